What follows belongs to an exercise in optimizing a design on an open flow for small area and a short achievable clock period; a production flow would make more cautious choices.
At most, simulation tests tie the RTL to the original design; equivalence was not proved.
Order is by start time. A run may have started before the one above it ended, and the first run may already hold edits.
Some runs may be left out. An edit can pass the tests and still lose a function that they never use.
For runs 4 to 7, 18 and 19, only the layout was checked, not whether the RTL still works.
Power is estimated from default activity; no workload was simulated.

==> design.v <==
module coeff_selector #(
    parameter TAP_WIDTH      = 32,
    parameter FF_TAP_COUNT   = 4,
    parameter FB_TAP_COUNT   = 3,
    parameter NUM_LP_FILTERS   = 20
)
(
    input  logic [8:0]           filter_index,   
    output logic [FF_TAP_COUNT*TAP_WIDTH-1:0]   B_flat,        
    output logic [FB_TAP_COUNT*TAP_WIDTH-1:0]   A_flat         
);
    logic signed [TAP_WIDTH-1:0] mem [0:NUM_LP_FILTERS*2*FF_TAP_COUNT-1];
    initial begin
        mem[0*8+0*4+0] = 2;
        mem[0*8+0*4+1] = 6;
        mem[0*8+0*4+2] = 6;
        mem[0*8+0*4+3] = 2;
        mem[0*8+1*4+0] = -22432;
        mem[0*8+1*4+1] = 20560;
        mem[0*8+1*4+2] = -6303;
        mem[0*8+1*4+3] = 0;
        mem[1*8+0*4+0] = 14;
        mem[1*8+0*4+1] = 43;
        mem[1*8+0*4+2] = 43;
        mem[1*8+0*4+3] = 14;
        mem[1*8+1*4+0] = -20298;
        mem[1*8+1*4+1] = 17066;
        mem[1*8+1*4+2] = -4845;
        mem[1*8+1*4+3] = 0;
        mem[2*8+0*4+0] = 43;
        mem[2*8+0*4+1] = 130;
        mem[2*8+0*4+2] = 130;
        mem[2*8+0*4+3] = 43;
        mem[2*8+1*4+0] = -18179;
        mem[2*8+1*4+1] = 14050;
        mem[2*8+1*4+2] = -3715;
        mem[2*8+1*4+3] = 0;
        mem[3*8+0*4+0] = 92;
        mem[3*8+0*4+1] = 278;
        mem[3*8+0*4+2] = 278;
        mem[3*8+0*4+3] = 92;
        mem[3*8+1*4+0] = -16080;
        mem[3*8+1*4+1] = 11468;
        mem[3*8+1*4+2] = -2837;
        mem[3*8+1*4+3] = 0;
        mem[4*8+0*4+0] = 164;
        mem[4*8+0*4+1] = 493;
        mem[4*8+0*4+2] = 493;
        mem[4*8+0*4+3] = 164;
        mem[4*8+1*4+0] = -14004;
        mem[4*8+1*4+1] = 9282;
        mem[4*8+1*4+2] = -2154;
        mem[4*8+1*4+3] = 0;
        mem[5*8+0*4+0] = 259;
        mem[5*8+0*4+1] = 778;
        mem[5*8+0*4+2] = 778;
        mem[5*8+0*4+3] = 259;
        mem[5*8+1*4+0] = -11952;
        mem[5*8+1*4+1] = 7457;
        mem[5*8+1*4+2] = -1620;
        mem[5*8+1*4+3] = 0;
        mem[6*8+0*4+0] = 378;
        mem[6*8+0*4+1] = 1136;
        mem[6*8+0*4+2] = 1136;
        mem[6*8+0*4+3] = 378;
        mem[6*8+1*4+0] = -9922;
        mem[6*8+1*4+1] = 5962;
        mem[6*8+1*4+2] = -1201;
        mem[6*8+1*4+3] = 0;
        mem[7*8+0*4+0] = 523;
        mem[7*8+0*4+1] = 1569;
        mem[7*8+0*4+2] = 1569;
        mem[7*8+0*4+3] = 523;
        mem[7*8+1*4+0] = -7911;
        mem[7*8+1*4+1] = 4773;
        mem[7*8+1*4+2] = -868;
        mem[7*8+1*4+3] = 0;
        mem[8*8+0*4+0] = 692;
        mem[8*8+0*4+1] = 2078;
        mem[8*8+0*4+2] = 2078;
        mem[8*8+0*4+3] = 692;
        mem[8*8+1*4+0] = -5918;
        mem[8*8+1*4+1] = 3868;
        mem[8*8+1*4+2] = -599;
        mem[8*8+1*4+3] = 0;
        mem[9*8+0*4+0] = 888;
        mem[9*8+0*4+1] = 2666;
        mem[9*8+0*4+2] = 2666;
        mem[9*8+0*4+3] = 888;
        mem[9*8+1*4+0] = -3937;
        mem[9*8+1*4+1] = 3232;
        mem[9*8+1*4+2] = -376;
        mem[9*8+1*4+3] = 0;
        mem[10*8+0*4+0] = 1112;
        mem[10*8+0*4+1] = 3337;
        mem[10*8+0*4+2] = 3337;
        mem[10*8+0*4+3] = 1112;
        mem[10*8+1*4+0] = -1966;
        mem[10*8+1*4+1] = 2855;
        mem[10*8+1*4+2] = -181;
        mem[10*8+1*4+3] = 0;
        mem[11*8+0*4+0] = 1365;
        mem[11*8+0*4+1] = 4095;
        mem[11*8+0*4+2] = 4095;
        mem[11*8+0*4+3] = 1365;
        mem[11*8+1*4+0] = -0;
        mem[11*8+1*4+1] = 2730;
        mem[11*8+1*4+2] = -0;
        mem[11*8+1*4+3] = 0;
        mem[12*8+0*4+0] = 1649;
        mem[12*8+0*4+1] = 4948;
        mem[12*8+0*4+2] = 4948;
        mem[12*8+0*4+3] = 1649;
        mem[12*8+1*4+0] = 1966;
        mem[12*8+1*4+1] = 2855;
        mem[12*8+1*4+2] = 181;
        mem[12*8+1*4+3] = 0;
        mem[13*8+0*4+0] = 1967;
        mem[13*8+0*4+1] = 5901;
        mem[13*8+0*4+2] = 5901;
        mem[13*8+0*4+3] = 1967;
        mem[13*8+1*4+0] = 3937;
        mem[13*8+1*4+1] = 3232;
        mem[13*8+1*4+2] = 376;
        mem[13*8+1*4+3] = 0;
        mem[14*8+0*4+0] = 2322;
        mem[14*8+0*4+1] = 6966;
        mem[14*8+0*4+2] = 6966;
        mem[14*8+0*4+3] = 2322;
        mem[14*8+1*4+0] = 5918;
        mem[14*8+1*4+1] = 3868;
        mem[14*8+1*4+2] = 599;
        mem[14*8+1*4+3] = 0;
        mem[15*8+0*4+0] = 2718;
        mem[15*8+0*4+1] = 8154;
        mem[15*8+0*4+2] = 8154;
        mem[15*8+0*4+3] = 2718;
        mem[15*8+1*4+0] = 7911;
        mem[15*8+1*4+1] = 4773;
        mem[15*8+1*4+2] = 868;
        mem[15*8+1*4+3] = 0;
        mem[16*8+0*4+0] = 3159;
        mem[16*8+0*4+1] = 9479;
        mem[16*8+0*4+2] = 9479;
        mem[16*8+0*4+3] = 3159;
        mem[16*8+1*4+0] = 9922;
        mem[16*8+1*4+1] = 5962;
        mem[16*8+1*4+2] = 1201;
        mem[16*8+1*4+3] = 0;
        mem[17*8+0*4+0] = 3652;
        mem[17*8+0*4+1] = 10958;
        mem[17*8+0*4+2] = 10958;
        mem[17*8+0*4+3] = 3652;
        mem[17*8+1*4+0] = 11952;
        mem[17*8+1*4+1] = 7457;
        mem[17*8+1*4+2] = 1620;
        mem[17*8+1*4+3] = 0;
        mem[18*8+0*4+0] = 4204;
        mem[18*8+0*4+1] = 12612;
        mem[18*8+0*4+2] = 12612;
        mem[18*8+0*4+3] = 4204;
        mem[18*8+1*4+0] = 14004;
        mem[18*8+1*4+1] = 9282;
        mem[18*8+1*4+2] = 2154;
        mem[18*8+1*4+3] = 0;
        mem[19*8+0*4+0] = 4822;
        mem[19*8+0*4+1] = 14467;
        mem[19*8+0*4+2] = 14467;
        mem[19*8+0*4+3] = 4822;
        mem[19*8+1*4+0] = 16080;
        mem[19*8+1*4+1] = 11468;
        mem[19*8+1*4+2] = 2837;
        mem[19*8+1*4+3] = 0;
    end
    always_comb begin
        B_flat = '0;
        A_flat = '0;
        if (filter_index < NUM_LP_FILTERS) begin
            B_flat[0*TAP_WIDTH +: TAP_WIDTH] = mem[filter_index*8+0*4+0];
            B_flat[1*TAP_WIDTH +: TAP_WIDTH] = mem[filter_index*8+0*4+1];
            B_flat[2*TAP_WIDTH +: TAP_WIDTH] = mem[filter_index*8+0*4+2];
            B_flat[3*TAP_WIDTH +: TAP_WIDTH] = mem[filter_index*8+0*4+3];
            A_flat[0*TAP_WIDTH +: TAP_WIDTH] = mem[filter_index*8+1*4+0];
            A_flat[1*TAP_WIDTH +: TAP_WIDTH] = mem[filter_index*8+1*4+1];
            A_flat[2*TAP_WIDTH +: TAP_WIDTH] = mem[filter_index*8+1*4+2];
        end
    end
endmodule
module iir_filter 
#(
    parameter DATA_IN_WIDTH  = 16,
    parameter DATA_OUT_WIDTH = 32,
    parameter TAP_WIDTH      = 16,
    parameter FF_TAP_COUNT   = 4,
    parameter FB_TAP_COUNT   = 3
)
(
    input  wire                               clk,
    input  wire                               reset_n,
    input  wire   signed [DATA_IN_WIDTH-1:0]  data_in,
    output wire    signed [DATA_OUT_WIDTH-1:0] data_out,
    input  wire   [FF_TAP_COUNT*TAP_WIDTH-1:0] B_flat,
    input  wire   [FB_TAP_COUNT*TAP_WIDTH-1:0] A_flat
);
    reg signed [DATA_IN_WIDTH-1:0] x_delay [0:FF_TAP_COUNT-2];
    reg signed [DATA_OUT_WIDTH-1:0] y_delay [0:FF_TAP_COUNT-2];
    wire signed [DATA_OUT_WIDTH-1:0] w_product_a [0:FB_TAP_COUNT-1];
    wire signed [DATA_OUT_WIDTH-1:0] w_product_b [0:FF_TAP_COUNT-1];
    integer i, j;
    wire signed [DATA_OUT_WIDTH-1:0] sum;
    reg signed [DATA_IN_WIDTH-1:0] r_x;
    reg signed [DATA_OUT_WIDTH-1:0] data_out_reg;
    wire signed [TAP_WIDTH-1:0] B [0:FF_TAP_COUNT-1] ;
    wire signed [TAP_WIDTH-1:0] A [0:FB_TAP_COUNT-1] ;
    generate
        genvar k;
        for (k = 0; k < FF_TAP_COUNT; k = k + 1) begin : b_unpack
            assign B[k] = B_flat[k*TAP_WIDTH +: TAP_WIDTH];
        end
        for (k = 0; k < FB_TAP_COUNT; k = k + 1) begin : a_unpack
            assign A[k] = A_flat[k*TAP_WIDTH +: TAP_WIDTH];
        end
    endgenerate
    always @(posedge clk or negedge reset_n) begin
        if (!reset_n) begin
            for (i = 0; i < FF_TAP_COUNT-1; i = i + 1)
                x_delay[i] <= 0;
            for (j = 0; j < FF_TAP_COUNT-1; j = j + 1)
                y_delay[j] <= 0;
            r_x <= 0;
            data_out_reg <= 0;
        end else begin
            r_x <= data_in;
            for (i = 1; i < FF_TAP_COUNT-1; i = i + 1)
                x_delay[i] <= x_delay[i-1];
            x_delay[0] <= r_x;
            for (j = 1; j < FF_TAP_COUNT-1; j = j + 1)
                y_delay[j] <= y_delay[j-1];
            y_delay[0] <= sum >>> TAP_WIDTH-3;
            data_out_reg <= sum >>> TAP_WIDTH-3;
        end
    end
    generate
		 genvar o;
		 for (o = 0; o < FB_TAP_COUNT; o = o + 1) begin : a_loop
		 assign w_product_a[o] = (-(A[o]) * y_delay[o]);
		 end
    endgenerate
    generate
		 genvar c;
		 for (c = 1; c < FF_TAP_COUNT; c = c + 1) begin : b_loop
		 assign w_product_b[c] = B[c] * x_delay[c-1];
		 end
    endgenerate
    assign w_product_b[0] = B[0] * r_x;
    wire signed [DATA_OUT_WIDTH-1:0] sum_a = w_product_a[0]+w_product_a[1]+w_product_a[2];
    wire signed [DATA_OUT_WIDTH-1:0] sum_b = w_product_b[0]+w_product_b[1]+w_product_b[2]+w_product_b[3];
    assign sum = sum_a + sum_b;
    assign data_out = data_out_reg;
endmodule
module iir_variable_filter
#(
    parameter DATA_IN_WIDTH  = 16,
    parameter DATA_OUT_WIDTH = 32,
    parameter TAP_WIDTH      = 16,
    parameter FF_TAP_COUNT   = 4,
    parameter FB_TAP_COUNT   = 3,
    parameter NUM_LP_FILTERS = 20
)
(
    input  wire                               clk,
    input  wire                               reset_n,
    input  wire        [8:0]                  filter_index,
    input  wire signed [DATA_IN_WIDTH-1:0]    data_in,
    output wire signed [DATA_OUT_WIDTH-1:0]   data_out
);
    wire [FF_TAP_COUNT*TAP_WIDTH-1:0] B_flat;
    wire [FB_TAP_COUNT*TAP_WIDTH-1:0] A_flat;
    coeff_selector #(
        .TAP_WIDTH(TAP_WIDTH),
        .FF_TAP_COUNT(FF_TAP_COUNT),
        .FB_TAP_COUNT(FB_TAP_COUNT),
        .NUM_LP_FILTERS(NUM_LP_FILTERS)
    ) coeff_sel (
        .filter_index(filter_index),
        .B_flat(B_flat),
        .A_flat(A_flat)
    );
    iir_filter #(
        .DATA_IN_WIDTH(DATA_IN_WIDTH),
        .DATA_OUT_WIDTH(DATA_OUT_WIDTH),
        .TAP_WIDTH(TAP_WIDTH),
        .FF_TAP_COUNT(FF_TAP_COUNT),
        .FB_TAP_COUNT(FB_TAP_COUNT)
    ) IIR (
        .clk(clk),
        .reset_n(reset_n),
        .data_in(data_in),
        .data_out(data_out),
        .B_flat(B_flat),
        .A_flat(A_flat)
    );
endmodule
==> run.sh <==
#!/bin/bash
# synth_recipe.tcl (not shown) runs the flow's synth.tcl, then flattens the netlist and writes it again
# the make line also repeats each setting of config.mk as NAME=value (left out here)
make -C /OpenROAD-flow-scripts/flow DESIGN_CONFIG=/design/flow/config.mk WORK_HOME=/design/flow/orfs CLKGATE_MAP_FILE= SYNTH_SCRIPT=/design/flow/synth_recipe.tcl finish
==> config.mk <==
export PLATFORM = sky130hd
export DESIGN_NAME = iir_variable_filter
export DESIGN_NICKNAME = iir_variable_filter
export VERILOG_FILES = /design/flow/design.v
export SDC_FILE = /design/flow/constraint.sdc
export NUM_CORES = 4
export LEC_CHECK = 0
export CAP_MARGIN = 20
export CORE_MARGIN = 2
export CORE_UTILIZATION = 40
export SLEW_MARGIN = 20
==> constraint.sdc <==
create_clock -name core_clock -period 15.0 [get_ports {clk}]
set_input_delay 3.0000 -clock core_clock [delete_from_list [all_inputs] [get_ports {clk}]]
set_output_delay 3.0000 -clock core_clock [all_outputs]
set_load 0.01 [all_outputs]
==> results.toml, run 1 <==
[synthesis]
yosysTopAreaCell = "fa_1"
avgSynthCellArea_sq_um = 9.31
synthesis.area_sq_um = 74900
syn_inst = 8047
yosysMostFrequentCell = "inv_1"
async_flop_share_pct = 100
ys_seq_area_share_pct = 4.04
yosysWarnings = 4
synth_fp_nets = 10700
synth_common_cells = "2,311 x inv_1, 2,006 x fa_1, 1,106 x nand2_1, 776 x and2_1, 580 x ha_1"
synth_cell_type_count = 90
yosys-top-cells-area = "fa_1 54%, inv_1 12%, ha_1 9.7%, and2_1 6.5%, nand2_1 5.5%"
synth_top_flop_cell = "dfrtp_1"
synth_top_area_share_pct = 53.6
ys_seq_elements = 121
synth_edf_count = 0

[timing]
worstMarginPinSlew_ns = 1.20
rsz0062_at_grt = "no"
final.setup_skew_ns = 0.0232
finalHoldViolCount = 0
fin_crit_sh_pct = 97.1
final_max_slew_viol_count = 0
slew_headroom_pct = 20.0
fin_crit_ns = 14.57
finalSetupViolCount = 0
setup_slack_ns = 0.435
max_freq_ghz = 0.0687
tns_ns = 0

[final_layout]
syn2layout_area_growth_pct = 8.64
final_nets = 10700
final_cell_area_sq_um = 81400
fin_util_pct = 43.8
drive_gt1_share_pct = 6.28
fillers = 18000

[clocking]
insertion_delay_ns = 0.55
numCtsBuffers = 17
htree_num_levels = 4
clock-root-buffer = "clkbuf_16"
cts_tree = "built"
path_clk_slew_ns = 0.07
cts.sinks = 121
clk_path_buf_depth = 2
ctsHoldBuffers = 0

[worst_setup_path]
critPathMaxStageDelay_ns = 0.73
critPathCaptureType = "register"
cp.arrival_ns = 14.98
crit_required_ns = 15.42
cp_common_cell = "fa_1"
critPathMaxFanout = 20
critPathLaunchType = "primary input"
slowest_stage = "or4_1"
path_class = "in -> reg"

[global_route]
grt_first_pass_wirelength_microns = 375000
first_global_vias = 60000
overflow = 0
grt_use_total_pct = 26.4
grt_max_degree = 52
antenna_found_initial = 8

[place]
gp_congestion = 0.996
hpwlAfterDp_microns = 205000
portBuffers = 58
dp_slack_ns = -0.262
placed_cell_area_sq_um = 80700

[die]
coreArea_sq_um = 186000
dieArea_sq_um = 191000
num_rows = 158
die_x_microns = 437
initial_core_util_pct = 40.3
pin_count = 59
die_h_microns = 437

[detailed_routing]
num_vias = 53100
wl_microns = 242000
ant_nets = 0
drtPass1Iterations = 6
drcViolationCount = 0
wl_per_cell_microns = 22.7
first_iter_violations = 3565
viasPerCell = 5.00

[flow_run]
drv_cap = 0

[outcome]
status = "complete, no violations"

[min_path]
hold_path_class = "reg -> reg"
==> sequential cells by signal, summed over array words and instances, names as in the netlist <==
register	cells
IIR.r_x	16
IIR.y_delay	57
IIR.x_delay	48
==> final timing paths <==
| check | from | to | slack, ns | depth (start not counted) |
|---|---|---|---|---|
| hold / removal | IIR.y_delay[0][13] | IIR.y_delay[1][13] | 0.36 | 0 |
| max in group asynchronous | reset_n | IIR.x_delay[0][6] | 11.34 | 2 |
| setup / recovery | filter_index[5] | IIR.y_delay[0][18] | 0.43 | 39 |
| setup reg to reg | IIR.y_delay[2][2] | IIR.y_delay[0][18] | 5.06 | 31 |
| hold reg to reg | IIR.y_delay[0][13] | IIR.y_delay[1][13] | 0.36 | 0 |
| min in group asynchronous | reset_n | IIR.y_delay[0][18] | 2.49 | 1 |
==> placed cells by master (no fill, tap or decap), drive strengths merged, types with 7 or more instances in the layout <==
cell type,instances
a211oi,11
a21oi,57
a31oi,10
and2,779
and3,28
buf,394
clkbuf,19
clkdlybuf4s50,54
clkinv,11
dfrtp,121
fa,2006
ha,580
inv,2313
mux2i,7
nand2,1107
nand2b,93
nand3,14
nor2,108
nor2b,59
nor3,16
o211ai,9
o21a,11
o21ai,45
o22ai,7
o31a,7
o31ai,7
or2,10
xnor2,125
xor2,29
==> what timing repair did <==
item | 4_1_cts | 5_1_grt
hold endpoints to repair | 0 | 0
setup endpoints to repair | 0 | 6
gates resized for setup | 0 | 22
setup buffers | 0 | 3
==> critical path, delay by kind of cell <==
family,cells,cell delay [ns]
compound gates,3,0.75
buf+inv,12,1.89
xor+xnor,10,2.48
simple gates,3,1.24
fa+ha+maj,11,5.59
==> cell type report <==
cell class	instances	area, sq um	area share (%)
clock buffers	19	433	0.532
clock inverters	12	104	0.128
multi-input cells	5221	61800	76.0
well taps	2480	3100	3.81
repair buffers	448	4150	5.10
flip-flops and latches	121	3030	3.73
diodes	3	7.51	0.00923
inverters	2316	8690	10.7
==> stage by stage <==
step / std cells / hold WS (ns)
finish: 10600 / 0.364
global route: 10600 / 0.369
CTS: 10600 / 0.366
detailed placement: 10600 / 0.370
global placement: 10600 / 0.357
floorplan: 8047 / 0.352
==> cell families (layout without fill, tap and decap cells) <==
kind of cell / count (synthesis) / after routing / share of synthesized area (%)
fa+ha+maj: 2587 / 2587 / 63.3
compound gates: 221 / 221 / 2.04
flops: 121 / 121 / 4.04
simple gates: 2242 / 2242 / 14.7
xor+xnor: 158 / 158 / 1.93
other cells: 0 / 3 / 0
mux: 13 / 13 / 0.199
buf+inv: 2705 / 2795 / 13.7
==> layer usage <==
layer	up-vias	GRT usage, %	part of all wire (%)
met3	440	4.30	6.3
met5	-	0	0.010
met2	1672	43.4	48
met4	4	11.7	5.3
li1	22700	-	-
met1	28300	34.5	41
Power of run 1 is not shown: default switching activity piles up to over one toggle a cycle in this logic, so the estimate is an artifact.
==> run 2: too many edits to list; what changed since run 1 <==
design.v: 303 -> 2249 lines; modules unchanged: 0
  coeff_selector: edited, 188 -> 357 lines
  iir_filter: edited, 72 -> 1868 lines, shown in part
  iir_variable_filter: edited, 43 -> 24 lines
==> module coeff_selector as of run 2 <==
module coeff_selector (
    input  logic [8:0] filter_index,
    output logic [6:0] b_neg,
    output logic [6:0] b_one,
    output logic [6:0] b_two,
    output logic [0:0] d_one,
    output logic [0:0] d_two,
    output logic [7:0] c0_neg,
    output logic [7:0] c0_one,
    output logic [7:0] c0_two,
    output logic [7:0] c1_neg,
    output logic [7:0] c1_one,
    output logic [7:0] c1_two,
    output logic [6:0] c2_neg,
    output logic [6:0] c2_one,
    output logic [6:0] c2_two
);
    always_comb begin
        b_neg = '0;
        b_one = '0;
        b_two = '0;
        d_one = '0;
        d_two = '0;
        c0_neg = '0;
        c0_one = '0;
        c0_two = '0;
        c1_neg = '0;
        c1_one = '0;
        c1_two = '0;
        c2_neg = '0;
        c2_one = '0;
        c2_two = '0;
        case (filter_index)
            9'd0: begin
                b_neg = 7'b0000001;
                b_one = 7'b0000010;
                b_two = 7'b0000001;
                d_one = 1'b0;
                d_two = 1'b0;
                c0_neg = 8'b00001100;
                c0_one = 8'b11001000;
                c0_two = 8'b00100100;
                c1_neg = 8'b11001100;
                c1_one = 8'b11001100;
                c1_two = 8'b00000000;
                c2_neg = 7'b0101001;
                c2_one = 7'b0010001;
                c2_two = 7'b1101100;
            end
            9'd1: begin
                b_neg = 7'b0000001;
                b_one = 7'b0000100;
                b_two = 7'b0000001;
                d_one = 1'b1;
                d_two = 1'b0;
                c0_neg = 8'b00010011;
                c0_one = 8'b11011110;
                c0_two = 8'b00000001;
                c1_neg = 8'b10100001;
                c1_one = 8'b10111100;
                c1_two = 8'b00000011;
                c2_neg = 7'b0010110;
                c2_one = 7'b1110111;
                c2_two = 7'b0000000;
            end
            9'd2: begin
                b_neg = 7'b0000111;
                b_one = 7'b0001111;
                b_two = 7'b0000000;
                d_one = 1'b1;
                d_two = 1'b0;
                c0_neg = 8'b00010001;
                c0_one = 8'b10010011;
                c0_two = 8'b00100000;
                c1_neg = 8'b10100001;
                c1_one = 8'b11010000;
                c1_two = 8'b00100101;
                c2_neg = 7'b0011001;
                c2_one = 7'b1010011;
                c2_two = 7'b0001000;
            end
            9'd3: begin
                b_neg = 7'b0000010;
                b_one = 7'b0001010;
                b_two = 7'b0000100;
                d_one = 1'b0;
                d_two = 1'b1;
                c0_neg = 8'b00011000;
                c0_one = 8'b10011100;
                c0_two = 8'b00000000;
                c1_neg = 8'b10010100;
                c1_one = 8'b11111110;
                c1_two = 8'b00000000;
                c2_neg = 7'b0110000;
                c2_one = 7'b1110111;
                c2_two = 7'b0000000;
            end
            9'd4: begin
                b_neg = 7'b0001100;
                b_one = 7'b0011010;
                b_two = 7'b0000100;
                d_one = 1'b1;
                d_two = 1'b0;
                c0_neg = 8'b01011100;
                c0_one = 8'b11011110;
                c0_two = 8'b00100000;
                c1_neg = 8'b10101001;
                c1_one = 8'b10101000;
                c1_two = 8'b01000001;
                c2_neg = 7'b0100111;
                c2_one = 7'b1000110;
                c2_two = 7'b0101001;
            end
            9'd5: begin
                b_neg = 7'b0000001;
                b_one = 7'b0010011;
                b_two = 7'b0000000;
                d_one = 1'b1;
                d_two = 1'b0;
                c0_neg = 8'b01011100;
                c0_one = 8'b11011100;
                c0_two = 8'b00000000;
                c1_neg = 8'b01011001;
                c1_one = 8'b00111001;
                c1_two = 8'b01000100;
                c2_neg = 7'b0010000;
                c2_one = 7'b0001110;
                c2_two = 7'b0110000;
            end
            9'd6: begin
                b_neg = 7'b0000011;
                b_one = 7'b0010010;
                b_two = 7'b0001001;
                d_one = 1'b0;
                d_two = 1'b1;
                c0_neg = 8'b01011001;
                c0_one = 8'b10011010;
                c0_two = 8'b01100001;
                c1_neg = 8'b01101101;
                c1_one = 8'b01011100;
                c1_two = 8'b00100011;
                c2_neg = 7'b0001100;
                c2_one = 7'b0111101;
                c2_two = 7'b0000000;
            end
            9'd7: begin
                b_neg = 7'b0010011;
                b_one = 7'b0100111;
                b_two = 7'b0010000;
                d_one = 1'b0;
                d_two = 1'b0;
                c0_neg = 8'b00010101;
                c0_one = 8'b00010001;
                c0_two = 8'b01000110;
                c1_neg = 8'b01100011;
                c1_one = 8'b01111011;
                c1_two = 8'b00000100;
                c2_neg = 7'b0010100;
                c2_one = 7'b0110010;
                c2_two = 7'b0001100;
            end
            9'd8: begin
                b_neg = 7'b0011100;
                b_one = 7'b0111110;
                b_two = 7'b0000000;
                d_one = 1'b0;
                d_two = 1'b1;
                c0_neg = 8'b00010001;
                c0_one = 8'b01010000;
                c0_two = 8'b00100101;
                c1_neg = 8'b01000100;
                c1_one = 8'b01010010;
                c1_two = 8'b00000100;
                c2_neg = 7'b0010001;
                c2_one = 7'b0101101;
                c2_two = 7'b0010010;
            end
            9'd9: begin
                b_neg = 7'b0010010;
                b_one = 7'b0110000;
                b_two = 7'b0001010;
                d_one = 1'b0;
                d_two = 1'b1;
                c0_neg = 8'b00010100;
                c0_one = 8'b01010001;
                c0_two = 8'b00001100;
                c1_neg = 8'b01010100;
                c1_one = 8'b01110000;
                c1_two = 8'b00001100;
                c2_neg = 7'b0000010;
                c2_one = 7'b0010000;
                c2_two = 7'b0001010;
            end
            9'd10: begin
                b_neg = 7'b0000010;
                b_one = 7'b0101000;
                b_two = 7'b0000110;
                d_one = 1'b1;
                d_two = 1'b0;
                c0_neg = 8'b00001101;
                c0_one = 8'b00001100;
                c0_two = 8'b00100001;
                c1_neg = 8'b01001010;
                c1_one = 8'b01111001;
                c1_two = 8'b00000110;
                c2_neg = 7'b0001100;
                c2_one = 7'b0011111;
                c2_two = 7'b0000000;
            end
            9'd11: begin
                b_neg = 7'b0000000;
                b_one = 7'b0111111;
                b_two = 7'b0000000;
                d_one = 1'b0;
                d_two = 1'b0;
                c0_neg = 8'b00000000;
                c0_one = 8'b00000000;
                c0_two = 8'b00000000;
                c1_neg = 8'b01000001;
                c1_one = 8'b01111100;
                c1_two = 8'b00000011;
                c2_neg = 7'b0000000;
                c2_one = 7'b0000000;
                c2_two = 7'b0000000;
            end
            9'd12: begin
                b_neg = 7'b0010100;
                b_one = 7'b0000101;
                b_two = 7'b0111000;
                d_one = 1'b1;
                d_two = 1'b0;
                c0_neg = 8'b00100001;
                c0_one = 8'b00001110;
                c0_two = 8'b00100001;
                c1_neg = 8'b01001010;
                c1_one = 8'b01111001;
                c1_two = 8'b00000110;
                c2_neg = 7'b0010011;
                c2_one = 7'b0011111;
                c2_two = 7'b0000000;
            end
            9'd13: begin
                b_neg = 7'b0001101;
                b_one = 7'b0001101;
                b_two = 7'b0100000;
                d_one = 1'b0;
                d_two = 1'b0;
                c0_neg = 8'b01001001;
                c0_one = 8'b01010001;
                c0_two = 8'b00001100;
                c1_neg = 8'b01010100;
                c1_one = 8'b01110000;
                c1_two = 8'b00001100;
                c2_neg = 7'b0011010;
                c2_one = 7'b0010100;
                c2_two = 7'b0001010;
            end
            9'd14: begin
                b_neg = 7'b0100001;
                b_one = 7'b1010110;
                b_two = 7'b0100001;
                d_one = 1'b0;
                d_two = 1'b0;
                c0_neg = 8'b01100101;
                c0_one = 8'b01010010;
                c0_two = 8'b00100101;
                c1_neg = 8'b01000100;
                c1_one = 8'b01010010;
                c1_two = 8'b00000100;
                c2_neg = 7'b0101110;
                c2_one = 7'b0101101;
                c2_two = 7'b0010010;
            end
            9'd15: begin
                b_neg = 7'b0111001;
                b_one = 7'b1110000;
                b_two = 7'b0001101;
                d_one = 1'b0;
                d_two = 1'b0;
                c0_neg = 8'b01000010;
                c0_one = 8'b00010001;
                c0_two = 8'b01000110;
                c1_neg = 8'b01100011;
                c1_one = 8'b01111011;
                c1_two = 8'b00000100;
                c2_neg = 7'b0101010;
                c2_one = 7'b0110010;
                c2_two = 7'b0001100;
            end
            9'd16: begin
                b_neg = 7'b0100001;
                b_one = 7'b1101101;
                b_two = 7'b0000010;
                d_one = 1'b0;
                d_two = 1'b1;
                c0_neg = 8'b10100001;
                c0_one = 8'b10011000;
                c0_two = 8'b01100001;
                c1_neg = 8'b01101101;
                c1_one = 8'b01011100;
                c1_two = 8'b00100011;
                c2_neg = 7'b0110001;
                c2_one = 7'b0111101;
                c2_two = 7'b0000000;
            end
            9'd17: begin
                b_neg = 7'b0010000;
                b_one = 7'b1001010;
                b_two = 7'b0010000;
                d_one = 1'b0;
                d_two = 1'b1;
                c0_neg = 8'b10000000;
                c0_one = 8'b11011100;
                c0_two = 8'b00000000;
                c1_neg = 8'b01011001;
                c1_one = 8'b00111001;
                c1_two = 8'b01000100;
                c2_neg = 7'b0101110;
                c2_one = 7'b0001110;
                c2_two = 7'b0110000;
            end
            9'd18: begin
                b_neg = 7'b0000110;
                b_one = 7'b1000110;
                b_two = 7'b0001000;
                d_one = 1'b0;
                d_two = 1'b0;
                c0_neg = 8'b10100010;
                c0_one = 8'b11011110;
                c0_two = 8'b00100000;
                c1_neg = 8'b10101001;
                c1_one = 8'b10101000;
                c1_two = 8'b01000001;
                c2_neg = 7'b1001001;
                c2_one = 7'b1000100;
                c2_two = 7'b0101011;
            end
            9'd19: begin
                b_neg = 7'b0011001;
                b_one = 7'b1111100;
                b_two = 7'b0000011;
                d_one = 1'b1;
                d_two = 1'b0;
                c0_neg = 8'b10000100;
                c0_one = 8'b10011100;
                c0_two = 8'b00000000;
                c1_neg = 8'b10010100;
                c1_one = 8'b11111110;
                c1_two = 8'b00000000;
                c2_neg = 7'b1000111;
                c2_one = 7'b1110111;
                c2_two = 7'b0000000;
            end
            default: ;
        endcase
    end
endmodule
==> module iir_filter, changes in run 2, first 48 of 1934 lines <==
@@ -1,72 +1,1868 @@
-module iir_filter 
-#(
-    parameter DATA_IN_WIDTH  = 16,
-    parameter DATA_OUT_WIDTH = 32,
-    parameter TAP_WIDTH      = 16,
-    parameter FF_TAP_COUNT   = 4,
-    parameter FB_TAP_COUNT   = 3
-)
-(
-    input  wire                               clk,
-    input  wire                               reset_n,
-    input  wire   signed [DATA_IN_WIDTH-1:0]  data_in,
-    output wire    signed [DATA_OUT_WIDTH-1:0] data_out,
-    input  wire   [FF_TAP_COUNT*TAP_WIDTH-1:0] B_flat,
-    input  wire   [FB_TAP_COUNT*TAP_WIDTH-1:0] A_flat
+module iir_filter (
+    input  wire               clk,
+    input  wire               reset_n,
+    input  wire signed [15:0] data_in,
+    output wire signed [31:0] data_out,
+    input  wire [6:0] b_neg,
+    input  wire [6:0] b_one,
+    input  wire [6:0] b_two,
+    input  wire [0:0] d_one,
+    input  wire [0:0] d_two,
+    input  wire [7:0] c0_neg,
+    input  wire [7:0] c0_one,
+    input  wire [7:0] c0_two,
+    input  wire [7:0] c1_neg,
+    input  wire [7:0] c1_one,
+    input  wire [7:0] c1_two,
+    input  wire [6:0] c2_neg,
+    input  wire [6:0] c2_one,
+    input  wire [6:0] c2_two
 );
-    reg signed [DATA_IN_WIDTH-1:0] x_delay [0:FF_TAP_COUNT-2];
-    reg signed [DATA_OUT_WIDTH-1:0] y_delay [0:FF_TAP_COUNT-2];
-    wire signed [DATA_OUT_WIDTH-1:0] w_product_a [0:FB_TAP_COUNT-1];
-    wire signed [DATA_OUT_WIDTH-1:0] w_product_b [0:FF_TAP_COUNT-1];
-    integer i, j;
-    wire signed [DATA_OUT_WIDTH-1:0] sum;
-    reg signed [DATA_IN_WIDTH-1:0] r_x;
-    reg signed [DATA_OUT_WIDTH-1:0] data_out_reg;
-    wire signed [TAP_WIDTH-1:0] B [0:FF_TAP_COUNT-1] ;
-    wire signed [TAP_WIDTH-1:0] A [0:FB_TAP_COUNT-1] ;
-    generate
-        genvar k;
==> module iir_variable_filter as of run 2 <==
module iir_variable_filter (
    input  wire               clk,
    input  wire               reset_n,
    input  wire        [8:0]  filter_index,
    input  wire signed [15:0] data_in,
    output wire signed [31:0] data_out
);
    wire [6:0] b_neg;
    wire [6:0] b_one;
    wire [6:0] b_two;
    wire [0:0] d_one;
    wire [0:0] d_two;
    wire [7:0] c0_neg;
    wire [7:0] c0_one;
    wire [7:0] c0_two;
    wire [7:0] c1_neg;
    wire [7:0] c1_one;
    wire [7:0] c1_two;
    wire [6:0] c2_neg;
    wire [6:0] c2_one;
    wire [6:0] c2_two;
    coeff_selector coeff_sel (.filter_index(filter_index), .b_neg(b_neg), .b_one(b_one), .b_two(b_two), .d_one(d_one), .d_two(d_two), .c0_neg(c0_neg), .c0_one(c0_one), .c0_two(c0_two), .c1_neg(c1_neg), .c1_one(c1_one), .c1_two(c1_two), .c2_neg(c2_neg), .c2_one(c2_one), .c2_two(c2_two));
    iir_filter IIR (.clk(clk), .reset_n(reset_n), .data_in(data_in), .data_out(data_out), .b_neg(b_neg), .b_one(b_one), .b_two(b_two), .d_one(d_one), .d_two(d_two), .c0_neg(c0_neg), .c0_one(c0_one), .c0_two(c0_two), .c1_neg(c1_neg), .c1_one(c1_one), .c1_two(c1_two), .c2_neg(c2_neg), .c2_one(c2_one), .c2_two(c2_two));
endmodule
==> run 2 against run 1 <==
Compared with the run above:
- flip-flop and latch count unchanged
- cell count down 57%
- sequential share of layout area up 4.9 points
- via count down 49%
- hold slack better by 0.010 ns
- critical path type is now reg -> reg
- die area down 56%
- utilization down 0.15 points
- wire length down 48%
- clock-buffer cell count unchanged
- synthesized area down 57%
==> results.toml, run 2 <==
[worst_setup_path]
critPathMaxFanout = 7
slowest_stage = "xor2_1"
reg2reg_slack_ns = 0.99
timing.rr.start = "IIR.x2[0]"
crit_required_ns = 15.38
r2r-end = "IIR.y0[18]"
cp_common_cell = "fa_1"
critPathMaxStageDelay_ns = 0.69
cp.arrival_ns = 14.38
critPathLaunchType = "register"
rr_worst_depth = 51
path_class = "reg -> reg"
critPathCaptureType = "register"

[final_layout]
fin_util_pct = 43.7
syn2layout_area_growth_pct = 8.52
diodes = 0
most-common-layout-cells = "704 x inv_1, 599 x fa_1, 455 x xnor2_1"
top_regs = "IIR.y0 (19), IIR.y1 (19), IIR.y2 (19)"
drive_gt1_share_pct = 8.09
layout_commonest_cell = "inv_1"
fin_cells = 4618
final_nets = 4246

[synthesis]
synthesis.area_sq_um = 32300
ys_seq_area_share_pct = 9.37
yosysWarnings = 2
syn_inst = 3558
synth_top_area_share_pct = 37.1
ys_seq_elements = 121
synth_common_cells = "704 x inv_1, 599 x fa_1, 457 x xnor2_1, 354 x a22oi_1, 157 x nand2_1"
avgSynthCellArea_sq_um = 9.08
yosysMostFrequentCell = "inv_1"
synth_edf_count = 0
yosysTopAreaCell = "fa_1"
synth_cell_type_count = 74
async_flop_share_pct = 100
yosys-top-cells-area = "fa_1 37%, xnor2_1 12%, dfrtp_1 9.4%, a22oi_1 8.2%, inv_1 8.2%"
synth_fp_nets = 4258
synth_top_flop_cell = "dfrtp_1"

[detailed_routing]
wl_per_cell_microns = 27.4
viasPerCell = 5.84
first_iter_violations = 3754
num_vias = 27000
ant_nets = 0
wl_microns = 126000
drtPass1Iterations = 6
drcViolationCount = 0

[timing]
final_max_slew_viol_count = 0
final.setup_skew_ns = 0.0239
finalSetupViolCount = 0
fin_crit_ns = 14.01
fin_crit_sh_pct = 93.4
slew_headroom_pct = 24.8
setup_slack_ns = 0.995
rsz0062_at_grt = "no"
tns_ns = 0
worstMarginPinSlew_ns = 1.13
finalHoldViolCount = 0
max_freq_ghz = 0.0714

[global_route]
antenna_found_initial = 0
first_global_vias = 27900
overflow = 0
grt_first_pass_wirelength_microns = 189000
grt_use_total_pct = 31.5
grt_max_degree = 70

[clocking]
htree_num_levels = 4
clock-root-buffer = "clkbuf_16"
ctsHoldBuffers = 0
cts.sinks = 121
numCtsBuffers = 17
cts_tree = "built"
clk_path_buf_depth = 2
cts_resized = 0
path_clk_slew_ns = 0.06
insertion_delay_ns = 0.52
cts_setup_buffers = 0

[die]
pin_count = 59
num_rows = 104
die_h_microns = 288
die_x_microns = 288
coreArea_sq_um = 80300
initial_core_util_pct = 40.2
dieArea_sq_um = 83100

[power]
ir_drop_mv = 0.265
pwr_density_cell_nw_per_um2 = 187
internal_power_mw = 2.80
p_clk_share_pct = 6.5
leakagePower_nw = 14.7
swShare_pct = 57.2
seq_power_share_pct = 11.3
pwr-share-comb_pct = 82.2
p_sw_mw = 3.74

[min_path]
min_delay_path_depth = 0
hold_path_class = "reg -> reg"
hold_end = "IIR.x2[3]"
min-delay-start = "IIR.x1[3]"

[outcome]
status = "complete, no violations"

[flow_run]
drv_cap = 0

[place]
gp_congestion = 1.08
portBuffers = 58
hpwlAfterDp_microns = 99500
placedCellCount = 4587
dp_slack_ns = 0.929
-- run 2: kinds of logic after synthesis --
family | count (synthesis) | synth area share (%)
multiplexers | 3 | 0.0929
XOR/XNOR | 601 | 16.4
flip-flops | 121 | 9.37
AO/OA/AOI/OAI | 769 | 16.2
buffers and inverters | 972 | 11.8
adder cells (fa/ha/maj) | 678 | 40.1
AND/OR/NAND/NOR | 414 | 6.00
-- run 2: cell type report --
type | count | area (sq um)
flip-flops and latches | 121 | 3030
inverters | 714 | 2680
multi-input cells | 2465 | 25600
repair buffers | 227 | 1840
clock buffers | 19 | 453
well taps | 1060 | 1330
clock inverters | 12 | 119
fillers | 7892 | 45200
-- run 2: metrics by stage --
step | hold slack (ns) | cell area [sq um] | total power, mW
2_1_floorplan | 0.354 | 32300 | 4.29
3_3_place_gp | 0.360 | 34500 | 5.96
3_5_place_dp | 0.364 | 34500 | 6.02
4_1_cts | 0.377 | 35100 | 6.48
5_1_grt | 0.386 | 35100 | 7.11
6_report | 0.374 | 35100 | 6.54
-- run 2: worst max-delay path, delay by kind of cell, from the launching register on --
family	cells	cell delay [ns]
simple gates	7	1.05
compound gates	13	3.15
flops	1	0.38
buf+inv	8	0.68
xor+xnor	6	1.68
fa+ha+maj	17	6.93
-- run 2: worst max path at each step --
| stage | end | startpoint | depth (start not counted) |
|---|---|---|---|
| after floorplan | IIR.y0[17] | filter_index[0] | 41 |
| after global placement | IIR.y0[18] | filter_index[1] | 38 |
| after detailed placement | IIR.y0[18] | filter_index[1] | 41 |
| after CTS | IIR.y0[18] | IIR.x2[0] | 51 |
| after global routing | IIR.y0[18] | IIR.x2[0] | 51 |
| final | IIR.y0[18] | IIR.x2[0] | 51 |
-- run 2: power by group through the flow --
stage | logic (mW) | registers, mW | clock network [mW]
after detailed placement | 5.30 | 0.726 | 0
after global placement | 5.23 | 0.725 | 0
after floorplan | 3.69 | 0.597 | 0
after global routing | 5.93 | 0.738 | 0.446
after CTS | 5.32 | 0.721 | 0.433
final | 5.38 | 0.737 | 0.425
-- run 2: metal layers --
metal / share of wire, % / global-route usage, % / routed length [microns]
met5: 0 / 0 / 0
met1: 39 / 42.4 / 49800
met3: 12 / 7.72 / 14600
met4: 7.0 / 18.2 / 8820
met2: 42 / 46.3 / 53200
==> run 3: too many edits to list; what changed since run 2 <==
design.v: 2249 -> 1972 lines; modules unchanged: 0
  coeff_selector: edited, 357 -> 30 lines
  iir_filter: edited, 1868 -> 1923 lines, shown in part
  iir_fa: new, 4 lines
  iir_ha: new, 4 lines
  iir_variable_filter: edited, 24 -> 11 lines
==> module coeff_selector as of run 3 <==
module coeff_selector (
    input  logic [8:0] filter_index,
    output logic [83:0] cw
);
    always_comb begin
        case (filter_index)
            9'd0: cw = 84'b110110000100010101001000000110011001001100010100110100000001100000000010000010000001;
            9'd1: cw = 84'b000000011101110010110000011101111000100001000001111111000010011010000010000100000001;
            9'd2: cw = 84'b000100010100110011001010101110100000100001010000101001100010001010000000001111000111;
            9'd3: cw = 84'b000000011101110110000000000111111100010100000000101110000011000100001000001010000010;
            9'd4: cw = 84'b010100110001100100111100001101010000101001010000111111001011100010001000011010001100;
            9'd5: cw = 84'b011000000011100010000100100001110011011001000000111110001011100010000000010011000001;
            9'd6: cw = 84'b000000001111010001100010011010111001101101110001101101001011001100010010010010000011;
            9'd7: cw = 84'b000110001100100010100000100011110111100011100110001000100010101000100000100111010011;
            9'd8: cw = 84'b001001001011010010001000100010100101000100010101011000000010001100000000111110011100;
            9'd9: cw = 84'b000101000100000000010001100011100001010100001100011000100010100100010100110000010010;
            9'd10: cw = 84'b000000000111110001100000110011110011001010010001000110000001101010001100101000000010;
            9'd11: cw = 84'b000000000000000000000000011011111001000001000000000000000000000000000000111111000000;
            9'd12: cw = 84'b000000000111110010011000110011110011001010010001000111000100001011110000000101010100;
            9'd13: cw = 84'b000101000101000011010001100011100001010100001100011000101001001001000000001101001101;
            9'd14: cw = 84'b001001001011010101110000100010100101000100010101011001001100101001000011010110100001;
            9'd15: cw = 84'b000110001100100101010000100011110111100011100110001000101000010000011011110000111001;
            9'd16: cw = 84'b000000001111010110001010011010111001101101110001101100010100001100000101101101100001;
            9'd17: cw = 84'b011000000011100101110100100001110011011001000000111110010000000100100001001010010000;
            9'd18: cw = 84'b010101110001001001001100001101010000101001010000111111010100010000010001000110000110;
            9'd19: cw = 84'b000000011101111000111000000111111100010100000000101110010000100010000111111100011001;
            default: cw = '0;
        endcase
    end
endmodule
==> module iir_filter as of run 3, first 43 of 1923 lines <==
module iir_filter (
    input  wire               clk,
    input  wire               reset_n,
    input  wire signed [15:0] data_in,
    output wire signed [31:0] data_out,
    input  wire [83:0] cw      
);
    reg signed [15:0] r_x, x1, x2;
    reg signed [18:0] s;         
    reg signed [18:0] y0, y1, y2;    
    wire signed [16:0] q = x1 + x2;
    wire signed [16:0] qn = r_x + x1;    
    wire shs0, shc0;
    iir_ha u_sh0 (.a(x2[1]), .b(qn[1]), .s(shs0), .co(shc0));
    wire ss0, sc0;
    iir_fa u_sa0 (.a(x2[2]), .b(qn[2]), .c(qn[1]), .s(ss0), .co(sc0));
    wire ss1, sc1;
    iir_fa u_sa1 (.a(x2[3]), .b(qn[3]), .c(qn[2]), .s(ss1), .co(sc1));
    wire ss2, sc2;
    iir_fa u_sa2 (.a(x2[4]), .b(qn[4]), .c(qn[3]), .s(ss2), .co(sc2));
    wire ss3, sc3;
    iir_fa u_sa3 (.a(x2[5]), .b(qn[5]), .c(qn[4]), .s(ss3), .co(sc3));
    wire ss4, sc4;
    iir_fa u_sa4 (.a(x2[6]), .b(qn[6]), .c(qn[5]), .s(ss4), .co(sc4));
    wire ss5, sc5;
    iir_fa u_sa5 (.a(x2[7]), .b(qn[7]), .c(qn[6]), .s(ss5), .co(sc5));
    wire ss6, sc6;
    iir_fa u_sa6 (.a(x2[8]), .b(qn[8]), .c(qn[7]), .s(ss6), .co(sc6));
    wire ss7, sc7;
    iir_fa u_sa7 (.a(x2[9]), .b(qn[9]), .c(qn[8]), .s(ss7), .co(sc7));
    wire ss8, sc8;
    iir_fa u_sa8 (.a(x2[10]), .b(qn[10]), .c(qn[9]), .s(ss8), .co(sc8));
    wire ss9, sc9;
    iir_fa u_sa9 (.a(x2[11]), .b(qn[11]), .c(qn[10]), .s(ss9), .co(sc9));
    wire ss10, sc10;
    iir_fa u_sa10 (.a(x2[12]), .b(qn[12]), .c(qn[11]), .s(ss10), .co(sc10));
    wire ss11, sc11;
    iir_fa u_sa11 (.a(x2[13]), .b(qn[13]), .c(qn[12]), .s(ss11), .co(sc11));
    wire ss12, sc12;
    iir_fa u_sa12 (.a(x2[14]), .b(qn[14]), .c(qn[13]), .s(ss12), .co(sc12));
    wire ss13, sc13;
    iir_fa u_sa13 (.a(~x2[15]), .b(qn[15]), .c(qn[14]), .s(ss13), .co(sc13));
    wire shs1, shc1;
==> module iir_fa as of run 3 <==
module iir_fa (input wire a, input wire b, input wire c, output wire s, output wire co);
    assign s = a ^ b ^ c;
    assign co = (a & b) | (a & c) | (b & c);
endmodule
==> module iir_ha as of run 3 <==
module iir_ha (input wire a, input wire b, output wire s, output wire co);
    assign s = a ^ b;
    assign co = a & b;
endmodule
==> module iir_variable_filter as of run 3 <==
module iir_variable_filter (
    input  wire               clk,
    input  wire               reset_n,
    input  wire        [8:0]  filter_index,
    input  wire signed [15:0] data_in,
    output wire signed [31:0] data_out
);
    wire [83:0] cw;
    coeff_selector coeff_sel (.filter_index(filter_index), .cw(cw));
    iir_filter IIR (.clk(clk), .reset_n(reset_n), .data_in(data_in), .data_out(data_out), .cw(cw));
endmodule
--- a/config.mk
+++ b/config.mk
@@ -11 +11,2 @@
 export SLEW_MARGIN = 20
+export SYNTH_HIERARCHICAL = 1
==> run 3 against run 2 <==
Compared with the run above:
- setup slack better by 1.3 ns
- combinational power is 17% lower
- global-route usage is 1.2 points lower
- first-iteration DRC count is 6.1% lower
- die area is 2.7% lower
- hold slack better by 0.0080 ns
- sequential power is 44% higher
- total power is 9.4% lower
- critical path type is now in -> reg
- synthesized area is 2.8% lower
- highest routed layer is now met5
==> results.toml, run 3 <==
[final_layout]
fin_util_pct = 43.5
most-common-layout-cells = "607 x fa_1, 552 x xnor2_1, 435 x a22oi_1"
diodes = 0
multi_input_area_sq_um = 27200
fillers = 7532
drive_gt1_share_pct = 7.20
layout_commonest_cell = "fa_1"
syn2layout_area_growth_pct = 7.54
final_nets = 3732
seq_area_sq_um = 3100
final_cell_area_sq_um = 33800

[worst_setup_path]
critPathCaptureType = "register"
critPathMaxStageDelay_ns = 0.92
crit_required_ns = 15.36
cp.arrival_ns = 13.03
cp_top_family = "adder cells"
crit_buf_inv = 3
slowest_stage = "ha_1"
cp_common_cell = "fa_1"
critPathLaunchType = "primary input"
path_class = "in -> reg"
critPathMaxFanout = 19

[timing]
tns_ns = 0
slew_headroom_pct = 24.8
worstMarginPinSlew_ns = 1.13
final.setup_skew_ns = 0.0149
finalSetupViolCount = 0
fin_crit_sh_pct = 84.5
max_freq_ghz = 0.0789
final_max_slew_viol_count = 0
finalHoldViolCount = 0
timing.hold.ws_ns = 0.383
fin_crit_ns = 12.67
rsz0062_at_grt = "no"

[synthesis]
synth_cell_type_count = 75
synth_compound_area_share_pct = 18.3
yosys.area_share.simple_pct = 6.48
muxShareOfSynthArea_pct = 0.104
yosysWarnings = 8
ys_seq_elements = 124
synth_common_cells = "607 x fa_1, 552 x xnor2_1, 435 x a22oi_1, 233 x clkbuf_1, 221 x nand2_1"
yosysTopAreaCell = "fa_1"
async_flop_share_pct = 100
synthXorXnorAreaFrac_pct = 17.1
ys_seq_area_share_pct = 9.88
synth_top_family_by_area = "adder cells"
synth_top_flop_cell = "dfrtp_1"
synth_edf_count = 0
synth_fa_ha_area_share_pct = 43.6
synth_fp_nets = 3848
yosys-top-cells-area = "fa_1 39%, xnor2_1 15%, a22oi_1 10%, dfrtp_1 9.9%, ha_1 4.9%"
syn_inst = 3091
synthesis.area_sq_um = 31400
avgSynthCellArea_sq_um = 10.2
synth_top_area_share_pct = 38.7
yosysMostFrequentCell = "fa_1"

[die]
num_rows = 102
die_x_microns = 284
pin_count = 59
dieArea_sq_um = 80800
initial_core_util_pct = 40.5
coreArea_sq_um = 77600
die_h_microns = 284

[clocking]
ctsHoldBuffers = 0
clock-root-buffer = "clkbuf_16"
cts.sinks = 124
clk_path_buf_depth = 2
cts_setup_buffers = 0
htree_num_levels = 4
path_clk_slew_ns = 0.07
insertion_delay_ns = 0.49
cts_resized = 0
numCtsBuffers = 17
cts_tree = "built"

[global_route]
overflow = 0
grt_first_pass_wirelength_microns = 180000
grt_use_total_pct = 30.3
grt_max_degree = 78
antenna_found_initial = 1
first_global_vias = 26700

[place]
gp_congestion = 1.01
portBuffers = 58
hpwlAfterDp_microns = 88700
placed_cell_area_sq_um = 33200

[power]
ir_drop_mv = 0.259
leakagePower_nw = 13.5
pwr_density_cell_nw_per_um2 = 176

[detailed_routing]
drcViolationCount = 0
ant_nets = 0
first_iter_violations = 3526
viasPerCell = 6.33
drtPass1Iterations = 9
wl_per_cell_microns = 29.9
wl_microns = 121000
num_vias = 25500

[outcome]
status = "complete, no violations"

[min_path]
hold_path_class = "reg -> reg"

[flow_run]
drv_cap = 0
==> run 3: cell count changes after synthesis, moves of 46 or more <==
cell	before	now
xor2_1	142	60
a22oi_1	354	435
o22ai_1	95	3
xnor2_1	457	552
clkbuf_1	153	233
buf_2	68	22
nand2_1	157	221
ha_1	74	123
inv_1	704	53
==> run 3: per-layer routing <==
layer | vias to the layer above | part of all wire (%) | GRT usage, %
met1 | 13000 | 37 | 38.3
li1 | 10300 | - | -
met4 | 2 | 7.6 | 19.1
met2 | 1739 | 45 | 46.5
met3 | 422 | 11 | 7.46
met5 | - | 0.011 | 0.119
==> run 3: final timing paths <==
check                                startpoint         end  slack (ns)  cells past startpoint
min in group asynchronous               reset_n  IIR.y1[10]        2.44                      1
worst min-delay path                 IIR.r_x[0]   IIR.x1[0]        0.38                      0
worst max register to register        IIR.x1[1]  IIR.y0[14]        6.42                     24
worst max-delay path            filter_index[1]  IIR.y0[17]        2.33                     26
max in group asynchronous               reset_n   IIR.x2[2]       11.33                      2
worst min register to register       IIR.r_x[0]   IIR.x1[0]        0.38                      0
==> run 3: cell families (layout without fill, tap and decap cells) <==
logic type / after synthesis / in the layout
mux: 2 / 2
compound gates: 818 / 818
flops: 124 / 124
xor+xnor: 612 / 612
simple gates: 447 / 447
fa+ha+maj: 730 / 730
buf+inv: 358 / 255
==> run 3: layout make-up <==
| type | count | share of cell area (%) |
|---|---|---|
| tap | 1040 | 3.85 |
| multi-input combinational | 2609 | 80.6 |
| clock inverter | 13 | 0.319 |
| sequential | 124 | 9.19 |
| clock buffer | 19 | 1.31 |
| inverter | 55 | 0.611 |
| timing repair buffer | 168 | 4.13 |
==> run 3: per-stage QoR <==
step           cells  worst slack (ns)  power [mW]
2_1_floorplan   3091              4.34        3.86
3_3_place_gp    3996              2.35        5.33
3_5_place_dp    3996              2.22        5.37
4_1_cts         4028              2.71        5.80
5_1_grt         4028              1.97        6.35
6_report        4028              2.33        5.93
==> run 3: worst reg2reg max path, delay by kind of cell (launching register included) <==
family,cells,cell delay [ns]
adders and majority gates,9,4.12
and+or+nand+nor,8,2.11
AOI/OAI and AO/OA,6,1.59
DFF,1,0.46
xor gates and xnor gates,1,0.15
==> run 3: report_power, final <==
group	switching, mW	internal [mW]	total, mW
logic	2.63	1.82	4.45
registers	0.565	0.496	1.06
clock network	0.201	0.219	0.420
total	3.39	2.53	5.93
==> run 3: Yosys stat by module, one instance, submodules excluded, a selection <==
module,flops+latches,cells inside,copies in the design
coeff_selector,0,398,1
iir_ha,0,1,27
iir_filter,124,2062,1
iir_fa,0,1,604
==> inputs of run 4 (changes only) <==
--- a/design.v
+++ b/design.v
@@ -2,29 +2,42 @@
     input  logic [8:0] filter_index,
-    output logic [83:0] cw
+    output logic [83:0] cw,
+    output logic       valid
 );
     always_comb begin
-        case (filter_index)
-            9'd0: cw = 84'b110110000100010101001000000110011001001100010100110100000001100000000010000010000001;
-            9'd1: cw = 84'b000000011101110010110000011101111000100001000001111111000010011010000010000100000001;
-            9'd2: cw = 84'b000100010100110011001010101110100000100001010000101001100010001010000000001111000111;
-            9'd3: cw = 84'b000000011101110110000000000111111100010100000000101110000011000100001000001010000010;
-            9'd4: cw = 84'b010100110001100100111100001101010000101001010000111111001011100010001000011010001100;
-            9'd5: cw = 84'b011000000011100010000100100001110011011001000000111110001011100010000000010011000001;
-            9'd6: cw = 84'b000000001111010001100010011010111001101101110001101101001011001100010010010010000011;
-            9'd7: cw = 84'b000110001100100010100000100011110111100011100110001000100010101000100000100111010011;
-            9'd8: cw = 84'b001001001011010010001000100010100101000100010101011000000010001100000000111110011100;
-            9'd9: cw = 84'b000101000100000000010001100011100001010100001100011000100010100100010100110000010010;
-            9'd10: cw = 84'b000000000111110001100000110011110011001010010001000110000001101010001100101000000010;
-            9'd11: cw = 84'b000000000000000000000000011011111001000001000000000000000000000000000000111111000000;
-            9'd12: cw = 84'b000000000111110010011000110011110011001010010001000111000100001011110000000101010100;
-            9'd13: cw = 84'b000101000101000011010001100011100001010100001100011000101001001001000000001101001101;
-            9'd14: cw = 84'b001001001011010101110000100010100101000100010101011001001100101001000011010110100001;
-            9'd15: cw = 84'b000110001100100101010000100011110111100011100110001000101000010000011011110000111001;
-            9'd16: cw = 84'b000000001111010110001010011010111001101101110001101100010100001100000101101101100001;
-            9'd17: cw = 84'b011000000011100101110100100001110011011001000000111110010000000100100001001010010000;
-            9'd18: cw = 84'b010101110001001001001100001101010000101001010000111111010100010000010001000110000110;
-            9'd19: cw = 84'b000000011101111000111000000111111100010100000000101110010000100010000111111100011001;
-            default: cw = '0;
+        case (filter_index[4:0])
+            5'd0: cw = 84'b110110000100010101001000000110011001101101010100110100000011101000000010000010011001;
+            5'd1: cw = 84'b000000011101110011110000011101111001100001000001111111000010011010000010000100010001;
+            5'd2: cw = 84'b000100010100110111101010101110100000101011010000101001100011001010000000001111000111;
+            5'd3: cw = 84'b000000011101110111000000000111111100010101000000101110000011011100001000001010010011;
+            5'd4: cw = 84'b010100110001100110111100001101010000101011010000111111001011101010001000011010001100;
+            5'd5: cw = 84'b011000000011100010000100100001110011011011000000111110001011101010000000010011001101;
+            5'd6: cw = 84'b000000001111010001100010011010111001101101110001101101001011101100010010010010000111;
+            5'd7: cw = 84'b000110001100100010100000100011110111100011100110001000100011101000100000100111011011;
+            5'd8: cw = 84'b001001001011010010001000100010100101001100010101011000000010001100000000111110011100;
+            5'd9: cw = 84'b000101000100000000110001100011100001010101001100011000100010110100010100110000010110;
+            5'd10: cw = 84'b000000000111110101100000110011110011001010010001000110000011101010001100101000000010;
+            5'd11: cw = 84'b000000000000000100010000011011111001000001000000000000000011110000000000111111000000;
+            5'd12: cw = 84'b000000000111110010011000110011110011001010010001000111001100001011110000000101010100;
+            5'd13: cw = 84'b000101000101000011010001100011100001010111001100011000101101011001000000001101011111;
+            5'd14: cw = 84'b001001001011010101110000100010100101101100010101011001001101101001000011010110100001;
+            5'd15: cw = 84'b000110001100100101010000100011110111100011100110001000101101010000011011110000111001;
+            5'd16: cw = 84'b000000001111011110001010011010111001101101110001101100010100111100000101101101110001;
+            5'd17: cw = 84'b011000000011101101111100100001110011011001000000111110010100011100100001001010110001;
+            5'd18: cw = 84'b010101110001001011001100001101010000101011010000111111010100011000010001000110000111;
+            5'd19: cw = 84'b000000011101111001111000000111111100010101000000101110010100111010000111111100011001;
+            5'd20: cw = 84'b000000110011101110111110011001111000101011110001101111011100101110001101111011100100;
+            5'd21: cw = 84'b011000000011101111101100100001110011011011000000111110011100101100100001011011100101;
+            5'd22: cw = 84'b010001101011001011111100011001011001101101110001111101011100101100010011010010000101;
+            5'd23: cw = 84'b000110001101101001101000000011110111100011100010001000010100101010100111111111011001;
+            5'd24: cw = 84'b001001001011011110001010101010111101001100110001001000010100011100010101111101110100;
+            5'd25: cw = 84'b001101000011001101111101100011110011011101001000011000010100110100110101111010110110;
+            5'd26: cw = 84'b000001100011001111001100011011010011001010010001010110010100111000001101101000000010;
+            5'd27: cw = 84'b000000000001001101111000001011111001000001000000000000010100110010010111111101001000;
+            5'd28: cw = 84'b000000000111111110011010111011111011001010110001000111011100011111110101101101110100;
+            5'd29: cw = 84'b001101000011001111111101100011110011011111001000011000011100011101100001001011110111;
+            5'd30: cw = 84'b001001101011001111011100001011010101101100010001011001011100111001000011010110100001;
+            5'd31: cw = 84'b000110001101101101111000000011110111100011100010001000011100110010011111111000111001;
         endcase
     end
+    assign valid = filter_index < 9'd20;
 endmodule
@@ -35,3 +48,4 @@
     output wire signed [31:0] data_out,
-    input  wire [83:0] cw      
+    input  wire [83:0] cw,     
+    input  wire        valid   
 );
@@ -1948,3 +1962,3 @@
             r_x <= data_in; x1 <= r_x; x2 <= x1; s <= s_next;
-            y0 <= sum[31:13]; y1 <= y0; y2 <= y1;
+            y0 <= sum[31:13] & {19{valid}}; y1 <= y0; y2 <= y1;
         end
@@ -1969,4 +1983,5 @@
     wire [83:0] cw;
-    coeff_selector coeff_sel (.filter_index(filter_index), .cw(cw));
-    iir_filter IIR (.clk(clk), .reset_n(reset_n), .data_in(data_in), .data_out(data_out), .cw(cw));
+    wire valid;
+    coeff_selector coeff_sel (.filter_index(filter_index), .cw(cw), .valid(valid));
+    iir_filter IIR (.clk(clk), .reset_n(reset_n), .data_in(data_in), .data_out(data_out), .cw(cw), .valid(valid));
 endmodule
--- a/config.mk
+++ b/config.mk
@@ -10,2 +10,3 @@
 export CORE_UTILIZATION = 40
+export SETUP_SLACK_MARGIN = 5
 export SLEW_MARGIN = 20
==> run 4 against run 3 <==
Compared with the run above:
- clock-buffer cell count shrank 2
- first-iteration DRC count is 5.5% lower
- die area grew 0.64%
- via count is 2.3% higher
- clock skew up 0.0065 ns
- register-to-register slack improved by 0.06 ns
- maximum frequency rose by 26%
- wire length decreased by 0.24%
- non-clock buffer count is 124 higher
- sequential share of layout area down 0.66 points
- critical path depth is 4 higher
- critical endpoint is now IIR.y0[18]
- highest routed layer is now met4
==> results.toml, run 4 <==
[final_layout]
fin_util_pct = 46.3
seq_area_sq_um = 3100
diodes = 0
multi_input_area_sq_um = 28400
fillers = 7411
final_nets = 3825
most-common-layout-cells = "547 x fa_1, 546 x xnor2_1, 406 x a22oi_1"
syn2layout_area_growth_pct = 15.1
layout_commonest_cell = "fa_1"
drive_gt1_share_pct = 17.2

[global_route]
grt_use_total_pct = 29.6
grt_max_degree = 68
first_global_vias = 26900
antenna_found_initial = 1
grt_first_pass_wirelength_microns = 179000
overflow = 0

[die]
num_rows = 103
initial_core_util_pct = 40.2
die_h_microns = 285
coreArea_sq_um = 78600
die_x_microns = 285
pin_count = 59
dieArea_sq_um = 81300

[clocking]
htree_num_levels = 4
clock-root-buffer = "clkbuf_16"
insertion_delay_ns = 0.49
ctsHoldBuffers = 0
cts_tree = "built"
clk_path_buf_depth = 2
numCtsBuffers = 17
cts.sinks = 124
path_clk_slew_ns = 0.08

[detailed_routing]
num_vias = 26100
first_iter_violations = 3331
wl_per_cell_microns = 29.1
drcViolationCount = 0
ant_nets = 0
drtPass1Iterations = 8
viasPerCell = 6.32
wl_microns = 120000

[worst_setup_path]
critPathLaunchType = "primary input"
crit_required_ns = 15.39
reg2reg_slack_ns = 6.48
r2r-end = "IIR.y0[15]"
critPathMaxStageDelay_ns = 0.60
slowest_stage = "fa_2"
cp_common_cell = "fa_2"
cp.arrival_ns = 10.48
crit_path_start = "filter_index[1]"
rr_worst_depth = 27
critPathCaptureType = "register"
critPathMaxFanout = 7
path_class = "in -> reg"
timing.rr.start = "IIR.x1[0]"

[synthesis]
ys_seq_elements = 124
synth_edf_count = 0
synth_top_flop_cell = "dfrtp_1"
yosysMostFrequentCell = "fa_1"
synth_fp_nets = 3823
yosysWarnings = 8
yosysTopAreaCell = "fa_1"
avgSynthCellArea_sq_um = 10.3
synth_top_area_share_pct = 38.4
synth_cell_type_count = 87
async_flop_share_pct = 100
syn_inst = 3061
synthesis.area_sq_um = 31600
synth_common_cells = "607 x fa_1, 557 x xnor2_1, 437 x a22oi_1, 224 x clkbuf_1, 186 x nand2_1"
ys_seq_area_share_pct = 9.81
yosys-top-cells-area = "fa_1 38%, xnor2_1 15%, a22oi_1 10%, dfrtp_1 9.8%, ha_1 5.1%"

[min_path]
min_delay_path_depth = 0
hold_path_class = "reg -> reg"
hold_end = "IIR.x1[0]"
min-delay-start = "IIR.r_x[0]"

[place]
hpwlAfterDp_microns = 83200
portBuffers = 58
gp_congestion = 0.944

[timing]
finalHoldViolCount = 0
fin_crit_ns = 10.09
rsz0062_at_grt = "yes"
slew_headroom_pct = 26.4
final_max_slew_viol_count = 0
final.setup_skew_ns = 0.0214
worstMarginPinSlew_ns = 1.10
fin_crit_sh_pct = 67.2
max_freq_ghz = 0.0991
finalSetupViolCount = 0
tns_ns = 0

[flow_run]
drv_cap = 0

[outcome]
status = "complete, no violations"
run 4: changes by cell type after synthesis, moves of 6 or more:
cell and change:
o21ai_0 -15, nand2_1 -35, buf_4 +10, mux2i_1 +6
clkbuf_1 -9, nor2b_1 +6, o31ai_1 +7, o21a_1 +14
a21oi_1 -38, nor2_1 -20, and3_1 -8, o22ai_1 +6
o21ai_1 +7
run 4: repair_timing:
action                     4_1_cts  5_1_grt
setup endpoints to repair       19       17
cloned                          11        5
gates resized for setup        150      159
pin swaps                       38       92
buffers inserted                68       62
run 4: critical path: cells and delay by family:
kind,cells,cell delay [ns]
compound gates,8,1.71
buf+inv,8,1.04
simple gates,4,0.64
fa+ha+maj,9,3.89
xor+xnor,1,0.18
run 4: kinds of logic after synthesis:
kind of cell    share of synthesized area, %
fa+ha+maj                               43.5
mux                                    0.447
buf+inv                                 4.96
simple gates                            6.10
compound gates                          18.2
flops                                   9.81
xor+xnor                                17.0
run 4: worst max path at each step:
stage / to / slack (ns) / cells past startpoint
finish: IIR.y0[18] / 4.91 / 30
global route: IIR.y0[18] / 4.72 / 29
CTS: IIR.y0[18] / 4.94 / 27
detailed placement: IIR.y0[18] / 3.00 / 24
global placement: IIR.y0[18] / 3.05 / 24
floorplan: IIR.y0[18] / 5.00 / 26
run 4: layer usage:
metal  part of all wire, %  up-vias  global-route usage (%)
li1                      -    10500                       -
met1                    37    13200                    38.2
met2                    44     1849                    44.9
met3                    11      492                    5.97
met4                   8.4        0                    20.2
met5                     0        -                   0.174
run 4: Yosys stat by module (local to each module, per instance), a selection:
module / flip-flops and latches / cells / area [sq um]
iir_fa: 0 / 1 / 20.0
coeff_selector: 0 / 355 / 2340
iir_ha: 0 / 1 / 12.5
iir_filter: 124 / 2075 / 16800
run 4: cell type report:
| class | count | share of cell area [%] |
|---|---|---|
| inverter | 55 | 0.608 |
| timing repair inverter | 1 | 0.0137 |
| sequential | 124 | 8.52 |
| multi-input combinational | 2572 | 77.9 |
| clock inverter | 15 | 0.406 |
| timing repair buffer | 292 | 7.78 |
| tap | 1050 | 3.61 |
| clock buffer | 17 | 1.17 |
run 4: stage by stage:
| step | hold WS (ns) | instances | cell area (sq um) | worst slack, ns |
|---|---|---|---|---|
| detailed placement | 0.368 | 3948 | 33200 | 3.00 |
| floorplan | 0.360 | 3061 | 31900 | 5.00 |
| CTS | 0.380 | 4059 | 35100 | 4.94 |
| finish | 0.382 | 4126 | 36400 | 4.91 |
| global route | 0.389 | 4126 | 36400 | 4.72 |
| global placement | 0.363 | 3948 | 33200 | 3.05 |
Power of run 4 is not shown: default switching activity piles up to over one toggle a cycle in this logic, so the estimate is an artifact.
==> inputs of run 5 (changes only) <==
==> flow/run.sh (new file) <==
#!/bin/bash
set -euo pipefail
bash standard.sh SETUP_SLACK_MARGIN=6.5 finish > flow_make.log 2>&1
==> standard.sh (new file) <==
#!/bin/bash
# synth_recipe.tcl (not shown) runs the flow's synth.tcl, then flattens the netlist and writes it again
# the make line also repeats each setting of config.mk as NAME=value (left out here)
make -C /OpenROAD-flow-scripts/flow DESIGN_CONFIG=/design/flow/config.mk WORK_HOME=/design/flow/orfs CLKGATE_MAP_FILE= SYNTH_SCRIPT=/design/flow/synth_recipe.tcl "${@:-finish}"
--- a/config.mk
+++ b/config.mk
@@ -9,3 +9,3 @@
 export CORE_MARGIN = 2
-export CORE_UTILIZATION = 40
+export CORE_UTILIZATION = 60
 export SETUP_SLACK_MARGIN = 5
removed: run.sh
==> run 5 against run 4 <==
Compared with the run above:
- die area shrank 33%
- hold slack lost 0.0079 ns
- setup slack lost 0.10 ns
- synthesized cell count did not move
- highest routed layer unchanged
- flip-flop and latch count unchanged
- still clean on timing, DRC and antenna
- clock-buffer cell count unchanged
==> results.toml, run 5 <==
[timing]
finalHoldViolCount = 0
finalSetupViolCount = 0
slew_headroom_pct = 15.4
final_max_slew_viol_count = 0
max_freq_ghz = 0.0981
worstMarginPinSlew_ns = 1.27
setup_slack_ns = 4.81
rsz0062_at_grt = "yes"
tns_ns = 0
fin_crit_sh_pct = 67.9
fin_crit_ns = 10.19
final.setup_skew_ns = 0.0171

[clocking]
insertion_delay_ns = 0.48
path_clk_slew_ns = 0.07
cts.sinks = 124
clk_path_buf_depth = 2
clock-root-buffer = "clkbuf_16"
numCtsBuffers = 17
cts_tree = "built"
htree_num_levels = 4

[final_layout]
syn2layout_area_growth_pct = 16.6
most-common-layout-cells = "541 x xnor2_1, 536 x fa_1, 396 x a22oi_1"
drive_gt1_share_pct = 19.6
final_nets = 3856
layout_commonest_cell = "xnor2_1"

[synthesis]
synth_top_area_share_pct = 38.4
synth_top_flop_cell = "dfrtp_1"
yosysWarnings = 8
yosysTopAreaCell = "fa_1"
async_flop_share_pct = 100
synth_fp_nets = 3823
ys_seq_area_share_pct = 9.81
synth_edf_count = 0
ys_seq_elements = 124
synth_common_cells = "607 x fa_1, 557 x xnor2_1, 437 x a22oi_1, 224 x clkbuf_1, 186 x nand2_1"
yosys-top-cells-area = "fa_1 38%, xnor2_1 15%, a22oi_1 10%, dfrtp_1 9.8%, ha_1 5.1%"
avgSynthCellArea_sq_um = 10.3
synth_cell_type_count = 87
syn_inst = 3061
yosysMostFrequentCell = "fa_1"
synthesis.area_sq_um = 31600

[worst_setup_path]
path_class = "in -> reg"
critPathMaxFanout = 10
critPathLaunchType = "primary input"
cp.arrival_ns = 10.54
rr_worst_depth = 27
critPathCaptureType = "register"
crit_required_ns = 15.35

[global_route]
grt_first_pass_wirelength_microns = 193000
first_global_vias = 29000
overflow = 0
grt_max_degree = 87
antenna_found_initial = 8
grt_use_total_pct = 49.5

[detailed_routing]
viasPerCell = 7.28
first_iter_violations = 3980
num_vias = 27600
drtPass1Iterations = 9
top_layer = "met4"
wl_per_cell_microns = 34.7
route.met2.wl_microns = 55700
dr_wl_met3_microns = 19200
drcViolationCount = 0
wl_met1_microns = 44100
ant_nets = 0
wl_microns = 132000

[die]
coreArea_sq_um = 52300
pin_count = 59
dieArea_sq_um = 54500
initial_core_util_pct = 60.4
die_h_microns = 234
num_rows = 84
die_x_microns = 234

[place]
dp_slack_ns = 2.53
portBuffers = 58
hpwlAfterDp_microns = 86100
gp_congestion = 1.01

[min_path]
hold_path_class = "reg -> reg"
min_delay_path_depth = 0

[outcome]
status = "complete, no violations"

[flow_run]
drv_cap = 0
[run 5: cell counts after synthesis]
No cell type changed its count.
[run 5: layout make-up]
cell class	instances	area (sq um)
Fill cell	3895	15500
Clock buffer	17	425
Clock inverter	15	175
Inverter	55	223
Multi-Input combinational cell	2575	28700
Tap cell	688	861
Antenna cell	4	10.0
Sequential cell	124	3100
Timing Repair Buffer	321	3340
[run 5: per-stage QoR]
stage | utilization [%] | hold slack, ns | std cells | cell area [sq um]
2_1_floorplan | - | 0.360 | 3061 | 32200
3_3_place_gp | 63.0 | 0.364 | 3582 | 33000
3_5_place_dp | 63.0 | 0.368 | 3582 | 33000
4_1_cts | 68.9 | 0.378 | 3757 | 36100
5_1_grt | 70.4 | 0.391 | 3795 | 36900
6_report | 70.4 | 0.374 | 3799 | 36900
[run 5: metal layers]
layer	GRT usage, %	vias up
li1	-	10600
met1	60.7	13800
met2	71.0	2479
met3	17.9	756
met4	37.9	0
met5	0.368	-
[run 5: kinds of logic after synthesis]
group	synth area share, %
AO/OA/AOI/OAI	18.2
XOR/XNOR	17.0
adder cells (fa/ha/maj)	43.5
buffers and inverters	4.96
flip-flops	9.81
multiplexers	0.447
AND/OR/NAND/NOR	6.10
[run 5: worst paths after layout]
path	startpoint	to	slack, ns
worst min-delay path	IIR.r_x[9]	IIR.x1[9]	0.37
max in group asynchronous	reset_n	IIR.y1[11]	11.25
min in group asynchronous	reset_n	IIR.r_x[1]	2.58
worst min register to register	IIR.r_x[9]	IIR.x1[9]	0.37
worst max register to register	IIR.x1[0]	IIR.y0[15]	6.42
worst max-delay path	filter_index[0]	IIR.y0[12]	4.81
[run 5: per-module statistics from Yosys, one instance, submodules excluded, a selection]
module	area, sq um	flip-flops and latches	copies in the design	cells inside
iir_ha	12.5	0	27	1
iir_fa	20.0	0	604	1
iir_filter	16800	124	1	2075
coeff_selector	2340	0	1	355
[run 5: timing repair]
action,CTS,global route
setup buffers,124,34
pin swaps,98,94
cloned,19,4
endpoints found under the setup margin,19,19
gates resized for setup,260,93
hold buffers,0,0
[run 5: worst max-delay path: stages]
cell	delay [ns]
buf_8	0.10
buf_12	0.12
clkinvlp_4	0.13
buf_6	0.13
ha_4	0.25
nand2_2	0.13
a21oi_1	0.47
a211o_4	0.31
a22oi_2	0.13
xnor2_2	0.19
fa_1	0.52
fa_1	0.44
fa_2	0.66
fa_1	0.45
fa_2	0.36
fa_1	0.48
fa_1	0.53
ha_4	0.33
nand4_1	0.21
or3_1	0.37
o22a_4	0.28
nand4_4	0.15
a31oi_4	0.16
buf_6	0.16
o31ai_2	0.25
xnor2_1	0.15
nor2_1	0.05
Power of run 5 is left out for the same reason.
==> inputs of run 6 (changes only) <==
--- a/design.v
+++ b/design.v
@@ -5,38 +5,115 @@
 );
+    wire [4:0] f = filter_index[4:0];
+    logic [83:0] rf, rlo, rhi;
     always_comb begin
-        case (filter_index[4:0])
-            5'd0: cw = 84'b110110000100010101001000000110011001101101010100110100000011101000000010000010011001;
-            5'd1: cw = 84'b000000011101110011110000011101111001100001000001111111000010011010000010000100010001;
-            5'd2: cw = 84'b000100010100110111101010101110100000101011010000101001100011001010000000001111000111;
-            5'd3: cw = 84'b000000011101110111000000000111111100010101000000101110000011011100001000001010010011;
-            5'd4: cw = 84'b010100110001100110111100001101010000101011010000111111001011101010001000011010001100;
-            5'd5: cw = 84'b011000000011100010000100100001110011011011000000111110001011101010000000010011001101;
-            5'd6: cw = 84'b000000001111010001100010011010111001101101110001101101001011101100010010010010000111;
-            5'd7: cw = 84'b000110001100100010100000100011110111100011100110001000100011101000100000100111011011;
-            5'd8: cw = 84'b001001001011010010001000100010100101001100010101011000000010001100000000111110011100;
-            5'd9: cw = 84'b000101000100000000110001100011100001010101001100011000100010110100010100110000010110;
-            5'd10: cw = 84'b000000000111110101100000110011110011001010010001000110000011101010001100101000000010;
-            5'd11: cw = 84'b000000000000000100010000011011111001000001000000000000000011110000000000111111000000;
-            5'd12: cw = 84'b000000000111110010011000110011110011001010010001000111001100001011110000000101010100;
-            5'd13: cw = 84'b000101000101000011010001100011100001010111001100011000101101011001000000001101011111;
-            5'd14: cw = 84'b001001001011010101110000100010100101101100010101011001001101101001000011010110100001;
-            5'd15: cw = 84'b000110001100100101010000100011110111100011100110001000101101010000011011110000111001;
-            5'd16: cw = 84'b000000001111011110001010011010111001101101110001101100010100111100000101101101110001;
-            5'd17: cw = 84'b011000000011101101111100100001110011011001000000111110010100011100100001001010110001;
-            5'd18: cw = 84'b010101110001001011001100001101010000101011010000111111010100011000010001000110000111;
-            5'd19: cw = 84'b000000011101111001111000000111111100010101000000101110010100111010000111111100011001;
-            5'd20: cw = 84'b000000110011101110111110011001111000101011110001101111011100101110001101111011100100;
-            5'd21: cw = 84'b011000000011101111101100100001110011011011000000111110011100101100100001011011100101;
-            5'd22: cw = 84'b010001101011001011111100011001011001101101110001111101011100101100010011010010000101;
-            5'd23: cw = 84'b000110001101101001101000000011110111100011100010001000010100101010100111111111011001;
-            5'd24: cw = 84'b001001001011011110001010101010111101001100110001001000010100011100010101111101110100;
-            5'd25: cw = 84'b001101000011001101111101100011110011011101001000011000010100110100110101111010110110;
-            5'd26: cw = 84'b000001100011001111001100011011010011001010010001010110010100111000001101101000000010;
-            5'd27: cw = 84'b000000000001001101111000001011111001000001000000000000010100110010010111111101001000;
-            5'd28: cw = 84'b000000000111111110011010111011111011001010110001000111011100011111110101101101110100;
-            5'd29: cw = 84'b001101000011001111111101100011110011011111001000011000011100011101100001001011110111;
-            5'd30: cw = 84'b001001101011001111011100001011010101101100010001011001011100111001000011010110100001;
-            5'd31: cw = 84'b000110001101101101111000000011110111100011100010001000011100110010011111111000111001;
+        case (f[3:0])
+            4'd0: rlo = 84'b110110000100010101001000000110011001101101010100110100000011101000000010000010001101;
+            4'd1: rlo = 84'b000000011101110011110000011101111001100001000001111111000010011010000010000100001011;
+            4'd2: rlo = 84'b000100010100110111101010101110100000101011010000101001100011101010000000001111000111;
+            4'd3: rlo = 84'b000000011101110111000000000111111100010101000000101110000011011100001000001010000011;
+            4'd4: rlo = 84'b010100110001100110111100001101010000101011010000111111001011101010001000011010001101;
+            4'd5: rlo = 84'b011000000011100010000100100001110011011011000000111110001011101010000000010011001001;
+            4'd6: rlo = 84'b000000001111010001110010011010111001101101110001101101001011101100010010010010000111;
+            4'd7: rlo = 84'b000110001100100010100000100011110111100011100110001000100011101000100000100111011011;
+            4'd8: rlo = 84'b001001001011010010001000100010100101001100010101011000000010001100000000111110011100;
+            4'd9: rlo = 84'b000101000100000000110001100011100001010101001100011000100010110100010100110000010110;
+            4'd10: rlo = 84'b000000000111110101100000110011110011001010010001000110000011101010001100101000000010;
+            4'd11: rlo = 84'b000000000000000100000000011011111001000001000000000000000011110000000000111111000000;
+            4'd12: rlo = 84'b000000000111110010011000110011110011001010010001000111001100001011110000000101010100;
+            4'd13: rlo = 84'b000101000101000011010001100011100001010111001100011000101101011001000000001101011101;
+            4'd14: rlo = 84'b001001001011010101110000100010100101101100010101011001001101101001000011010110100001;
+            4'd15: rlo = 84'b000110001100100101010000100011110111100011100110001000101101010000011011110000111001;
+        endcase
+        case (f[1:0])
+            2'd0: rhi = 84'b000000001111011110001010011010111001101101110001101100010100011100000101101101110001;
+            2'd1: rhi = 84'b011000000011101101111100100001110011011001000000111110010100011100100001001010110001;
+            2'd2: rhi = 84'b010101110001001011001100001101010000101101010000111111010100011000010001000110010111;
+            2'd3: rhi = 84'b000000011101111001111000000111111100010101000000101110010100111010000111111100011001;
         endcase
     end
+    assign rf = f[4] ? rhi : rlo;
+    assign cw[0] = rf[0];
+    assign cw[1] = rf[1];
+    assign cw[2] = rf[2];
+    assign cw[3] = rf[3];
+    assign cw[4] = rf[4];
+    assign cw[5] = rf[5];
+    assign cw[6] = rf[6];
+    assign cw[7] = rf[7];
+    assign cw[8] = rf[8];
+    assign cw[9] = rf[9];
+    assign cw[10] = rf[10];
+    assign cw[11] = rf[11];
+    assign cw[12] = rf[12];
+    assign cw[13] = rf[13];
+    assign cw[14] = rf[14];
+    assign cw[15] = rf[15];
+    assign cw[16] = rf[16];
+    assign cw[17] = rf[17];
+    assign cw[18] = rf[18];
+    assign cw[19] = rf[19];
+    assign cw[20] = rf[20];
+    assign cw[21] = rf[21];
+    assign cw[22] = rf[22];
+    assign cw[23] = rf[23];
+    assign cw[24] = rf[24];
+    assign cw[25] = rf[25];
+    assign cw[26] = rf[26];
+    assign cw[27] = rf[27];
+    assign cw[28] = rf[28];
+    assign cw[29] = rf[29];
+    assign cw[30] = rf[30];
+    assign cw[31] = rf[31];
+    assign cw[32] = rf[32];
+    assign cw[33] = rf[33];
+    assign cw[34] = rf[34];
+    assign cw[35] = rf[35];
+    assign cw[36] = rf[36];
+    assign cw[37] = rf[37];
+    assign cw[38] = rf[38];
+    assign cw[39] = rf[39];
+    assign cw[40] = rf[40];
+    assign cw[41] = rf[41];
+    assign cw[42] = rf[42];
+    assign cw[43] = rf[43];
+    assign cw[44] = rf[44];
+    assign cw[45] = rf[45];
+    assign cw[46] = rf[46];
+    assign cw[47] = rf[47];
+    assign cw[48] = rf[48];
+    assign cw[49] = rf[49];
+    assign cw[50] = rf[50];
+    assign cw[51] = rf[51];
+    assign cw[52] = rf[52];
+    assign cw[53] = rf[53];
+    assign cw[54] = rf[54];
+    assign cw[55] = rf[55];
+    assign cw[56] = rf[56];
+    assign cw[57] = rf[57];
+    assign cw[58] = rf[58];
+    assign cw[59] = rf[59];
+    assign cw[60] = rf[60];
+    assign cw[61] = rf[61];
+    assign cw[62] = rf[62];
+    assign cw[63] = rf[63];
+    assign cw[64] = rf[64];
+    assign cw[65] = rf[65];
+    assign cw[66] = rf[66];
+    assign cw[67] = rf[67];
+    assign cw[68] = rf[68];
+    assign cw[69] = rf[69];
+    assign cw[70] = rf[70];
+    assign cw[71] = rf[71];
+    assign cw[72] = rf[72];
+    assign cw[73] = rf[73];
+    assign cw[74] = rf[74];
+    assign cw[75] = rf[75];
+    assign cw[76] = rf[76];
+    assign cw[77] = rf[77];
+    assign cw[78] = rf[78];
+    assign cw[79] = rf[79];
+    assign cw[80] = rf[80];
+    assign cw[81] = rf[81];
+    assign cw[82] = rf[82];
+    assign cw[83] = rf[83];
     assign valid = filter_index < 9'd20;
==> run.sh (new file) <==
#!/bin/bash
# synth_recipe.tcl (not shown) runs the flow's synth.tcl, then flattens the netlist and writes it again
# the make line also repeats each setting of config.mk as NAME=value (left out here)
make -C /OpenROAD-flow-scripts/flow DESIGN_CONFIG=/design/flow/config.mk WORK_HOME=/design/flow/orfs CLKGATE_MAP_FILE= SYNTH_SCRIPT=/design/flow/synth_recipe.tcl finish
--- a/config.mk
+++ b/config.mk
@@ -9,3 +9,3 @@
 export CORE_MARGIN = 2
-export CORE_UTILIZATION = 60
+export CORE_UTILIZATION = 50
 export SETUP_SLACK_MARGIN = 5
removed: flow/run.sh
removed: standard.sh
==> run 6 against run 5 <==
Compared with the run above:
- first-iteration DRC count decreased by 18%
- hold slack improved by 0.011 ns
- register-to-register slack better by 0.32 ns
- maximum frequency increased by 2.5%
- clock-buffer cell count did not move
- cell area down 4.7%
- global-route usage down 8.5 points
- sequential share of layout area grew 0.42 points
- wire length fell by 2.5%
- clock skew decreased by 0.0021 ns
- flip-flop and latch count unchanged
- utilization decreased by 13 points
==> results.toml, run 6 <==
[outcome]
status = "complete, no violations"

[timing]
fin_crit_ns = 9.95
final.setup_skew_ns = 0.0150
timing.hold.ws_ns = 0.385
finalSetupViolCount = 0
slew_headroom_pct = 17.2
tns_ns = 0
final_max_slew_viol_count = 0
worstMarginPinSlew_ns = 1.24
fin_crit_sh_pct = 66.3
max_freq_ghz = 0.101
finalHoldViolCount = 0
setup_slack_ns = 5.05
rsz0062_at_grt = "yes"

[clocking]
cts_tree = "built"
cts.sinks = 124
path_clk_slew_ns = 0.07
htree_num_levels = 4
ctsHoldBuffers = 0
clock-root-buffer = "clkbuf_16"
insertion_delay_ns = 0.51
numCtsBuffers = 17
clk_path_buf_depth = 2

[worst_setup_path]
critPathCaptureType = "register"
path_class = "in -> reg"
critPathLaunchType = "primary input"
cp.arrival_ns = 10.32
crit_required_ns = 15.37
critPathMaxFanout = 19

[detailed_routing]
num_vias = 26000
dr_wl_met3_microns = 16100
wl_microns = 128000
first_iter_violations = 3258
top_layer = "met5"
drcViolationCount = 0
viasPerCell = 6.90
ant_nets = 0
route.met2.wl_microns = 55100
wl_met1_microns = 45500
wl_per_cell_microns = 34.1
drtPass1Iterations = 6

[place]
portBuffers = 58
gp_congestion = 0.988
hpwlAfterDp_microns = 88500
dp_slack_ns = 2.33

[synthesis]
synth_fa_ha_area_share_pct = 44.2
synth_common_cells = "607 x fa_1, 557 x xnor2_1, 434 x a22oi_1, 224 x clkbuf_1, 180 x nand2_1"
yosysWarnings = 8
synth_top_family_by_area = "adder cells"
yosys-top-cells-area = "fa_1 39%, xnor2_1 16%, a22oi_1 11%, dfrtp_1 10%, ha_1 5.0%"
ys_seq_area_share_pct = 10.0
async_flop_share_pct = 100
yosysTopAreaCell = "fa_1"
synth_cell_type_count = 86
synth_compound_area_share_pct = 17.6
synthXorXnorAreaFrac_pct = 17.3
yosysMostFrequentCell = "fa_1"
synth_top_area_share_pct = 39.2
yosys.area_share.simple_pct = 5.99
synthesis.area_sq_um = 31000
avgSynthCellArea_sq_um = 10.4
ys_seq_elements = 124
synth_top_flop_cell = "dfrtp_1"
synth_fp_nets = 3736
muxShareOfSynthArea_pct = 0.295
synth_edf_count = 0
syn_inst = 2979

[final_layout]
multi_input_area_sq_um = 27600
fillers = 5266
drive_gt1_share_pct = 15.2
final_nets = 3723
seq_area_sq_um = 3100
syn2layout_area_growth_pct = 13.4
most-common-layout-cells = "575 x fa_1, 547 x xnor2_1, 418 x a22oi_1"
layout_commonest_cell = "fa_1"

[global_route]
antenna_found_initial = 4
grt_use_total_pct = 41.0
first_global_vias = 27600
grt_max_degree = 75
grt_first_pass_wirelength_microns = 187000
overflow = 0

[flow_run]
drv_cap = 0

[min_path]
hold_path_class = "reg -> reg"

[die]
die_x_microns = 253
dieArea_sq_um = 64000
coreArea_sq_um = 61500
pin_count = 59
num_rows = 91
initial_core_util_pct = 50.4
die_h_microns = 253
## run 6: changes by cell type after synthesis, moves of 6 or more
cell | previous run | this run
or2_2 | 9 | 3
a21oi_1 | 86 | 71
nand2_1 | 186 | 180
buf_2 | 22 | 10
o21ai_0 | 74 | 84
nand2b_1 | 24 | 11
a31oi_1 | 21 | 10
## run 6: critical path, stage by stage
cell and delay (ns):
buf_16 0.11, clkinvlp_4 0.18, buf_4 0.20, ha_4 0.20, and2_4 0.21, nor3_2 0.17
nor3_2 0.06, buf_6 0.20, a22oi_1 0.27, xnor2_1 0.20, fa_1 0.47, fa_1 0.53
fa_1 0.47, fa_1 0.54, fa_2 0.38, fa_1 0.48, fa_1 0.52, ha_4 0.31
nand4_1 0.18, or3_4 0.44, o22a_4 0.28, nand4_4 0.17, a31oi_4 0.15, buf_6 0.16
o31ai_4 0.17, xnor2_1 0.17, nor2_1 0.06
## run 6: layout make-up
cell class                 instances  share of cell area (%)
multi-input combinational       2509                    78.6
clock buffer                      17                    1.21
tap                              790                    2.81
clock inverter                    15                   0.581
inverter                          52                   0.595
antenna                            1                 0.00712
sequential                       124                    8.83
timing repair buffer             262                    7.35
## run 6: path summary, 6_finish.rpt
check	from	to	slack, ns	depth (start not counted)
worst max-delay path	filter_index[1]	IIR.y0[12]	5.05	27
worst min-delay path	IIR.r_x[6]	IIR.x1[6]	0.38	0
worst max register to register	IIR.x1[0]	IIR.y0[18]	6.74	25
worst min register to register	IIR.r_x[6]	IIR.x1[6]	0.38	0
max in group asynchronous	reset_n	IIR.y1[5]	11.03	2
min in group asynchronous	reset_n	IIR.r_x[13]	2.51	1
## run 6: what timing repair did
action,CTS,global route
cloned,4,5
setup endpoints to repair,19,17
pin swaps,31,83
resized for setup,139,176
setup buffers,55,54
hold endpoints to repair,0,0
## run 6: kinds of logic after synthesis
family                     after synthesis
muxes                                    9
xor gates and xnor gates               612
and+or+nand+nor                        392
DFF                                    124
buffers and inverters                  347
AOI/OAI and AO/OA                      765
adders and majority gates              730
## run 6: layer usage
metal  global-route usage [%]  vias up
met5                        0        -
met4                     29.6        2
met3                     12.8      594
met2                     60.4     2006
met1                     51.0    13300
li1                         -    10200
## run 6: through the flow
stage               instance area [sq um]  util, %  std cells
CTS                                 33900     55.1       3710
floorplan                           31100        -       2979
finish                              35100     57.1       3770
detailed placement                  32200     52.4       3619
global placement                    32200     52.4       3619
global route                        35100     57.1       3769
## run 6: per-module statistics from Yosys, one instance, submodules excluded, excerpt
| module | area (sq um) | flip-flops and latches | cells | times used |
|---|---|---|---|---|
| iir_filter | 16800 | 124 | 2075 | 1 |
| coeff_selector | 1710 | 0 | 273 | 1 |
| iir_fa | 20.0 | 0 | 1 | 604 |
| iir_ha | 12.5 | 0 | 1 | 27 |
Power of run 6 is left out for the same reason.
==> inputs of run 7 (changes only) <==
--- a/design.v
+++ b/design.v
@@ -131,4 +131,12 @@
     reg signed [18:0] y0, y1, y2;    
-    wire signed [16:0] q = x1 + x2;
-    wire signed [16:0] qn = r_x + x1;    
+    reg  signed [16:0] q;        
+    wire [16:0] qn;
+    wire [16:0] qc;
+    iir_ha u_qa0 (.a(r_x[0]), .b(x1[0]), .s(qn[0]), .co(qc[1]));
+    genvar gi;
+    generate for (gi = 1; gi < 16; gi = gi + 1) begin : qrip
+        iir_fa u_qa (.a(r_x[gi]), .b(x1[gi]), .c(qc[gi]), .s(qn[gi]), .co(qc[gi+1]));
+    end endgenerate
+    assign qn[16] = r_x[15] ^ x1[15] ^ qc[16];
+    assign qc[0] = 1'b0;
     wire shs0, shc0;
@@ -2035,6 +2043,6 @@
         if (!reset_n) begin
-            r_x <= 0; x1 <= 0; x2 <= 0; s <= 0;
+            r_x <= 0; x1 <= 0; x2 <= 0; s <= 0; q <= 0;
             y0 <= 0; y1 <= 0; y2 <= 0;
         end else begin
-            r_x <= data_in; x1 <= r_x; x2 <= x1; s <= s_next;
+            r_x <= data_in; x1 <= r_x; x2 <= x1; s <= s_next; q <= qn;
             y0 <= sum[31:13] & {19{valid}}; y1 <= y0; y2 <= y1;
==> run 7 against run 6 <==
Compared with the run above:
- highest routed layer unchanged
- still clean on timing, DRC and antenna
- cell count fell by 3.0%
- die area fell by 1.3%
- global-route usage fell by 0.52 points
- critical endpoint is now IIR.y0[18]
- sequential share of layout area rose by 1.3 points
- largest cell class unchanged
- clock-buffer cell count rose by 1
- maximum frequency fell by 0.21%
- synthesized cell count fell by 3.4%
==> results.toml, run 7 <==
[detailed_routing]
route.met2.wl_microns = 54100
first_iter_violations = 3393
top_layer = "met5"
viasPerCell = 6.94
drcViolationCount = 0
drtPass1Iterations = 6
num_vias = 25400
wl_met1_microns = 44400
ant_nets = 0
wl_microns = 126000
wl_per_cell_microns = 34.5
dr_wl_met3_microns = 15600

[worst_setup_path]
slowest_stage = "fa_2"
path_class = "in -> reg"
rr_worst_depth = 24
cp.depth = 28
r2r-end = "IIR.s[18]"
critPathLaunchType = "primary input"
crit_required_ns = 15.39
critPathCaptureType = "register"
timing.rr.start = "IIR.r_x[0]"
cp_common_cell = "fa_1"
critPathMaxStageDelay_ns = 0.60
crit_buf_inv = 8
cp.arrival_ns = 10.36
critPathMaxFanout = 7
reg2reg_slack_ns = 6.22
cp_top_family = "adder cells"
crit_path_start = "filter_index[0]"

[synthesis]
syn_inst = 2879
synth_fp_nets = 3618
yosysWarnings = 8
synth_top_flop_cell = "dfrtp_1"
ys_seq_area_share_pct = 11.5
synthesis.area_sq_um = 30600
async_flop_share_pct = 100
ys_seq_elements = 141
synth_common_cells = "620 x fa_1, 533 x xnor2_1, 434 x a22oi_1, 230 x clkbuf_1, 190 x nand2_1"
synth_edf_count = 0
yosys-top-cells-area = "fa_1 41%, xnor2_1 15%, dfrtp_1 12%, a22oi_1 11%, ha_1 3.8%"
yosysTopAreaCell = "fa_1"
yosysMostFrequentCell = "fa_1"
synth_top_area_share_pct = 40.6
avgSynthCellArea_sq_um = 10.6
synth_cell_type_count = 73

[final_layout]
layout_commonest_cell = "fa_1"
most-common-layout-cells = "585 x fa_1, 522 x xnor2_1, 409 x a22oi_1"
final_nets = 3598
drive_gt1_share_pct = 16.3
fillers = 5100
seq_area_sq_um = 3530
fin_cells = 3658
syn2layout_area_growth_pct = 13.7
multi_input_area_sq_um = 26900

[die]
die_h_microns = 251
initial_core_util_pct = 50.7
coreArea_sq_um = 60400
die_x_microns = 251
dieArea_sq_um = 63100
num_rows = 90
pin_count = 59

[timing]
finalSetupViolCount = 0
rsz0062_at_grt = "yes"
max_freq_ghz = 0.100
fin_crit_ns = 9.97
worstMarginPinSlew_ns = 1.23
fin_crit_sh_pct = 66.5
final.setup_skew_ns = 0.0233
finalHoldViolCount = 0
final_max_slew_viol_count = 0
tns_ns = 0
slew_headroom_pct = 17.7

[clocking]
htree_num_levels = 4
path_clk_slew_ns = 0.08
numCtsBuffers = 17
ctsHoldBuffers = 0
clock-root-buffer = "clkbuf_16"
cts.sinks = 141
clk_path_buf_depth = 2
cts_tree = "built"
insertion_delay_ns = 0.51

[place]
gp_congestion = 0.944
portBuffers = 58
hpwlAfterDp_microns = 86600
placedCellCount = 3504

[outcome]
status = "complete, no violations"

[min_path]
min_delay_path_depth = 0
hold_end = "IIR.x2[0]"
hold_path_class = "reg -> reg"
min-delay-start = "IIR.x1[0]"

[flow_run]
drv_cap = 0

[global_route]
grt_max_degree = 86
overflow = 0
first_global_vias = 27200
antenna_found_initial = 4
grt_use_total_pct = 40.5
grt_first_pass_wirelength_microns = 184000
==> run 7: cell count changes in the layout (fill, tap and decap cells not counted), sizes merged, moves of 10 or more <==
cell	before	now
a21o	29	18
dfrtp	124	141
xnor2	557	533
xor2	55	45
o21a	23	12
fa	607	620
nor2	69	39
ha	123	92
nand2	181	191
==> run 7: layout make-up <==
| type | instances | area share, % |
|---|---|---|
| multi-input cells | 2392 | 77.5 |
| flip-flops and latches | 141 | 10.1 |
| repair buffers | 258 | 7.15 |
| well taps | 782 | 2.81 |
| clock buffers | 18 | 1.26 |
| inverters | 49 | 0.558 |
| clock inverters | 14 | 0.540 |
| diodes | 4 | 0.0288 |
==> run 7: modules after synthesis (local to each module, per instance), excerpt <==
| module | area (sq um) | flops+latches | cells |
|---|---|---|---|
| coeff_selector | 1710 | 0 | 273 |
| iir_fa | 20.0 | 0 | 1 |
| iir_filter | 16100 | 141 | 1959 |
| iir_ha | 12.5 | 0 | 1 |
==> run 7: per-stage QoR <==
step / setup WS [ns] / area, sq um / utilization [%] / hold slack (ns)
CTS: 5.02 / 33500 / 55.5 / 0.393
floorplan: 5.02 / 30600 / - / 0.357
finish: 5.03 / 34800 / 57.6 / 0.389
global route: 4.96 / 34800 / 57.6 / 0.407
global placement: 2.09 / 31700 / 52.5 / 0.364
detailed placement: 2.14 / 31700 / 52.5 / 0.377
==> run 7: worst max path at each step <==
stage	end	slack, ns
floorplan	IIR.y0[18]	5.02
global placement	IIR.y0[9]	2.09
detailed placement	IIR.y0[9]	2.14
CTS	IIR.y0[18]	5.02
global route	IIR.y0[18]	4.96
finish	IIR.y0[18]	5.03
==> run 7: cell families (layout without fill, tap and decap cells) <==
logic type,Yosys count,in the layout,synth area share [%]
AOI/OAI and AO/OA,715,716,16.5
muxes,18,18,0.597
DFF,141,141,11.5
buffers and inverters,349,339,4.73
other,0,4,0
xor gates and xnor gates,578,578,16.6
and+or+nand+nor,366,368,5.70
adders and majority gates,712,712,44.4
==> run 7: worst reg2reg max path, cell delays in order (launching register included) <==
cell     delay, ns
dfrtp_1       0.39
ha_1          0.21
fa_1          0.38
fa_1          0.40
fa_1          0.39
fa_1          0.39
fa_1          0.38
fa_1          0.39
fa_1          0.38
fa_1          0.38
fa_1          0.39
fa_1          0.39
fa_1          0.38
fa_1          0.40
fa_1          0.40
fa_1          0.40
fa_1          0.54
fa_1          0.56
fa_1          0.42
ha_1          0.35
nand3_1       0.11
a21oi_1       0.14
o21ai_0       0.20
a31oi_1       0.23
nor2_1        0.07
==> run 7: what timing repair did <==
item                       4_1_cts  5_1_grt
cloned                           7        8
setup endpoints to repair       19       16
buffers inserted                55       48
gates resized for setup        175      171
pin swaps                       50       97
==> run 7: metal layers <==
| layer | GRT usage [%] | up-vias |
|---|---|---|
| met5 | 0 | - |
| met4 | 28.6 | 6 |
| met3 | 10.9 | 616 |
| met2 | 60.8 | 2067 |
| met1 | 50.9 | 13000 |
| li1 | - | 9745 |
Power of run 7 is left out for the same reason.
==> inputs of run 8 (changes only) <==
--- a/design.v
+++ b/design.v
@@ -205,3 +205,96 @@
     iir_fa u_sa29 (.a(~qn[16]), .b(qn[15]), .c(sc13), .s(ss29), .co(sc29));
-    wire [18:0] s_next = {1'b1, sc29, sc28, sc27, sc26, sc25, sc24, sc23, sc22, sc21, sc20, sc19, sc18, sc17, sc16, sc15, sc14, shc1, shs1} + {1'b0, ~qn[16], ss29, ss28, ss27, ss26, ss25, ss24, ss23, ss22, ss21, ss20, ss19, ss18, ss17, ss16, ss15, ss14, data_in[0]};
+    wire [18:0] s_next;
+    wire [18:0] sn_a = {1'b1, sc29, sc28, sc27, sc26, sc25, sc24, sc23, sc22, sc21, sc20, sc19, sc18, sc17, sc16, sc15, sc14, shc1, shs1};
+    wire [18:0] sn_b = {1'b0, ~qn[16], ss29, ss28, ss27, ss26, ss25, ss24, ss23, ss22, ss21, ss20, ss19, ss18, ss17, ss16, ss15, ss14, data_in[0]};
+    wire [18:0] sn_g = sn_a & sn_b;
+    wire [18:0] sn_p = sn_a ^ sn_b;
+    wire sn_G1 = sn_g[1] | (sn_p[1] & sn_g[0]);
+    wire sn_P1 = sn_p[1] & sn_p[0];
+    wire sn_G2 = sn_g[3] | (sn_p[3] & sn_g[2]);
+    wire sn_P2 = sn_p[3] & sn_p[2];
+    wire sn_G3 = sn_g[5] | (sn_p[5] & sn_g[4]);
+    wire sn_P3 = sn_p[5] & sn_p[4];
+    wire sn_G4 = sn_g[7] | (sn_p[7] & sn_g[6]);
+    wire sn_P4 = sn_p[7] & sn_p[6];
+    wire sn_G5 = sn_g[9] | (sn_p[9] & sn_g[8]);
+    wire sn_P5 = sn_p[9] & sn_p[8];
+    wire sn_G6 = sn_g[11] | (sn_p[11] & sn_g[10]);
+    wire sn_P6 = sn_p[11] & sn_p[10];
+    wire sn_G7 = sn_g[13] | (sn_p[13] & sn_g[12]);
+    wire sn_P7 = sn_p[13] & sn_p[12];
+    wire sn_G8 = sn_g[15] | (sn_p[15] & sn_g[14]);
+    wire sn_P8 = sn_p[15] & sn_p[14];
+    wire sn_G9 = sn_g[17] | (sn_p[17] & sn_g[16]);
+    wire sn_P9 = sn_p[17] & sn_p[16];
+    wire sn_G10 = sn_g[2] | (sn_p[2] & sn_G1);
+    wire sn_P10 = sn_p[2] & sn_P1;
+    wire sn_G11 = sn_G2 | (sn_P2 & sn_G1);
+    wire sn_P11 = sn_P2 & sn_P1;
+    wire sn_G12 = sn_g[6] | (sn_p[6] & sn_G3);
+    wire sn_P12 = sn_p[6] & sn_P3;
+    wire sn_G13 = sn_G4 | (sn_P4 & sn_G3);
+    wire sn_P13 = sn_P4 & sn_P3;
+    wire sn_G14 = sn_g[10] | (sn_p[10] & sn_G5);
+    wire sn_P14 = sn_p[10] & sn_P5;
+    wire sn_G15 = sn_G6 | (sn_P6 & sn_G5);
+    wire sn_P15 = sn_P6 & sn_P5;
+    wire sn_G16 = sn_g[14] | (sn_p[14] & sn_G7);
+    wire sn_P16 = sn_p[14] & sn_P7;
+    wire sn_G17 = sn_G8 | (sn_P8 & sn_G7);
+    wire sn_P17 = sn_P8 & sn_P7;
+    wire sn_G18 = sn_g[4] | (sn_p[4] & sn_G11);
+    wire sn_P18 = sn_p[4] & sn_P11;
+    wire sn_G19 = sn_G3 | (sn_P3 & sn_G11);
+    wire sn_P19 = sn_P3 & sn_P11;
+    wire sn_G20 = sn_G12 | (sn_P12 & sn_G11);
+    wire sn_P20 = sn_P12 & sn_P11;
+    wire sn_G21 = sn_G13 | (sn_P13 & sn_G11);
+    wire sn_P21 = sn_P13 & sn_P11;
+    wire sn_G22 = sn_g[12] | (sn_p[12] & sn_G15);
+    wire sn_P22 = sn_p[12] & sn_P15;
+    wire sn_G23 = sn_G7 | (sn_P7 & sn_G15);
+    wire sn_P23 = sn_P7 & sn_P15;
+    wire sn_G24 = sn_G16 | (sn_P16 & sn_G15);
+    wire sn_P24 = sn_P16 & sn_P15;
+    wire sn_G25 = sn_G17 | (sn_P17 & sn_G15);
+    wire sn_P25 = sn_P17 & sn_P15;
+    wire sn_G26 = sn_g[8] | (sn_p[8] & sn_G21);
+    wire sn_P26 = sn_p[8] & sn_P21;
+    wire sn_G27 = sn_G5 | (sn_P5 & sn_G21);
+    wire sn_P27 = sn_P5 & sn_P21;
+    wire sn_G28 = sn_G14 | (sn_P14 & sn_G21);
+    wire sn_P28 = sn_P14 & sn_P21;
+    wire sn_G29 = sn_G15 | (sn_P15 & sn_G21);
+    wire sn_P29 = sn_P15 & sn_P21;
+    wire sn_G30 = sn_G22 | (sn_P22 & sn_G21);
+    wire sn_P30 = sn_P22 & sn_P21;
+    wire sn_G31 = sn_G23 | (sn_P23 & sn_G21);
+    wire sn_P31 = sn_P23 & sn_P21;
+    wire sn_G32 = sn_G24 | (sn_P24 & sn_G21);
+    wire sn_P32 = sn_P24 & sn_P21;
+    wire sn_G33 = sn_G25 | (sn_P25 & sn_G21);
+    wire sn_P33 = sn_P25 & sn_P21;
+    wire sn_G34 = sn_g[16] | (sn_p[16] & sn_G33);
+    wire sn_P34 = sn_p[16] & sn_P33;
+    wire sn_G35 = sn_G9 | (sn_P9 & sn_G33);
+    wire sn_P35 = sn_P9 & sn_P33;
+    assign s_next[0] = sn_p[0];
+    assign s_next[1] = sn_p[1] ^ sn_g[0];
+    assign s_next[2] = sn_p[2] ^ sn_G1;
+    assign s_next[3] = sn_p[3] ^ sn_G10;
+    assign s_next[4] = sn_p[4] ^ sn_G11;
+    assign s_next[5] = sn_p[5] ^ sn_G18;
+    assign s_next[6] = sn_p[6] ^ sn_G19;
+    assign s_next[7] = sn_p[7] ^ sn_G20;
+    assign s_next[8] = sn_p[8] ^ sn_G21;
+    assign s_next[9] = sn_p[9] ^ sn_G26;
+    assign s_next[10] = sn_p[10] ^ sn_G27;
+    assign s_next[11] = sn_p[11] ^ sn_G28;
+    assign s_next[12] = sn_p[12] ^ sn_G29;
+    assign s_next[13] = sn_p[13] ^ sn_G30;
+    assign s_next[14] = sn_p[14] ^ sn_G31;
+    assign s_next[15] = sn_p[15] ^ sn_G32;
+    assign s_next[16] = sn_p[16] ^ sn_G33;
+    assign s_next[17] = sn_p[17] ^ sn_G34;
+    assign s_next[18] = sn_p[18] ^ sn_G35;
     wire pp_b_0_0 = (((cw[6] & s[0])) ^ cw[0]);
@@ -2038,5 +2131,176 @@
     iir_fa u_fa581 (.a(fs550), .b(fc517), .c(fc549), .s(fs581), .co(fc581));
-    wire [31:0] sa = {fc580, fc579, fc578, fc577, fc576, fc575, fc574, fc573, fc572, fc571, fc570, fc569, fc568, fc567, fc566, fc565, fc564, fc563, fc562, fc561, fc560, fc559, fc558, fc557, fc556, fc555, fc554, fc553, fc552, fc551, fhc26, fhs26};
-    wire [31:0] sb = {fs581, fs580, fs579, fs578, fs577, fs576, fs575, fs574, fs573, fs572, fs571, fs570, fs569, fs568, fs567, fs566, fs565, fs564, fs563, fs562, fs561, fs560, fs559, fs558, fs557, fs556, fs555, fs554, fs553, fs552, fs551, fhs25};
-    wire [31:0] sum = sa + sb;
+    wire [31:0] sum;    
+    wire [31:0] cp_a = {fc580, fc579, fc578, fc577, fc576, fc575, fc574, fc573, fc572, fc571, fc570, fc569, fc568, fc567, fc566, fc565, fc564, fc563, fc562, fc561, fc560, fc559, fc558, fc557, fc556, fc555, fc554, fc553, fc552, fc551, fhc26, fhs26};
+    wire [31:0] cp_b = {fs581, fs580, fs579, fs578, fs577, fs576, fs575, fs574, fs573, fs572, fs571, fs570, fs569, fs568, fs567, fs566, fs565, fs564, fs563, fs562, fs561, fs560, fs559, fs558, fs557, fs556, fs555, fs554, fs553, fs552, fs551, fhs25};
+    wire [31:0] cp_g = cp_a & cp_b;
+    wire [31:0] cp_p = cp_a ^ cp_b;
+    wire cp_G1 = cp_g[1] | (cp_p[1] & cp_g[0]);
+    wire cp_P1 = cp_p[1] & cp_p[0];
+    wire cp_G2 = cp_g[3] | (cp_p[3] & cp_g[2]);
+    wire cp_P2 = cp_p[3] & cp_p[2];
+    wire cp_G3 = cp_g[5] | (cp_p[5] & cp_g[4]);
+    wire cp_P3 = cp_p[5] & cp_p[4];
+    wire cp_G4 = cp_g[7] | (cp_p[7] & cp_g[6]);
+    wire cp_P4 = cp_p[7] & cp_p[6];
+    wire cp_G5 = cp_g[9] | (cp_p[9] & cp_g[8]);
+    wire cp_P5 = cp_p[9] & cp_p[8];
+    wire cp_G6 = cp_g[11] | (cp_p[11] & cp_g[10]);
+    wire cp_P6 = cp_p[11] & cp_p[10];
+    wire cp_G7 = cp_g[13] | (cp_p[13] & cp_g[12]);
+    wire cp_P7 = cp_p[13] & cp_p[12];
+    wire cp_G8 = cp_g[15] | (cp_p[15] & cp_g[14]);
+    wire cp_P8 = cp_p[15] & cp_p[14];
+    wire cp_G9 = cp_g[17] | (cp_p[17] & cp_g[16]);
+    wire cp_P9 = cp_p[17] & cp_p[16];
+    wire cp_G10 = cp_g[19] | (cp_p[19] & cp_g[18]);
+    wire cp_P10 = cp_p[19] & cp_p[18];
+    wire cp_G11 = cp_g[21] | (cp_p[21] & cp_g[20]);
+    wire cp_P11 = cp_p[21] & cp_p[20];
+    wire cp_G12 = cp_g[23] | (cp_p[23] & cp_g[22]);
+    wire cp_P12 = cp_p[23] & cp_p[22];
+    wire cp_G13 = cp_g[25] | (cp_p[25] & cp_g[24]);
+    wire cp_P13 = cp_p[25] & cp_p[24];
+    wire cp_G14 = cp_g[27] | (cp_p[27] & cp_g[26]);
+    wire cp_P14 = cp_p[27] & cp_p[26];
+    wire cp_G15 = cp_g[29] | (cp_p[29] & cp_g[28]);
+    wire cp_P15 = cp_p[29] & cp_p[28];
+    wire cp_G16 = cp_g[2] | (cp_p[2] & cp_G1);
+    wire cp_P16 = cp_p[2] & cp_P1;
+    wire cp_G17 = cp_G2 | (cp_P2 & cp_G1);
+    wire cp_P17 = cp_P2 & cp_P1;
+    wire cp_G18 = cp_g[6] | (cp_p[6] & cp_G3);
+    wire cp_P18 = cp_p[6] & cp_P3;
+    wire cp_G19 = cp_G4 | (cp_P4 & cp_G3);
+    wire cp_P19 = cp_P4 & cp_P3;
+    wire cp_G20 = cp_g[10] | (cp_p[10] & cp_G5);
+    wire cp_P20 = cp_p[10] & cp_P5;
+    wire cp_G21 = cp_G6 | (cp_P6 & cp_G5);
+    wire cp_P21 = cp_P6 & cp_P5;
+    wire cp_G22 = cp_g[14] | (cp_p[14] & cp_G7);
+    wire cp_P22 = cp_p[14] & cp_P7;
+    wire cp_G23 = cp_G8 | (cp_P8 & cp_G7);
+    wire cp_P23 = cp_P8 & cp_P7;
+    wire cp_G24 = cp_g[18] | (cp_p[18] & cp_G9);
+    wire cp_P24 = cp_p[18] & cp_P9;
+    wire cp_G25 = cp_G10 | (cp_P10 & cp_G9);
+    wire cp_P25 = cp_P10 & cp_P9;
+    wire cp_G26 = cp_g[22] | (cp_p[22] & cp_G11);
+    wire cp_P26 = cp_p[22] & cp_P11;
+    wire cp_G27 = cp_G12 | (cp_P12 & cp_G11);
+    wire cp_P27 = cp_P12 & cp_P11;
+    wire cp_G28 = cp_g[26] | (cp_p[26] & cp_G13);
+    wire cp_P28 = cp_p[26] & cp_P13;
+    wire cp_G29 = cp_G14 | (cp_P14 & cp_G13);
+    wire cp_P29 = cp_P14 & cp_P13;
+    wire cp_G30 = cp_g[30] | (cp_p[30] & cp_G15);
+    wire cp_P30 = cp_p[30] & cp_P15;
+    wire cp_G31 = cp_g[4] | (cp_p[4] & cp_G17);
+    wire cp_P31 = cp_p[4] & cp_P17;
+    wire cp_G32 = cp_G3 | (cp_P3 & cp_G17);
+    wire cp_P32 = cp_P3 & cp_P17;
+    wire cp_G33 = cp_G18 | (cp_P18 & cp_G17);
+    wire cp_P33 = cp_P18 & cp_P17;
+    wire cp_G34 = cp_G19 | (cp_P19 & cp_G17);
+    wire cp_P34 = cp_P19 & cp_P17;
+    wire cp_G35 = cp_g[12] | (cp_p[12] & cp_G21);
+    wire cp_P35 = cp_p[12] & cp_P21;
+    wire cp_G36 = cp_G7 | (cp_P7 & cp_G21);
+    wire cp_P36 = cp_P7 & cp_P21;
+    wire cp_G37 = cp_G22 | (cp_P22 & cp_G21);
+    wire cp_P37 = cp_P22 & cp_P21;
+    wire cp_G38 = cp_G23 | (cp_P23 & cp_G21);
+    wire cp_P38 = cp_P23 & cp_P21;
+    wire cp_G39 = cp_g[20] | (cp_p[20] & cp_G25);
+    wire cp_P39 = cp_p[20] & cp_P25;
+    wire cp_G40 = cp_G11 | (cp_P11 & cp_G25);
+    wire cp_P40 = cp_P11 & cp_P25;
+    wire cp_G41 = cp_G26 | (cp_P26 & cp_G25);
+    wire cp_P41 = cp_P26 & cp_P25;
+    wire cp_G42 = cp_G27 | (cp_P27 & cp_G25);
+    wire cp_P42 = cp_P27 & cp_P25;
+    wire cp_G43 = cp_g[28] | (cp_p[28] & cp_G29);
+    wire cp_P43 = cp_p[28] & cp_P29;
+    wire cp_G44 = cp_G15 | (cp_P15 & cp_G29);
+    wire cp_P44 = cp_P15 & cp_P29;
+    wire cp_G45 = cp_G30 | (cp_P30 & cp_G29);
+    wire cp_P45 = cp_P30 & cp_P29;
+    wire cp_G46 = cp_g[8] | (cp_p[8] & cp_G34);
+    wire cp_P46 = cp_p[8] & cp_P34;
+    wire cp_G47 = cp_G5 | (cp_P5 & cp_G34);
+    wire cp_P47 = cp_P5 & cp_P34;
+    wire cp_G48 = cp_G20 | (cp_P20 & cp_G34);
+    wire cp_P48 = cp_P20 & cp_P34;
+    wire cp_G49 = cp_G21 | (cp_P21 & cp_G34);
+    wire cp_P49 = cp_P21 & cp_P34;
+    wire cp_G50 = cp_G35 | (cp_P35 & cp_G34);
+    wire cp_P50 = cp_P35 & cp_P34;
+    wire cp_G51 = cp_G36 | (cp_P36 & cp_G34);
+    wire cp_P51 = cp_P36 & cp_P34;
+    wire cp_G52 = cp_G37 | (cp_P37 & cp_G34);
+    wire cp_P52 = cp_P37 & cp_P34;
+    wire cp_G53 = cp_G38 | (cp_P38 & cp_G34);
+    wire cp_P53 = cp_P38 & cp_P34;
+    wire cp_G54 = cp_g[24] | (cp_p[24] & cp_G42);
+    wire cp_P54 = cp_p[24] & cp_P42;
+    wire cp_G55 = cp_G13 | (cp_P13 & cp_G42);
+    wire cp_P55 = cp_P13 & cp_P42;
+    wire cp_G56 = cp_G28 | (cp_P28 & cp_G42);
+    wire cp_P56 = cp_P28 & cp_P42;
+    wire cp_G57 = cp_G29 | (cp_P29 & cp_G42);
+    wire cp_P57 = cp_P29 & cp_P42;
+    wire cp_G58 = cp_G43 | (cp_P43 & cp_G42);
+    wire cp_P58 = cp_P43 & cp_P42;
+    wire cp_G59 = cp_G44 | (cp_P44 & cp_G42);
+    wire cp_P59 = cp_P44 & cp_P42;
+    wire cp_G60 = cp_G45 | (cp_P45 & cp_G42);
+    wire cp_P60 = cp_P45 & cp_P42;
+    wire cp_G61 = cp_g[16] | (cp_p[16] & cp_G53);
+    wire cp_P61 = cp_p[16] & cp_P53;
+    wire cp_G62 = cp_G9 | (cp_P9 & cp_G53);
+    wire cp_P62 = cp_P9 & cp_P53;
+    wire cp_G63 = cp_G24 | (cp_P24 & cp_G53);
+    wire cp_P63 = cp_P24 & cp_P53;
+    wire cp_G64 = cp_G25 | (cp_P25 & cp_G53);
+    wire cp_P64 = cp_P25 & cp_P53;
+    wire cp_G65 = cp_G39 | (cp_P39 & cp_G53);
+    wire cp_P65 = cp_P39 & cp_P53;
+    wire cp_G66 = cp_G40 | (cp_P40 & cp_G53);
+    wire cp_P66 = cp_P40 & cp_P53;
+    wire cp_G67 = cp_G41 | (cp_P41 & cp_G53);
+    wire cp_P67 = cp_P41 & cp_P53;
+    wire cp_G68 = cp_G42 | (cp_P42 & cp_G53);
+    wire cp_P68 = cp_P42 & cp_P53;
+    wire cp_G69 = cp_G54 | (cp_P54 & cp_G53);
+    wire cp_P69 = cp_P54 & cp_P53;
+    wire cp_G70 = cp_G55 | (cp_P55 & cp_G53);
+    wire cp_P70 = cp_P55 & cp_P53;
+    wire cp_G71 = cp_G56 | (cp_P56 & cp_G53);
+    wire cp_P71 = cp_P56 & cp_P53;
+    wire cp_G72 = cp_G57 | (cp_P57 & cp_G53);
+    wire cp_P72 = cp_P57 & cp_P53;
+    wire cp_G73 = cp_G58 | (cp_P58 & cp_G53);
+    wire cp_P73 = cp_P58 & cp_P53;
+    wire cp_G74 = cp_G59 | (cp_P59 & cp_G53);
+    wire cp_P74 = cp_P59 & cp_P53;
+    wire cp_G75 = cp_G60 | (cp_P60 & cp_G53);
+    wire cp_P75 = cp_P60 & cp_P53;
+    assign sum[13] = cp_p[13] ^ cp_G50;
+    assign sum[14] = cp_p[14] ^ cp_G51;
+    assign sum[15] = cp_p[15] ^ cp_G52;
+    assign sum[16] = cp_p[16] ^ cp_G53;
+    assign sum[17] = cp_p[17] ^ cp_G61;
+    assign sum[18] = cp_p[18] ^ cp_G62;
+    assign sum[19] = cp_p[19] ^ cp_G63;
+    assign sum[20] = cp_p[20] ^ cp_G64;
+    assign sum[21] = cp_p[21] ^ cp_G65;
+    assign sum[22] = cp_p[22] ^ cp_G66;
+    assign sum[23] = cp_p[23] ^ cp_G67;
+    assign sum[24] = cp_p[24] ^ cp_G68;
+    assign sum[25] = cp_p[25] ^ cp_G69;
+    assign sum[26] = cp_p[26] ^ cp_G70;
+    assign sum[27] = cp_p[27] ^ cp_G71;
+    assign sum[28] = cp_p[28] ^ cp_G72;
+    assign sum[29] = cp_p[29] ^ cp_G73;
+    assign sum[30] = cp_p[30] ^ cp_G74;
+    assign sum[31] = cp_p[31] ^ cp_G75;
     always @(posedge clk or negedge reset_n) begin
--- a/config.mk
+++ b/config.mk
@@ -10,2 +10,3 @@
 export CORE_UTILIZATION = 50
+export CTS_BUF_LIST = sky130_fd_sc_hd__clkbuf_4 sky130_fd_sc_hd__clkbuf_8
 export SETUP_SLACK_MARGIN = 5
==> run 8 against run 7 <==
Compared with the run above:
- critical endpoint is now IIR.y0[13]
- non-clock buffer count shrank 33
- critical path depth shrank 2
- first-iteration DRC count shrank 12%
- synthesized cell count decreased by 4.5%
- cell count is 4.4% lower
- maximum frequency shrank 0.32%
==> results.toml, run 8 <==
[worst_setup_path]
critPathLaunchType = "primary input"
reg2reg_slack_ns = 5.92
r2r-end = "IIR.s[17]"
crit_path_start = "filter_index[1]"
crit_path_end = "IIR.y0[13]"
critPathMaxFanout = 21
rr_worst_depth = 24
timing.rr.start = "IIR.x1[0]"
path_class = "in -> reg"
critPathCaptureType = "register"
crit_required_ns = 15.45
cp.arrival_ns = 10.45

[timing]
final.setup_skew_ns = 0.0407
final_max_slew_viol_count = 0
worstMarginPinSlew_ns = 1.22
fin_crit_ns = 10.0
rsz0062_at_grt = "yes"
tns_ns = 0
setup_slack_ns = 5.00
finalSetupViolCount = 0
slew_headroom_pct = 18.5
fin_crit_sh_pct = 66.7
max_freq_ghz = 0.100
finalHoldViolCount = 0

[global_route]
grt_use_total_pct = 39.4
overflow = 0
first_global_vias = 26100
grt_max_degree = 58
antenna_found_initial = 4
grt_first_pass_wirelength_microns = 176000

[synthesis]
ys_seq_elements = 141
synthesis.area_sq_um = 30000
synth_edf_count = 0
avgSynthCellArea_sq_um = 10.9
yosys-top-cells-area = "fa_1 42%, xnor2_1 16%, dfrtp_1 12%, a22oi_1 11%, ha_1 3.8%"
yosysWarnings = 8
synth_top_flop_cell = "dfrtp_1"
synth_cell_type_count = 74
syn_inst = 2750
yosysMostFrequentCell = "fa_1"
synth_top_area_share_pct = 41.8
yosysTopAreaCell = "fa_1"
ys_seq_area_share_pct = 11.8
synth_common_cells = "625 x fa_1, 535 x xnor2_1, 434 x a22oi_1, 217 x clkbuf_1, 164 x nand2_1"
synth_fp_nets = 3493
async_flop_share_pct = 100

[clocking]
clk_path_buf_depth = 2
cts_tree = "built"
insertion_delay_ns = 0.56
htree_num_levels = 4
numCtsBuffers = 17
clock-root-buffer = "clkbuf_8"
path_clk_slew_ns = 0.12
cts.sinks = 141

[die]
initial_core_util_pct = 50.7
coreArea_sq_um = 59100
dieArea_sq_um = 61900
num_rows = 89
die_x_microns = 249
pin_count = 59
die_h_microns = 249

[place]
dp_slack_ns = 2.63
portBuffers = 58
hpwlAfterDp_microns = 82000
gp_congestion = 0.986

[final_layout]
most-common-layout-cells = "589 x fa_1, 534 x xnor2_1, 422 x a22oi_1"
fin_util_pct = 56.5
syn2layout_area_growth_pct = 11.4
final_nets = 3451
layout_commonest_cell = "fa_1"
drive_gt1_share_pct = 14.1

[detailed_routing]
wl_microns = 121000
drtPass1Iterations = 6
ant_nets = 0
num_vias = 24000
drcViolationCount = 0
first_iter_violations = 2972
viasPerCell = 6.87
wl_per_cell_microns = 34.5

[min_path]
min_delay_path_depth = 0
hold_path_class = "reg -> reg"

[outcome]
status = "complete, no violations"

[flow_run]
drv_cap = 0
==> run 8: cell count changes after synthesis, moves of 5 or more <==
cell      previous run  this run
buf_1               32        37
mux2i_1             16         8
a21oi_1             69        37
nand4_1              9         2
clkbuf_1           230       217
nand2_1            190       164
nand3_1             19        12
nand2b_1            17         7
fa_1               620       625
o21ai_0             81        62
==> run 8: worst min path at each step <==
| stage | startpoint | end | slack (ns) |
|---|---|---|---|
| finish | IIR.r_x[0] | IIR.x1[0] | 0.38 |
| global route | IIR.r_x[0] | IIR.x1[0] | 0.39 |
| CTS | IIR.r_x[0] | IIR.x1[0] | 0.37 |
| detailed placement | IIR.r_x[0] | IIR.x1[0] | 0.37 |
| global placement | IIR.r_x[0] | IIR.x1[0] | 0.37 |
| floorplan | IIR.x1[0] | IIR.x2[0] | 0.36 |
==> run 8: Yosys stat by module, one instance, submodules excluded, excerpt <==
module | copies in the design | cells | cell area, sq um
coeff_selector | 1 | 273 | 1710
iir_fa | 619 | 1 | 20.0
iir_filter | 1 | 1830 | 15500
iir_ha | 28 | 1 | 12.5
==> run 8: metal layers <==
metal / part of all wire [%] / vias to the layer above / track usage [%] / wire [microns]
met4: 9.0 / 2 / 30.0 / 10900
met3: 12 / 563 / 11.9 / 14300
met1: 35 / 12400 / 47.2 / 42100
met5: 0.014 / - / 0 / 17
li1: - / 9191 / - / -
met2: 44 / 1867 / 59.8 / 53500
==> run 8: stage by stage <==
step | instance area (sq um) | hold WS [ns] | instances
2_1_floorplan | 30200 | 0.357 | 2750
3_3_place_gp | 31200 | 0.368 | 3370
3_5_place_dp | 31200 | 0.374 | 3370
4_1_cts | 32800 | 0.373 | 3461
5_1_grt | 33400 | 0.386 | 3495
6_report | 33400 | 0.379 | 3497
==> run 8: layout make-up <==
class,instances,area [sq um]
Clock buffer,17,234
Timing Repair Buffer,225,2260
Antenna cell,3,7.51
Clock inverter,15,175
Sequential cell,141,3530
Tap cell,773,967
Fill cell,5035,25700
Multi-Input combinational cell,2276,26000
Inverter,47,186
==> run 8: critical path, cell delays in order <==
cell     delay [ns]
buf_4          0.14
buf_12         0.13
inv_4          0.11
ha_4           0.19
buf_2          0.18
nor2b_2        0.26
o21ai_1        0.11
nand3_1        0.11
buf_4          0.52
xnor2_1        0.19
fa_1           0.52
fa_1           0.53
fa_1           0.44
fa_1           0.41
fa_1           0.59
fa_1           0.45
fa_1           0.57
ha_4           0.23
a21o_1         0.20
a21o_1         0.19
a221o_1        0.38
and2_4         0.20
or3_4          0.38
a21oi_2        0.16
xnor2_1        0.07
and2_1         0.15
==> run 8: timing repair <==
action | CTS | global route
gates cloned | 10 | 2
setup endpoints to repair | 19 | 13
setup buffers | 49 | 31
endpoints found under the hold margin | 0 | 0
hold buffers | 0 | 0
resized for setup | 147 | 75
pin swaps | 27 | 40
==> run 8: cells by family after synthesis <==
family	Yosys count	synth area share [%]
flops	141	11.8
simple gates	326	5.26
xor+xnor	582	17.0
mux	9	0.305
fa+ha+maj	716	45.6
buf+inv	337	4.66
compound gates	639	15.4
Power of run 8 is left out for the same reason.
==> inputs of run 9 (changes only) <==
--- a/config.mk
+++ b/config.mk
@@ -10,3 +10,2 @@
 export CORE_UTILIZATION = 50
-export CTS_BUF_LIST = sky130_fd_sc_hd__clkbuf_4 sky130_fd_sc_hd__clkbuf_8
 export SETUP_SLACK_MARGIN = 5
==> run 9 against run 8 <==
Compared with the run above:
- synthesized cell count unchanged
- highest routed layer is now met4
- utilization increased by 1.2 points
- clock skew decreased by 0.019 ns
==> results.toml, run 9 <==
[outcome]
status = "complete, no violations"

[timing]
final_max_slew_viol_count = 0
fin_crit_ns = 10.0
max_freq_ghz = 0.100
final.setup_skew_ns = 0.0221
worstMarginPinSlew_ns = 1.21
tns_ns = 0
finalSetupViolCount = 0
fin_crit_sh_pct = 66.7
finalHoldViolCount = 0
slew_headroom_pct = 19.0
rsz0062_at_grt = "yes"

[synthesis]
synth_top_flop_cell = "dfrtp_1"
yosysTopAreaCell = "fa_1"
async_flop_share_pct = 100
yosysMostFrequentCell = "fa_1"
avgSynthCellArea_sq_um = 10.9
synth_fp_nets = 3493
synth_common_cells = "625 x fa_1, 535 x xnor2_1, 434 x a22oi_1, 217 x clkbuf_1, 164 x nand2_1"
yosys-top-cells-area = "fa_1 42%, xnor2_1 16%, dfrtp_1 12%, a22oi_1 11%, ha_1 3.8%"
ys_seq_elements = 141
syn_inst = 2750
synthesis.area_sq_um = 30000
synth_top_area_share_pct = 41.8
yosysWarnings = 8
synth_edf_count = 0
synth_cell_type_count = 74
ys_seq_area_share_pct = 11.8

[detailed_routing]
ant_nets = 0
num_vias = 24200
viasPerCell = 6.87
drtPass1Iterations = 7
first_iter_violations = 3184
wl_per_cell_microns = 34.6
wl_microns = 122000
drcViolationCount = 0

[die]
die_h_microns = 249
dieArea_sq_um = 61900
num_rows = 89
die_x_microns = 249
pin_count = 59
initial_core_util_pct = 50.7
coreArea_sq_um = 59100

[worst_setup_path]
crit_required_ns = 15.40
timing.rr.start = "IIR.x1[0]"
cp_common_cell = "fa_2"
critPathMaxFanout = 6
rr_worst_depth = 24
path_class = "in -> reg"
critPathMaxStageDelay_ns = 0.57
cp_top_family = "adder cells"
crit_path_start = "filter_index[1]"
crit_buf_inv = 6
cp.arrival_ns = 10.40
cp.depth = 29
critPathLaunchType = "primary input"
critPathCaptureType = "register"
slowest_stage = "fa_1"

[clocking]
insertion_delay_ns = 0.49
htree_num_levels = 4
cts_tree = "built"
clock-root-buffer = "clkbuf_16"
cts.sinks = 141
clk_path_buf_depth = 2
numCtsBuffers = 17
path_clk_slew_ns = 0.08

[global_route]
overflow = 0
antenna_found_initial = 2
first_global_vias = 26200
grt_max_degree = 58
grt_use_total_pct = 39.6
grt_first_pass_wirelength_microns = 177000

[place]
hpwlAfterDp_microns = 82000
portBuffers = 58
gp_congestion = 0.986

[flow_run]
drv_cap = 0

[final_layout]
syn2layout_area_growth_pct = 13.7
layout_commonest_cell = "fa_1"
seq_area_sq_um = 3530
multi_input_area_sq_um = 26200
fillers = 4962
final_nets = 3476
most-common-layout-cells = "575 x fa_1, 529 x xnor2_1, 420 x a22oi_1"
drive_gt1_share_pct = 16.1

[min_path]
hold_path_class = "reg -> reg"
min-delay-start = "IIR.r_x[0]"
min_delay_path_depth = 0
## run 9: timing repair
action	in CTS	in global routing
endpoints found under the setup margin	19	13
setup buffers	63	39
pin swaps	52	71
hold buffers	0	0
cloned	11	4
resized for setup	183	98
## run 9: through the flow
stage,cell area (sq um),hold slack (ns),cells,util [%],setup WS [ns]
6_report,34100,0.382,3520,57.6,5.00
5_1_grt,34100,0.385,3519,57.6,4.84
4_1_cts,33300,0.376,3476,56.3,5.00
3_5_place_dp,31200,0.374,3370,52.8,2.63
3_3_place_gp,31200,0.368,3370,52.8,2.77
2_1_floorplan,30200,0.357,2750,-,5.00
## run 9: Yosys stat by module, one instance, submodules excluded, excerpt
module,area (sq um),times used
iir_filter,15500,1
coeff_selector,1710,1
iir_fa,20.0,619
iir_ha,12.5,28
## run 9: layout make-up
class | count | area share [%]
diodes | 1 | 0.00734
clock buffers | 17 | 1.25
clock inverters | 15 | 0.514
inverters | 47 | 0.562
multi-input cells | 2275 | 76.9
flip-flops and latches | 141 | 10.4
well taps | 773 | 2.84
repair buffers | 251 | 7.53
## run 9: final timing paths
check / endpoint / slack (ns)
hold / removal: IIR.x1[0] / 0.38
hold reg to reg: IIR.x1[0] / 0.38
max in group asynchronous: IIR.y2[16] / 10.79
setup reg to reg: IIR.s[17] / 5.94
setup / recovery: IIR.y0[17] / 5.00
min in group asynchronous: IIR.r_x[4] / 2.46
## run 9: cell families (layout without fill, tap and decap cells)
family          count (synthesis)  count (layout)  share of synthesized area (%)
flops                         141             141                           11.8
other cells                     0               1                              0
xor+xnor                      582             582                           17.0
mux                             9               9                          0.305
simple gates                  326             327                           5.26
fa+ha+maj                     716             716                           45.6
compound gates                639             641                           15.4
buf+inv                       337             330                           4.66
## run 9: metal layers
metal	track usage (%)	vias up	wire (microns)
li1	-	9242	-
met1	47.6	12400	42100
met2	60.4	1939	53700
met3	11.7	574	14700
met4	30.0	0	11200
met5	0	-	0
Power of run 9 is left out for the same reason.
## Run 10: large edit since run 9, in outline
design.v: 2336 -> 2324 lines; modules unchanged: 4
  iir_filter: edited, 2196 -> 2184 lines, shown in part
==> module iir_filter, changes in run 10, first 34 of 1966 lines <==
@@ -21,69 +21,69 @@
     assign qc[0] = 1'b0;
-    wire shs0, shc0;
-    iir_ha u_sh0 (.a(x2[1]), .b(qn[1]), .s(shs0), .co(shc0));
     wire ss0, sc0;
-    iir_fa u_sa0 (.a(x2[2]), .b(qn[2]), .c(qn[1]), .s(ss0), .co(sc0));
+    iir_fa u_sa0 (.a(x2[1]), .b(qn[1]), .c(qn[0]), .s(ss0), .co(sc0));
     wire ss1, sc1;
-    iir_fa u_sa1 (.a(x2[3]), .b(qn[3]), .c(qn[2]), .s(ss1), .co(sc1));
+    iir_fa u_sa1 (.a(x2[2]), .b(qn[2]), .c(qn[1]), .s(ss1), .co(sc1));
     wire ss2, sc2;
-    iir_fa u_sa2 (.a(x2[4]), .b(qn[4]), .c(qn[3]), .s(ss2), .co(sc2));
+    iir_fa u_sa2 (.a(x2[3]), .b(qn[3]), .c(qn[2]), .s(ss2), .co(sc2));
     wire ss3, sc3;
-    iir_fa u_sa3 (.a(x2[5]), .b(qn[5]), .c(qn[4]), .s(ss3), .co(sc3));
+    iir_fa u_sa3 (.a(x2[4]), .b(qn[4]), .c(qn[3]), .s(ss3), .co(sc3));
     wire ss4, sc4;
-    iir_fa u_sa4 (.a(x2[6]), .b(qn[6]), .c(qn[5]), .s(ss4), .co(sc4));
+    iir_fa u_sa4 (.a(x2[5]), .b(qn[5]), .c(qn[4]), .s(ss4), .co(sc4));
     wire ss5, sc5;
-    iir_fa u_sa5 (.a(x2[7]), .b(qn[7]), .c(qn[6]), .s(ss5), .co(sc5));
+    iir_fa u_sa5 (.a(x2[6]), .b(qn[6]), .c(qn[5]), .s(ss5), .co(sc5));
     wire ss6, sc6;
-    iir_fa u_sa6 (.a(x2[8]), .b(qn[8]), .c(qn[7]), .s(ss6), .co(sc6));
+    iir_fa u_sa6 (.a(x2[7]), .b(qn[7]), .c(qn[6]), .s(ss6), .co(sc6));
     wire ss7, sc7;
-    iir_fa u_sa7 (.a(x2[9]), .b(qn[9]), .c(qn[8]), .s(ss7), .co(sc7));
+    iir_fa u_sa7 (.a(x2[8]), .b(qn[8]), .c(qn[7]), .s(ss7), .co(sc7));
     wire ss8, sc8;
-    iir_fa u_sa8 (.a(x2[10]), .b(qn[10]), .c(qn[9]), .s(ss8), .co(sc8));
+    iir_fa u_sa8 (.a(x2[9]), .b(qn[9]), .c(qn[8]), .s(ss8), .co(sc8));
     wire ss9, sc9;
-    iir_fa u_sa9 (.a(x2[11]), .b(qn[11]), .c(qn[10]), .s(ss9), .co(sc9));
+    iir_fa u_sa9 (.a(x2[10]), .b(qn[10]), .c(qn[9]), .s(ss9), .co(sc9));
removed: run.sh
==> flow/run.sh (new file) <==
#!/bin/bash
# The standard layout (standard.sh: the standard flow's synthesis and ORFS flow, unchanged), except that the
# port buffers are the platform's smallest buffer (buffer_ports -buffer_cell) instead of the
# delay cell the resizer picks by default. make's full output goes to flow_make.log; ORFS keeps
# each step's own log under orfs/logs/.
set -euo pipefail
bash standard.sh "BUFFER_PORTS_ARGS=-buffer_cell sky130_fd_sc_hd__buf_1" finish > flow_make.log 2>&1
==> standard.sh (new file) <==
#!/bin/bash
# synth_recipe.tcl (not shown) runs the flow's synth.tcl, then flattens the netlist and writes it again
# the make line also repeats each setting of config.mk as NAME=value (left out here)
make -C /OpenROAD-flow-scripts/flow DESIGN_CONFIG=/design/flow/config.mk WORK_HOME=/design/flow/orfs CLKGATE_MAP_FILE= SYNTH_SCRIPT=/design/flow/synth_recipe.tcl "${@:-finish}"
--- a/config.mk
+++ b/config.mk
@@ -10,2 +10,3 @@
 export CORE_UTILIZATION = 50
+export CTS_BUF_LIST = sky130_fd_sc_hd__clkbuf_8
 export SETUP_SLACK_MARGIN = 5
==> run 10 against run 9 <==
Compared with the run above:
- still clean
- synthesized cell count barely moved
- clock skew increased by 0.013 ns
- cell area decreased by 3.6%
- critical path type unchanged
- die area decreased by 0.39%
- hold slack improved by 0.016 ns
- maximum frequency down 0.34%
==> results.toml, run 10 <==
[synthesis]
ys_seq_elements = 141
synth_common_cells = "624 x fa_1, 530 x xnor2_1, 434 x a22oi_1, 218 x clkbuf_1, 164 x nand2_1"
yosysWarnings = 8
muxShareOfSynthArea_pct = 0.340
synth_cell_type_count = 79
synth_fp_nets = 3485
synth_fa_ha_area_share_pct = 45.5
yosys-top-cells-area = "fa_1 42%, xnor2_1 16%, dfrtp_1 12%, a22oi_1 11%, ha_1 3.6%"
yosysMostFrequentCell = "fa_1"
ys_seq_area_share_pct = 11.8
yosys.area_share.simple_pct = 5.25
synth_top_area_share_pct = 41.9
synthesis.area_sq_um = 29800
synth_top_flop_cell = "dfrtp_1"
syn_inst = 2748
synth_top_family_by_area = "adder cells"
yosysTopAreaCell = "fa_1"
synth_edf_count = 0
synthXorXnorAreaFrac_pct = 16.9
synth_compound_area_share_pct = 15.5
async_flop_share_pct = 100
avgSynthCellArea_sq_um = 10.9

[global_route]
grtUsageMet1_pct = 49.6
antenna_found_initial = 6
grt_first_pass_wirelength_microns = 175000
grtUsageMet3_pct = 12.6
grt_max_degree = 55
top_usage_layer = "met2"
first_global_vias = 26100
overflow = 0
grt_use_met2_pct = 60.6
grt_use_total_pct = 40.0

[worst_setup_path]
cp_top_family = "adder cells"
critPathCaptureType = "register"
critPathMaxFanout = 8
path_class = "in -> reg"
slowest_stage = "fa_2"
cp_common_cell = "fa_1"
critPathMaxStageDelay_ns = 0.61
cp.arrival_ns = 10.53
crit_buf_inv = 7
critPathLaunchType = "primary input"
reg2reg_slack_ns = 6.03
crit_required_ns = 15.50

[place]
hpwlAfterDp_microns = 82000
gp_congestion = 0.977
portBuffers = 58
placedCellCount = 3382

[clocking]
path_clk_slew_ns = 0.11
numCtsBuffers = 17
cts_tree = "built"
ctsHoldBuffers = 0
clk_path_buf_depth = 2
cts.sinks = 141
insertion_delay_ns = 0.61
clock-root-buffer = "clkbuf_8"
htree_num_levels = 4

[final_layout]
fin_cells = 3508
syn2layout_area_growth_pct = 10.1
final_nets = 3455
most-common-layout-cells = "599 x fa_1, 527 x xnor2_1, 421 x a22oi_1"
fin_util_pct = 55.7
layout_commonest_cell = "fa_1"
drive_gt1_share_pct = 14.0

[die]
dieArea_sq_um = 61700
die_h_microns = 248
initial_core_util_pct = 50.6
die_x_microns = 248
pin_count = 59
num_rows = 89
coreArea_sq_um = 59000

[timing]
max_freq_ghz = 0.0997
timing.hold.ws_ns = 0.398
fin_crit_ns = 10.03
tns_ns = 0
finalSetupViolCount = 0
rsz0062_at_grt = "yes"
final.setup_skew_ns = 0.0352
worstMarginPinSlew_ns = 1.11
finalHoldViolCount = 0
fin_crit_sh_pct = 66.9
final_max_slew_viol_count = 0
slew_headroom_pct = 26.2

[detailed_routing]
num_vias = 24200
wl_microns = 120000
wl_per_cell_microns = 34.1
drtPass1Iterations = 7
drcViolationCount = 0
ant_nets = 0
viasPerCell = 6.88
first_iter_violations = 3066

[min_path]
hold_path_class = "reg -> reg"

[outcome]
status = "complete, no violations"

[flow_run]
drv_cap = 0
## run 10: layout make-up
cell class | count | area [sq um]
inverters | 50 | 201
flip-flops and latches | 141 | 3530
well taps | 773 | 967
diodes | 4 | 10.0
multi-input cells | 2267 | 25800
clock buffers | 18 | 248
fillers | 5175 | 26200
repair buffers | 241 | 1980
clock inverters | 14 | 145
## run 10: per-module statistics from Yosys, one instance, submodules excluded, a selection
module | cells inside | area (sq um) | flops+latches | times used
coeff_selector | 273 | 1710 | 0 | 1
iir_fa | 1 | 20.0 | 0 | 619
iir_filter | 1834 | 15500 | 141 | 1
iir_ha | 1 | 12.5 | 0 | 22
## run 10: cell families after synthesis
logic type | count (synthesis)
buffers and inverters | 340
muxes | 10
AOI/OAI and AO/OA | 640
adders and majority gates | 710
xor gates and xnor gates | 575
DFF | 141
and+or+nand+nor | 332
## run 10: path summary, 6_finish.rpt
path                                 start           to  cells past startpoint
setup reg to reg                IIR.r_x[0]    IIR.s[17]                     23
setup / recovery           filter_index[1]   IIR.y0[18]                     28
max in group asynchronous          reset_n   IIR.y0[18]                      3
hold / removal                   IIR.x1[1]    IIR.x2[1]                      0
hold reg to reg                  IIR.x1[1]    IIR.x2[1]                      0
min in group asynchronous          reset_n  IIR.r_x[10]                      1
## run 10: stage by stage
step                area [sq um]  setup slack (ns)
global placement           30800              3.45
finish                     32900              4.97
global route               32800              4.90
detailed placement         30800              3.40
CTS                        31800              5.00
floorplan                  29900              5.00
## run 10: routing by layer
layer  wire length, microns  vias to the layer above  share of wire (%)
met3                  15300                      582                 13
li1                       -                     9196                  -
met5                     13                        -              0.011
met1                  41900                    12400                 35
met2                  53000                     1990                 44
met4                   9500                        2                7.9
## run 10: what timing repair did
item                                    CTS  global route
endpoints found under the setup margin   18            16
pin swaps                                10            67
cloned                                    3             6
gates resized for setup                  91           142
setup buffers                            21            60
Power of run 10 is left out for the same reason.
==> inputs of run 11 (changes only) <==
--- a/config.mk
+++ b/config.mk
@@ -14 +14,2 @@
 export SYNTH_HIERARCHICAL = 1
+export TNS_END_PERCENT = 0
==> run 11 against run 10 <==
Compared with the run above:
- wire length down 0.37%
- global-route usage unchanged
- critical path type unchanged
- register-to-register slack about the same
- clock skew down 0.0051 ns
- maximum frequency about the same
- first-iteration DRC count down 0.23%
- hold slack about the same
- still clean
- die area unchanged
==> results.toml, run 11 <==
[outcome]
status = "complete, no violations"

[timing]
worstMarginPinSlew_ns = 1.10
fin_crit_sh_pct = 66.8
fin_crit_ns = 10.02
max_freq_ghz = 0.0998
finalHoldViolCount = 0
rsz0062_at_grt = "yes"
slew_headroom_pct = 26.9
final_max_slew_viol_count = 0
finalSetupViolCount = 0
final.setup_skew_ns = 0.0302
tns_ns = 0

[min_path]
hold_path_class = "reg -> reg"
min_delay_path_depth = 0

[detailed_routing]
first_iter_violations = 3059
wl_per_cell_microns = 34.1
drcViolationCount = 0
drtPass1Iterations = 8
num_vias = 24000
wl_microns = 119000
viasPerCell = 6.87
ant_nets = 0

[worst_setup_path]
slowest_stage = "fa_2"
crit_path_end = "IIR.y0[18]"
critPathLaunchType = "primary input"
crit_path_start = "filter_index[1]"
timing.rr.start = "IIR.r_x[0]"
cp_common_cell = "fa_1"
r2r-end = "IIR.s[17]"
crit_buf_inv = 7
cp.depth = 28
cp.arrival_ns = 10.51
critPathMaxStageDelay_ns = 0.61
path_class = "in -> reg"
critPathMaxFanout = 8
cp_top_family = "adder cells"
reg2reg_slack_ns = 6.02
critPathCaptureType = "register"
rr_worst_depth = 23
crit_required_ns = 15.49

[synthesis]
synth_cell_type_count = 79
yosysMostFrequentCell = "fa_1"
avgSynthCellArea_sq_um = 10.9
synth_edf_count = 0
yosysTopAreaCell = "fa_1"
ys_seq_area_share_pct = 11.8
synth_top_flop_cell = "dfrtp_1"
syn_inst = 2748
synth_top_area_share_pct = 41.9
synth_fp_nets = 3485
async_flop_share_pct = 100
synthesis.area_sq_um = 29800
yosysWarnings = 8
synth_common_cells = "624 x fa_1, 530 x xnor2_1, 434 x a22oi_1, 218 x clkbuf_1, 164 x nand2_1"
ys_seq_elements = 141
yosys-top-cells-area = "fa_1 42%, xnor2_1 16%, dfrtp_1 12%, a22oi_1 11%, ha_1 3.6%"

[place]
portBuffers = 58
hpwlAfterDp_microns = 82000
gp_congestion = 0.977

[flow_run]
drv_cap = 0

[global_route]
grt_max_degree = 55
grt_use_total_pct = 40.0
overflow = 0
antenna_found_initial = 6
first_global_vias = 26100
grt_first_pass_wirelength_microns = 175000

[clocking]
clk_path_buf_depth = 2
htree_num_levels = 4
cts.sinks = 141
path_clk_slew_ns = 0.12
insertion_delay_ns = 0.59
cts_tree = "built"
clock-root-buffer = "clkbuf_8"
numCtsBuffers = 17

[final_layout]
most-common-layout-cells = "599 x fa_1, 527 x xnor2_1, 421 x a22oi_1"
layout_commonest_cell = "fa_1"
drive_gt1_share_pct = 13.7
syn2layout_area_growth_pct = 9.84
final_nets = 3448

[die]
num_rows = 89
dieArea_sq_um = 61700
die_h_microns = 248
initial_core_util_pct = 50.6
pin_count = 59
coreArea_sq_um = 59000
die_x_microns = 248
run 11: through the flow:
step	utilization [%]	setup WS [ns]	hold WS [ns]	instance area, sq um	cells
after floorplan	-	5.00	0.357	29900	2748
after global placement	52.1	3.45	0.368	30800	3382
after detailed placement	52.1	3.40	0.387	30800	3382
after CTS	53.8	5.00	0.400	31800	3438
after global routing	55.5	4.90	0.421	32800	3499
final	55.5	4.98	0.397	32800	3500
run 11: worst min-delay path by stage:
stage | end | start | slack [ns]
2_1_floorplan | IIR.x2[0] | IIR.x1[0] | 0.36
3_3_place_gp | IIR.x1[0] | IIR.r_x[0] | 0.37
3_5_place_dp | IIR.x2[0] | IIR.x1[0] | 0.39
4_1_cts | IIR.x2[1] | IIR.x1[1] | 0.40
5_1_grt | IIR.x1[0] | IIR.r_x[0] | 0.42
6_report | IIR.x2[1] | IIR.x1[1] | 0.40
run 11: what timing repair did:
item	CTS	global route
buffers inserted	21	54
cloned	3	5
pin swaps	10	64
endpoints found under the setup margin	18	16
hold buffers	0	0
resized for setup	91	142
run 11: per-layer routing:
layer / vias to the layer above / GRT usage [%] / share of wire, %
met3: 582 / 12.6 / 13
li1: 9179 / - / -
met4: 4 / 25.5 / 7.8
met5: - / 0 / 0.021
met1: 12300 / 49.6 / 35
met2: 1968 / 60.6 / 44
run 11: kinds of logic after synthesis:
family / share of synthesized area (%)
AO/OA/AOI/OAI: 15.5
XOR/XNOR: 16.9
adder cells (fa/ha/maj): 45.5
buffers and inverters: 4.72
flip-flops: 11.8
multiplexers: 0.340
AND/OR/NAND/NOR: 5.25
run 11: area by class of cell:
class                   instances  area (sq um)
diodes                          3          7.51
clock buffers                  18           248
clock inverters                14           145
fillers                      5183         26200
inverters                      50           201
multi-input cells            2267         25800
flip-flops and latches        141          3530
well taps                     773           967
repair buffers                234          1910
run 11: modules after synthesis, one instance, submodules excluded, excerpt:
module          cells inside  copies in the design
coeff_selector           273                     1
iir_fa                     1                   619
iir_filter              1834                     1
iir_ha                     1                    22
Power of run 11 is left out for the same reason.
==> inputs of run 12 (changes only) <==
--- a/config.mk
+++ b/config.mk
@@ -7,3 +7,3 @@
 export LEC_CHECK = 0
-export CAP_MARGIN = 20
+export CAP_MARGIN = 5
 export CORE_MARGIN = 2
@@ -12,3 +12,3 @@
 export SETUP_SLACK_MARGIN = 5
-export SLEW_MARGIN = 20
+export SLEW_MARGIN = 5
 export SYNTH_HIERARCHICAL = 1
==> run 12 against run 11 <==
Compared with the run above:
- first-iteration DRC count unchanged
- utilization unchanged
- sequential share of layout area unchanged
- die area unchanged
- cell area unchanged
- setup slack unchanged
- non-clock buffer count unchanged
- global-route usage unchanged
- still clean
- largest cell class unchanged
- flip-flop and latch count unchanged
- maximum frequency unchanged
- synthesized area unchanged
==> results.toml, run 12 <==
[outcome]
status = "complete, no violations"

[die]
coreArea_sq_um = 59000
die_x_microns = 248
initial_core_util_pct = 50.6
num_rows = 89
die_h_microns = 248
pin_count = 59
dieArea_sq_um = 61700

[timing]
rsz0062_at_grt = "yes"
slew_headroom_pct = 26.9
tns_ns = 0
final_max_slew_viol_count = 0
fin_crit_sh_pct = 66.8
finalHoldViolCount = 0
final.setup_skew_ns = 0.0302
finalSetupViolCount = 0
max_freq_ghz = 0.0998
worstMarginPinSlew_ns = 1.10
fin_crit_ns = 10.02

[worst_setup_path]
path_class = "in -> reg"
slowest_stage = "fa_2"
cp.arrival_ns = 10.51
critPathMaxFanout = 8
cp_top_family = "adder cells"
cp_common_cell = "fa_1"
crit_buf_inv = 7
critPathLaunchType = "primary input"
critPathMaxStageDelay_ns = 0.61
crit_required_ns = 15.49
critPathCaptureType = "register"

[global_route]
grt_max_degree = 55
grtUsageMet3_pct = 12.6
top_usage_layer = "met2"
grt_use_met2_pct = 60.6
first_global_vias = 26100
grt_use_total_pct = 40.0
antenna_found_initial = 6
grt_first_pass_wirelength_microns = 175000
overflow = 0
grtUsageMet1_pct = 49.6

[synthesis]
async_flop_share_pct = 100
avgSynthCellArea_sq_um = 10.9
yosysWarnings = 8
synth_top_area_share_pct = 41.9
synth_edf_count = 0
ys_seq_area_share_pct = 11.8
synth_top_flop_cell = "dfrtp_1"
synth_common_cells = "624 x fa_1, 530 x xnor2_1, 434 x a22oi_1, 218 x clkbuf_1, 164 x nand2_1"
synth_fp_nets = 3485
yosysTopAreaCell = "fa_1"
ys_seq_elements = 141
synthesis.area_sq_um = 29800
yosysMostFrequentCell = "fa_1"
synth_cell_type_count = 79
syn_inst = 2748
yosys-top-cells-area = "fa_1 42%, xnor2_1 16%, dfrtp_1 12%, a22oi_1 11%, ha_1 3.6%"

[final_layout]
layout_commonest_cell = "fa_1"
most-common-layout-cells = "599 x fa_1, 527 x xnor2_1, 421 x a22oi_1"
drive_gt1_share_pct = 13.7
syn2layout_area_growth_pct = 9.84
final_nets = 3448

[min_path]
hold_path_class = "reg -> reg"

[clocking]
clock-root-buffer = "clkbuf_8"
insertion_delay_ns = 0.59
clk_path_buf_depth = 2
htree_num_levels = 4
ctsHoldBuffers = 0
cts.sinks = 141
numCtsBuffers = 17
cts_tree = "built"
path_clk_slew_ns = 0.12

[place]
gp_congestion = 0.977
hpwlAfterDp_microns = 82000
portBuffers = 58

[detailed_routing]
wl_per_cell_microns = 34.1
drcViolationCount = 0
first_iter_violations = 3059
wl_microns = 119000
ant_nets = 0
drtPass1Iterations = 8
viasPerCell = 6.87
num_vias = 24000

[flow_run]
drv_cap = 0
-- run 12: cell counts after synthesis --
Identical to the previous run, type by type.
-- run 12: what timing repair did --
| item | CTS | global route |
|---|---|---|
| gates resized for setup | 91 | 142 |
| gates cloned | 3 | 5 |
| setup endpoints to repair | 18 | 16 |
| pin swaps | 10 | 64 |
| setup buffers | 21 | 54 |
-- run 12: area by class of cell --
class | instances | area (sq um)
diodes | 3 | 7.51
clock buffers | 18 | 248
clock inverters | 14 | 145
fillers | 5183 | 26200
inverters | 50 | 201
multi-input cells | 2267 | 25800
flip-flops and latches | 141 | 3530
well taps | 773 | 967
repair buffers | 234 | 1910
-- run 12: per-stage QoR --
stage               cells  setup WS, ns  util (%)  cell area [sq um]  hold slack, ns
floorplan            2748          5.00         -              29900           0.357
global placement     3382          3.45      52.1              30800           0.368
detailed placement   3382          3.40      52.1              30800           0.387
CTS                  3438          5.00      53.8              31800           0.400
global route         3499          4.90      55.5              32800           0.421
finish               3500          4.98      55.5              32800           0.397
-- run 12: path summary, 6_finish.rpt --
path / startpoint / end / slack (ns) / cells past startpoint
min in group asynchronous: reset_n / IIR.x1[3] / 2.49 / 1
max in group asynchronous: reset_n / IIR.y0[18] / 10.60 / 3
setup reg to reg: IIR.r_x[0] / IIR.s[17] / 6.02 / 23
hold / removal: IIR.x1[1] / IIR.x2[1] / 0.40 / 0
hold reg to reg: IIR.x1[1] / IIR.x2[1] / 0.40 / 0
setup / recovery: filter_index[1] / IIR.y0[18] / 4.98 / 28
-- run 12: per-layer routing --
layer / vias up / part of all wire [%] / wire length (microns)
li1: 9179 / - / -
met1: 12300 / 35 / 42100
met2: 1968 / 44 / 53000
met3: 582 / 13 / 15000
met4: 4 / 7.8 / 9280
met5: - / 0.021 / 25
-- run 12: per-module statistics from Yosys (local to each module, per instance), excerpt --
module	times used	cells inside
iir_fa	619	1
iir_filter	1	1834
iir_ha	22	1
coeff_selector	1	273
-- run 12: cell families (layout without fill, tap and decap cells) --
logic type               Yosys count  after routing  synth area share [%]
XOR/XNOR                         575            575                  16.9
multiplexers                      10             10                 0.340
adder cells (fa/ha/maj)          710            710                  45.5
flip-flops                       141            141                  11.8
other                              0              3                     0
AND/OR/NAND/NOR                  332            332                  5.25
buffers and inverters            340            316                  4.72
AO/OA/AOI/OAI                    640            640                  15.5
Power of run 12 is left out for the same reason.
==> inputs of run 13 (changes only) <==
--- a/config.mk
+++ b/config.mk
@@ -7,8 +7,8 @@
 export LEC_CHECK = 0
-export CAP_MARGIN = 5
+export CAP_MARGIN = 20
 export CORE_MARGIN = 2
 export CORE_UTILIZATION = 50
-export CTS_BUF_LIST = sky130_fd_sc_hd__clkbuf_8
+export CTS_BUF_LIST = sky130_fd_sc_hd__clkbuf_8 sky130_fd_sc_hd__clkbuf_16
 export SETUP_SLACK_MARGIN = 5
-export SLEW_MARGIN = 5
+export SLEW_MARGIN = 20
 export SYNTH_HIERARCHICAL = 1
==> run 13 against run 12 <==
Compared with the run above:
- still clean
- utilization grew 0.96 points
- global-route usage grew 0.31 points
- sequential share of layout area shrank 0.18 points
- clock-buffer cell count unchanged
- flip-flop and latch count unchanged
- first-iteration DRC count is 1.8% higher
- non-clock buffer count increased by 3
- synthesized cell count stayed put
- wire length grew 1.4%
- synthesized area stayed put
- largest cell class unchanged
==> results.toml, run 13 <==
[global_route]
first_global_vias = 26200
overflow = 0
antenna_found_initial = 4
grt_max_degree = 55
grt_use_total_pct = 40.3
grt_first_pass_wirelength_microns = 176000

[synthesis]
yosysWarnings = 8
muxShareOfSynthArea_pct = 0.340
yosysMostFrequentCell = "fa_1"
yosys-top-cells-area = "fa_1 42%, xnor2_1 16%, dfrtp_1 12%, a22oi_1 11%, ha_1 3.6%"
synth_fa_ha_area_share_pct = 45.5
ys_seq_elements = 141
synth_compound_area_share_pct = 15.5
synth_cell_type_count = 79
synth_top_family_by_area = "adder cells"
synth_edf_count = 0
async_flop_share_pct = 100
avgSynthCellArea_sq_um = 10.9
yosysTopAreaCell = "fa_1"
synth_fp_nets = 3485
syn_inst = 2748
synth_top_flop_cell = "dfrtp_1"
yosys.area_share.simple_pct = 5.25
synthXorXnorAreaFrac_pct = 16.9
synthesis.area_sq_um = 29800
ys_seq_area_share_pct = 11.8
synth_common_cells = "624 x fa_1, 530 x xnor2_1, 434 x a22oi_1, 218 x clkbuf_1, 164 x nand2_1"
synth_top_area_share_pct = 41.9

[timing]
slew_headroom_pct = 20.7
setup_slack_ns = 4.98
fin_crit_ns = 10.02
final_max_slew_viol_count = 0
final.setup_skew_ns = 0.0192
rsz0062_at_grt = "yes"
finalHoldViolCount = 0
worstMarginPinSlew_ns = 1.19
finalSetupViolCount = 0
tns_ns = 0
max_freq_ghz = 0.0998
fin_crit_sh_pct = 66.8

[worst_setup_path]
cp.arrival_ns = 10.43
critPathMaxStageDelay_ns = 0.60
slowest_stage = "fa_1"
critPathCaptureType = "register"
path_class = "in -> reg"
crit_required_ns = 15.41
critPathLaunchType = "primary input"
critPathMaxFanout = 8
cp_common_cell = "fa_1"

[clocking]
path_clk_slew_ns = 0.08
cts_tree = "built"
cts.sinks = 141
insertion_delay_ns = 0.51
ctsHoldBuffers = 0
htree_num_levels = 4
numCtsBuffers = 17
clock-root-buffer = "clkbuf_16"
clk_path_buf_depth = 2

[final_layout]
drive_gt1_share_pct = 15.2
layout_commonest_cell = "fa_1"
syn2layout_area_growth_pct = 11.7
final_nets = 3452
most-common-layout-cells = "591 x fa_1, 522 x xnor2_1, 414 x a22oi_1"

[die]
dieArea_sq_um = 61700
coreArea_sq_um = 59000
num_rows = 89
initial_core_util_pct = 50.6
die_x_microns = 248
pin_count = 59
die_h_microns = 248

[outcome]
status = "complete, no violations"

[min_path]
hold_path_class = "reg -> reg"

[detailed_routing]
num_vias = 24100
drtPass1Iterations = 7
ant_nets = 0
wl_per_cell_microns = 34.6
wl_microns = 121000
drcViolationCount = 0
first_iter_violations = 3115
viasPerCell = 6.88

[place]
portBuffers = 58
dp_slack_ns = 3.40
hpwlAfterDp_microns = 82000
gp_congestion = 0.977

[flow_run]
drv_cap = 0
[run 13: routing by layer]
layer  global-route usage (%)  share of wire (%)  wire length (microns)  up-vias
li1                         -                  -                      -     9203
met1                     50.2                 35                  42800    12400
met2                     60.5                 44                  53500     1912
met3                     12.9                 13                  15400      558
met4                     25.8                7.8                   9420        2
met5                        0              0.011                     13        -
[run 13: kinds of logic (layout without fill, tap and decap cells)]
| family | Yosys count | in the layout |
|---|---|---|
| simple gates | 332 | 332 |
| flops | 141 | 141 |
| compound gates | 640 | 641 |
| other cells | 0 | 2 |
| mux | 10 | 10 |
| xor+xnor | 575 | 575 |
| fa+ha+maj | 710 | 710 |
| buf+inv | 340 | 319 |
[run 13: metrics by stage]
step / cells / cell area [sq um] / hold slack [ns] / util (%)
after floorplan: 2748 / 29900 / 0.357 / -
after global placement: 3382 / 30800 / 0.368 / 52.1
after detailed placement: 3382 / 30800 / 0.387 / 52.1
after CTS: 3454 / 32200 / 0.401 / 54.6
after global routing: 3502 / 33300 / 0.411 / 56.5
final: 3503 / 33300 / 0.397 / 56.5
[run 13: worst max-delay path: cells and delay by family]
kind                     cells  cell delay, ns
AO/OA/AOI/OAI                6            1.17
XOR/XNOR                     1            0.26
adder cells (fa/ha/maj)      9            3.94
buffers and inverters        7            0.98
AND/OR/NAND/NOR              5            1.06
[run 13: layout make-up]
class / instances / area [sq um]
antenna: 2 / 5.00
clock buffer: 18 / 439
clock inverter: 14 / 145
fill: 5120 / 25700
inverter: 50 / 201
multi-input combinational: 2268 / 26000
sequential: 141 / 3530
tap: 773 / 967
timing repair buffer: 237 / 2050
[run 13: worst paths after layout]
| kind | startpoint | to | slack [ns] | cells after the start |
|---|---|---|---|---|
| worst max register to register | IIR.r_x[0] | IIR.s[17] | 6.02 | 23 |
| worst min-delay path | IIR.r_x[0] | IIR.x1[0] | 0.40 | 0 |
| worst max-delay path | filter_index[1] | IIR.y0[18] | 4.98 | 28 |
| min in group asynchronous | reset_n | IIR.r_x[10] | 2.58 | 1 |
| worst min register to register | IIR.r_x[0] | IIR.x1[0] | 0.40 | 0 |
| max in group asynchronous | reset_n | IIR.y0[18] | 10.51 | 3 |
[run 13: Yosys stat by module (local to each module, per instance), a selection]
module / cells inside / times used
coeff_selector: 273 / 1
iir_fa: 1 / 619
iir_filter: 1834 / 1
iir_ha: 1 / 22
[run 13: what timing repair did]
action	in CTS	in global routing
pin swaps	21	84
hold endpoints to repair	0	0
resized for setup	121	166
gates cloned	5	8
setup endpoints to repair	19	16
buffers inserted	35	39
Power of run 13 is left out for the same reason.
==> inputs of run 14 (changes only) <==
--- a/config.mk
+++ b/config.mk
@@ -11,3 +11,3 @@
 export CTS_BUF_LIST = sky130_fd_sc_hd__clkbuf_8 sky130_fd_sc_hd__clkbuf_16
-export SETUP_SLACK_MARGIN = 5
+export SETUP_SLACK_MARGIN = 4
 export SLEW_MARGIN = 20
==> run 14 against run 13 <==
Compared with the run above:
- first-iteration DRC count decreased by 15%
- flip-flop and latch count unchanged
- cell count shrank 2.2%
- wire length fell by 6.4%
- hold slack worse by 0.0027 ns
- via count shrank 3.4%
- synthesized cell count unchanged
- clock-buffer cell count down 1
- cell area decreased by 5.1%
- non-clock buffer count down 79
- maximum frequency is 7.2% lower
==> results.toml, run 14 <==
[outcome]
status = "complete, no violations"

[detailed_routing]
first_iter_violations = 2651
num_vias = 23300
wl_microns = 113000
viasPerCell = 6.80
drcViolationCount = 0
drtPass1Iterations = 5
wl_per_cell_microns = 33.1
ant_nets = 0

[die]
initial_core_util_pct = 50.6
die_x_microns = 248
die_h_microns = 248
num_rows = 89
pin_count = 59
dieArea_sq_um = 61700
coreArea_sq_um = 59000

[worst_setup_path]
crit_path_end = "IIR.y0[17]"
slowest_stage = "a211o_1"
path_class = "in -> reg"
critPathMaxStageDelay_ns = 0.82
cp_common_cell = "fa_1"
crit_required_ns = 15.42
crit_buf_inv = 3
critPathLaunchType = "primary input"
critPathCaptureType = "register"
cp.depth = 22
cp_top_family = "adder cells"
timing.rr.start = "IIR.r_x[0]"
reg2reg_slack_ns = 6.13
r2r-end = "IIR.s[17]"
cp.arrival_ns = 11.22
crit_path_start = "filter_index[4]"
rr_worst_depth = 23
crit_chain = "buf_4 -> buf_6 -> a211o_1 -> buf_4 -> a22oi_1 -> xnor2_1 -> fa_1 -> fa_1 -> fa_1 -> fa_1 -> fa_1 -> fa_1 -> fa_1 -> ha_1 -> a21o_1 -> a21oi_1 -> o21ai_0 -> o211ai_1 -> o211a_1 -> nor3_4 -> a31oi_1 -> mux2i_1"
critPathMaxFanout = 50

[synthesis]
synthesis.area_sq_um = 29800
yosysMostFrequentCell = "fa_1"
yosysTopAreaCell = "fa_1"
synth_common_cells = "624 x fa_1, 530 x xnor2_1, 434 x a22oi_1, 218 x clkbuf_1, 164 x nand2_1"
synth_cell_type_count = 79
synth_fp_nets = 3485
syn_inst = 2748
yosysWarnings = 8
yosys-top-cells-area = "fa_1 42%, xnor2_1 16%, dfrtp_1 12%, a22oi_1 11%, ha_1 3.6%"
ys_seq_area_share_pct = 11.8
synth_top_area_share_pct = 41.9
synth_edf_count = 0
synth_top_flop_cell = "dfrtp_1"
avgSynthCellArea_sq_um = 10.9
async_flop_share_pct = 100
ys_seq_elements = 141

[global_route]
first_global_vias = 25000
overflow = 0
grt_use_total_pct = 38.4
grt_max_degree = 79
antenna_found_initial = 2
grt_first_pass_wirelength_microns = 169000

[flow_run]
drv_cap = 0

[timing]
tns_ns = 0
rsz0062_at_grt = "yes"
final_max_slew_viol_count = 0
fin_crit_ns = 10.80
slew_headroom_pct = 22.2
final.setup_skew_ns = 0.0338
finalSetupViolCount = 0
worstMarginPinSlew_ns = 1.17
fin_crit_sh_pct = 72.0
finalHoldViolCount = 0
max_freq_ghz = 0.0926

[clocking]
htree_num_levels = 4
clock-root-buffer = "clkbuf_16"
cts_tree = "built"
cts.sinks = 141
insertion_delay_ns = 0.52
path_clk_slew_ns = 0.07
numCtsBuffers = 17
ctsHoldBuffers = 0
clk_path_buf_depth = 2

[final_layout]
fin_util_pct = 53.6
fillers = 5196
drive_gt1_share_pct = 8.15
most-common-layout-cells = "624 x fa_1, 530 x xnor2_1, 434 x a22oi_1"
seq_area_sq_um = 3530
multi_input_area_sq_um = 25300
layout_commonest_cell = "fa_1"
final_nets = 3374
syn2layout_area_growth_pct = 5.99

[min_path]
min_delay_path_depth = 0
hold_path_class = "reg -> reg"

[place]
hpwlAfterDp_microns = 80000
gp_congestion = 0.993
portBuffers = 58
[run 14: changes by cell type in the layout (fill, tap and decap cells not counted), moves of 12 or more]
cell	change
a22oi_1	+20
o21ai_0	+12
buf_4	-19
buf_6	-25
fa_1	+33
buf_12	-14
ha_1	+14
fa_2	-33
a22oi_2	-20
ha_4	-15
[run 14: area by class of cell]
| class | count | area share [%] |
|---|---|---|
| timing repair buffer | 158 | 3.28 |
| clock inverter | 15 | 0.641 |
| inverter | 50 | 0.593 |
| tap | 773 | 3.06 |
| sequential | 141 | 11.2 |
| antenna | 2 | 0.0158 |
| multi-input combinational | 2269 | 79.9 |
| clock buffer | 17 | 1.34 |
[run 14: stage by stage]
stage / instance area [sq um] / hold slack, ns / setup WS (ns) / std cells
after floorplan: 29800 / 0.357 / 4.59 / 2748
after global placement: 30700 / 0.371 / 2.86 / 3379
after detailed placement: 30700 / 0.379 / 2.80 / 3379
after CTS: 31400 / 0.397 / 4.03 / 3418
after global routing: 31600 / 0.411 / 4.00 / 3423
final: 31600 / 0.394 / 4.20 / 3425
[run 14: what timing repair did]
item	4_1_cts	5_1_grt
pin swaps	2	0
setup endpoints to repair	16	11
cloned	1	1
resized for setup	12	25
buffers inserted	6	3
[run 14: cell families (layout without fill, tap and decap cells)]
logic type,Yosys count,count (layout),synth area share (%)
AOI/OAI and AO/OA,640,642,15.5
xor gates and xnor gates,575,575,16.9
adders and majority gates,710,710,45.5
buffers and inverters,340,240,4.72
DFF,141,141,11.8
muxes,10,10,0.340
other,0,2,0
and+or+nand+nor,332,332,5.25
[run 14: modules after synthesis (local to each module, per instance), a selection]
module	copies in the design	cells	flops+latches	cell area, sq um
coeff_selector	1	273	0	1710
iir_filter	1	1834	141	15500
iir_ha	22	1	0	12.5
iir_fa	619	1	0	20.0
[run 14: routing by layer]
metal / up-vias / part of all wire [%] / GRT usage (%)
met2: 1677 / 45 / 57.7
met3: 444 / 11 / 9.39
met1: 12100 / 37 / 49.9
li1: 9036 / - / -
met5: - / 0 / 0
met4: 0 / 7.5 / 24.4
[run 14: how the worst min path moves through the flow]
stage / endpoint / start / slack, ns
finish: IIR.x2[0] / IIR.x1[0] / 0.39
global placement: IIR.x1[0] / IIR.r_x[0] / 0.37
global route: IIR.x2[0] / IIR.x1[0] / 0.41
floorplan: IIR.x2[0] / IIR.x1[0] / 0.36
CTS: IIR.x2[0] / IIR.x1[0] / 0.40
detailed placement: IIR.x2[0] / IIR.x1[0] / 0.38
[run 14: worst register-to-register path: cells and delay by family, from the launching register on]
family | cells | cell delay (ns)
and+or+nand+nor | 1 | 0.23
xor gates and xnor gates | 1 | 0.17
AOI/OAI and AO/OA | 1 | 0.14
adders and majority gates | 20 | 7.80
DFF | 1 | 0.39
Power of run 14 is left out for the same reason.
==> inputs of run 15 (changes only) <==
==> flow/run.sh (replaced) <==
#!/bin/bash
# The standard layout (standard.sh: the standard flow's synthesis and ORFS flow, unchanged), except that the
# port buffers are the platform's smallest buffer (buffer_ports -buffer_cell) instead of the
# delay cell the resizer picks by default, and repair_timing aims for 6 ns of setup slack. make's full output goes to flow_make.log; ORFS keeps
# each step's own log under orfs/logs/.
set -euo pipefail
bash standard.sh "BUFFER_PORTS_ARGS=-buffer_cell sky130_fd_sc_hd__buf_1" SETUP_SLACK_MARGIN=6 finish > flow_make.log 2>&1
--- a/config.mk
+++ b/config.mk
@@ -7,2 +7,3 @@
 export LEC_CHECK = 0
+export ABC_AREA = 1
 export CAP_MARGIN = 20
@@ -11,3 +12,3 @@
 export CTS_BUF_LIST = sky130_fd_sc_hd__clkbuf_8 sky130_fd_sc_hd__clkbuf_16
-export SETUP_SLACK_MARGIN = 4
+export SETUP_SLACK_MARGIN = 5
 export SLEW_MARGIN = 20
==> run 15 against run 14 <==
Compared with the run above:
- utilization increased by 6.0 points
- cell area increased by 11%
- clock skew increased by 0.0049 ns
- hold slack about the same
- still clean on timing, DRC and antenna
- synthesized cell count increased by 11%
- die area increased by 0.42%
- critical endpoint is now IIR.y0[3]
- non-clock buffer count increased by 129
- register-to-register slack got worse by 0.14 ns
- maximum frequency increased by 16%
- global-route usage increased by 5.2 points
==> results.toml, run 15 <==
[synthesis]
synth_cell_type_count = 45
synth_common_cells = "624 x fa_1, 545 x xor2_1, 447 x o22ai_1, 369 x nand2_1, 211 x inv_1"
yosysMostFrequentCell = "fa_1"
ys_seq_elements = 141
syn_inst = 3040
yosys-top-cells-area = "fa_1 42%, xor2_1 16%, dfrtp_1 12%, o22ai_1 9.3%, nand2_1 4.6%"
async_flop_share_pct = 100
synth_top_flop_cell = "dfrtp_1"
synth_top_area_share_pct = 41.7
avgSynthCellArea_sq_um = 9.86
synth_fp_nets = 3777
synthesis.area_sq_um = 30000
yosysTopAreaCell = "fa_1"
synth_edf_count = 0
ys_seq_area_share_pct = 11.8
yosysWarnings = 8

[place]
hpwlAfterDp_microns = 94800
gp_congestion = 1.01
portBuffers = 58

[flow_run]
drv_cap = 0

[timing]
worstMarginPinSlew_ns = 0.977
rsz0062_at_grt = "yes"
tns_ns = 0
slew_headroom_pct = 34.9
finalSetupViolCount = 0
max_freq_ghz = 0.107
fin_crit_sh_pct = 62.1
final_max_slew_viol_count = 0
finalHoldViolCount = 0
final.setup_skew_ns = 0.0387
fin_crit_ns = 9.31

[clocking]
htree_num_levels = 4
insertion_delay_ns = 0.53
cts_tree = "built"
cts.sinks = 141
numCtsBuffers = 17
clock-root-buffer = "clkbuf_16"
clk_path_buf_depth = 2
path_clk_slew_ns = 0.11

[worst_setup_path]
r2r-end = "IIR.s[17]"
critPathMaxFanout = 7
critPathMaxStageDelay_ns = 0.61
cp.arrival_ns = 9.79
reg2reg_slack_ns = 5.99
crit_required_ns = 15.47
critPathLaunchType = "primary input"
critPathCaptureType = "register"
slowest_stage = "fa_1"
path_class = "in -> reg"
cp_common_cell = "fa_1"
timing.rr.start = "IIR.r_x[0]"
rr_worst_depth = 24

[final_layout]
fillers = 4998
most-common-layout-cells = "559 x fa_1, 527 x xor2_1, 397 x o22ai_1"
drive_gt1_share_pct = 20.0
layout_commonest_cell = "fa_1"
fin_util_pct = 59.6
final_nets = 3883
diodes = 0
syn2layout_area_growth_pct = 17.6
multi_input_area_sq_um = 26000
seq_area_sq_um = 3530

[die]
dieArea_sq_um = 61900
coreArea_sq_um = 59100
die_h_microns = 249
die_x_microns = 249
num_rows = 89
pin_count = 59
initial_core_util_pct = 50.7

[detailed_routing]
ant_nets = 0
drtPass1Iterations = 7
wl_per_cell_microns = 33.5
first_iter_violations = 3497
viasPerCell = 6.60
wl_microns = 132000
drcViolationCount = 0
num_vias = 25900

[outcome]
status = "complete, no violations"

[min_path]
min_delay_path_depth = 0
min-delay-start = "IIR.x1[0]"
hold_path_class = "reg -> reg"
hold_end = "IIR.x2[0]"

[global_route]
first_global_vias = 27800
grt_use_total_pct = 43.6
antenna_found_initial = 1
overflow = 0
grt_max_degree = 79
grt_first_pass_wirelength_microns = 193000
run 15: timing repair:
action	4_1_cts	5_1_grt
pin swaps	112	46
gates cloned	13	0
setup buffers	157	12
hold buffers	0	0
gates resized for setup	400	46
setup endpoints to repair	22	21
run 15: per-module statistics from Yosys, one instance, submodules excluded, excerpt:
| module | cell area [sq um] | cells inside |
|---|---|---|
| iir_ha | 12.5 | 1 |
| iir_fa | 20.0 | 1 |
| coeff_selector | 1600 | 316 |
| iir_filter | 15700 | 2083 |
run 15: worst max path at each step:
stage | startpoint | endpoint | slack [ns] | cells past startpoint
5_1_grt | filter_index[1] | IIR.y0[6] | 5.57 | 32
3_3_place_gp | filter_index[0] | IIR.y0[3] | 3.13 | 26
2_1_floorplan | filter_index[0] | IIR.y0[3] | 5.70 | 28
4_1_cts | filter_index[1] | IIR.y0[3] | 5.85 | 28
3_5_place_dp | filter_index[0] | IIR.y0[3] | 3.08 | 26
6_report | filter_index[1] | IIR.y0[3] | 5.69 | 30
run 15: metal layers:
layer  vias to the layer above  global-route usage [%]  share of wire [%]  routed length, microns
li1                      10100                       -                  -                       -
met1                     13100                    55.5                 36                   47900
met2                      2095                    63.2                 42                   55800
met3                       567                    14.6                 13                   17200
met4                         2                    29.3                8.2                   10900
met5                         -                       0              0.011                      14
run 15: cell type report:
type | count | share of cell area (%)
repair inverters | 6 | 0.131
multi-input cells | 2404 | 73.8
inverters | 289 | 4.10
clock buffers | 17 | 1.21
flip-flops and latches | 141 | 10.0
repair buffers | 287 | 7.41
well taps | 773 | 2.74
clock inverters | 15 | 0.572
run 15: cells by family after synthesis:
group           after synthesis  share of synthesized area, %
compound gates              593                          12.0
xor+xnor                    567                          16.6
fa+ha+maj                   710                          45.3
buf+inv                     497                          6.97
flops                       141                          11.8
simple gates                532                          7.39
run 15: metrics by stage:
step           cell area [sq um]  hold WS (ns)  instances  worst slack (ns)
2_1_floorplan              30500         0.352       3040              5.70
3_3_place_gp               30900         0.365       3717              3.13
3_5_place_dp               30900         0.380       3717              3.08
4_1_cts                    34900         0.395       3919              5.85
5_1_grt                    35200         0.406       3932              5.57
6_report                   35200         0.394       3932              5.69
run 15: critical path, delay by kind of cell:
| kind | cells | cell delay, ns |
|---|---|---|
| compound gates | 3 | 0.38 |
| xor+xnor | 1 | 0.19 |
| fa+ha+maj | 10 | 4.40 |
| buf+inv | 10 | 1.11 |
| simple gates | 6 | 0.66 |
Power of run 15 is left out for the same reason.
==> inputs of run 16 (changes only) <==
==> flow/run.sh (replaced) <==
#!/bin/bash
# The standard layout (standard.sh: the standard flow's synthesis and ORFS flow, unchanged), except that the
# port buffers are the platform's smallest buffer (buffer_ports -buffer_cell) instead of the
# delay cell the resizer picks by default. make's full output goes to flow_make.log; ORFS keeps
# each step's own log under orfs/logs/.
set -euo pipefail
bash standard.sh "BUFFER_PORTS_ARGS=-buffer_cell sky130_fd_sc_hd__buf_1" finish > flow_make.log 2>&1
==> run 16 against run 15 <==
Compared with the run above:
- utilization fell by 5.2 points
- global-route usage is 4.3 points lower
- via count down 3.9%
- cell count fell by 3.3%
- maximum frequency is 5.9% lower
- sequential share of layout area up 0.96 points
- flip-flop and latch count is the same
- critical path depth is 4 lower
- wire length decreased by 9.6%
- register-to-register slack worse by 0.04 ns
==> results.toml, run 16 <==
[timing]
fin_crit_sh_pct = 66.0
max_freq_ghz = 0.101
final.setup_skew_ns = 0.0239
finalSetupViolCount = 0
fin_crit_ns = 9.89
worstMarginPinSlew_ns = 0.950
slew_headroom_pct = 36.7
finalHoldViolCount = 0
final_max_slew_viol_count = 0
rsz0062_at_grt = "yes"
tns_ns = 0

[global_route]
antenna_found_initial = 1
grt_first_pass_wirelength_microns = 176000
overflow = 0
first_global_vias = 26200
grt_use_total_pct = 39.3
grt_max_degree = 76

[detailed_routing]
wl_per_cell_microns = 31.3
viasPerCell = 6.56
num_vias = 24900
wl_microns = 119000
drcViolationCount = 0
first_iter_violations = 3034
ant_nets = 0
drtPass1Iterations = 5

[synthesis]
yosysTopAreaCell = "fa_1"
ys_seq_area_share_pct = 11.8
synthesis.area_sq_um = 30000
synth_top_area_share_pct = 41.7
syn_inst = 3040
async_flop_share_pct = 100
synth_edf_count = 0
synth_cell_type_count = 45
yosys-top-cells-area = "fa_1 42%, xor2_1 16%, dfrtp_1 12%, o22ai_1 9.3%, nand2_1 4.6%"
yosysMostFrequentCell = "fa_1"
ys_seq_elements = 141
synth_fp_nets = 3777
yosysWarnings = 8
avgSynthCellArea_sq_um = 9.86
synth_common_cells = "624 x fa_1, 545 x xor2_1, 447 x o22ai_1, 369 x nand2_1, 211 x inv_1"
synth_top_flop_cell = "dfrtp_1"

[die]
initial_core_util_pct = 50.7
die_h_microns = 249
coreArea_sq_um = 59100
num_rows = 89
die_x_microns = 249
pin_count = 59
dieArea_sq_um = 61900

[worst_setup_path]
slowest_stage = "fa_1"
cp_common_cell = "fa_1"
critPathMaxStageDelay_ns = 0.58
critPathMaxFanout = 21
cp.arrival_ns = 10.27
critPathCaptureType = "register"
path_class = "in -> reg"
crit_required_ns = 15.38
critPathLaunchType = "primary input"

[clocking]
insertion_delay_ns = 0.51
path_clk_slew_ns = 0.07
clock-root-buffer = "clkbuf_16"
cts.sinks = 141
cts_tree = "built"
ctsHoldBuffers = 0
htree_num_levels = 4
numCtsBuffers = 17
clk_path_buf_depth = 2

[final_layout]
diodes = 0
final_nets = 3754
most-common-layout-cells = "619 x fa_1, 543 x xor2_1, 442 x o22ai_1"
syn2layout_area_growth_pct = 7.32
drive_gt1_share_pct = 9.11
layout_commonest_cell = "fa_1"

[place]
portBuffers = 58
gp_congestion = 1.06
hpwlAfterDp_microns = 91300

[flow_run]
drv_cap = 0

[outcome]
status = "complete, no violations"

[min_path]
hold_path_class = "reg -> reg"
==> run 16: cell type report <==
type | count | area [sq um]
clock inverter | 15 | 171
inverter | 289 | 1230
tap | 773 | 967
sequential | 141 | 3530
fill | 5391 | 27000
clock buffer | 17 | 425
timing repair buffer | 165 | 1160
multi-input combinational | 2403 | 24700
==> run 16: path summary, 6_finish.rpt <==
check / from / endpoint / slack (ns) / depth (start not counted)
min: IIR.x1[0] / IIR.x2[0] / 0.39 / 0
max in group asynchronous: reset_n / IIR.r_x[10] / 11.36 / 2
max reg2reg: IIR.r_x[0] / IIR.s[17] / 5.95 / 24
min reg2reg: IIR.x1[0] / IIR.x2[0] / 0.39 / 0
max: filter_index[0] / IIR.y0[14] / 5.11 / 26
min in group asynchronous: reset_n / IIR.y2[18] / 2.40 / 1
==> run 16: cells by family (layout without fill, tap and decap cells) <==
family | after synthesis | count (layout) | synth area share (%)
AND/OR/NAND/NOR | 532 | 533 | 7.39
flip-flops | 141 | 141 | 11.8
adder cells (fa/ha/maj) | 710 | 710 | 45.3
XOR/XNOR | 567 | 567 | 16.6
AO/OA/AOI/OAI | 593 | 593 | 12.0
buffers and inverters | 497 | 486 | 6.97
==> run 16: layer usage <==
| metal | vias up | part of all wire, % | global-route usage [%] |
|---|---|---|---|
| met5 | - | 0 | 0 |
| met4 | 0 | 7.3 | 24.3 |
| met1 | 12500 | 37 | 51.8 |
| met3 | 490 | 12 | 11.3 |
| met2 | 2030 | 43 | 57.2 |
| li1 | 9890 | - | - |
==> run 16: Yosys stat by module (local to each module, per instance), excerpt <==
| module | times used | cell area [sq um] | flip-flops and latches |
|---|---|---|---|
| iir_ha | 22 | 12.5 | 0 |
| iir_fa | 619 | 20.0 | 0 |
| iir_filter | 1 | 15700 | 141 |
| coeff_selector | 1 | 1600 | 0 |
==> run 16: worst max-delay path: cells and delay by family <==
family          cells  cell delay [ns]
compound gates      1             0.16
xor+xnor            1             0.47
fa+ha+maj           9             4.15
simple gates        9             1.16
buf+inv             6             1.32
==> run 16: repair_timing <==
item,CTS,global route
gates cloned,0,1
pin swaps,3,5
setup buffers,10,38
resized for setup,80,72
endpoints found under the setup margin,19,16
==> run 16: metrics by stage <==
stage	worst slack, ns	util [%]	std cells	hold slack, ns	instance area (sq um)
after floorplan	5.26	-	3040	0.352	30000
after global placement	3.37	51.8	3722	0.369	30600
after detailed placement	3.32	51.8	3722	0.376	30600
after CTS	4.97	53.3	3764	0.394	31500
after global routing	4.91	54.4	3803	0.406	32200
final	5.11	54.4	3803	0.389	32200
Power of run 16 is left out for the same reason.
==> inputs of run 17 (changes only) <==
--- a/config.mk
+++ b/config.mk
@@ -12,2 +12,4 @@
 export CTS_BUF_LIST = sky130_fd_sc_hd__clkbuf_8 sky130_fd_sc_hd__clkbuf_16
+export CTS_CLUSTER_DIAMETER = 100
+export CTS_CLUSTER_SIZE = 30
 export SETUP_SLACK_MARGIN = 5
==> run 17 against run 16 <==
Compared with the run above:
- via count unchanged
- die area stayed put
- synthesized area unchanged
- cell count stayed put
- maximum frequency is the same
- global-route usage did not move
- non-clock buffer count unchanged
- register-to-register slack barely moved
- cell area unchanged
- clock skew unchanged
- flip-flop and latch count unchanged
==> results.toml, run 17 <==
[place]
portBuffers = 58
placedCellCount = 3722
gp_congestion = 1.06
hpwlAfterDp_microns = 91300

[synthesis]
yosys-top-cells-area = "fa_1 42%, xor2_1 16%, dfrtp_1 12%, o22ai_1 9.3%, nand2_1 4.6%"
ys_seq_area_share_pct = 11.8
syn_inst = 3040
synth_edf_count = 0
yosysWarnings = 8
synth_top_flop_cell = "dfrtp_1"
avgSynthCellArea_sq_um = 9.86
synthesis.area_sq_um = 30000
synth_common_cells = "624 x fa_1, 545 x xor2_1, 447 x o22ai_1, 369 x nand2_1, 211 x inv_1"
synth_fp_nets = 3777
async_flop_share_pct = 100
synth_top_area_share_pct = 41.7
synth_cell_type_count = 45
yosysMostFrequentCell = "fa_1"
ys_seq_elements = 141
yosysTopAreaCell = "fa_1"

[final_layout]
final_nets = 3754
drive_gt1_share_pct = 9.11
layout_commonest_cell = "fa_1"
diodes = 0
syn2layout_area_growth_pct = 7.32
multi_input_area_sq_um = 24700
fillers = 5391
fin_cells = 3803
seq_area_sq_um = 3530
most-common-layout-cells = "619 x fa_1, 543 x xor2_1, 442 x o22ai_1"

[worst_setup_path]
critPathMaxFanout = 21
critPathCaptureType = "register"
cp.arrival_ns = 10.27
crit_required_ns = 15.38
reg2reg_slack_ns = 5.95
critPathLaunchType = "primary input"
r2r-end = "IIR.s[17]"
path_class = "in -> reg"
timing.rr.start = "IIR.r_x[0]"
rr_worst_depth = 24

[clocking]
ctsHoldBuffers = 0
cts_tree = "built"
clock-root-buffer = "clkbuf_16"
cts.sinks = 141
clk_path_buf_depth = 2
insertion_delay_ns = 0.51
path_clk_slew_ns = 0.07
htree_num_levels = 4
numCtsBuffers = 17

[die]
initial_core_util_pct = 50.7
coreArea_sq_um = 59100
die_h_microns = 249
pin_count = 59
dieArea_sq_um = 61900
die_x_microns = 249
num_rows = 89

[flow_run]
drv_cap = 0

[timing]
fin_crit_sh_pct = 66.0
rsz0062_at_grt = "yes"
final_max_slew_viol_count = 0
worstMarginPinSlew_ns = 0.950
max_freq_ghz = 0.101
tns_ns = 0
finalSetupViolCount = 0
final.setup_skew_ns = 0.0239
finalHoldViolCount = 0
fin_crit_ns = 9.89
slew_headroom_pct = 36.7

[detailed_routing]
viasPerCell = 6.56
drcViolationCount = 0
first_iter_violations = 3034
wl_per_cell_microns = 31.3
wl_microns = 119000
drtPass1Iterations = 5
num_vias = 24900
ant_nets = 0

[min_path]
min-delay-start = "IIR.x1[0]"
hold_end = "IIR.x2[0]"
min_delay_path_depth = 0
hold_path_class = "reg -> reg"

[global_route]
first_global_vias = 26200
top_usage_layer = "met2"
overflow = 0
grtUsageMet3_pct = 11.3
grtUsageMet1_pct = 51.8
grt_first_pass_wirelength_microns = 176000
antenna_found_initial = 1
grt_max_degree = 76
grt_use_met2_pct = 57.2
grt_use_total_pct = 39.3

[outcome]
status = "complete, no violations"
==> run 17: modules after synthesis, one instance, submodules excluded, excerpt <==
module          cells  times used  area (sq um)  flip-flops and latches
coeff_selector    316           1          1600                       0
iir_fa              1         619          20.0                       0
iir_filter       2083           1         15700                     141
iir_ha              1          22          12.5                       0
==> run 17: through the flow <==
step                cell area, sq um  hold slack (ns)  utilization (%)  setup WS, ns
floorplan                      30000            0.352                -          5.26
global placement               30600            0.369             51.8          3.37
detailed placement             30600            0.376             51.8          3.32
CTS                            31500            0.394             53.3          4.97
global route                   32200            0.406             54.4          4.91
finish                         32200            0.389             54.4          5.11
==> run 17: cells by family (layout without fill, tap and decap cells) <==
logic type | after synthesis | after routing | synth area share [%]
adder cells (fa/ha/maj) | 710 | 710 | 45.3
AO/OA/AOI/OAI | 593 | 593 | 12.0
XOR/XNOR | 567 | 567 | 16.6
AND/OR/NAND/NOR | 532 | 533 | 7.39
buffers and inverters | 497 | 486 | 6.97
flip-flops | 141 | 141 | 11.8
==> run 17: worst max-delay path by stage <==
stage               slack [ns]             from  depth (start not counted)          to
finish                    5.11  filter_index[0]                         26  IIR.y0[14]
global route              4.91  filter_index[1]                         28  IIR.y0[16]
global placement          3.37  filter_index[3]                         27   IIR.y0[4]
CTS                       4.97  filter_index[3]                         27   IIR.y0[4]
detailed placement        3.32  filter_index[0]                         28   IIR.y0[4]
floorplan                 5.26  filter_index[0]                         29   IIR.y0[4]
==> run 17: critical path: stages <==
cell and delay [ns]:
clkbuf_4 0.23, clkinvlp_4 0.20, buf_4 0.19, ha_4 0.19, inv_1 0.14, nand2_1 0.23
nand2_1 0.15, buf_4 0.48, xor2_1 0.47, fa_1 0.54, fa_1 0.55, fa_1 0.50
fa_1 0.58, fa_1 0.45, fa_1 0.56, fa_1 0.42, ha_1 0.36, nand2_1 0.10
inv_2 0.08, nand2_1 0.06, nor2_2 0.15, nand2_2 0.16, nor3_2 0.16, nand2_2 0.08
a21oi_1 0.16, nor2_1 0.07
==> run 17: timing repair <==
item	CTS	global route
hold endpoints to repair	0	0
pin swaps	3	5
buffers inserted	10	38
gates cloned	0	1
resized for setup	80	72
endpoints found under the setup margin	19	16
==> run 17: final cells by class <==
| type | instances | area share (%) |
|---|---|---|
| inverter | 289 | 3.84 |
| clock buffer | 17 | 1.32 |
| multi-input combinational | 2403 | 76.7 |
| clock inverter | 15 | 0.533 |
| tap | 773 | 3.01 |
| timing repair buffer | 165 | 3.61 |
| sequential | 141 | 11.0 |
==> run 17: layer usage <==
metal,up-vias,part of all wire (%)
li1,9890,-
met1,12500,37
met2,2030,43
met3,490,12
met4,0,7.3
met5,-,0
Power of run 17 is left out for the same reason.
==> inputs of run 18 (changes only) <==
--- a/design.v
+++ b/design.v
@@ -6,30 +6,107 @@
     wire [4:0] f = filter_index[4:0];
-    logic [83:0] rf, rlo, rhi;
-    always_comb begin
-        case (f[3:0])
-            4'd0: rlo = 84'b110110000100010101001000000110011001101101010100110100000011101000000010000010001101;
-            4'd1: rlo = 84'b000000011101110011110000011101111001100001000001111111000010011010000010000100001011;
-            4'd2: rlo = 84'b000100010100110111101010101110100000101011010000101001100011101010000000001111000111;
-            4'd3: rlo = 84'b000000011101110111000000000111111100010101000000101110000011011100001000001010000011;
-            4'd4: rlo = 84'b010100110001100110111100001101010000101011010000111111001011101010001000011010001101;
-            4'd5: rlo = 84'b011000000011100010000100100001110011011011000000111110001011101010000000010011001001;
-            4'd6: rlo = 84'b000000001111010001110010011010111001101101110001101101001011101100010010010010000111;
-            4'd7: rlo = 84'b000110001100100010100000100011110111100011100110001000100011101000100000100111011011;
-            4'd8: rlo = 84'b001001001011010010001000100010100101001100010101011000000010001100000000111110011100;
-            4'd9: rlo = 84'b000101000100000000110001100011100001010101001100011000100010110100010100110000010110;
-            4'd10: rlo = 84'b000000000111110101100000110011110011001010010001000110000011101010001100101000000010;
-            4'd11: rlo = 84'b000000000000000100000000011011111001000001000000000000000011110000000000111111000000;
-            4'd12: rlo = 84'b000000000111110010011000110011110011001010010001000111001100001011110000000101010100;
-            4'd13: rlo = 84'b000101000101000011010001100011100001010111001100011000101101011001000000001101011101;
-            4'd14: rlo = 84'b001001001011010101110000100010100101101100010101011001001101101001000011010110100001;
-            4'd15: rlo = 84'b000110001100100101010000100011110111100011100110001000101101010000011011110000111001;
-        endcase
-        case (f[1:0])
-            2'd0: rhi = 84'b000000001111011110001010011010111001101101110001101100010100011100000101101101110001;
-            2'd1: rhi = 84'b011000000011101101111100100001110011011001000000111110010100011100100001001010110001;
-            2'd2: rhi = 84'b010101110001001011001100001101010000101101010000111111010100011000010001000110010111;
-            2'd3: rhi = 84'b000000011101111001111000000111111100010101000000101110010100111010000111111100011001;
-        endcase
-    end
-    assign rf = f[4] ? rhi : rlo;
+    wire [4:0] sel;
+    assign sel[0] = ~f[4] & (f[3:2] == 2'd0);
+    assign sel[1] = ~f[4] & (f[3:2] == 2'd1);
+    assign sel[2] = ~f[4] & (f[3:2] == 2'd2);
+    assign sel[3] = ~f[4] & (f[3:2] == 2'd3);
+    assign sel[4] = f[4];
+    wire g1 = (f[1:0] == 2'd0);
+    wire g2 = (f[1:0] == 2'd1);
+    wire g3 = (f[1:0] == 2'd0) | (f[1:0] == 2'd1);
+    wire g4 = (f[1:0] == 2'd2);
+    wire g5 = (f[1:0] == 2'd0) | (f[1:0] == 2'd2);
+    wire g6 = (f[1:0] == 2'd1) | (f[1:0] == 2'd2);
+    wire g7 = (f[1:0] == 2'd0) | (f[1:0] == 2'd1) | (f[1:0] == 2'd2);
+    wire g8 = (f[1:0] == 2'd3);
+    wire g9 = (f[1:0] == 2'd0) | (f[1:0] == 2'd3);
+    wire g10 = (f[1:0] == 2'd1) | (f[1:0] == 2'd3);
+    wire g11 = (f[1:0] == 2'd0) | (f[1:0] == 2'd1) | (f[1:0] == 2'd3);
+    wire g12 = (f[1:0] == 2'd2) | (f[1:0] == 2'd3);
+    wire g13 = (f[1:0] == 2'd0) | (f[1:0] == 2'd2) | (f[1:0] == 2'd3);
+    wire g14 = (f[1:0] == 2'd1) | (f[1:0] == 2'd2) | (f[1:0] == 2'd3);
+    wire [83:0] rf;
+    assign rf[0] = sel[0] | sel[1] | (sel[3] & g14) | sel[4];
+    assign rf[1] = (sel[0] & g14) | (sel[1] & g12) | (sel[2] & g6) | (sel[4] & g4);
+    assign rf[2] = (sel[0] & g5) | (sel[1] & g5) | (sel[2] & g3) | (sel[3] & g3) | (sel[4] & g4);
+    assign rf[3] = (sel[0] & g3) | (sel[1] & g11) | (sel[2] & g1) | (sel[3] & g10) | (sel[4] & g8);
+    assign rf[4] = (sel[1] & g8) | (sel[2] & g3) | (sel[3] & g11) | sel[4];
+    assign rf[5] = (sel[3] & g12) | (sel[4] & g3);
+    assign rf[6] = (sel[0] & g4) | (sel[1] & g10) | (sel[2] & g8) | (sel[3] & g3) | (sel[4] & g1);
+    assign rf[7] = (sel[0] & g13) | sel[1] | (sel[2] & g9) | (sel[3] & g4) | (sel[4] & g6);
+    assign rf[8] = (sel[0] & g6) | (sel[1] & g8) | (sel[2] & g9) | (sel[3] & g7) | (sel[4] & g13);
+    assign rf[9] = (sel[0] & g12) | (sel[1] & g1) | (sel[2] & g13) | (sel[3] & g2) | (sel[4] & g11);
+    assign rf[10] = (sel[1] & g7) | (sel[2] & g11) | (sel[3] & g12) | (sel[4] & g8);
+    assign rf[11] = (sel[1] & g8) | sel[2] | (sel[3] & g8) | (sel[4] & g9);
+    assign rf[12] = (sel[3] & g12) | sel[4];
+    assign rf[13] = (sel[0] & g3) | (sel[1] & g4) | (sel[3] & g12) | (sel[4] & g8);
+    assign rf[14] = (sel[2] & g6) | (sel[4] & g9);
+    assign rf[15] = (sel[0] & g8) | (sel[1] & g1) | (sel[2] & g4) | (sel[3] & g8);
+    assign rf[16] = (sel[1] & g4) | (sel[2] & g2) | (sel[3] & g9) | (sel[4] & g4);
+    assign rf[17] = (sel[1] & g8) | (sel[3] & g1) | (sel[4] & g2);
+    assign rf[18] = (sel[3] & g7);
+    assign rf[19] = (sel[0] & g6) | (sel[1] & g3) | (sel[2] & g4) | (sel[3] & g1) | (sel[4] & g8);
+    assign rf[20] = (sel[0] & g8) | (sel[1] & g4) | (sel[2] & g3) | (sel[4] & g3);
+    assign rf[21] = sel[0] | sel[1] | (sel[2] & g5) | (sel[3] & g7) | sel[4];
+    assign rf[22] = (sel[0] & g10) | (sel[2] & g10) | (sel[3] & g10) | sel[4];
+    assign rf[23] = (sel[0] & g5) | sel[1] | (sel[2] & g14) | (sel[3] & g4) | (sel[4] & g8);
+    assign rf[24] = (sel[0] & g13) | sel[1] | (sel[2] & g12) | (sel[3] & g14);
+    assign rf[25] = sel[0] | sel[1] | sel[2];
+    assign rf[26] = sel[3] | sel[4];
+    assign rf[27] = (sel[1] & g7) | sel[3];
+    assign rf[28] = sel[4];
+    assign rf[29] = (sel[0] & g4) | (sel[1] & g8) | (sel[2] & g2) | (sel[3] & g10);
+    assign rf[30] = (sel[0] & g6) | (sel[1] & g5) | (sel[3] & g5) | (sel[4] & g4);
+    assign rf[31] = (sel[0] & g10) | (sel[1] & g3) | (sel[2] & g4) | (sel[3] & g1) | (sel[4] & g14);
+    assign rf[32] = (sel[0] & g11) | (sel[1] & g7) | (sel[2] & g4) | (sel[3] & g1) | sel[4];
+    assign rf[33] = (sel[0] & g14) | sel[1] | (sel[2] & g3) | (sel[3] & g14) | sel[4];
+    assign rf[34] = (sel[0] & g3) | (sel[1] & g3) | (sel[2] & g3) | (sel[3] & g6) | (sel[4] & g6);
+    assign rf[35] = sel[0] | (sel[1] & g7) | sel[4];
+    assign rf[36] = (sel[0] & g2) | (sel[1] & g4) | (sel[2] & g5) | (sel[3] & g5) | (sel[4] & g1);
+    assign rf[37] = (sel[1] & g8) | (sel[3] & g8);
+    assign rf[38] = (sel[0] & g1) | (sel[1] & g8) | (sel[2] & g3) | (sel[3] & g14);
+    assign rf[39] = (sel[2] & g2) | (sel[3] & g2);
+    assign rf[40] = (sel[0] & g5) | (sel[1] & g5) | (sel[2] & g5) | (sel[3] & g5) | (sel[4] & g5);
+    assign rf[41] = (sel[1] & g12) | (sel[3] & g8) | (sel[4] & g1);
+    assign rf[42] = sel[0] | sel[1] | (sel[2] & g10) | (sel[3] & g10) | sel[4];
+    assign rf[43] = (sel[0] & g4) | (sel[1] & g11) | (sel[2] & g4) | (sel[3] & g11);
+    assign rf[44] = (sel[0] & g9) | (sel[1] & g4) | (sel[2] & g3) | (sel[3] & g6) | (sel[4] & g13);
+    assign rf[45] = (sel[0] & g5) | (sel[1] & g7) | (sel[2] & g5) | (sel[3] & g5) | (sel[4] & g7);
+    assign rf[46] = (sel[0] & g8) | (sel[1] & g2) | (sel[2] & g2) | (sel[3] & g2) | (sel[4] & g10);
+    assign rf[47] = (sel[0] & g7) | (sel[1] & g13) | (sel[3] & g12) | (sel[4] & g5);
+    assign rf[48] = (sel[0] & g3) | (sel[1] & g14) | sel[2] | sel[3] | (sel[4] & g3);
+    assign rf[49] = (sel[1] & g10) | (sel[2] & g4) | (sel[3] & g9) | (sel[4] & g2);
+    assign rf[50] = (sel[0] & g8) | (sel[1] & g8) | (sel[2] & g1) | (sel[3] & g12) | (sel[4] & g8);
+    assign rf[51] = (sel[0] & g11) | (sel[1] & g4) | (sel[2] & g8) | (sel[4] & g9);
+    assign rf[52] = (sel[0] & g11) | sel[1] | (sel[2] & g12) | (sel[3] & g9) | sel[4];
+    assign rf[53] = (sel[0] & g14) | (sel[1] & g14) | sel[2] | sel[3] | (sel[4] & g11);
+    assign rf[54] = (sel[0] & g10) | (sel[1] & g11) | (sel[2] & g14) | (sel[3] & g11) | (sel[4] & g14);
+    assign rf[55] = (sel[0] & g13) | (sel[1] & g12) | sel[2] | sel[3] | (sel[4] & g9);
+    assign rf[56] = sel[0] | (sel[1] & g1) | (sel[4] & g12);
+    assign rf[57] = (sel[0] & g6) | (sel[1] & g5) | (sel[2] & g8) | (sel[4] & g5);
+    assign rf[58] = (sel[0] & g2) | (sel[1] & g4) | (sel[2] & g12) | (sel[3] & g1) | (sel[4] & g1);
+    assign rf[59] = (sel[0] & g4) | (sel[1] & g10) | (sel[2] & g7) | sel[3] | (sel[4] & g2);
+    assign rf[60] = (sel[2] & g2) | (sel[3] & g2);
+    assign rf[61] = (sel[0] & g4) | (sel[1] & g4) | (sel[4] & g1);
+    assign rf[62] = (sel[1] & g3) | (sel[4] & g6);
+    assign rf[63] = (sel[0] & g5) | (sel[1] & g1) | (sel[2] & g1) | (sel[3] & g1) | sel[4];
+    assign rf[64] = (sel[0] & g2) | (sel[1] & g5) | (sel[2] & g2) | sel[3] | (sel[4] & g10);
+    assign rf[65] = (sel[0] & g6) | (sel[1] & g13) | (sel[2] & g6) | (sel[3] & g4) | (sel[4] & g10);
+    assign rf[66] = sel[0] | (sel[1] & g4) | (sel[2] & g4) | (sel[3] & g14) | (sel[4] & g14);
+    assign rf[67] = (sel[0] & g14) | (sel[1] & g11) | (sel[2] & g1) | (sel[3] & g3) | (sel[4] & g5);
+    assign rf[68] = (sel[0] & g13) | (sel[1] & g1) | (sel[2] & g12) | (sel[3] & g12) | (sel[4] & g3);
+    assign rf[69] = sel[4];
+    assign rf[70] = sel[0] | (sel[1] & g4) | (sel[2] & g5) | (sel[3] & g5) | (sel[4] & g9);
+    assign rf[71] = (sel[0] & g14) | (sel[1] & g11) | (sel[2] & g4) | (sel[3] & g9) | (sel[4] & g10);
+    assign rf[72] = (sel[0] & g10) | (sel[1] & g7) | (sel[2] & g5) | (sel[3] & g7) | sel[4];
+    assign rf[73] = (sel[1] & g6) | (sel[2] & g5) | (sel[3] & g5) | (sel[4] & g3);
+    assign rf[74] = sel[0] | (sel[1] & g12) | (sel[2] & g6) | (sel[3] & g11) | (sel[4] & g9);
+    assign rf[75] = (sel[0] & g10) | (sel[1] & g12) | (sel[2] & g1) | (sel[3] & g12) | (sel[4] & g9);
+    assign rf[76] = (sel[0] & g14) | (sel[1] & g1) | (sel[4] & g12);
+    assign rf[77] = (sel[1] & g1) | (sel[4] & g4);
+    assign rf[78] = (sel[2] & g3) | (sel[3] & g6) | (sel[4] & g4);
+    assign rf[79] = (sel[0] & g1) | (sel[1] & g8) | (sel[3] & g8);
+    assign rf[80] = (sel[0] & g5) | (sel[1] & g9) | (sel[2] & g2) | (sel[3] & g10) | (sel[4] & g4);
+    assign rf[81] = (sel[1] & g2) | (sel[2] & g1) | (sel[3] & g4) | (sel[4] & g2);
+    assign rf[82] = (sel[0] & g1) | (sel[1] & g3) | (sel[4] & g6);
+    assign rf[83] = (sel[0] & g1);
     assign cw[0] = rf[0];
--- a/config.mk
+++ b/config.mk
@@ -12,4 +12,2 @@
 export CTS_BUF_LIST = sky130_fd_sc_hd__clkbuf_8 sky130_fd_sc_hd__clkbuf_16
-export CTS_CLUSTER_DIAMETER = 100
-export CTS_CLUSTER_SIZE = 30
 export SETUP_SLACK_MARGIN = 5
==> run 18 against run 17 <==
Compared with the run above:
- flip-flop and latch count is the same
- die area shrank 0.28%
- cell count hardly changed
- wire length up 3.4%
==> results.toml, run 18 <==
[synthesis]
synth_top_flop_cell = "dfrtp_1"
yosysWarnings = 7
yosysMostFrequentCell = "fa_1"
syn_inst = 3036
yosysTopAreaCell = "fa_1"
async_flop_share_pct = 100
synth_common_cells = "624 x fa_1, 545 x xor2_1, 446 x o22ai_1, 352 x nand2_1, 235 x inv_1"
synth_top_area_share_pct = 41.8
yosys-top-cells-area = "fa_1 42%, xor2_1 16%, dfrtp_1 12%, o22ai_1 9.3%, nand2_1 4.4%"
synth_fp_nets = 3773
ys_seq_elements = 141
avgSynthCellArea_sq_um = 9.84
synthesis.area_sq_um = 29900
synth_edf_count = 0
ys_seq_area_share_pct = 11.8
synth_cell_type_count = 40

[clocking]
path_clk_slew_ns = 0.08
cts_tree = "built"
clk_path_buf_depth = 2
ctsHoldBuffers = 0
insertion_delay_ns = 0.50
htree_num_levels = 4
numCtsBuffers = 17
clock-root-buffer = "clkbuf_16"
cts.sinks = 141

[die]
die_h_microns = 248
num_rows = 89
die_x_microns = 248
pin_count = 59
dieArea_sq_um = 61700
initial_core_util_pct = 50.6
coreArea_sq_um = 59000

[worst_setup_path]
crit_required_ns = 15.41
crit_buf_inv = 4
slowest_stage = "fa_1"
critPathCaptureType = "register"
path_class = "in -> reg"
critPathLaunchType = "primary input"
cp.depth = 25
cp.arrival_ns = 10.25
cp_top_family = "adder cells"
critPathMaxFanout = 15
critPathMaxStageDelay_ns = 0.53
rr_worst_depth = 24
cp_common_cell = "fa_1"

[timing]
final.setup_skew_ns = 0.0281
finalSetupViolCount = 0
slew_headroom_pct = 32.0
final_max_slew_viol_count = 0
finalHoldViolCount = 0
rsz0062_at_grt = "yes"
max_freq_ghz = 0.102
worstMarginPinSlew_ns = 1.02
timing.hold.ws_ns = 0.395
fin_crit_sh_pct = 65.6
fin_crit_ns = 9.84
tns_ns = 0

[outcome]
status = "complete, no violations"

[place]
hpwlAfterDp_microns = 94800
placedCellCount = 3726
gp_congestion = 1.02
portBuffers = 58

[global_route]
grt_first_pass_wirelength_microns = 181000
overflow = 0
first_global_vias = 26000
antenna_found_initial = 1
grt_use_total_pct = 40.6
grt_max_degree = 64

[min_path]
hold_path_class = "reg -> reg"
min_delay_path_depth = 0

[detailed_routing]
viasPerCell = 6.52
wl_per_cell_microns = 32.4
drcViolationCount = 0
first_iter_violations = 3057
wl_microns = 123000
ant_nets = 0
drtPass1Iterations = 9
num_vias = 24800

[final_layout]
fin_cells = 3800
fin_util_pct = 54.4
final_nets = 3750
layout_commonest_cell = "fa_1"
drive_gt1_share_pct = 9.15
most-common-layout-cells = "618 x fa_1, 543 x xor2_1, 442 x o22ai_1"
syn2layout_area_growth_pct = 7.33

[flow_run]
drv_cap = 0
run 18: cell count changes after synthesis, moves of 4 or more:
| cell | previous run | this run |
|---|---|---|
| buf_6 | 10 | 5 |
| o21ai_0 | 54 | 34 |
| nand4_1 | 1 | 22 |
| nand3_1 | 67 | 53 |
| nand3_2 | 4 | 8 |
| a21oi_1 | 62 | 52 |
| inv_1 | 211 | 235 |
| nor2_1 | 60 | 94 |
| nand2_1 | 369 | 352 |
run 18: cell families after synthesis:
group / share of synthesized area [%]
and+or+nand+nor: 8.13
xor gates and xnor gates: 16.6
AOI/OAI and AO/OA: 11.1
buffers and inverters: 6.92
DFF: 11.8
adders and majority gates: 45.4
run 18: final cells by class:
| class | count | area, sq um |
|---|---|---|
| inverters | 311 | 1340 |
| clock inverters | 15 | 193 |
| diodes | 1 | 2.50 |
| well taps | 773 | 967 |
| flip-flops and latches | 141 | 3530 |
| clock buffers | 17 | 425 |
| fillers | 5372 | 26900 |
| multi-input cells | 2388 | 24600 |
| repair buffers | 154 | 1050 |
run 18: what timing repair did:
action	4_1_cts	5_1_grt
buffers inserted	23	17
pin swaps	6	3
gates resized for setup	96	71
endpoints found under the setup margin	19	16
cloned	0	1
run 18: worst register-to-register path, delay by kind of cell, from the launching register on:
kind	cells	cell delay, ns
flops	1	0.39
fa+ha+maj	20	8.09
simple gates	3	0.40
xor+xnor	1	0.17
run 18: path summary, 6_finish.rpt:
| check | slack, ns | start | to |
|---|---|---|---|
| max | 5.16 | filter_index[1] | IIR.y0[7] |
| min | 0.39 | IIR.x1[0] | IIR.x2[0] |
| max reg2reg | 5.84 | IIR.r_x[0] | IIR.s[17] |
| min reg2reg | 0.39 | IIR.x1[0] | IIR.x2[0] |
| max in group asynchronous | 11.35 | reset_n | IIR.y1[7] |
| min in group asynchronous | 2.45 | reset_n | IIR.x1[15] |
run 18: through the flow:
stage                     setup WS, ns  area [sq um]
after floorplan                   5.39         29900
after global placement            3.39         30600
after detailed placement          3.33         30600
after CTS                         4.98         31700
after global routing              4.97         32100
final                             5.16         32100
run 18: layer usage:
layer	global-route usage, %	part of all wire (%)	vias to the layer above
met5	0	0	-
met4	26.8	8.4	0
met3	10.4	12	489
met2	58.4	42	1941
met1	54.3	38	12500
li1	-	-	9840
run 18: modules after synthesis (local to each module, per instance), excerpt:
module          copies in the design  flip-flops and latches  cells inside  cell area [sq um]
iir_fa                           619                       0             1               20.0
coeff_selector                     1                       0           312               1520
iir_filter                         1                     141          2083              15700
iir_ha                            22                       0             1               12.5
Power of run 18 is left out for the same reason.
==> inputs of run 19 (changes only) <==
--- a/config.mk
+++ b/config.mk
@@ -10,3 +10,3 @@
 export CORE_MARGIN = 2
-export CORE_UTILIZATION = 50
+export CORE_UTILIZATION = 60
 export CTS_BUF_LIST = sky130_fd_sc_hd__clkbuf_8 sky130_fd_sc_hd__clkbuf_16
==> run 19 against run 18 <==
Compared with the run above:
- flip-flop and latch count unchanged
- cell area decreased by 0.41%
- still clean on timing, DRC and antenna
- first-iteration DRC count rose by 22%
- highest routed layer unchanged
- cell count fell by 2.9%
- clock-buffer cell count did not move
- non-clock buffer count down 4
- wire length shrank 1.5%
==> results.toml, run 19 <==
[synthesis]
synth_compound_area_share_pct = 11.1
synth_cell_type_count = 40
yosys-top-cells-area = "fa_1 42%, xor2_1 16%, dfrtp_1 12%, o22ai_1 9.3%, nand2_1 4.4%"
synth_top_family_by_area = "adder cells"
yosysMostFrequentCell = "fa_1"
syn_inst = 3036
synth_fa_ha_area_share_pct = 45.4
muxShareOfSynthArea_pct = 0
yosys.area_share.simple_pct = 8.13
async_flop_share_pct = 100
ys_seq_elements = 141
yosysTopAreaCell = "fa_1"
synth_edf_count = 0
synth_common_cells = "624 x fa_1, 545 x xor2_1, 446 x o22ai_1, 352 x nand2_1, 235 x inv_1"
synth_top_flop_cell = "dfrtp_1"
avgSynthCellArea_sq_um = 9.84
ys_seq_area_share_pct = 11.8
synth_top_area_share_pct = 41.8
yosysWarnings = 7
synthXorXnorAreaFrac_pct = 16.6
synthesis.area_sq_um = 29900
synth_fp_nets = 3773

[timing]
worstMarginPinSlew_ns = 0.912
final.setup_skew_ns = 0.0296
fin_crit_sh_pct = 65.6
finalSetupViolCount = 0
slew_headroom_pct = 39.2
rsz0062_at_grt = "yes"
max_freq_ghz = 0.102
tns_ns = 0
finalHoldViolCount = 0
final_max_slew_viol_count = 0
fin_crit_ns = 9.84

[die]
num_rows = 81
coreArea_sq_um = 49100
die_x_microns = 227
pin_count = 59
initial_core_util_pct = 60.9
dieArea_sq_um = 51600
die_h_microns = 227

[final_layout]
drive_gt1_share_pct = 9.40
most-common-layout-cells = "620 x fa_1, 539 x xor2_1, 439 x o22ai_1"
layout_commonest_cell = "fa_1"
syn2layout_area_growth_pct = 6.89
final_nets = 3746

[worst_setup_path]
critPathLaunchType = "primary input"
reg2reg_slack_ns = 5.73
slowest_stage = "fa_1"
critPathMaxFanout = 9
cp_common_cell = "fa_1"
path_class = "in -> reg"
critPathCaptureType = "register"
crit_required_ns = 15.39
cp.arrival_ns = 10.23
critPathMaxStageDelay_ns = 0.55

[global_route]
grt_use_total_pct = 49.0
grt_first_pass_wirelength_microns = 179000
first_global_vias = 26900
grt_max_degree = 78
overflow = 0
antenna_found_initial = 1

[detailed_routing]
num_vias = 25500
viasPerCell = 6.91
first_iter_violations = 3727
drcViolationCount = 0
ant_nets = 0
drtPass1Iterations = 14
wl_per_cell_microns = 32.9
wl_microns = 121000

[flow_run]
drv_cap = 0

[clocking]
cts.sinks = 141
clock-root-buffer = "clkbuf_16"
ctsHoldBuffers = 0
clk_path_buf_depth = 2
numCtsBuffers = 17
htree_num_levels = 4
path_clk_slew_ns = 0.07
cts_tree = "built"
insertion_delay_ns = 0.52

[outcome]
status = "complete, no violations"

[place]
hpwlAfterDp_microns = 90900
gp_congestion = 1.04
portBuffers = 58

[min_path]
hold_path_class = "reg -> reg"
## run 19: cell counts after synthesis
No cell type changed its count.
## run 19: layout make-up
cell class / instances / area, sq um
Clock inverter: 15 / 130
Fill cell: 4101 / 17100
Multi-Input combinational cell: 2388 / 24600
Sequential cell: 141 / 3530
Inverter: 311 / 1350
Clock buffer: 17 / 425
Tap cell: 664 / 831
Timing Repair Buffer: 150 / 1030
Antenna cell: 2 / 5.00
## run 19: worst paths after layout
path	from	depth (start not counted)	to
worst max-delay path	filter_index[0]	30	IIR.y0[12]
worst min register to register	IIR.r_x[0]	0	IIR.x1[0]
worst max register to register	IIR.r_x[0]	24	IIR.s[17]
min in group asynchronous	reset_n	1	IIR.y0[0]
max in group asynchronous	reset_n	2	IIR.y2[14]
worst min-delay path	IIR.r_x[0]	0	IIR.x1[0]
## run 19: timing repair
| action | in CTS | in global routing |
|---|---|---|
| resized for setup | 101 | 79 |
| setup buffers | 15 | 30 |
| endpoints found under the setup margin | 19 | 16 |
| pin swaps | 5 | 4 |
| gates cloned | 0 | 1 |
## run 19: per-module statistics from Yosys (local to each module, per instance), a selection
module,copies in the design,cells,cell area [sq um]
coeff_selector,1,312,1520
iir_filter,1,2083,15700
iir_ha,22,1,12.5
iir_fa,619,1,20.0
## run 19: logic make-up after synthesis
kind of cell             Yosys count
flip-flops                       141
AO/OA/AOI/OAI                    547
adder cells (fa/ha/maj)          710
buffers and inverters            507
AND/OR/NAND/NOR                  564
XOR/XNOR                         567
## run 19: layer usage
layer  GRT usage (%)  vias to the layer above  wire length, microns
met5               0                        -                     0
met4            36.6                        0                 12000
met3            21.2                      727                 18000
met2            67.9                     2358                 49500
met1            60.8                    12600                 41800
li1                -                     9813                     -
## run 19: critical path: cells and delay by family
kind,cells,cell delay (ns)
xor+xnor,1,0.20
fa+ha+maj,10,4.43
compound gates,2,0.30
buf+inv,4,0.63
simple gates,13,1.63
## run 19: stage by stage
step           instances  worst slack (ns)  area, sq um  utilization [%]  hold WS, ns
2_1_floorplan       3036              5.39        29900                -        0.352
3_3_place_gp        3607              3.41        30400             61.9        0.366
3_5_place_dp        3607              3.40        30400             61.9        0.373
4_1_cts             3654              4.99        31400             63.9        0.387
5_1_grt             3686              4.97        31900             65.1        0.393
6_report            3688              5.16        31900             65.1        0.382
Power of run 19 is left out for the same reason.
==> inputs of run 20 (changes only) <==
--- a/design.v
+++ b/design.v
@@ -282,96 +282,25 @@
     iir_fa u_sa30 (.a(~qn[16]), .b(qn[15]), .c(sc14), .s(ss30), .co(sc30));
-    wire [18:0] s_next;
-    wire [18:0] sn_a = {1'b1, sc30, sc29, sc28, sc27, sc26, sc25, sc24, sc23, sc22, sc21, sc20, sc19, sc18, sc17, sc16, shc0, sc15, ss15};
-    wire [18:0] sn_b = {1'b0, ~qn[16], ss30, ss29, ss28, ss27, ss26, ss25, ss24, ss23, ss22, ss21, ss20, ss19, ss18, ss17, ss16, shs0, 1'b0};
-    wire [18:0] sn_g = sn_a & sn_b;
-    wire [18:0] sn_p = sn_a ^ sn_b;
-    wire sn_G1 = sn_g[1] | (sn_p[1] & sn_g[0]);
-    wire sn_P1 = sn_p[1] & sn_p[0];
-    wire sn_G2 = sn_g[3] | (sn_p[3] & sn_g[2]);
-    wire sn_P2 = sn_p[3] & sn_p[2];
-    wire sn_G3 = sn_g[5] | (sn_p[5] & sn_g[4]);
-    wire sn_P3 = sn_p[5] & sn_p[4];
-    wire sn_G4 = sn_g[7] | (sn_p[7] & sn_g[6]);
-    wire sn_P4 = sn_p[7] & sn_p[6];
-    wire sn_G5 = sn_g[9] | (sn_p[9] & sn_g[8]);
-    wire sn_P5 = sn_p[9] & sn_p[8];
-    wire sn_G6 = sn_g[11] | (sn_p[11] & sn_g[10]);
-    wire sn_P6 = sn_p[11] & sn_p[10];
-    wire sn_G7 = sn_g[13] | (sn_p[13] & sn_g[12]);
-    wire sn_P7 = sn_p[13] & sn_p[12];
-    wire sn_G8 = sn_g[15] | (sn_p[15] & sn_g[14]);
-    wire sn_P8 = sn_p[15] & sn_p[14];
-    wire sn_G9 = sn_g[17] | (sn_p[17] & sn_g[16]);
-    wire sn_P9 = sn_p[17] & sn_p[16];
-    wire sn_G10 = sn_g[2] | (sn_p[2] & sn_G1);
-    wire sn_P10 = sn_p[2] & sn_P1;
-    wire sn_G11 = sn_G2 | (sn_P2 & sn_G1);
-    wire sn_P11 = sn_P2 & sn_P1;
-    wire sn_G12 = sn_g[6] | (sn_p[6] & sn_G3);
-    wire sn_P12 = sn_p[6] & sn_P3;
-    wire sn_G13 = sn_G4 | (sn_P4 & sn_G3);
-    wire sn_P13 = sn_P4 & sn_P3;
-    wire sn_G14 = sn_g[10] | (sn_p[10] & sn_G5);
-    wire sn_P14 = sn_p[10] & sn_P5;
-    wire sn_G15 = sn_G6 | (sn_P6 & sn_G5);
-    wire sn_P15 = sn_P6 & sn_P5;
-    wire sn_G16 = sn_g[14] | (sn_p[14] & sn_G7);
-    wire sn_P16 = sn_p[14] & sn_P7;
-    wire sn_G17 = sn_G8 | (sn_P8 & sn_G7);
-    wire sn_P17 = sn_P8 & sn_P7;
-    wire sn_G18 = sn_g[4] | (sn_p[4] & sn_G11);
-    wire sn_P18 = sn_p[4] & sn_P11;
-    wire sn_G19 = sn_G3 | (sn_P3 & sn_G11);
-    wire sn_P19 = sn_P3 & sn_P11;
-    wire sn_G20 = sn_G12 | (sn_P12 & sn_G11);
-    wire sn_P20 = sn_P12 & sn_P11;
-    wire sn_G21 = sn_G13 | (sn_P13 & sn_G11);
-    wire sn_P21 = sn_P13 & sn_P11;
-    wire sn_G22 = sn_g[12] | (sn_p[12] & sn_G15);
-    wire sn_P22 = sn_p[12] & sn_P15;
-    wire sn_G23 = sn_G7 | (sn_P7 & sn_G15);
-    wire sn_P23 = sn_P7 & sn_P15;
-    wire sn_G24 = sn_G16 | (sn_P16 & sn_G15);
-    wire sn_P24 = sn_P16 & sn_P15;
-    wire sn_G25 = sn_G17 | (sn_P17 & sn_G15);
-    wire sn_P25 = sn_P17 & sn_P15;
-    wire sn_G26 = sn_g[8] | (sn_p[8] & sn_G21);
-    wire sn_P26 = sn_p[8] & sn_P21;
-    wire sn_G27 = sn_G5 | (sn_P5 & sn_G21);
-    wire sn_P27 = sn_P5 & sn_P21;
-    wire sn_G28 = sn_G14 | (sn_P14 & sn_G21);
-    wire sn_P28 = sn_P14 & sn_P21;
-    wire sn_G29 = sn_G15 | (sn_P15 & sn_G21);
-    wire sn_P29 = sn_P15 & sn_P21;
-    wire sn_G30 = sn_G22 | (sn_P22 & sn_G21);
-    wire sn_P30 = sn_P22 & sn_P21;
-    wire sn_G31 = sn_G23 | (sn_P23 & sn_G21);
-    wire sn_P31 = sn_P23 & sn_P21;
-    wire sn_G32 = sn_G24 | (sn_P24 & sn_G21);
-    wire sn_P32 = sn_P24 & sn_P21;
-    wire sn_G33 = sn_G25 | (sn_P25 & sn_G21);
-    wire sn_P33 = sn_P25 & sn_P21;
-    wire sn_G34 = sn_g[16] | (sn_p[16] & sn_G33);
-    wire sn_P34 = sn_p[16] & sn_P33;
-    wire sn_G35 = sn_G9 | (sn_P9 & sn_G33);
-    wire sn_P35 = sn_P9 & sn_P33;
-    assign s_next[0] = sn_p[0];
-    assign s_next[1] = sn_p[1] ^ sn_g[0];
-    assign s_next[2] = sn_p[2] ^ sn_G1;
-    assign s_next[3] = sn_p[3] ^ sn_G10;
-    assign s_next[4] = sn_p[4] ^ sn_G11;
-    assign s_next[5] = sn_p[5] ^ sn_G18;
-    assign s_next[6] = sn_p[6] ^ sn_G19;
-    assign s_next[7] = sn_p[7] ^ sn_G20;
-    assign s_next[8] = sn_p[8] ^ sn_G21;
-    assign s_next[9] = sn_p[9] ^ sn_G26;
-    assign s_next[10] = sn_p[10] ^ sn_G27;
-    assign s_next[11] = sn_p[11] ^ sn_G28;
-    assign s_next[12] = sn_p[12] ^ sn_G29;
-    assign s_next[13] = sn_p[13] ^ sn_G30;
-    assign s_next[14] = sn_p[14] ^ sn_G31;
-    assign s_next[15] = sn_p[15] ^ sn_G32;
-    assign s_next[16] = sn_p[16] ^ sn_G33;
-    assign s_next[17] = sn_p[17] ^ sn_G34;
-    assign s_next[18] = sn_p[18] ^ sn_G35;
+    wire [18:0] s_next;    
+    wire [19:0] snc;
+    assign snc[0] = 1'b0;
+    assign s_next[0] = ss15;
+    assign snc[1] = 1'b0;
+    iir_fa u_snf1 (.a(sc15), .b(shs0), .c(snc[1]), .s(s_next[1]), .co(snc[2]));
+    iir_fa u_snf2 (.a(shc0), .b(ss16), .c(snc[2]), .s(s_next[2]), .co(snc[3]));
+    iir_fa u_snf3 (.a(sc16), .b(ss17), .c(snc[3]), .s(s_next[3]), .co(snc[4]));
+    iir_fa u_snf4 (.a(sc17), .b(ss18), .c(snc[4]), .s(s_next[4]), .co(snc[5]));
+    iir_fa u_snf5 (.a(sc18), .b(ss19), .c(snc[5]), .s(s_next[5]), .co(snc[6]));
+    iir_fa u_snf6 (.a(sc19), .b(ss20), .c(snc[6]), .s(s_next[6]), .co(snc[7]));
+    iir_fa u_snf7 (.a(sc20), .b(ss21), .c(snc[7]), .s(s_next[7]), .co(snc[8]));
+    iir_fa u_snf8 (.a(sc21), .b(ss22), .c(snc[8]), .s(s_next[8]), .co(snc[9]));
+    iir_fa u_snf9 (.a(sc22), .b(ss23), .c(snc[9]), .s(s_next[9]), .co(snc[10]));
+    iir_fa u_snf10 (.a(sc23), .b(ss24), .c(snc[10]), .s(s_next[10]), .co(snc[11]));
+    iir_fa u_snf11 (.a(sc24), .b(ss25), .c(snc[11]), .s(s_next[11]), .co(snc[12]));
+    iir_fa u_snf12 (.a(sc25), .b(ss26), .c(snc[12]), .s(s_next[12]), .co(snc[13]));
+    iir_fa u_snf13 (.a(sc26), .b(ss27), .c(snc[13]), .s(s_next[13]), .co(snc[14]));
+    iir_fa u_snf14 (.a(sc27), .b(ss28), .c(snc[14]), .s(s_next[14]), .co(snc[15]));
+    iir_fa u_snf15 (.a(sc28), .b(ss29), .c(snc[15]), .s(s_next[15]), .co(snc[16]));
+    iir_fa u_snf16 (.a(sc29), .b(ss30), .c(snc[16]), .s(s_next[16]), .co(snc[17]));
+    iir_fa u_snf17 (.a(sc30), .b(~qn[16]), .c(snc[17]), .s(s_next[17]), .co(snc[18]));
+    assign s_next[18] = 1'b1 ^ 1'b0 ^ snc[18];
     wire pp_b_0_0 = (((cw[6] & s[0])) ^ cw[0]);
==> flow/run.sh (replaced) <==
#!/bin/bash
# The standard layout (standard.sh: the standard flow's synthesis and ORFS flow, unchanged), except that the
# port buffers are the platform's smallest buffer (buffer_ports -buffer_cell) instead of the
# delay cell the resizer picks by default, and repair_timing aims for 5.5 ns of setup slack. make's full output goes to flow_make.log; ORFS keeps
# each step's own log under orfs/logs/.
set -euo pipefail
bash standard.sh "BUFFER_PORTS_ARGS=-buffer_cell sky130_fd_sc_hd__buf_1" SETUP_SLACK_MARGIN=5.5 finish > flow_make.log 2>&1
--- a/config.mk
+++ b/config.mk
@@ -10,3 +10,3 @@
 export CORE_MARGIN = 2
-export CORE_UTILIZATION = 60
+export CORE_UTILIZATION = 50
 export CTS_BUF_LIST = sky130_fd_sc_hd__clkbuf_8 sky130_fd_sc_hd__clkbuf_16
==> run 20 against run 19 <==
Compared with the run above:
- hold slack better by 0.0088 ns
- first-iteration DRC count is 4.1% lower
- sequential share of layout area is 0.50 points lower
- cell area is 4.8% higher
- synthesized area is 1.3% lower
- cell count is 3.0% higher
- via count is 1.9% lower
- maximum frequency is 4.7% higher
- global-route usage is 7.7 points lower
- synthesized cell count is 3.1% lower
- die area is 18% higher
- critical path type unchanged
- highest routed layer unchanged
==> results.toml, run 20 <==
[place]
gp_congestion = 1.04
placedCellCount = 3631
hpwlAfterDp_microns = 91300
portBuffers = 58

[worst_setup_path]
critPathMaxStageDelay_ns = 0.56
crit_buf_inv = 4
cp_top_family = "adder cells"
cp.arrival_ns = 9.78
cp_common_cell = "fa_1"
critPathLaunchType = "primary input"
path_class = "in -> reg"
critPathCaptureType = "register"
crit_required_ns = 15.39
slowest_stage = "fa_1"
critPathMaxFanout = 18

[synthesis]
synth_common_cells = "637 x fa_1, 540 x xor2_1, 446 x o22ai_1, 327 x nand2_1, 212 x inv_1"
async_flop_share_pct = 100
synth_fp_nets = 3674
synth_fa_ha_area_share_pct = 46.2
synth_edf_count = 0
muxShareOfSynthArea_pct = 0
ys_seq_area_share_pct = 12.0
synth_compound_area_share_pct = 10.9
synth_top_area_share_pct = 43.2
synthesis.area_sq_um = 29500
yosysMostFrequentCell = "fa_1"
synth_top_flop_cell = "dfrtp_1"
yosysTopAreaCell = "fa_1"
yosys.area_share.simple_pct = 7.61
synth_cell_type_count = 37
ys_seq_elements = 141
avgSynthCellArea_sq_um = 10.0
synthXorXnorAreaFrac_pct = 16.6
syn_inst = 2941
yosys-top-cells-area = "fa_1 43%, xor2_1 16%, dfrtp_1 12%, o22ai_1 9.5%, nand2_1 4.2%"
yosysWarnings = 7
synth_top_family_by_area = "adder cells"

[clocking]
clk_path_buf_depth = 2
clock-root-buffer = "clkbuf_16"
cts_tree = "built"
insertion_delay_ns = 0.52
numCtsBuffers = 17
htree_num_levels = 4
cts.sinks = 141
path_clk_slew_ns = 0.07

[die]
die_h_microns = 247
dieArea_sq_um = 61000
initial_core_util_pct = 50.3
die_x_microns = 247
num_rows = 89
pin_count = 59
coreArea_sq_um = 58700

[detailed_routing]
viasPerCell = 6.58
wl_microns = 123000
wl_per_cell_microns = 32.5
drtPass1Iterations = 8
drcViolationCount = 0
num_vias = 25000
first_iter_violations = 3574
ant_nets = 0

[timing]
rsz0062_at_grt = "yes"
worstMarginPinSlew_ns = 0.899
final.setup_skew_ns = 0.0314
finalSetupViolCount = 0
final_max_slew_viol_count = 0
fin_crit_ns = 9.39
finalHoldViolCount = 0
slew_headroom_pct = 40.0
fin_crit_sh_pct = 62.6
max_freq_ghz = 0.106
timing.hold.ws_ns = 0.390
tns_ns = 0

[global_route]
first_global_vias = 26100
antenna_found_initial = 3
grt_use_total_pct = 41.3
overflow = 0
grt_first_pass_wirelength_microns = 178000
grt_max_degree = 53

[final_layout]
layout_commonest_cell = "fa_1"
most-common-layout-cells = "594 x fa_1, 527 x xor2_1, 423 x o22ai_1"
syn2layout_area_growth_pct = 13.5
fillers = 5114
fin_cells = 3800
fin_util_pct = 57.0
drive_gt1_share_pct = 16.2
final_nets = 3743

[min_path]
hold_path_class = "reg -> reg"

[flow_run]
drv_cap = 0

[outcome]
status = "complete, no violations"
[run 20: cell count changes after synthesis, moves of 6 or more]
cell / change
nand3_1: -11
nor2_1: -6
nand2_1: -25
ha_1: -17
inv_1: -23
a21oi_1: -9
fa_1: +13
[run 20: final timing paths]
path	depth (start not counted)	endpoint	startpoint	slack, ns
setup / recovery	27	IIR.y0[16]	filter_index[2]	5.61
hold / removal	0	IIR.x2[0]	IIR.x1[0]	0.39
setup reg to reg	21	IIR.s[17]	IIR.r_x[0]	5.90
hold reg to reg	0	IIR.x2[0]	IIR.x1[0]	0.39
max in group asynchronous	3	IIR.y1[3]	reset_n	10.48
min in group asynchronous	1	IIR.r_x[14]	reset_n	2.54
[run 20: per-stage QoR]
step	worst slack [ns]	instance area, sq um
after floorplan	5.48	29500
after global placement	3.43	30200
after detailed placement	3.39	30200
after CTS	5.44	32000
after global routing	5.46	33500
final	5.61	33500
[run 20: timing repair]
action                                  in CTS  in global routing
pin swaps                                   11                 55
hold buffers                                 0                  0
hold endpoints to repair                     0                  0
setup buffers                               61                 65
resized for setup                          174                200
gates cloned                                 1                  6
endpoints found under the setup margin      19                 17
[run 20: cell type report]
class                           instances  area (sq um)  share of cell area, %
Sequential cell                       141          3530                   10.5
Tap cell                              773           967                   2.89
Timing Repair Buffer                  240          1950                   5.82
Clock inverter                         15           180                  0.538
Inverter                              288          1360                   4.06
Antenna cell                            4          10.0                 0.0299
Timing Repair inverter                  4          30.0                 0.0897
Clock buffer                           17           425                   1.27
Multi-Input combinational cell       2318         25000                   74.8
[run 20: routing by layer]
metal  vias to the layer above  track usage, %  part of all wire [%]
met5                         -           0.408                     0
met4                         0            27.9                   9.0
met3                       673            13.6                    13
met2                      2165            59.6                    42
met1                     12500            52.8                    36
li1                       9704               -                     -
[run 20: Yosys stat by module, one instance, submodules excluded, excerpt]
module / flip-flops and latches / copies in the design
coeff_selector: 0 / 1
iir_filter: 141 / 1
iir_fa: 0 / 636
iir_ha: 0 / 22
[run 20: kinds of logic (layout without fill, tap and decap cells)]
family                   Yosys count  count (layout)
buffers and inverters            484             564
other                              1               5
XOR/XNOR                         559             559
adder cells (fa/ha/maj)          706             706
flip-flops                       141             141
AND/OR/NAND/NOR                  520             522
AO/OA/AOI/OAI                    530             530
Power of run 20 is left out for the same reason.
==> inputs of run 21 (changes only) <==
==> flow/run.sh (replaced) <==
#!/bin/bash
# The standard layout (standard.sh: the standard flow's synthesis and ORFS flow, unchanged), except that the
# port buffers are the platform's smallest buffer (buffer_ports -buffer_cell) instead of the
# delay cell the resizer picks by default. make's full output goes to flow_make.log; ORFS keeps
# each step's own log under orfs/logs/.
set -euo pipefail
bash standard.sh "BUFFER_PORTS_ARGS=-buffer_cell sky130_fd_sc_hd__buf_1" finish > flow_make.log 2>&1
==> run 21 against run 20 <==
Compared with the run above:
- clock-buffer cell count stayed put
- cell count is 2.3% lower
- synthesized cell count stayed put
- sequential share of layout area is 0.58 points higher
- wire length is 0.21% higher
- critical path depth is 1 lower
- flip-flop and latch count stayed put
- utilization is 3.0 points lower
- setup slack worse by 0.51 ns
- cell area is 5.2% lower
- critical endpoint is now IIR.y0[4]
==> results.toml, run 21 <==
[synthesis]
synth_top_flop_cell = "dfrtp_1"
async_flop_share_pct = 100
yosys-top-cells-area = "fa_1 43%, xor2_1 16%, dfrtp_1 12%, o22ai_1 9.5%, nand2_1 4.2%"
synth_cell_type_count = 37
syn_inst = 2941
synth_fp_nets = 3674
yosysTopAreaCell = "fa_1"
synth_common_cells = "637 x fa_1, 540 x xor2_1, 446 x o22ai_1, 327 x nand2_1, 212 x inv_1"
synth_edf_count = 0
yosysWarnings = 7
ys_seq_elements = 141
synth_top_area_share_pct = 43.2
yosysMostFrequentCell = "fa_1"
synthesis.area_sq_um = 29500
avgSynthCellArea_sq_um = 10.0
ys_seq_area_share_pct = 12.0

[global_route]
grt_first_pass_wirelength_microns = 180000
antenna_found_initial = 3
first_global_vias = 25900
overflow = 0
grt_max_degree = 53
grt_use_total_pct = 42.0

[min_path]
hold_path_class = "reg -> reg"

[timing]
final.setup_skew_ns = 0.0341
rsz0062_at_grt = "yes"
tns_ns = 0
slew_headroom_pct = 37.7
finalHoldViolCount = 0
max_freq_ghz = 0.101
fin_crit_sh_pct = 66.0
final_max_slew_viol_count = 0
timing.hold.ws_ns = 0.390
finalSetupViolCount = 0
fin_crit_ns = 9.90
worstMarginPinSlew_ns = 0.935

[worst_setup_path]
crit_buf_inv = 4
cp.arrival_ns = 10.27
critPathCaptureType = "register"
slowest_stage = "fa_1"
path_class = "in -> reg"
critPathMaxStageDelay_ns = 0.56
crit_required_ns = 15.37
critPathLaunchType = "primary input"
cp_top_family = "adder cells"
critPathMaxFanout = 40
cp_common_cell = "fa_1"

[die]
coreArea_sq_um = 58700
pin_count = 59
initial_core_util_pct = 50.3
num_rows = 89
die_h_microns = 247
dieArea_sq_um = 61000
die_x_microns = 247

[detailed_routing]
drcViolationCount = 0
wl_microns = 124000
drtPass1Iterations = 7
ant_nets = 0
first_iter_violations = 3153
viasPerCell = 6.56
wl_per_cell_microns = 33.3
num_vias = 24300

[outcome]
status = "complete, no violations"

[place]
hpwlAfterDp_microns = 94200
portBuffers = 58
gp_congestion = 1.07

[clocking]
clock-root-buffer = "clkbuf_16"
ctsHoldBuffers = 0
numCtsBuffers = 17
clk_path_buf_depth = 2
htree_num_levels = 4
cts_tree = "built"
insertion_delay_ns = 0.52
cts.sinks = 141
path_clk_slew_ns = 0.08

[final_layout]
most-common-layout-cells = "633 x fa_1, 536 x xor2_1, 442 x o22ai_1"
drive_gt1_share_pct = 9.50
fillers = 5277
syn2layout_area_growth_pct = 7.58
final_nets = 3658
layout_commonest_cell = "fa_1"

[flow_run]
drv_cap = 0
run 21: timing repair:
action                                  4_1_cts  5_1_grt
endpoints found under the hold margin         0        0
setup buffers                                 6       36
pin swaps                                     4        6
gates cloned                                  0        2
endpoints found under the setup margin       19       17
gates resized for setup                      64       97
run 21: kinds of logic (layout without fill, tap and decap cells):
| logic type | Yosys count | after routing | synth area share, % |
|---|---|---|---|
| compound gates | 530 | 530 | 10.9 |
| fa+ha+maj | 706 | 706 | 46.2 |
| flops | 141 | 141 | 12.0 |
| simple gates | 520 | 521 | 7.61 |
| buf+inv | 484 | 479 | 6.71 |
| other cells | 1 | 2 | 0.0127 |
| xor+xnor | 559 | 559 | 16.6 |
run 21: metal layers:
metal / global-route usage (%) / share of wire [%] / vias up / wire length, microns
li1: - / - / 9531 / -
met1: 52.7 / 36 / 12300 / 44500
met2: 61.3 / 43 / 1925 / 52600
met3: 12.8 / 12 / 581 / 15100
met4: 30.7 / 9.3 / 0 / 11500
met5: 0 / 0 / - / 0
run 21: worst paths after layout:
check                               to  slack, ns  depth (start not counted)             from
min                          IIR.x1[0]       0.39                          0       IIR.r_x[0]
min in group asynchronous  IIR.r_x[14]       2.56                          1          reset_n
max reg2reg                  IIR.s[17]       5.82                         21       IIR.r_x[0]
max                          IIR.y0[4]       5.10                         26  filter_index[4]
min reg2reg                  IIR.x1[0]       0.39                          0       IIR.r_x[0]
max in group asynchronous    IIR.y2[4]      11.15                          2          reset_n
run 21: cell type report:
class	count	area, sq um	area share [%]
multi-input combinational	2317	24300	76.6
timing repair buffer	160	1100	3.47
antenna	1	2.50	0.00789
sequential	141	3530	11.1
tap	773	967	3.05
clock buffer	17	425	1.34
clock inverter	14	201	0.635
inverter	288	1210	3.80
run 21: worst reg2reg max path, delay by kind of cell (launching register included):
kind / cells / cell delay (ns)
flops: 1 / 0.38
fa+ha+maj: 21 / 8.69
run 21: per-stage QoR:
| step | setup slack [ns] | instance area [sq um] | util [%] | std cells |
|---|---|---|---|---|
| floorplan | 5.04 | 29500 | - | 2941 |
| CTS | 4.93 | 31100 | 52.9 | 3672 |
| global placement | 3.40 | 30200 | 51.5 | 3635 |
| detailed placement | 3.36 | 30200 | 51.5 | 3635 |
| global route | 4.93 | 31700 | 54.1 | 3710 |
| finish | 5.10 | 31700 | 54.1 | 3711 |
run 21: per-module statistics from Yosys, one instance, submodules excluded, a selection:
module	cells	copies in the design	area (sq um)	flops+latches
iir_filter	1971	1	15000	141
coeff_selector	312	1	1520	0
iir_fa	1	636	20.0	0
iir_ha	1	22	12.5	0
Power of run 21 is left out for the same reason.
==> inputs of run 22 (changes only) <==
==> run.sh (new file) <==
#!/bin/bash
# synth_recipe.tcl (not shown) runs the flow's synth.tcl, then flattens the netlist and writes it again
# the make line also repeats each setting of config.mk as NAME=value (left out here)
make -C /OpenROAD-flow-scripts/flow DESIGN_CONFIG=/design/flow/config.mk WORK_HOME=/design/flow/orfs CLKGATE_MAP_FILE= SYNTH_SCRIPT=/design/flow/synth_recipe.tcl finish
removed: flow/run.sh
removed: standard.sh
==> run 22 against run 21 <==
Compared with the run above:
- via count is 0.23% lower
- setup slack gained 0.082 ns
- global-route usage increased by 0.49 points
- still clean
- highest routed layer is now met5
==> results.toml, run 22 <==
[outcome]
status = "complete, no violations"

[detailed_routing]
dr_wl_met3_microns = 14500
wl_microns = 125000
num_vias = 24300
drtPass1Iterations = 8
top_layer = "met5"
wl_per_cell_microns = 33.7
ant_nets = 0
viasPerCell = 6.56
first_iter_violations = 3340
route.met2.wl_microns = 53000
drcViolationCount = 0
wl_met1_microns = 46500

[min_path]
hold_path_class = "reg -> reg"
min-delay-start = "IIR.r_x[0]"

[worst_setup_path]
critPathLaunchType = "primary input"
path_class = "in -> reg"
cp_common_cell = "fa_1"
critPathMaxFanout = 26
crit_path_start = "filter_index[4]"
timing.rr.start = "IIR.r_x[0]"
critPathMaxStageDelay_ns = 0.54
crit_required_ns = 15.44
critPathCaptureType = "register"
slowest_stage = "fa_1"
cp.arrival_ns = 10.26

[final_layout]
diodes = 0
final_nets = 3647
most-common-layout-cells = "626 x fa_1, 536 x xor2_1, 444 x o22ai_1"
layout_commonest_cell = "fa_1"
final_cell_area_sq_um = 31900
syn2layout_area_growth_pct = 8.31
drive_gt1_share_pct = 9.60
fin_util_pct = 54.4

[synthesis]
syn_inst = 2941
yosys-top-cells-area = "fa_1 43%, xor2_1 16%, dfrtp_1 12%, o22ai_1 9.5%, nand2_1 4.2%"
synth_top_area_share_pct = 43.2
synth_common_cells = "637 x fa_1, 540 x xor2_1, 446 x o22ai_1, 327 x nand2_1, 212 x inv_1"
avgSynthCellArea_sq_um = 10.0
synthesis.area_sq_um = 29500
ys_seq_elements = 141
synth_edf_count = 0
async_flop_share_pct = 100
yosysMostFrequentCell = "fa_1"
yosysTopAreaCell = "fa_1"
synth_cell_type_count = 37
synth_fp_nets = 3674
yosysWarnings = 7
synth_top_flop_cell = "dfrtp_1"
ys_seq_area_share_pct = 12.0

[die]
num_rows = 89
initial_core_util_pct = 50.3
die_x_microns = 247
pin_count = 59
coreArea_sq_um = 58700
die_h_microns = 247
dieArea_sq_um = 61000

[clocking]
numCtsBuffers = 17
cts_tree = "built"
path_clk_slew_ns = 0.08
ctsHoldBuffers = 0
clock-root-buffer = "clkbuf_16"
cts.sinks = 141
insertion_delay_ns = 0.52
htree_num_levels = 4
clk_path_buf_depth = 2

[timing]
final.setup_skew_ns = 0.0314
max_freq_ghz = 0.102
slew_headroom_pct = 40.7
rsz0062_at_grt = "yes"
fin_crit_sh_pct = 65.5
tns_ns = 0
fin_crit_ns = 9.82
finalHoldViolCount = 0
worstMarginPinSlew_ns = 0.889
final_max_slew_viol_count = 0
finalSetupViolCount = 0

[place]
placed_cell_area_sq_um = 30600
hpwlAfterDp_microns = 95300
portBuffers = 58
gp_congestion = 1.04

[global_route]
overflow = 0
grt_max_degree = 89
grt_use_total_pct = 42.5
antenna_found_initial = 2
grt_first_pass_wirelength_microns = 181000
first_global_vias = 25800

[flow_run]
drv_cap = 0
## run 22: cell counts after synthesis
Identical to the previous run, type by type.
## run 22: timing repair
action | in CTS | in global routing
pin swaps | 9 | 3
setup buffers | 24 | 11
gates resized for setup | 125 | 54
setup endpoints to repair | 21 | 18
## run 22: path summary, 6_finish.rpt
kind | end | slack, ns | cells after the start
worst max register to register | IIR.s[17] | 5.80 | 21
worst min register to register | IIR.x1[0] | 0.39 | 0
worst max-delay path | IIR.y0[7] | 5.18 | 25
max in group asynchronous | IIR.y1[7] | 11.07 | 2
worst min-delay path | IIR.x1[0] | 0.39 | 0
min in group asynchronous | IIR.r_x[14] | 2.54 | 1
## run 22: metal layers
layer | track usage (%) | vias to the layer above
met5 | 0 | -
met2 | 62.0 | 1921
li1 | - | 9501
met4 | 27.4 | 4
met3 | 11.1 | 526
met1 | 56.2 | 12300
## run 22: metrics by stage
step           hold slack (ns)  setup WS [ns]  std cells
6_report                 0.393           5.18       3700
5_1_grt                  0.422           4.96       3700
4_1_cts                  0.396           4.96       3689
2_1_floorplan            0.352           5.04       2941
3_5_place_dp             0.381           2.85       3633
3_3_place_gp             0.363           2.79       3633
## run 22: modules after synthesis, one instance, submodules excluded, excerpt
module	area, sq um	cells
iir_fa	20.0	1
iir_ha	12.5	1
iir_filter	15000	1971
coeff_selector	1520	312
## run 22: logic make-up after synthesis
| group | share of synthesized area [%] |
|---|---|
| fa+ha+maj | 46.2 |
| flops | 12.0 |
| buf+inv | 6.71 |
| simple gates | 7.61 |
| compound gates | 10.9 |
| xor+xnor | 16.6 |
| other cells | 0.0127 |
## run 22: final cells by class
| class | count | area (sq um) |
|---|---|---|
| multi-input cells | 2316 | 24300 |
| clock buffers | 17 | 425 |
| repair buffers | 150 | 1320 |
| well taps | 773 | 967 |
| clock inverters | 15 | 170 |
| flip-flops and latches | 141 | 3530 |
| fillers | 5293 | 26700 |
| inverters | 288 | 1230 |
## run 22: worst max-delay path, delay by kind of cell
family                   cells  cell delay [ns]
XOR/XNOR                     1             0.26
buffers and inverters        5             1.08
AO/OA/AOI/OAI                2             0.41
AND/OR/NAND/NOR              9             1.85
adder cells (fa/ha/maj)      8             3.64
Power of run 22 is left out for the same reason.
==> inputs of run 23 (changes only) <==
--- a/config.mk
+++ b/config.mk
@@ -10,4 +10,5 @@
 export CORE_MARGIN = 2
-export CORE_UTILIZATION = 50
+export CORE_UTILIZATION = 55
 export CTS_BUF_LIST = sky130_fd_sc_hd__clkbuf_8 sky130_fd_sc_hd__clkbuf_16
+export PLACE_DENSITY = 0.7
 export SETUP_SLACK_MARGIN = 5
==> run 23 against run 22 <==
Compared with the run above:
- highest routed layer is now met4
- largest cell class unchanged
- cell area up 0.15%
- flip-flop and latch count unchanged
- first-iteration DRC count up 12%
==> results.toml, run 23 <==
[outcome]
status = "complete, no violations"

[clocking]
numCtsBuffers = 17
path_clk_slew_ns = 0.07
clock-root-buffer = "clkbuf_16"
htree_num_levels = 4
cts.sinks = 141
insertion_delay_ns = 0.51
cts_tree = "built"
clk_path_buf_depth = 2

[final_layout]
final_nets = 3663
drive_gt1_share_pct = 9.92
seq_area_sq_um = 3530
layout_commonest_cell = "fa_1"
fillers = 4520
most-common-layout-cells = "626 x fa_1, 537 x xor2_1, 443 x o22ai_1"
multi_input_area_sq_um = 24300
syn2layout_area_growth_pct = 8.47

[global_route]
overflow = 0
grt_use_total_pct = 46.0
antenna_found_initial = 2
grt_max_degree = 75
grt_first_pass_wirelength_microns = 181000
first_global_vias = 26000

[flow_run]
drv_cap = 0

[min_path]
hold_end = "IIR.x2[0]"
min-delay-start = "IIR.x1[0]"
hold_path_class = "reg -> reg"
min_delay_path_depth = 0

[die]
initial_core_util_pct = 55.9
die_h_microns = 236
dieArea_sq_um = 55500
coreArea_sq_um = 52800
die_x_microns = 236
pin_count = 59
num_rows = 84

[place]
hpwlAfterDp_microns = 93600
gp_congestion = 1.04
portBuffers = 58

[synthesis]
ys_seq_elements = 141
synth_common_cells = "637 x fa_1, 540 x xor2_1, 446 x o22ai_1, 327 x nand2_1, 212 x inv_1"
async_flop_share_pct = 100
synth_fp_nets = 3674
yosysTopAreaCell = "fa_1"
synthesis.area_sq_um = 29500
yosysWarnings = 7
avgSynthCellArea_sq_um = 10.0
synth_top_area_share_pct = 43.2
yosys-top-cells-area = "fa_1 43%, xor2_1 16%, dfrtp_1 12%, o22ai_1 9.5%, nand2_1 4.2%"
ys_seq_area_share_pct = 12.0
yosysMostFrequentCell = "fa_1"
synth_cell_type_count = 37
synth_edf_count = 0
synth_top_flop_cell = "dfrtp_1"
syn_inst = 2941

[timing]
slew_headroom_pct = 34.3
fin_crit_sh_pct = 66.3
final_max_slew_viol_count = 0
rsz0062_at_grt = "yes"
worstMarginPinSlew_ns = 0.984
finalSetupViolCount = 0
final.setup_skew_ns = 0.0221
fin_crit_ns = 9.95
max_freq_ghz = 0.101
finalHoldViolCount = 0
tns_ns = 0

[worst_setup_path]
path_class = "in -> reg"
reg2reg_slack_ns = 5.66
critPathMaxFanout = 40
critPathCaptureType = "register"
r2r-end = "IIR.s[17]"
timing.rr.start = "IIR.r_x[0]"
crit_required_ns = 15.39
critPathLaunchType = "primary input"
cp.arrival_ns = 10.34
rr_worst_depth = 21

[detailed_routing]
first_iter_violations = 3756
drtPass1Iterations = 14
viasPerCell = 6.84
drcViolationCount = 0
ant_nets = 0
wl_microns = 125000
wl_per_cell_microns = 34.3
num_vias = 24800
-- run 23: changes by cell type in the layout (fill, tap and decap cells not counted), sizes merged --
cell	before	now
bufinv	2	1
clkinv	57	70
buf	95	112
diode	0	1
clkinvlp	3	6
inv	241	225
-- run 23: worst max path at each step --
stage	from	end	slack, ns
after global placement	filter_index[0]	IIR.y0[4]	3.04
after detailed placement	filter_index[0]	IIR.y0[4]	3.08
after global routing	data_in[1]	IIR.s[17]	4.89
after CTS	filter_index[4]	IIR.y0[16]	4.97
final	filter_index[4]	IIR.y0[16]	5.05
after floorplan	data_in[0]	IIR.s[17]	5.04
-- run 23: repair_timing --
item,CTS,global route
setup endpoints to repair,21,18
resized for setup,147,29
hold buffers,0,0
pin swaps,10,5
endpoints found under the hold margin,0,0
setup buffers,43,11
-- run 23: layout make-up --
type	count	share of cell area [%]
Clock inverter	14	0.426
Inverter	288	3.90
Multi-Input combinational cell	2316	75.9
Clock buffer	18	1.37
Tap cell	688	2.69
Timing Repair Buffer	166	4.64
Antenna cell	1	0.00782
Sequential cell	141	11.0
-- run 23: per-layer routing --
layer | global-route usage (%) | part of all wire (%)
met1 | 59.6 | 35
met2 | 66.5 | 42
met3 | 13.1 | 13
met4 | 33.1 | 9.6
met5 | 0 | 0
-- run 23: cell families (layout without fill, tap and decap cells) --
| family | count (synthesis) | count (layout) | share of synthesized area (%) |
|---|---|---|---|
| buf+inv | 484 | 486 | 6.71 |
| flops | 141 | 141 | 12.0 |
| compound gates | 530 | 530 | 10.9 |
| fa+ha+maj | 706 | 706 | 46.2 |
| other cells | 1 | 2 | 0.0127 |
| xor+xnor | 559 | 559 | 16.6 |
| simple gates | 520 | 520 | 7.61 |
-- run 23: per-module statistics from Yosys, one instance, submodules excluded, excerpt --
module / times used / flops+latches / cells / area (sq um)
iir_ha: 22 / 0 / 1 / 12.5
iir_filter: 1 / 141 / 1971 / 15000
iir_fa: 636 / 0 / 1 / 20.0
coeff_selector: 1 / 0 / 312 / 1520
-- run 23: per-stage QoR --
stage | instances | setup slack, ns | hold WS, ns | cell area, sq um | util (%)
3_3_place_gp | 3545 | 3.04 | 0.368 | 30500 | 57.7
3_5_place_dp | 3545 | 3.08 | 0.377 | 30500 | 57.7
4_1_cts | 3620 | 4.97 | 0.396 | 31800 | 60.3
6_report | 3632 | 5.05 | 0.391 | 32000 | 60.6
5_1_grt | 3631 | 4.89 | 0.417 | 32000 | 60.6
2_1_floorplan | 2941 | 5.04 | 0.352 | 29500 | -
-- run 23: worst max-delay path, cell delays in order --
cell,delay [ns]
buf_2,0.11
buf_12,0.21
clkinv_8,0.18
nand2_2,0.15
nor2_4,0.29
nand2_1,0.26
nand3_1,0.15
buf_4,0.48
xor2_1,0.25
fa_1,0.48
fa_1,0.51
fa_1,0.45
fa_2,0.45
fa_1,0.49
fa_1,0.43
fa_1,0.53
fa_1,0.44
ha_1,0.39
nand2_1,0.12
inv_2,0.08
nand2_1,0.06
nor2_2,0.13
nand2_2,0.16
nor3_2,0.17
nand2_2,0.09
a21oi_1,0.15
nor2_1,0.07
Power of run 23 is left out for the same reason.
==> inputs of run 24 (changes only) <==
--- a/config.mk
+++ b/config.mk
@@ -10,5 +10,5 @@
 export CORE_MARGIN = 2
-export CORE_UTILIZATION = 55
+export CORE_UTILIZATION = 50
 export CTS_BUF_LIST = sky130_fd_sc_hd__clkbuf_8 sky130_fd_sc_hd__clkbuf_16
-export PLACE_DENSITY = 0.7
+export GPL_TIMING_DRIVEN = 0
 export SETUP_SLACK_MARGIN = 5
==> run 24 against run 23 <==
Compared with the run above:
- still clean on timing, DRC and antenna
- hold slack worse by 0.00057 ns
- first-iteration DRC count shrank 11%
- maximum frequency is 0.31% higher
- critical path type unchanged
==> results.toml, run 24 <==
[clocking]
clk_path_buf_depth = 2
htree_num_levels = 4
clock-root-buffer = "clkbuf_16"
cts_tree = "built"
numCtsBuffers = 17
path_clk_slew_ns = 0.08
insertion_delay_ns = 0.52
ctsHoldBuffers = 0
cts.sinks = 141

[flow_run]
drv_cap = 0

[synthesis]
yosysWarnings = 7
synth_edf_count = 0
synth_fp_nets = 3674
async_flop_share_pct = 100
synth_cell_type_count = 37
synth_top_flop_cell = "dfrtp_1"
avgSynthCellArea_sq_um = 10.0
synthesis.area_sq_um = 29500
synth_top_area_share_pct = 43.2
ys_seq_elements = 141
synth_common_cells = "637 x fa_1, 540 x xor2_1, 446 x o22ai_1, 327 x nand2_1, 212 x inv_1"
ys_seq_area_share_pct = 12.0
yosys-top-cells-area = "fa_1 43%, xor2_1 16%, dfrtp_1 12%, o22ai_1 9.5%, nand2_1 4.2%"
yosysTopAreaCell = "fa_1"
yosysMostFrequentCell = "fa_1"
syn_inst = 2941

[detailed_routing]
wl_per_cell_microns = 31.8
drcViolationCount = 0
num_vias = 24400
first_iter_violations = 3341
wl_microns = 123000
viasPerCell = 6.31
ant_nets = 0
drtPass1Iterations = 9

[die]
die_x_microns = 247
die_h_microns = 247
num_rows = 89
coreArea_sq_um = 58700
dieArea_sq_um = 61000
pin_count = 59
initial_core_util_pct = 50.3

[final_layout]
syn2layout_area_growth_pct = 12.5
most-common-layout-cells = "601 x fa_1, 524 x xor2_1, 441 x o22ai_1"
seq_area_sq_um = 3530
fillers = 5212
layout_commonest_cell = "fa_1"
final_nets = 3815
diodes = 0
drive_gt1_share_pct = 15.1
multi_input_area_sq_um = 24700

[place]
gp_congestion = 1.10
hpwlAfterDp_microns = 103000
dp_slack_ns = 2.76
portBuffers = 56

[worst_setup_path]
cp.arrival_ns = 10.29
slowest_stage = "fa_1"
path_class = "in -> reg"
critPathLaunchType = "primary input"
critPathMaxStageDelay_ns = 0.53
cp_common_cell = "fa_1"
critPathMaxFanout = 10
crit_required_ns = 15.37
cp_top_family = "adder cells"
crit_buf_inv = 8
critPathCaptureType = "register"

[timing]
fin_crit_sh_pct = 66.1
final.setup_skew_ns = 0.0319
max_freq_ghz = 0.101
tns_ns = 0
fin_crit_ns = 9.92
finalHoldViolCount = 0
slew_headroom_pct = 33.1
rsz0062_at_grt = "yes"
finalSetupViolCount = 0
setup_slack_ns = 5.08
worstMarginPinSlew_ns = 1.00
final_max_slew_viol_count = 0

[global_route]
grt_first_pass_wirelength_microns = 178000
first_global_vias = 25200
grt_max_degree = 78
grt_use_total_pct = 41.9
overflow = 0
antenna_found_initial = 2

[outcome]
status = "complete, no violations"

[min_path]
hold_path_class = "reg -> reg"
run 24: kinds of logic after synthesis:
family          share of synthesized area [%]
fa+ha+maj                                46.2
xor+xnor                                 16.6
compound gates                           10.9
simple gates                             7.61
buf+inv                                  6.71
flops                                    12.0
other cells                            0.0127
run 24: modules after synthesis (local to each module, per instance), a selection:
module | flops+latches | cells inside | cell area, sq um | copies in the design
iir_filter | 141 | 1971 | 15000 | 1
coeff_selector | 0 | 312 | 1520 | 1
iir_fa | 0 | 1 | 20.0 | 636
iir_ha | 0 | 1 | 12.5 | 22
run 24: per-layer routing:
metal / GRT usage, % / part of all wire (%)
met5: 0 / 0.013
met4: 28.7 / 8.7
met3: 9.32 / 11
met2: 59.5 / 42
met1: 57.2 / 39
run 24: final timing paths:
path | from | endpoint | slack [ns] | cells after the start
setup / recovery | filter_index[0] | IIR.y0[4] | 5.08 | 32
hold / removal | IIR.r_x[0] | IIR.x1[0] | 0.39 | 0
setup reg to reg | IIR.r_x[0] | IIR.s[17] | 5.91 | 21
hold reg to reg | IIR.r_x[0] | IIR.x1[0] | 0.39 | 0
max in group asynchronous | reset_n | IIR.y2[4] | 11.72 | 2
min in group asynchronous | reset_n | IIR.x2[14] | 2.44 | 1
run 24: metrics by stage:
step	instances	utilization [%]	instance area, sq um	hold WS, ns
2_1_floorplan	2941	-	29500	0.352
3_5_place_dp	3772	53.0	31100	0.376
3_3_place_gp	3770	52.9	31000	0.367
6_report	3868	56.6	33200	0.390
4_1_cts	3850	55.6	32700	0.393
5_1_grt	3868	56.6	33200	0.412
run 24: area by class of cell:
cell class	instances	share of cell area, %
buffer	196	3.48
timing repair buffer	122	3.21
sequential	141	10.6
clock inverter	13	0.456
multi-input combinational	2316	74.3
clock buffer	19	1.36
inverter	288	3.60
tap	773	2.91
run 24: timing repair:
action | CTS | global route
setup buffers | 46 | 18
pin swaps | 23 | 31
setup endpoints to repair | 21 | 18
gates resized for setup | 257 | 148
Power of run 24 is left out for the same reason.
==> inputs of run 25 (changes only) <==
--- a/config.mk
+++ b/config.mk
@@ -10,5 +10,4 @@
 export CORE_MARGIN = 2
-export CORE_UTILIZATION = 50
+export CORE_UTILIZATION = 45
 export CTS_BUF_LIST = sky130_fd_sc_hd__clkbuf_8 sky130_fd_sc_hd__clkbuf_16
-export GPL_TIMING_DRIVEN = 0
 export SETUP_SLACK_MARGIN = 5
==> run 25 against run 24 <==
Compared with the run above:
- wire length up 0.81%
- critical path depth shrank 4
- register-to-register slack better by 0.09 ns
- synthesized area stayed put
- flip-flop and latch count stayed put
- clock skew down 0.0035 ns
- utilization decreased by 6.4 points
==> results.toml, run 25 <==
[outcome]
status = "complete, no violations"

[final_layout]
fin_util_pct = 50.2
most-common-layout-cells = "622 x fa_1, 537 x xor2_1, 439 x o22ai_1"
layout_commonest_cell = "fa_1"
syn2layout_area_growth_pct = 9.86
final_nets = 3658
drive_gt1_share_pct = 10.7

[detailed_routing]
ant_nets = 0
wl_per_cell_microns = 32.7
drcViolationCount = 0
drtPass1Iterations = 9
num_vias = 24400
viasPerCell = 6.44
first_iter_violations = 3206
wl_microns = 124000

[timing]
fin_crit_ns = 9.80
setup_slack_ns = 5.20
max_freq_ghz = 0.102
tns_ns = 0
finalSetupViolCount = 0
final_max_slew_viol_count = 0
fin_crit_sh_pct = 65.3
slew_headroom_pct = 34.7
rsz0062_at_grt = "yes"
timing.hold.ws_ns = 0.384
final.setup_skew_ns = 0.0284
finalHoldViolCount = 0
worstMarginPinSlew_ns = 0.980

[min_path]
min_delay_path_depth = 0
hold_end = "IIR.x2[0]"
hold_path_class = "reg -> reg"
min-delay-start = "IIR.x1[0]"

[synthesis]
ys_seq_area_share_pct = 12.0
synth_top_flop_cell = "dfrtp_1"
yosysWarnings = 7
syn_inst = 2941
synthesis.area_sq_um = 29500
yosysMostFrequentCell = "fa_1"
async_flop_share_pct = 100
synth_common_cells = "637 x fa_1, 540 x xor2_1, 446 x o22ai_1, 327 x nand2_1, 212 x inv_1"
synth_top_area_share_pct = 43.2
avgSynthCellArea_sq_um = 10.0
synth_edf_count = 0
ys_seq_elements = 141
yosysTopAreaCell = "fa_1"
synth_cell_type_count = 37
yosys-top-cells-area = "fa_1 43%, xor2_1 16%, dfrtp_1 12%, o22ai_1 9.5%, nand2_1 4.2%"
synth_fp_nets = 3674

[worst_setup_path]
rr_worst_depth = 21
critPathMaxFanout = 19
reg2reg_slack_ns = 6.00
timing.rr.start = "IIR.r_x[0]"
cp_common_cell = "fa_1"
critPathCaptureType = "register"
critPathMaxStageDelay_ns = 0.59
r2r-end = "IIR.s[17]"
cp.arrival_ns = 10.18
critPathLaunchType = "primary input"
crit_required_ns = 15.38
path_class = "in -> reg"
slowest_stage = "fa_1"

[die]
coreArea_sq_um = 64600
initial_core_util_pct = 45.7
pin_count = 59
num_rows = 93
die_x_microns = 260
dieArea_sq_um = 67600
die_h_microns = 260

[clocking]
clk_path_buf_depth = 2
htree_num_levels = 4
insertion_delay_ns = 0.51
ctsHoldBuffers = 0
cts.sinks = 141
cts_tree = "built"
numCtsBuffers = 17
clock-root-buffer = "clkbuf_16"
path_clk_slew_ns = 0.07

[flow_run]
drv_cap = 0

[place]
hpwlAfterDp_microns = 93500
dp_slack_ns = 3.06
portBuffers = 58
gp_congestion = 1.03

[global_route]
first_global_vias = 26500
grt_use_total_pct = 37.8
antenna_found_initial = 0
grt_first_pass_wirelength_microns = 182000
overflow = 0
grt_max_degree = 93
[run 25: logic make-up (layout without fill, tap and decap cells)]
family,after synthesis,after routing,synth area share (%)
AOI/OAI and AO/OA,530,530,10.9
xor gates and xnor gates,559,559,16.6
adders and majority gates,706,706,46.2
buffers and inverters,484,481,6.71
DFF,141,141,12.0
other,1,3,0.0127
and+or+nand+nor,520,520,7.61
[run 25: per-layer routing]
layer / part of all wire, % / global-route usage, % / up-vias / wire (microns)
met5: 0 / 0.0712 / - / 0
li1: - / - / 9542 / -
met4: 9.0 / 25.9 / 0 / 11100
met3: 13 / 10.7 / 603 / 15700
met1: 36 / 48.5 / 12300 / 44400
met2: 42 / 55.5 / 2040 / 52700
[run 25: worst max-delay path by stage]
stage	slack, ns	end	cells after the start	start
2_1_floorplan	5.04	IIR.s[17]	18	data_in[0]
3_3_place_gp	3.00	IIR.y0[4]	27	filter_index[3]
3_5_place_dp	3.06	IIR.y0[4]	27	filter_index[3]
4_1_cts	4.99	IIR.s[17]	19	data_in[0]
5_1_grt	4.94	IIR.y0[6]	27	filter_index[0]
6_report	5.20	IIR.y0[8]	28	filter_index[1]
[run 25: final cells by class]
type                       instances  area, sq um
tap                              855         1070
multi-input combinational       2316        24400
sequential                       141         3530
clock buffer                      18          439
antenna                            2         5.00
fill                            5926        32200
timing repair buffer             161         1480
inverter                         288         1290
clock inverter                    14          151
[run 25: timing repair]
action                                  CTS  global route
gates resized for setup                 145            84
endpoints found under the setup margin   21            18
pin swaps                                 7             6
cloned                                    0             2
setup buffers                            33            17
[run 25: per-stage QoR]
stage | instances | instance area [sq um]
3_5_place_dp | 3709 | 30600
6_report | 3795 | 32400
2_1_floorplan | 2941 | 29500
5_1_grt | 3793 | 32400
4_1_cts | 3774 | 31900
3_3_place_gp | 3709 | 30600
[run 25: worst max-delay path, delay by kind of cell]
kind | cells | cell delay, ns
adder cells (fa/ha/maj) | 9 | 4.03
buffers and inverters | 5 | 1.11
AO/OA/AOI/OAI | 1 | 0.15
AND/OR/NAND/NOR | 12 | 1.35
XOR/XNOR | 1 | 0.53
[run 25: Yosys stat by module (local to each module, per instance), excerpt]
module | copies in the design | flip-flops and latches
coeff_selector | 1 | 0
iir_filter | 1 | 141
iir_fa | 636 | 0
iir_ha | 22 | 0
Power of run 25 is left out for the same reason.

-- static timing again, ports no longer ideal --
The results above use ideal ports. As a check the final layouts listed here were re-extracted and re-timed, cells and wires unchanged.
Step 1 assumes that a clkbuf_16 drives the clock port and a buf_2 every other input.
Step 2 also shifts input and output timing later by t, the mid clock arrival at the registers, as if the neighbouring blocks saw the same clock.
Three values: no drivers, after step 1, after step 2; two values: the first two.
run | shift t [ns] | slack for setup (ns) | worst register clock-pin slew, ns
run 1 | 0.623 | 0.435 / 0.501 / -0.122 | 0.08 / 0.08
run 2 | 0.570 | 0.995 / 0.995 / 0.838 | 0.08 / 0.08
run 3 | 0.556 | 2.326 / 2.358 / 1.801 | 0.07 / 0.07
run 4 | 0.552 | 4.913 / 4.932 / 4.380 | 0.08 / 0.08
run 5 | 0.538 | 4.809 / 4.833 / 4.295 | 0.08 / 0.08
run 6 | 0.562 | 5.053 / 4.945 / 4.383 | 0.07 / 0.07
run 7 | 0.560 | 5.032 / 4.978 / 4.418 | 0.09 / 0.09
run 8 | 0.601 | 5.000 / 5.010 / 4.409 | 0.12 / 0.12
run 9 | 0.538 | 5.002 / 4.990 / 4.452 | 0.08 / 0.08
run 10 | 0.652 | 4.968 / 4.969 / 4.317 | 0.12 / 0.12
run 11 | 0.644 | 4.976 / 4.978 / 4.334 | 0.12 / 0.12
run 12 | 0.644 | 4.976 / 4.978 / 4.334 | 0.12 / 0.12
run 13 | 0.562 | 4.977 / 4.977 / 4.415 | 0.08 / 0.08
run 14 | 0.566 | 4.202 / 4.239 / 3.673 | 0.10 / 0.10
run 15 | 0.580 | 5.688 / 5.672 / 5.093 | 0.11 / 0.11
run 16 | 0.558 | 5.107 / 5.143 / 4.585 | 0.09 / 0.09
run 17 | 0.558 | 5.107 / 5.143 / 4.585 | 0.09 / 0.09
run 18 | 0.557 | 5.163 / 5.210 / 4.653 | 0.10 / 0.10
run 19 | 0.567 | 5.164 / 5.207 / 4.640 | 0.10 / 0.10
run 20 | 0.568 | 5.608 / 5.642 / 5.074 | 0.10 / 0.10
run 21 | 0.559 | 5.097 / 5.138 / 4.579 | 0.10 / 0.10
run 22 | 0.579 | 5.179 / 5.227 / 4.648 | 0.10 / 0.10
run 23 | 0.561 | 5.051 / 5.096 / 4.535 | 0.09 / 0.09
run 24 | 0.569 | 5.082 / 5.116 / 4.548 | 0.10 / 0.10
run 25 | 0.563 | 5.198 / 5.245 / 4.682 | 0.09 / 0.09
With both steps, setup timing fails in run 1, where it was met with ideal ports. For run 6, which loses most, drivers alone change the setup slack by -0.108 ns; drivers and shift together by -0.670 ns.
